This design comes from an exercise in tuning for small area on the open sky130 flow, not from production work. In this exercise RTL edits were held to simulation tests only and were not proved equivalent to the original. Order is by start time. A run may have started before the one above it ended, and the first run may already hold edits. Not every run is shown, and edits may drop behaviour that the tests do not exercise. Power and IR drop assume default switching activity.

--- flow/run.sh ---
#!/bin/bash
# synth_recipe.tcl (not shown) runs the flow's synth.tcl, then flattens the netlist and writes it again
# the make line also repeats each setting of config.mk as NAME=value (left out here)
make -C /OpenROAD-flow-scripts/flow DESIGN_CONFIG=/design/flow/config.mk WORK_HOME=/design/flow/orfs CLKGATE_MAP_FILE= SYNTH_SCRIPT=/design/flow/synth_recipe.tcl finish
--- flow/config.mk ---
export PLATFORM = sky130hd
export DESIGN_NAME = tv80a
export DESIGN_NICKNAME = tv80a
export VERILOG_FILES = /design/flow/design.v
export SDC_FILE = /design/flow/constraint.sdc
export NUM_CORES = 4
export LEC_CHECK = 0
export CAP_MARGIN = 20
export CORE_MARGIN = 2
export CORE_UTILIZATION = 30
export SLEW_MARGIN = 20
--- flow/constraint.sdc ---
create_clock -name core_clock -period 20.0 [get_ports {clk}]
set_input_delay 4.0000 -clock core_clock [delete_from_list [all_inputs] [get_ports {clk}]]
set_output_delay 4.0000 -clock core_clock [all_outputs]
set_load 0.01 [all_outputs]
--- flow/design.v ---
`default_nettype wire
module tv80_alu ( 
  Q, F_Out, 
  Arith16, Z16, ALU_Op, IR, ISet, BusA, BusB, F_In
  );
  parameter		Mode   = 0;
  parameter		Flag_C = 0;
  parameter		Flag_N = 1;
  parameter		Flag_P = 2;
  parameter		Flag_X = 3;
  parameter		Flag_H = 4;
  parameter		Flag_Y = 5;
  parameter		Flag_Z = 6;
  parameter		Flag_S = 7;
  input 		Arith16;
  input 		Z16;
  input [3:0]           ALU_Op ;
  input [5:0]           IR;
  input [1:0]           ISet;
  input [7:0]           BusA;
  input [7:0]           BusB;
  input [7:0]           F_In;
  output [7:0]          Q;
  output [7:0]          F_Out;
  reg [7:0]             Q;
  reg [7:0]             F_Out;
  function [4:0] AddSub4;
    input [3:0] A;
    input [3:0] B;
    input Sub;
    input Carry_In;
    begin
      AddSub4 = { 1'b0, A } + { 1'b0, (Sub)?~B:B } + {4'h0,Carry_In};
    end
  endfunction  
  function [3:0] AddSub3;
    input [2:0] A;
    input [2:0] B;
    input Sub;
    input Carry_In;
    begin
      AddSub3 = { 1'b0, A } + { 1'b0, (Sub)?~B:B } + {3'h0,Carry_In};
    end
  endfunction  
  function [1:0] AddSub1;
    input A;
    input B;
    input Sub;
    input Carry_In;
    begin
      AddSub1 = { 1'b0, A } + { 1'b0, (Sub)?~B:B } + {1'h0,Carry_In};
    end
  endfunction  
  reg UseCarry;
  reg Carry7_v;
  reg OverFlow_v;
  reg HalfCarry_v;
  reg Carry_v;
  reg [7:0] Q_v;
  reg [7:0] BitMask;
  always @( ALU_Op or BusA or BusB or F_In or IR)
    begin
      case (IR[5:3])
        3'b000 : BitMask = 8'b00000001;
        3'b001 : BitMask = 8'b00000010;
        3'b010 : BitMask = 8'b00000100; 
        3'b011 : BitMask = 8'b00001000; 
        3'b100 : BitMask = 8'b00010000; 
        3'b101 : BitMask = 8'b00100000; 
        3'b110 : BitMask = 8'b01000000; 
        default: BitMask = 8'b10000000; 
      endcase  
      UseCarry = ~ ALU_Op[2] && ALU_Op[0];
      { HalfCarry_v, Q_v[3:0] } = AddSub4(BusA[3:0], BusB[3:0], ALU_Op[1], ALU_Op[1] ^ (UseCarry && F_In[Flag_C]) );
      { Carry7_v, Q_v[6:4]  } = AddSub3(BusA[6:4], BusB[6:4], ALU_Op[1], HalfCarry_v);
      { Carry_v, Q_v[7] } = AddSub1(BusA[7], BusB[7], ALU_Op[1], Carry7_v);
      OverFlow_v = Carry_v ^ Carry7_v;
    end  
  reg [7:0] Q_t;
  reg [8:0] DAA_Q;
  always @ ( ALU_Op or Arith16 or BitMask or BusA or BusB
	    or Carry_v or F_In or HalfCarry_v or IR or ISet
	    or OverFlow_v or Q_v or Z16)
    begin
      Q_t = 8'hxx;
      DAA_Q = {9{1'bx}};
      F_Out = F_In;
      case (ALU_Op)
	4'b0000, 4'b0001,  4'b0010, 4'b0011, 4'b0100, 4'b0101, 4'b0110, 4'b0111 :
          begin
	    F_Out[Flag_N] = 1'b0;
	    F_Out[Flag_C] = 1'b0;
	    case (ALU_Op[2:0])
	      3'b000, 3'b001 :  
                begin
		  Q_t = Q_v;
		  F_Out[Flag_C] = Carry_v;
		  F_Out[Flag_H] = HalfCarry_v;
		  F_Out[Flag_P] = OverFlow_v;
                end
	      3'b010, 3'b011, 3'b111 :  
                begin
		  Q_t = Q_v;
		  F_Out[Flag_N] = 1'b1;
		  F_Out[Flag_C] = ~ Carry_v;
		  F_Out[Flag_H] = ~ HalfCarry_v;
		  F_Out[Flag_P] = OverFlow_v;
                end
	      3'b100 :  
                begin
		  Q_t[7:0] = BusA & BusB;
		  F_Out[Flag_H] = 1'b1;
                end
	      3'b101 :  
                begin
		  Q_t[7:0] = BusA ^ BusB;
		  F_Out[Flag_H] = 1'b0;
                end
	      default :  
                begin
		  Q_t[7:0] = BusA | BusB;
		  F_Out[Flag_H] = 1'b0;
                end
	    endcase  
	    if (ALU_Op[2:0] == 3'b111 ) 
              begin  
		F_Out[Flag_X] = BusB[3];
		F_Out[Flag_Y] = BusB[5];
	      end 
            else 
              begin
		F_Out[Flag_X] = Q_t[3];
		F_Out[Flag_Y] = Q_t[5];
	      end
	    if (Q_t[7:0] == 8'b00000000 ) 
              begin
		F_Out[Flag_Z] = 1'b1;
		if (Z16 == 1'b1 ) 
                  begin
		    F_Out[Flag_Z] = F_In[Flag_Z];	 
		  end
	      end 
            else 
              begin
		F_Out[Flag_Z] = 1'b0;
	      end  
	    F_Out[Flag_S] = Q_t[7];
	    case (ALU_Op[2:0])
	      3'b000, 3'b001, 3'b010, 3'b011, 3'b111 :  
                ;
	      default :
	        F_Out[Flag_P] = ~(^Q_t);                    
	    endcase  
	    if (Arith16 == 1'b1 ) 
              begin
		F_Out[Flag_S] = F_In[Flag_S];
		F_Out[Flag_Z] = F_In[Flag_Z];
		F_Out[Flag_P] = F_In[Flag_P];
	      end
          end  
	4'b1100 :
          begin
	    F_Out[Flag_H] = F_In[Flag_H];
	    F_Out[Flag_C] = F_In[Flag_C];
	    DAA_Q[7:0] = BusA;
	    DAA_Q[8] = 1'b0;
	    if (F_In[Flag_N] == 1'b0 ) 
              begin
		if (DAA_Q[3:0] > 9 || F_In[Flag_H] == 1'b1 ) 
                  begin
		    if ((DAA_Q[3:0] > 9) ) 
                      begin
			F_Out[Flag_H] = 1'b1;
		      end 
                    else 
                      begin
			F_Out[Flag_H] = 1'b0;
		      end
		    DAA_Q = DAA_Q + 6;
		  end  
		if (DAA_Q[8:4] > 9 || F_In[Flag_C] == 1'b1 ) 
                  begin
		    DAA_Q = DAA_Q + 96;  
		  end
	      end 
            else 
              begin
		if (DAA_Q[3:0] > 9 || F_In[Flag_H] == 1'b1 ) 
                  begin
		    if (DAA_Q[3:0] > 5 ) 
                      begin
			F_Out[Flag_H] = 1'b0;
		      end
		    DAA_Q[7:0] = DAA_Q[7:0] - 6;
		  end
		if (BusA > 153 || F_In[Flag_C] == 1'b1 ) 
                  begin
		    DAA_Q = DAA_Q - 352;  
		  end
	      end  
	    F_Out[Flag_X] = DAA_Q[3];
	    F_Out[Flag_Y] = DAA_Q[5];
	    F_Out[Flag_C] = F_In[Flag_C] || DAA_Q[8];
	    Q_t = DAA_Q[7:0];
	    if (DAA_Q[7:0] == 8'b00000000 ) 
              begin
		F_Out[Flag_Z] = 1'b1;
	      end 
            else 
              begin
		F_Out[Flag_Z] = 1'b0;
	      end
	    F_Out[Flag_S] = DAA_Q[7];
	    F_Out[Flag_P] = ~ (^DAA_Q);
          end  
	4'b1101, 4'b1110 :
          begin
	    Q_t[7:4] = BusA[7:4];
	    if (ALU_Op[0] == 1'b1 ) 
              begin
		Q_t[3:0] = BusB[7:4];
	      end 
            else 
              begin
		Q_t[3:0] = BusB[3:0];
	      end
	    F_Out[Flag_H] = 1'b0;
	    F_Out[Flag_N] = 1'b0;
	    F_Out[Flag_X] = Q_t[3];
	    F_Out[Flag_Y] = Q_t[5];
	    if (Q_t[7:0] == 8'b00000000 ) 
              begin
		F_Out[Flag_Z] = 1'b1;
	      end 
            else 
              begin
		F_Out[Flag_Z] = 1'b0;
	      end
	    F_Out[Flag_S] = Q_t[7];
            F_Out[Flag_P] = ~(^Q_t);
          end  
	4'b1001 :
          begin
	    Q_t[7:0] = BusB & BitMask;
	    F_Out[Flag_S] = Q_t[7];
	    if (Q_t[7:0] == 8'b00000000 ) 
              begin
		F_Out[Flag_Z] = 1'b1;
		F_Out[Flag_P] = 1'b1;
	      end 
            else 
              begin
		F_Out[Flag_Z] = 1'b0;
		F_Out[Flag_P] = 1'b0;
	      end
	    F_Out[Flag_H] = 1'b1;
	    F_Out[Flag_N] = 1'b0;
	    F_Out[Flag_X] = 1'b0;
	    F_Out[Flag_Y] = 1'b0;
	    if (IR[2:0] != 3'b110 ) 
              begin
		F_Out[Flag_X] = BusB[3];
		F_Out[Flag_Y] = BusB[5];
	      end
          end  
	4'b1010 :
	  Q_t[7:0] = BusB | BitMask;
	4'b1011 :
	  Q_t[7:0] = BusB & ~ BitMask;
	4'b1000 :
          begin
	    case (IR[5:3])
	      3'b000 :  
                begin
		  Q_t[7:1] = BusA[6:0];
		  Q_t[0] = BusA[7];
		  F_Out[Flag_C] = BusA[7];
                end
	      3'b010 :  
                begin
		  Q_t[7:1] = BusA[6:0];
		  Q_t[0] = F_In[Flag_C];
		  F_Out[Flag_C] = BusA[7];
                end
	      3'b001 :  
                begin
		  Q_t[6:0] = BusA[7:1];
		  Q_t[7] = BusA[0];
		  F_Out[Flag_C] = BusA[0];
                end
	      3'b011 :  
                begin                        
		  Q_t[6:0] = BusA[7:1];
		  Q_t[7] = F_In[Flag_C];
		  F_Out[Flag_C] = BusA[0];
                end
	      3'b100 :  
                begin
		  Q_t[7:1] = BusA[6:0];
		  Q_t[0] = 1'b0;
		  F_Out[Flag_C] = BusA[7];
                end
	      3'b110 :  
                begin
		  if (Mode == 3 ) 
                    begin
		      Q_t[7:4] = BusA[3:0];
		      Q_t[3:0] = BusA[7:4];
		      F_Out[Flag_C] = 1'b0;                            
		    end 
                  else 
                    begin
		      Q_t[7:1] = BusA[6:0];
		      Q_t[0] = 1'b1;
		      F_Out[Flag_C] = BusA[7];
		    end  
                end  
	      3'b101 :  
                begin
		  Q_t[6:0] = BusA[7:1];
		  Q_t[7] = BusA[7];
		  F_Out[Flag_C] = BusA[0];
                end
	      default :  
                begin
		  Q_t[6:0] = BusA[7:1];
		  Q_t[7] = 1'b0;
		  F_Out[Flag_C] = BusA[0];
                end
	    endcase  
	    F_Out[Flag_H] = 1'b0;
	    F_Out[Flag_N] = 1'b0;
	    F_Out[Flag_X] = Q_t[3];
	    F_Out[Flag_Y] = Q_t[5];
	    F_Out[Flag_S] = Q_t[7];
	    if (Q_t[7:0] == 8'b00000000 ) 
              begin
		F_Out[Flag_Z] = 1'b1;
	      end 
            else 
              begin
		F_Out[Flag_Z] = 1'b0;
	      end
            F_Out[Flag_P] = ~(^Q_t);
	    if (ISet == 2'b00 ) 
              begin
		F_Out[Flag_P] = F_In[Flag_P];
		F_Out[Flag_S] = F_In[Flag_S];
		F_Out[Flag_Z] = F_In[Flag_Z];
	      end
          end  
	default :
	  ;
      endcase  
      Q = Q_t;
    end  
endmodule  
`default_nettype wire
module tv80_mcode 
  ( 
  MCycles, TStates, Prefix, Inc_PC, Inc_WZ, IncDec_16, Read_To_Reg, 
  Read_To_Acc, Set_BusA_To, Set_BusB_To, ALU_Op, Save_ALU, PreserveC, 
  Arith16, Set_Addr_To, IORQ, Jump, JumpE, JumpXY, Call, RstP, LDZ, 
  LDW, LDSPHL, Special_LD, ExchangeDH, ExchangeRp, ExchangeAF, 
  ExchangeRS, I_DJNZ, I_CPL, I_CCF, I_SCF, I_RETN, I_BT, I_BC, I_BTR, 
  I_RLD, I_RRD, I_INRC, SetDI, SetEI, IMode, Halt, NoRead, Write, 
  IR, ISet, MCycle, F, NMICycle, IntCycle
  );
  parameter             Mode   = 0;
  parameter             Flag_C = 0;
  parameter             Flag_N = 1;
  parameter             Flag_P = 2;
  parameter             Flag_X = 3;
  parameter             Flag_H = 4;
  parameter             Flag_Y = 5;
  parameter             Flag_Z = 6;
  parameter             Flag_S = 7;
  input [7:0]           IR;
  input [1:0]           ISet                    ;
  input [6:0]           MCycle                  ;
  input [7:0]           F                       ;
  input                 NMICycle                ;
  input                 IntCycle                ;
  output [2:0]          MCycles                 ;
  output [2:0]          TStates                 ;
  output [1:0]          Prefix                  ;  
  output                Inc_PC                  ;
  output                Inc_WZ                  ;
  output [3:0]          IncDec_16               ;  
  output                Read_To_Reg             ;
  output                Read_To_Acc             ;
  output [3:0]          Set_BusA_To     ;  
  output [3:0]          Set_BusB_To     ;  
  output [3:0]          ALU_Op                  ;
  output                Save_ALU                ;
  output                PreserveC               ;
  output                Arith16                 ;
  output [2:0]          Set_Addr_To             ;  
  output                IORQ                    ;
  output                Jump                    ;
  output                JumpE                   ;
  output                JumpXY                  ;
  output                Call                    ;
  output                RstP                    ;
  output                LDZ                     ;
  output                LDW                     ;
  output                LDSPHL                  ;
  output [2:0]          Special_LD              ;  
  output                ExchangeDH              ;
  output                ExchangeRp              ;
  output                ExchangeAF              ;
  output                ExchangeRS              ;
  output                I_DJNZ                  ;
  output                I_CPL                   ;
  output                I_CCF                   ;
  output                I_SCF                   ;
  output                I_RETN                  ;
  output                I_BT                    ;
  output                I_BC                    ;
  output                I_BTR                   ;
  output                I_RLD                   ;
  output                I_RRD                   ;
  output                I_INRC                  ;
  output                SetDI                   ;
  output                SetEI                   ;
  output [1:0]          IMode                   ;
  output                Halt                    ;
  output                NoRead                  ;
  output                Write   ;                
  reg [2:0]             MCycles                 ;
  reg [2:0]             TStates                 ;
  reg [1:0]             Prefix                  ;  
  reg                   Inc_PC                  ;
  reg                   Inc_WZ                  ;
  reg [3:0]             IncDec_16               ;  
  reg                   Read_To_Reg             ;
  reg                   Read_To_Acc             ;
  reg [3:0]             Set_BusA_To     ;  
  reg [3:0]             Set_BusB_To     ;  
  reg [3:0]             ALU_Op                  ;
  reg                   Save_ALU                ;
  reg                   PreserveC               ;
  reg                   Arith16                 ;
  reg [2:0]             Set_Addr_To             ;  
  reg                   IORQ                    ;
  reg                   Jump                    ;
  reg                   JumpE                   ;
  reg                   JumpXY                  ;
  reg                   Call                    ;
  reg                   RstP                    ;
  reg                   LDZ                     ;
  reg                   LDW                     ;
  reg                   LDSPHL                  ;
  reg [2:0]             Special_LD              ;  
  reg                   ExchangeDH              ;
  reg                   ExchangeRp              ;
  reg                   ExchangeAF              ;
  reg                   ExchangeRS              ;
  reg                   I_DJNZ                  ;
  reg                   I_CPL                   ;
  reg                   I_CCF                   ;
  reg                   I_SCF                   ;
  reg                   I_RETN                  ;
  reg                   I_BT                    ;
  reg                   I_BC                    ;
  reg                   I_BTR                   ;
  reg                   I_RLD                   ;
  reg                   I_RRD                   ;
  reg                   I_INRC                  ;
  reg                   SetDI                   ;
  reg                   SetEI                   ;
  reg [1:0]             IMode                   ;
  reg                   Halt                    ;
  reg                   NoRead                  ;
  reg                   Write   ;                
  parameter             aNone   = 3'b111;
  parameter             aBC     = 3'b000;
  parameter             aDE     = 3'b001;
  parameter             aXY     = 3'b010;
  parameter             aIOA    = 3'b100;
  parameter             aSP     = 3'b101;
  parameter             aZI     = 3'b110;
  function is_cc_true;
    input [7:0] FF;
    input [2:0] cc;
    begin
      if (Mode == 3 ) 
        begin
          case (cc)
            3'b000  : is_cc_true = FF[7] == 1'b0;  
            3'b001  : is_cc_true = FF[7] == 1'b1;  
            3'b010  : is_cc_true = FF[4] == 1'b0;  
            3'b011  : is_cc_true = FF[4] == 1'b1;  
            3'b100  : is_cc_true = 0;
            3'b101  : is_cc_true = 0;
            3'b110  : is_cc_true = 0;
            3'b111  : is_cc_true = 0;
          endcase
        end 
      else 
        begin
          case (cc)
            3'b000  : is_cc_true = FF[6] == 1'b0;  
            3'b001  : is_cc_true = FF[6] == 1'b1;  
            3'b010  : is_cc_true = FF[0] == 1'b0;  
            3'b011  : is_cc_true = FF[0] == 1'b1;  
            3'b100  : is_cc_true = FF[2] == 1'b0;  
            3'b101  : is_cc_true = FF[2] == 1'b1;  
            3'b110  : is_cc_true = FF[7] == 1'b0;  
            3'b111  : is_cc_true = FF[7] == 1'b1;  
          endcase
        end
    end
  endfunction  
  reg [2:0] DDD;
  reg [2:0] SSS;
  reg [1:0] DPAIR;
  always @ ( F or IR or ISet or IntCycle or MCycle
            or NMICycle)
    begin
      DDD = IR[5:3];
      SSS = IR[2:0];
      DPAIR = IR[5:4];
      MCycles = 3'b001;
      if (MCycle[0] ) 
        begin
          TStates = 3'b100;
        end 
      else 
        begin
          TStates = 3'b011;
        end
      Prefix = 2'b00;
      Inc_PC = 1'b0;
      Inc_WZ = 1'b0;
      IncDec_16 = 4'b0000;
      Read_To_Acc = 1'b0;
      Read_To_Reg = 1'b0;
      Set_BusB_To = 4'b0000;
      Set_BusA_To = 4'b0000;
      ALU_Op = { 1'b0, IR[5:3] };
      Save_ALU = 1'b0;
      PreserveC = 1'b0;
      Arith16 = 1'b0;
      IORQ = 1'b0;
      Set_Addr_To = aNone;
      Jump = 1'b0;
      JumpE = 1'b0;
      JumpXY = 1'b0;
      Call = 1'b0;
      RstP = 1'b0;
      LDZ = 1'b0;
      LDW = 1'b0;
      LDSPHL = 1'b0;
      Special_LD = 3'b000;
      ExchangeDH = 1'b0;
      ExchangeRp = 1'b0;
      ExchangeAF = 1'b0;
      ExchangeRS = 1'b0;
      I_DJNZ = 1'b0;
      I_CPL = 1'b0;
      I_CCF = 1'b0;
      I_SCF = 1'b0;
      I_RETN = 1'b0;
      I_BT = 1'b0;
      I_BC = 1'b0;
      I_BTR = 1'b0;
      I_RLD = 1'b0;
      I_RRD = 1'b0;
      I_INRC = 1'b0;
      SetDI = 1'b0;
      SetEI = 1'b0;
      IMode = 2'b11;
      Halt = 1'b0;
      NoRead = 1'b0;
      Write = 1'b0;
      case (ISet)
        2'b00  :
          begin
            casez (IR)
              8'b01zzzzzz :
                begin
                  if (IR[5:0] == 6'b110110)
                    Halt = 1'b1;
                  else if (IR[2:0] == 3'b110)
                    begin
                      MCycles = 3'b010;
                      if (MCycle[0])
                        Set_Addr_To = aXY;
                      if (MCycle[1])
                        begin
                          Set_BusA_To[2:0] = DDD;
                          Read_To_Reg = 1'b1;
                        end
                    end  
                  else if (IR[5:3] == 3'b110)
                    begin
                      MCycles = 3'b010;
                      if (MCycle[0])
                        begin
                          Set_Addr_To = aXY;
                          Set_BusB_To[2:0] = SSS;
                          Set_BusB_To[3] = 1'b0;
                        end
                      if (MCycle[1])
                        Write = 1'b1;
                    end  
                  else
                    begin
                      Set_BusB_To[2:0] = SSS;
                      ExchangeRp = 1'b1;
                      Set_BusA_To[2:0] = DDD;
                      Read_To_Reg = 1'b1;
                    end  
                end  
              8'b00zzz110 :
                begin
                  if (IR[5:3] == 3'b110)
                    begin
                      MCycles = 3'b011;
                      if (MCycle[1])
                        begin
                          Inc_PC = 1'b1;
                          Set_Addr_To = aXY;
                          Set_BusB_To[2:0] = SSS;
                          Set_BusB_To[3] = 1'b0;
                        end
                      if (MCycle[2])
                        Write = 1'b1;
                    end  
                  else
                    begin
                      MCycles = 3'b010;
                      if (MCycle[1])
                        begin
                          Inc_PC = 1'b1;
                          Set_BusA_To[2:0] = DDD;
                          Read_To_Reg = 1'b1;
                        end
                    end
                end
              8'b00001010  :
                begin
                  MCycles = 3'b010;
                  if (MCycle[0])
                    Set_Addr_To = aBC;
                  if (MCycle[1])
                    Read_To_Acc = 1'b1;
                end  
              8'b00011010  :
                begin
                  MCycles = 3'b010;
                  if (MCycle[0])
                    Set_Addr_To = aDE;
                  if (MCycle[1])
                    Read_To_Acc = 1'b1;
                end  
              8'b00111010  :
                begin
                  if (Mode == 3 ) 
                    begin
                      MCycles = 3'b010;
                      if (MCycle[0])
                        Set_Addr_To = aXY;
                      if (MCycle[1])
                        begin
                          Read_To_Acc = 1'b1;
                          IncDec_16 = 4'b1110;
                        end
                    end 
                  else 
                    begin
                      MCycles = 3'b100;
                      if (MCycle[1])
                        begin
                          Inc_PC = 1'b1;
                          LDZ = 1'b1;
                        end
                      if (MCycle[2])
                        begin
                          Set_Addr_To = aZI;
                          Inc_PC = 1'b1;
                        end
                      if (MCycle[3])
                        begin
                          Read_To_Acc = 1'b1;
                        end
                    end  
                end  
              8'b00000010  :
                begin
                  MCycles = 3'b010;
                  if (MCycle[0])
                    begin
                      Set_Addr_To = aBC;
                      Set_BusB_To = 4'b0111;
                    end
                  if (MCycle[1])
                    begin
                      Write = 1'b1;
                    end
                end  
              8'b00010010  :
                begin
                  MCycles = 3'b010;
                  case (1'b1)  
                    MCycle[0] :
                      begin
                        Set_Addr_To = aDE;
                        Set_BusB_To = 4'b0111;
                      end
                    MCycle[1] :
                      Write = 1'b1;
                    default :;
                  endcase  
                end  
              8'b00110010  :
                begin
                  if (Mode == 3 ) 
                    begin
                      MCycles = 3'b010;
                      case (1'b1)  
                        MCycle[0] :
                          begin
                            Set_Addr_To = aXY;
                            Set_BusB_To = 4'b0111;
                          end
                        MCycle[1] :
                          begin
                            Write = 1'b1;
                            IncDec_16 = 4'b1110;
                          end
                        default :;
                      endcase  
                    end 
                  else 
                    begin
                      MCycles = 3'b100;
                      case (1'b1)  
                        MCycle[1] :
                          begin
                            Inc_PC = 1'b1;
                            LDZ = 1'b1;
                          end
                        MCycle[2] :
                          begin
                            Set_Addr_To = aZI;
                            Inc_PC = 1'b1;
                            Set_BusB_To = 4'b0111;
                          end
                        MCycle[3] :
                          begin
                            Write = 1'b1;
                          end
                        default :;
                      endcase
                    end  
                end  
              8'b00000001,8'b00010001,8'b00100001,8'b00110001  :
                begin
                  MCycles = 3'b011;
                  case (1'b1)  
                    MCycle[1] :
                      begin
                        Inc_PC = 1'b1;
                        Read_To_Reg = 1'b1;
                        if (DPAIR == 2'b11 ) 
                          begin
                            Set_BusA_To[3:0] = 4'b1000;
                          end 
                        else 
                          begin
                            Set_BusA_To[2:1] = DPAIR;
                            Set_BusA_To[0] = 1'b1;
                          end
                      end  
                    MCycle[2] :
                      begin
                        Inc_PC = 1'b1;
                        Read_To_Reg = 1'b1;
                        if (DPAIR == 2'b11 ) 
                          begin
                            Set_BusA_To[3:0] = 4'b1001;
                          end 
                        else 
                          begin
                            Set_BusA_To[2:1] = DPAIR;
                            Set_BusA_To[0] = 1'b0;
                          end
                      end  
                    default :;
                  endcase  
                end  
              8'b00101010  :
                begin
                  if (Mode == 3 ) 
                    begin
                      MCycles = 3'b010;
                      case (1'b1)  
                        MCycle[0] :
                          Set_Addr_To = aXY;
                        MCycle[1] :
                          begin
                            Read_To_Acc = 1'b1;
                            IncDec_16 = 4'b0110;
                          end
                        default :;
                      endcase
                    end 
                  else 
                    begin
                      MCycles = 3'b101;
                      case (1'b1)  
                        MCycle[1] :
                          begin
                            Inc_PC = 1'b1;
                            LDZ = 1'b1;
                          end
                        MCycle[2] :
                          begin
                            Set_Addr_To = aZI;
                            Inc_PC = 1'b1;
                            LDW = 1'b1;
                          end
                        MCycle[3] :
                          begin
                            Set_BusA_To[2:0] = 3'b101;  
                            Read_To_Reg = 1'b1;
                            Inc_WZ = 1'b1;
                            Set_Addr_To = aZI;
                          end
                        MCycle[4] :
                          begin
                            Set_BusA_To[2:0] = 3'b100;  
                            Read_To_Reg = 1'b1;
                          end
                        default :;
                      endcase
                    end  
                end  
              8'b00100010  :
                begin
                  if (Mode == 3 ) 
                    begin
                      MCycles = 3'b010;
                      case (1'b1)  
                        MCycle[0] :
                          begin
                            Set_Addr_To = aXY;
                            Set_BusB_To = 4'b0111;
                          end
                        MCycle[1] :
                          begin
                            Write = 1'b1;
                            IncDec_16 = 4'b0110;
                          end
                        default :;
                      endcase
                    end 
                  else 
                    begin
                      MCycles = 3'b101;
                      case (1'b1)  
                        MCycle[1] :
                          begin
                            Inc_PC = 1'b1;
                            LDZ = 1'b1;
                          end
                        MCycle[2] :
                          begin
                            Set_Addr_To = aZI;
                            Inc_PC = 1'b1;
                            LDW = 1'b1;
                            Set_BusB_To = 4'b0101;  
                          end
                        MCycle[3] :
                          begin
                            Inc_WZ = 1'b1;
                            Set_Addr_To = aZI;
                            Write = 1'b1;
                            Set_BusB_To = 4'b0100;  
                          end
                        MCycle[4] :                          
                          Write = 1'b1;
                        default :;
                      endcase
                    end  
                end  
              8'b11111001  :
                begin
                  TStates = 3'b110;
                  LDSPHL = 1'b1;
                end
              8'b11zz0101 :
                begin
                  MCycles = 3'b011;
                  case (1'b1)  
                    MCycle[0] :
                      begin
                        TStates = 3'b101;
                        IncDec_16 = 4'b1111;
                        Set_Addr_To = aSP;
                        if (DPAIR == 2'b11 ) 
                          begin
                            Set_BusB_To = 4'b0111;
                          end 
                        else
                          begin
                            Set_BusB_To[2:1] = DPAIR;
                            Set_BusB_To[0] = 1'b0;
                            Set_BusB_To[3] = 1'b0;
                          end
                      end  
                    MCycle[1] :
                      begin
                        IncDec_16 = 4'b1111;
                        Set_Addr_To = aSP;
                        if (DPAIR == 2'b11 ) 
                          begin
                            Set_BusB_To = 4'b1011;
                          end 
                        else 
                          begin
                            Set_BusB_To[2:1] = DPAIR;
                            Set_BusB_To[0] = 1'b1;
                            Set_BusB_To[3] = 1'b0;
                          end
                        Write = 1'b1;
                      end  
                    MCycle[2] :
                      Write = 1'b1;
                    default :;
                  endcase  
                end  
              8'b11zz0001 :
                begin
                  MCycles = 3'b011;
                  case (1'b1)  
                    MCycle[0] :
                      Set_Addr_To = aSP;
                    MCycle[1] :
                      begin
                        IncDec_16 = 4'b0111;
                        Set_Addr_To = aSP;
                        Read_To_Reg = 1'b1;
                        if (DPAIR == 2'b11 ) 
                          begin
                            Set_BusA_To[3:0] = 4'b1011;
                          end 
                        else 
                          begin
                            Set_BusA_To[2:1] = DPAIR;
                            Set_BusA_To[0] = 1'b1;
                          end
                      end  
                    MCycle[2] :
                      begin
                        IncDec_16 = 4'b0111;
                        Read_To_Reg = 1'b1;
                        if (DPAIR == 2'b11 ) 
                          begin
                            Set_BusA_To[3:0] = 4'b0111;
                          end 
                        else 
                          begin
                            Set_BusA_To[2:1] = DPAIR;
                            Set_BusA_To[0] = 1'b0;
                          end
                      end  
                    default :;
                  endcase  
                end  
              8'b11101011  :
                begin
                  if (Mode != 3 ) 
                    begin
                      ExchangeDH = 1'b1;
                    end
                end
              8'b00001000  :
                begin
                  if (Mode == 3 ) 
                    begin
                      MCycles = 3'b101;
                      case (1'b1)  
                        MCycle[1] :
                          begin
                            Inc_PC = 1'b1;
                            LDZ = 1'b1;
                          end
                        MCycle[2] :
                          begin
                            Set_Addr_To = aZI;
                            Inc_PC = 1'b1;
                            LDW = 1'b1;
                            Set_BusB_To = 4'b1000;
                          end
                        MCycle[3] :
                          begin
                            Inc_WZ = 1'b1;
                            Set_Addr_To = aZI;
                            Write = 1'b1;
                            Set_BusB_To = 4'b1001;
                          end
                        MCycle[4] :
                          Write = 1'b1;
                        default :;
                      endcase
                    end 
                  else if (Mode < 2 ) 
                    begin
                      ExchangeAF = 1'b1;
                    end
                end  
              8'b11011001  :
                begin
                  if (Mode == 3 ) 
                    begin
                      MCycles = 3'b011;
                      case (1'b1)  
                        MCycle[0] :
                          Set_Addr_To = aSP;
                        MCycle[1] :
                          begin
                            IncDec_16 = 4'b0111;
                            Set_Addr_To = aSP;
                            LDZ = 1'b1;
                          end
                        MCycle[2] :
                          begin
                            Jump = 1'b1;
                            IncDec_16 = 4'b0111;
                            I_RETN = 1'b1;
                            SetEI = 1'b1;
                          end
                        default :;
                      endcase
                    end 
                  else if (Mode < 2 ) 
                    begin
                      ExchangeRS = 1'b1;
                    end
                end  
              8'b11100011  :
                begin
                  if (Mode != 3 ) 
                    begin
                      MCycles = 3'b101;
                      case (1'b1)  
                        MCycle[0] :
                          Set_Addr_To = aSP;
                        MCycle[1] :
                          begin
                            Read_To_Reg = 1'b1;
                            Set_BusA_To = 4'b0101;
                            Set_BusB_To = 4'b0101;
                            Set_Addr_To = aSP;
                          end
                        MCycle[2] :
                          begin
                            IncDec_16 = 4'b0111;
                            Set_Addr_To = aSP;
                            TStates = 3'b100;
                            Write = 1'b1;
                          end
                        MCycle[3] :
                          begin
                            Read_To_Reg = 1'b1;
                            Set_BusA_To = 4'b0100;
                            Set_BusB_To = 4'b0100;
                            Set_Addr_To = aSP;
                          end
                        MCycle[4] :
                          begin
                            IncDec_16 = 4'b1111;
                            TStates = 3'b101;
                            Write = 1'b1;
                          end
                        default :;
                      endcase
                    end  
                end  
              8'b10zzzzzz :
                begin
                  if (IR[2:0] == 3'b110)
                    begin
                      MCycles = 3'b010;
                      case (1'b1)  
                        MCycle[0] :
                          Set_Addr_To = aXY;
                        MCycle[1] :
                          begin
                            Read_To_Reg = 1'b1;
                            Save_ALU = 1'b1;
                            Set_BusB_To[2:0] = SSS;
                            Set_BusA_To[2:0] = 3'b111;
                          end
                        default :;
                      endcase  
                    end  
                  else
                    begin
                      Set_BusB_To[2:0] = SSS;
                      Set_BusA_To[2:0] = 3'b111;
                      Read_To_Reg = 1'b1;
                      Save_ALU = 1'b1;
                    end  
                end  
              8'b11zzz110 :
                begin
                  MCycles = 3'b010;
                  if (MCycle[1] ) 
                    begin
                      Inc_PC = 1'b1;
                      Read_To_Reg = 1'b1;
                      Save_ALU = 1'b1;
                      Set_BusB_To[2:0] = SSS;
                      Set_BusA_To[2:0] = 3'b111;
                    end
                end
              8'b00zzz100 :
                begin
                  if (IR[5:3] == 3'b110)
                    begin
                      MCycles = 3'b011;
                      case (1'b1)  
                        MCycle[0] :
                          Set_Addr_To = aXY;
                        MCycle[1] :
                          begin
                            TStates = 3'b100;
                            Set_Addr_To = aXY;
                            Read_To_Reg = 1'b1;
                            Save_ALU = 1'b1;
                            PreserveC = 1'b1;
                            ALU_Op = 4'b0000;
                            Set_BusB_To = 4'b1010;
                            Set_BusA_To[2:0] = DDD;
                          end  
                        MCycle[2] :
                          Write = 1'b1;
                        default :;
                      endcase  
                    end  
                  else
                    begin
                      Set_BusB_To = 4'b1010;
                      Set_BusA_To[2:0] = DDD;
                      Read_To_Reg = 1'b1;
                      Save_ALU = 1'b1;
                      PreserveC = 1'b1;
                      ALU_Op = 4'b0000;
                    end
                end
              8'b00zzz101 :
                begin               
                  if (IR[5:3] == 3'b110)
                    begin
                      MCycles = 3'b011;
                      case (1'b1)  
                        MCycle[0] :
                          Set_Addr_To = aXY;
                        MCycle[1] :
                          begin
                            TStates = 3'b100;
                            Set_Addr_To = aXY;
                            ALU_Op = 4'b0010;
                            Read_To_Reg = 1'b1;
                            Save_ALU = 1'b1;
                            PreserveC = 1'b1;
                            Set_BusB_To = 4'b1010;
                            Set_BusA_To[2:0] = DDD;
                          end  
                        MCycle[2] :
                          Write = 1'b1;
                        default :;
                      endcase  
                    end
                  else
                    begin
                      Set_BusB_To = 4'b1010;
                      Set_BusA_To[2:0] = DDD;
                      Read_To_Reg = 1'b1;
                      Save_ALU = 1'b1;
                      PreserveC = 1'b1;
                      ALU_Op = 4'b0010;
                    end
                end
              8'b00100111  :
                begin
                  Set_BusA_To[2:0] = 3'b111;
                  Read_To_Reg = 1'b1;
                  ALU_Op = 4'b1100;
                  Save_ALU = 1'b1;
                end
              8'b00101111  :
                I_CPL = 1'b1;
              8'b00111111  :
                I_CCF = 1'b1;
              8'b00110111  :
                I_SCF = 1'b1;
              8'b00000000  :
                begin
                  if (NMICycle == 1'b1 ) 
                    begin
                      MCycles = 3'b011;
                      case (1'b1)  
                        MCycle[0] :
                          begin
                            TStates = 3'b101;
                            IncDec_16 = 4'b1111;
                            Set_Addr_To = aSP;
                            Set_BusB_To = 4'b1101;
                          end
                        MCycle[1] :
                          begin
                            TStates = 3'b100;
                            Write = 1'b1;
                            IncDec_16 = 4'b1111;
                            Set_Addr_To = aSP;
                            Set_BusB_To = 4'b1100;
                          end
                        MCycle[2] :
                          begin
                            TStates = 3'b100;
                            Write = 1'b1;
                          end
                        default :;
                      endcase  
                    end 
                  else if (IntCycle == 1'b1 ) 
                    begin
                      MCycles = 3'b101;
                      case (1'b1)  
                        MCycle[0] :
                          begin
                            LDZ = 1'b1;
                            TStates = 3'b101;
                            IncDec_16 = 4'b1111;
                            Set_Addr_To = aSP;
                            Set_BusB_To = 4'b1101;
                          end
                        MCycle[1] :
                          begin
                            TStates = 3'b100;
                            Write = 1'b1;
                            IncDec_16 = 4'b1111;
                            Set_Addr_To = aSP;
                            Set_BusB_To = 4'b1100;
                          end
                        MCycle[2] :
                          begin
                            TStates = 3'b100;
                            Write = 1'b1;
                          end
                        MCycle[3] :
                          begin
                            Inc_PC = 1'b1;
                            LDZ = 1'b1;
                          end
                        MCycle[4] :
                          Jump = 1'b1;
                        default :;
                      endcase
                    end
                end  
              8'b11110011  :
                SetDI = 1'b1;
              8'b11111011  :
                SetEI = 1'b1;
              8'b00zz1001  :
                begin
                  MCycles = 3'b011;
                  case (1'b1)  
                    MCycle[1] :
                      begin
                        NoRead = 1'b1;
                        ALU_Op = 4'b0000;
                        Read_To_Reg = 1'b1;
                        Save_ALU = 1'b1;
                        Set_BusA_To[2:0] = 3'b101;
                        case (IR[5:4])
                          0,1,2  :
                            begin
                              Set_BusB_To[2:1] = IR[5:4];
                              Set_BusB_To[0] = 1'b1;
                            end
                          default :
                            Set_BusB_To = 4'b1000;
                        endcase  
                        TStates = 3'b100;
                        Arith16 = 1'b1;
                      end  
                    MCycle[2] :
                      begin
                        NoRead = 1'b1;
                        Read_To_Reg = 1'b1;
                        Save_ALU = 1'b1;
                        ALU_Op = 4'b0001;
                        Set_BusA_To[2:0] = 3'b100;
                        case (IR[5:4])
                          0,1,2  :
                            Set_BusB_To[2:1] = IR[5:4];
                          default :
                            Set_BusB_To = 4'b1001;
                        endcase
                        Arith16 = 1'b1;
                      end  
                    default :;
                  endcase  
                end  
              8'b00zz0011 :
                begin
                  TStates = 3'b110;
                  IncDec_16[3:2] = 2'b01;
                  IncDec_16[1:0] = DPAIR;
                end
              8'b00zz1011 :
                begin
                  TStates = 3'b110;
                  IncDec_16[3:2] = 2'b11;
                  IncDec_16[1:0] = DPAIR;
                end
              8'b00000111,
                  8'b00010111,
                  8'b00001111,
                  8'b00011111 :
                    begin
                      Set_BusA_To[2:0] = 3'b111;
                      ALU_Op = 4'b1000;
                      Read_To_Reg = 1'b1;
                      Save_ALU = 1'b1;
                    end  
              8'b11000011  :
                begin
                  MCycles = 3'b011;
                  if (MCycle[1])
                    begin
                      Inc_PC = 1'b1;
                      LDZ = 1'b1;
                    end
                  if (MCycle[2])
                    begin
                      Inc_PC = 1'b1;
                      Jump = 1'b1;
                    end
                end  
              8'b11zzz010  :
                begin
                  if (IR[5] == 1'b1 && Mode == 3 ) 
                    begin
                      case (IR[4:3])
                        2'b00  :
                          begin
                            MCycles = 3'b010;
                            case (1'b1)  
                              MCycle[0] :
                                begin
                                  Set_Addr_To = aBC;
                                  Set_BusB_To   = 4'b0111;
                                end
                              MCycle[1] :
                                begin
                                  Write = 1'b1;
                                  IORQ = 1'b1;
                                end
                              default :;
                            endcase  
                          end  
                        2'b01  :
                          begin
                            MCycles = 3'b100;
                            case (1'b1)  
                              MCycle[1] :
                                begin
                                  Inc_PC = 1'b1;
                                  LDZ = 1'b1;
                                end
                              MCycle[2] :
                                begin
                                  Set_Addr_To = aZI;
                                  Inc_PC = 1'b1;
                                  Set_BusB_To = 4'b0111;
                                end
                              MCycle[3] :
                                Write = 1'b1;
                              default :;
                            endcase  
                          end  
                        2'b10  :
                          begin
                            MCycles = 3'b010;
                            case (1'b1)  
                              MCycle[0] :
                                Set_Addr_To = aBC;
                              MCycle[1] :
                                begin
                                  Read_To_Acc = 1'b1;
                                  IORQ = 1'b1;
                                end
                              default :;
                            endcase  
                          end  
                        2'b11  :
                          begin
                            MCycles = 3'b100;
                            case (1'b1)  
                              MCycle[1] :
                                begin
                                  Inc_PC = 1'b1;
                                  LDZ = 1'b1;
                                end
                              MCycle[2] :
                                begin
                                  Set_Addr_To = aZI;
                                  Inc_PC = 1'b1;
                                end
                              MCycle[3] :
                                Read_To_Acc = 1'b1;
                              default :;
                            endcase  
                          end
                      endcase
                    end 
                  else 
                    begin
                      MCycles = 3'b011;
                      case (1'b1)  
                        MCycle[1] :
                          begin
                            Inc_PC = 1'b1;
                            LDZ = 1'b1;
                          end
                        MCycle[2] :
                          begin
                            Inc_PC = 1'b1;
                            if (is_cc_true(F, IR[5:3]) ) 
                              begin
                                Jump = 1'b1;
                              end
                          end
                        default :;
                      endcase
                    end  
                end  
              8'b00011000  :
                begin
                  if (Mode != 2 ) 
                    begin
                      MCycles = 3'b011;
                      case (1'b1)  
                        MCycle[1] :
                          Inc_PC = 1'b1;
                        MCycle[2] :
                          begin
                            NoRead = 1'b1;
                            JumpE = 1'b1;
                            TStates = 3'b101;
                          end
                        default :;
                      endcase
                    end  
                end  
              8'b001zz000  :
                begin
                  if (Mode != 2 ) 
                    begin
                      MCycles = 3'd3;
                      case (1'b1)  
                        MCycle[1] :
                          begin
                            Inc_PC = 1'b1;
                            case (IR[4:3])
                              0 : MCycles = (F[Flag_Z]) ? 3'd2 : 3'd3;
                              1 : MCycles = (!F[Flag_Z]) ? 3'd2 : 3'd3;
                              2 : MCycles = (F[Flag_C]) ? 3'd2 : 3'd3;
                              3 : MCycles = (!F[Flag_C]) ? 3'd2 : 3'd3;
                            endcase
                          end
                        MCycle[2] :
                          begin
                            NoRead = 1'b1;
                            JumpE = 1'b1;
                            TStates = 3'd5;
                          end
                        default :;
                      endcase
                    end  
                end  
              8'b11101001  :
                JumpXY = 1'b1;
              8'b00010000  :
                begin
                  if (Mode == 3 ) 
                    begin
                      I_DJNZ = 1'b1;
                    end 
                  else if (Mode < 2 ) 
                    begin
                      MCycles = 3'b011;
                      case (1'b1)  
                        MCycle[0] :
                          begin
                            TStates = 3'b101;
                            I_DJNZ = 1'b1;
                            Set_BusB_To = 4'b1010;
                            Set_BusA_To[2:0] = 3'b000;
                            Read_To_Reg = 1'b1;
                            Save_ALU = 1'b1;
                            ALU_Op = 4'b0010;
                          end
                        MCycle[1] :
                          begin
                            I_DJNZ = 1'b1;
                            Inc_PC = 1'b1;
                          end
                        MCycle[2] :
                          begin
                            NoRead = 1'b1;
                            JumpE = 1'b1;
                            TStates = 3'b101;
                          end
                        default :;
                      endcase
                    end  
                end  
              8'b11001101  :
                begin
                  MCycles = 3'b101;
                  case (1'b1)  
                    MCycle[1] :
                      begin
                        Inc_PC = 1'b1;
                        LDZ = 1'b1;
                      end
                    MCycle[2] :
                      begin
                        IncDec_16 = 4'b1111;
                        Inc_PC = 1'b1;
                        TStates = 3'b100;
                        Set_Addr_To = aSP;
                        LDW = 1'b1;
                        Set_BusB_To = 4'b1101;
                      end
                    MCycle[3] :
                      begin
                        Write = 1'b1;
                        IncDec_16 = 4'b1111;
                        Set_Addr_To = aSP;
                        Set_BusB_To = 4'b1100;
                      end
                    MCycle[4] :
                      begin
                        Write = 1'b1;
                        Call = 1'b1;
                      end
                    default :;
                  endcase  
                end  
              8'b11zzz100  :
                begin
                  if (IR[5] == 1'b0 || Mode != 3 ) 
                    begin
                      MCycles = 3'b101;
                      case (1'b1)  
                        MCycle[1] :
                          begin
                            Inc_PC = 1'b1;
                            LDZ = 1'b1;
                          end
                        MCycle[2] :
                          begin
                            Inc_PC = 1'b1;
                            LDW = 1'b1;
                            if (is_cc_true(F, IR[5:3]) ) 
                              begin
                                IncDec_16 = 4'b1111;
                                Set_Addr_To = aSP;
                                TStates = 3'b100;
                                Set_BusB_To = 4'b1101;
                              end 
                            else 
                              begin
                                MCycles = 3'b011;
                              end  
                          end  
                        MCycle[3] :
                          begin
                            Write = 1'b1;
                            IncDec_16 = 4'b1111;
                            Set_Addr_To = aSP;
                            Set_BusB_To = 4'b1100;
                          end
                        MCycle[4] :
                          begin
                            Write = 1'b1;
                            Call = 1'b1;
                          end
                        default :;
                      endcase
                    end  
                end  
              8'b11001001  :
                begin
                  MCycles = 3'b011;
                  case (1'b1)  
                    MCycle[0] :
                      begin
                        TStates = 3'b101;
                        Set_Addr_To = aSP;
                      end
                    MCycle[1] :
                      begin
                        IncDec_16 = 4'b0111;
                        Set_Addr_To = aSP;
                        LDZ = 1'b1;
                      end
                    MCycle[2] :
                      begin
                        Jump = 1'b1;
                        IncDec_16 = 4'b0111;
                      end
                    default :;
                  endcase  
                end  
              8'b11000000,8'b11001000,8'b11010000,8'b11011000,8'b11100000,8'b11101000,8'b11110000,8'b11111000  :
                begin                  
                  if (IR[5] == 1'b1 && Mode == 3 ) 
                    begin
                      case (IR[4:3])
                        2'b00  :
                          begin
                            MCycles = 3'b011;
                            case (1'b1)  
                              MCycle[1] :
                                begin
                                  Inc_PC = 1'b1;
                                  Set_Addr_To = aIOA;
                                  Set_BusB_To   = 4'b0111;
                                end
                              MCycle[2] :
                                Write = 1'b1;
                              default :;
                            endcase  
                          end  
                        2'b01  :
                          begin
                            MCycles = 3'b011;
                            case (1'b1)  
                              MCycle[1] :
                                begin
                                  ALU_Op = 4'b0000;
                                  Inc_PC = 1'b1;
                                  Read_To_Reg = 1'b1;
                                  Save_ALU = 1'b1;
                                  Set_BusA_To = 4'b1000;
                                  Set_BusB_To = 4'b0110;
                                end
                              MCycle[2] :
                                begin
                                  NoRead = 1'b1;
                                  Read_To_Reg = 1'b1;
                                  Save_ALU = 1'b1;
                                  ALU_Op = 4'b0001;
                                  Set_BusA_To = 4'b1001;
                                  Set_BusB_To = 4'b1110;         
                                end
                              default :;
                            endcase  
                          end  
                        2'b10  :
                          begin
                            MCycles = 3'b011;
                            case (1'b1)  
                              MCycle[1] :
                                begin
                                  Inc_PC = 1'b1;
                                  Set_Addr_To = aIOA;
                                end
                              MCycle[2] :
                                Read_To_Acc = 1'b1;
                              default :;
                            endcase  
                          end  
                        2'b11  :
                          begin
                            MCycles = 3'b101;
                            case (1'b1)  
                              MCycle[1] :
                                begin
                                  Inc_PC = 1'b1;
                                  LDZ = 1'b1;
                                end
                              MCycle[2] :
                                begin
                                  Set_Addr_To = aZI;
                                  Inc_PC = 1'b1;
                                  LDW = 1'b1;
                                end
                              MCycle[3] :
                                begin
                                  Set_BusA_To[2:0] = 3'b101;  
                                  Read_To_Reg = 1'b1;
                                  Inc_WZ = 1'b1;
                                  Set_Addr_To = aZI;
                                end
                              MCycle[4] :
                                begin
                                  Set_BusA_To[2:0] = 3'b100;  
                                  Read_To_Reg = 1'b1;
                                end
                              default :;
                            endcase  
                          end  
                      endcase  
                    end 
                  else 
                    begin
                      MCycles = 3'b011;
                      case (1'b1)  
                        MCycle[0] :
                          begin
                            if (is_cc_true(F, IR[5:3]) )                              
                              begin
                                Set_Addr_To = aSP;
                              end 
                            else 
                              begin
                                MCycles = 3'b001;
                              end
                            TStates = 3'b101;
                          end  
                        MCycle[1] :
                          begin
                            IncDec_16 = 4'b0111;
                            Set_Addr_To = aSP;
                            LDZ = 1'b1;
                          end
                        MCycle[2] :
                          begin
                            Jump = 1'b1;
                            IncDec_16 = 4'b0111;
                          end
                        default :;
                      endcase
                    end  
                end  
              8'b11000111,8'b11001111,8'b11010111,8'b11011111,8'b11100111,8'b11101111,8'b11110111,8'b11111111  :
                begin
                  MCycles = 3'b011;
                  case (1'b1)  
                    MCycle[0] :
                      begin
                        TStates = 3'b101;
                        IncDec_16 = 4'b1111;
                        Set_Addr_To = aSP;
                        Set_BusB_To = 4'b1101;
                      end
                    MCycle[1] :
                      begin
                        Write = 1'b1;
                        IncDec_16 = 4'b1111;
                        Set_Addr_To = aSP;
                        Set_BusB_To = 4'b1100;
                      end
                    MCycle[2] :
                      begin
                        Write = 1'b1;
                        RstP = 1'b1;
                      end
                    default :;
                  endcase  
                end  
              8'b11011011  :
                begin
                  if (Mode != 3 ) 
                    begin
                      MCycles = 3'b011;
                      case (1'b1)  
                        MCycle[1] :
                          begin
                            Inc_PC = 1'b1;
                            Set_Addr_To = aIOA;
                          end
                        MCycle[2] :
                          begin
                            Read_To_Acc = 1'b1;
                            IORQ = 1'b1;
                          end
                        default :;
                      endcase
                    end  
                end  
              8'b11010011  :
                begin
                  if (Mode != 3 ) 
                    begin
                      MCycles = 3'b011;
                      case (1'b1)  
                        MCycle[1] :
                          begin
                            Inc_PC = 1'b1;
                            Set_Addr_To = aIOA;
                            Set_BusB_To = 4'b0111;
                          end
                        MCycle[2] :
                          begin
                            Write = 1'b1;
                            IORQ = 1'b1;
                          end
                        default :;
                      endcase
                    end  
                end  
              8'b11001011  :
                begin
                  if (Mode != 2 ) 
                    begin
                      Prefix = 2'b01;
                    end
                end              
              8'b11101101  :
                begin
                  if (Mode < 2 ) 
                    begin
                      Prefix = 2'b10;
                    end
                end
              8'b11011101,8'b11111101  :
                begin
                  if (Mode < 2 ) 
                    begin
                      Prefix = 2'b11;
                    end
                end
            endcase  
          end  
        2'b01  :
          begin
            Set_BusA_To[2:0] = IR[2:0];
            Set_BusB_To[2:0] = IR[2:0];
            casez (IR)
              8'b00000000,8'b00000001,8'b00000010,8'b00000011,8'b00000100,8'b00000101,8'b00000111,
              8'b00010000,8'b00010001,8'b00010010,8'b00010011,8'b00010100,8'b00010101,8'b00010111,
              8'b00001000,8'b00001001,8'b00001010,8'b00001011,8'b00001100,8'b00001101,8'b00001111,
              8'b00011000,8'b00011001,8'b00011010,8'b00011011,8'b00011100,8'b00011101,8'b00011111,
              8'b00100000,8'b00100001,8'b00100010,8'b00100011,8'b00100100,8'b00100101,8'b00100111,
              8'b00101000,8'b00101001,8'b00101010,8'b00101011,8'b00101100,8'b00101101,8'b00101111,
              8'b00110000,8'b00110001,8'b00110010,8'b00110011,8'b00110100,8'b00110101,8'b00110111,
              8'b00111000,8'b00111001,8'b00111010,8'b00111011,8'b00111100,8'b00111101,8'b00111111 :
                begin
                  if (MCycle[0] ) begin
                    ALU_Op = 4'b1000;
                    Read_To_Reg = 1'b1;
                    Save_ALU = 1'b1;
                  end
                end  
              8'b00zzz110  :
                begin
                  MCycles = 3'b011;
                  case (1'b1)  
                    MCycle[0], MCycle[6] :
                      Set_Addr_To = aXY;
                    MCycle[1] :
                      begin
                        ALU_Op = 4'b1000;
                        Read_To_Reg = 1'b1;
                        Save_ALU = 1'b1;
                        Set_Addr_To = aXY;
                        TStates = 3'b100;
                      end
                    MCycle[2] :
                      Write = 1'b1;
                    default :;
                  endcase  
                end  
              8'b01000000,8'b01000001,8'b01000010,8'b01000011,8'b01000100,8'b01000101,8'b01000111,
                  8'b01001000,8'b01001001,8'b01001010,8'b01001011,8'b01001100,8'b01001101,8'b01001111,
                  8'b01010000,8'b01010001,8'b01010010,8'b01010011,8'b01010100,8'b01010101,8'b01010111,
                  8'b01011000,8'b01011001,8'b01011010,8'b01011011,8'b01011100,8'b01011101,8'b01011111,
                  8'b01100000,8'b01100001,8'b01100010,8'b01100011,8'b01100100,8'b01100101,8'b01100111,
                  8'b01101000,8'b01101001,8'b01101010,8'b01101011,8'b01101100,8'b01101101,8'b01101111,
                  8'b01110000,8'b01110001,8'b01110010,8'b01110011,8'b01110100,8'b01110101,8'b01110111,
                  8'b01111000,8'b01111001,8'b01111010,8'b01111011,8'b01111100,8'b01111101,8'b01111111 :
                    begin
                      if (MCycle[0] )
                        begin
                          Set_BusB_To[2:0] = IR[2:0];
                          ALU_Op = 4'b1001;
                        end
                    end  
              8'b01000110,8'b01001110,8'b01010110,8'b01011110,8'b01100110,8'b01101110,8'b01110110,8'b01111110  :
                begin
                  MCycles = 3'b010;
                  case (1'b1)  
                    MCycle[0], MCycle[6] :
                      Set_Addr_To = aXY;
                    MCycle[1] :
                      begin
                        ALU_Op = 4'b1001;
                        TStates = 3'b100;
                      end
                    default :;
                  endcase  
                end  
              8'b11000000,8'b11000001,8'b11000010,8'b11000011,8'b11000100,8'b11000101,8'b11000111,
                  8'b11001000,8'b11001001,8'b11001010,8'b11001011,8'b11001100,8'b11001101,8'b11001111,
                  8'b11010000,8'b11010001,8'b11010010,8'b11010011,8'b11010100,8'b11010101,8'b11010111,
                  8'b11011000,8'b11011001,8'b11011010,8'b11011011,8'b11011100,8'b11011101,8'b11011111,
                  8'b11100000,8'b11100001,8'b11100010,8'b11100011,8'b11100100,8'b11100101,8'b11100111,
                  8'b11101000,8'b11101001,8'b11101010,8'b11101011,8'b11101100,8'b11101101,8'b11101111,
                  8'b11110000,8'b11110001,8'b11110010,8'b11110011,8'b11110100,8'b11110101,8'b11110111,
                  8'b11111000,8'b11111001,8'b11111010,8'b11111011,8'b11111100,8'b11111101,8'b11111111 :
                    begin
                      if (MCycle[0] ) 
                        begin
                          ALU_Op = 4'b1010;
                          Read_To_Reg = 1'b1;
                          Save_ALU = 1'b1;
                        end
                    end  
              8'b11000110,8'b11001110,8'b11010110,8'b11011110,8'b11100110,8'b11101110,8'b11110110,8'b11111110  :
                begin
                  MCycles = 3'b011;
                  case (1'b1)  
                    MCycle[0], MCycle[6] :
                      Set_Addr_To = aXY;
                    MCycle[1] :
                      begin
                        ALU_Op = 4'b1010;
                        Read_To_Reg = 1'b1;
                        Save_ALU = 1'b1;
                        Set_Addr_To = aXY;
                        TStates = 3'b100;
                      end
                    MCycle[2] :
                      Write = 1'b1;
                    default :;
                  endcase  
                end  
              8'b10000000,8'b10000001,8'b10000010,8'b10000011,8'b10000100,8'b10000101,8'b10000111,
                  8'b10001000,8'b10001001,8'b10001010,8'b10001011,8'b10001100,8'b10001101,8'b10001111,
                  8'b10010000,8'b10010001,8'b10010010,8'b10010011,8'b10010100,8'b10010101,8'b10010111,
                  8'b10011000,8'b10011001,8'b10011010,8'b10011011,8'b10011100,8'b10011101,8'b10011111,
                  8'b10100000,8'b10100001,8'b10100010,8'b10100011,8'b10100100,8'b10100101,8'b10100111,
                  8'b10101000,8'b10101001,8'b10101010,8'b10101011,8'b10101100,8'b10101101,8'b10101111,
                  8'b10110000,8'b10110001,8'b10110010,8'b10110011,8'b10110100,8'b10110101,8'b10110111,
                  8'b10111000,8'b10111001,8'b10111010,8'b10111011,8'b10111100,8'b10111101,8'b10111111 :
                    begin
                      if (MCycle[0] ) 
                        begin
                          ALU_Op = 4'b1011;
                          Read_To_Reg = 1'b1;
                          Save_ALU = 1'b1;
                        end
                    end  
              8'b10000110,8'b10001110,8'b10010110,8'b10011110,8'b10100110,8'b10101110,8'b10110110,8'b10111110  :
                begin
                  MCycles = 3'b011;
                  case (1'b1)  
                    MCycle[0], MCycle[6] :
                      Set_Addr_To = aXY;
                    MCycle[1] :
                      begin
                        ALU_Op = 4'b1011;
                        Read_To_Reg = 1'b1;
                        Save_ALU = 1'b1;
                        Set_Addr_To = aXY;
                        TStates = 3'b100;
                      end
                    MCycle[2] :
                      Write = 1'b1;
                    default :;
                  endcase  
                end  
            endcase  
          end  
        default :
          begin : default_ed_block
            casez (IR)
              8'b01010111  :
                begin
                  Special_LD = 3'b100;
                  TStates = 3'b101;
                end
              8'b01011111  :
                begin
                  Special_LD = 3'b101;
                  TStates = 3'b101;
                end
              8'b01000111  :
                begin
                  Special_LD = 3'b110;
                  TStates = 3'b101;
                end
              8'b01001111  :
                begin
                  Special_LD = 3'b111;
                  TStates = 3'b101;
                end
              8'b01001011,8'b01011011,8'b01101011,8'b01111011  :
                begin
                  MCycles = 3'b101;
                  case (1'b1)  
                    MCycle[1] :
                      begin
                        Inc_PC = 1'b1;
                        LDZ = 1'b1;
                      end
                    MCycle[2] :
                      begin
                        Set_Addr_To = aZI;
                        Inc_PC = 1'b1;
                        LDW = 1'b1;
                      end
                    MCycle[3] :
                      begin
                        Read_To_Reg = 1'b1;
                        if (IR[5:4] == 2'b11 ) 
                          begin
                            Set_BusA_To = 4'b1000;
                          end 
                        else 
                          begin
                            Set_BusA_To[2:1] = IR[5:4];
                            Set_BusA_To[0] = 1'b1;
                          end
                        Inc_WZ = 1'b1;
                        Set_Addr_To = aZI;
                      end  
                    MCycle[4] :
                      begin
                        Read_To_Reg = 1'b1;
                        if (IR[5:4] == 2'b11 ) 
                          begin
                            Set_BusA_To = 4'b1001;
                          end 
                        else 
                          begin
                            Set_BusA_To[2:1] = IR[5:4];
                            Set_BusA_To[0] = 1'b0;
                          end
                      end  
                    default :;
                  endcase  
                end  
              8'b01000011,8'b01010011,8'b01100011,8'b01110011  :
                begin
                  MCycles = 3'b101;
                  case (1'b1)  
                    MCycle[1] :
                      begin
                        Inc_PC = 1'b1;
                        LDZ = 1'b1;
                      end
                    MCycle[2] :
                      begin
                        Set_Addr_To = aZI;
                        Inc_PC = 1'b1;
                        LDW = 1'b1;
                        if (IR[5:4] == 2'b11 ) 
                          begin
                            Set_BusB_To = 4'b1000;
                          end 
                        else 
                          begin
                            Set_BusB_To[2:1] = IR[5:4];
                            Set_BusB_To[0] = 1'b1;
                            Set_BusB_To[3] = 1'b0;
                          end
                      end  
                    MCycle[3] :
                      begin
                        Inc_WZ = 1'b1;
                        Set_Addr_To = aZI;
                        Write = 1'b1;
                        if (IR[5:4] == 2'b11 ) 
                          begin
                            Set_BusB_To = 4'b1001;
                          end 
                        else 
                          begin
                            Set_BusB_To[2:1] = IR[5:4];
                            Set_BusB_To[0] = 1'b0;
                            Set_BusB_To[3] = 1'b0;
                          end
                      end  
                    MCycle[4] :
                      begin
                        Write = 1'b1;
                      end
                    default :;
                  endcase  
                end  
              8'b10100000 , 8'b10101000 , 8'b10110000 , 8'b10111000  :
                begin
                  MCycles = 3'b100;
                  case (1'b1)  
                    MCycle[0] :
                      begin
                        Set_Addr_To = aXY;
                        IncDec_16 = 4'b1100;  
                      end
                    MCycle[1] :
                      begin
                        Set_BusB_To = 4'b0110;
                        Set_BusA_To[2:0] = 3'b111;
                        ALU_Op = 4'b0000;
                        Set_Addr_To = aDE;
                        if (IR[3] == 1'b0 ) 
                          begin
                            IncDec_16 = 4'b0110;  
                          end 
                        else 
                          begin
                            IncDec_16 = 4'b1110;
                          end
                      end  
                    MCycle[2] :
                      begin
                        I_BT = 1'b1;
                        TStates = 3'b101;
                        Write = 1'b1;
                        if (IR[3] == 1'b0 ) 
                          begin
                            IncDec_16 = 4'b0101;  
                          end 
                        else 
                          begin
                            IncDec_16 = 4'b1101;
                          end
                      end  
                    MCycle[3] :
                      begin
                        NoRead = 1'b1;
                        TStates = 3'b101;
                      end
                    default :;
                  endcase  
                end  
              8'b10100001 , 8'b10101001 , 8'b10110001 , 8'b10111001  :
                begin
                  MCycles = 3'b100;
                  case (1'b1)  
                    MCycle[0] :
                      begin
                        Set_Addr_To = aXY;
                        IncDec_16 = 4'b1100;  
                      end
                    MCycle[1] :
                      begin
                        Set_BusB_To = 4'b0110;
                        Set_BusA_To[2:0] = 3'b111;
                        ALU_Op = 4'b0111;
                        Save_ALU = 1'b1;
                        PreserveC = 1'b1;
                        if (IR[3] == 1'b0 ) 
                          begin
                            IncDec_16 = 4'b0110;
                          end 
                        else 
                          begin
                            IncDec_16 = 4'b1110;
                          end
                      end  
                    MCycle[2] :
                      begin
                        NoRead = 1'b1;
                        I_BC = 1'b1;
                        TStates = 3'b101;
                      end
                    MCycle[3] :
                      begin
                        NoRead = 1'b1;
                        TStates = 3'b101;
                      end
                    default :;
                  endcase  
                end  
              8'b01000100,8'b01001100,8'b01010100,8'b01011100,8'b01100100,8'b01101100,8'b01110100,8'b01111100  :
                begin
                  ALU_Op = 4'b0010;
                  Set_BusB_To = 4'b0111;
                  Set_BusA_To = 4'b1010;
                  Read_To_Acc = 1'b1;
                  Save_ALU = 1'b1;
                end
              8'b01000110,8'b01001110,8'b01100110,8'b01101110  :
                begin
                  IMode = 2'b00;
                end
              8'b01010110,8'b01110110  :
                IMode = 2'b01;
              8'b01011110,8'b01110111  :
                IMode = 2'b10;
              8'b01001010,8'b01011010,8'b01101010,8'b01111010  :
                begin
                  MCycles = 3'b011;
                  case (1'b1)  
                    MCycle[1] :
                      begin
                        NoRead = 1'b1;
                        ALU_Op = 4'b0001;
                        Read_To_Reg = 1'b1;
                        Save_ALU = 1'b1;
                        Set_BusA_To[2:0] = 3'b101;
                        case (IR[5:4])
                          0,1,2  :
                            begin
                              Set_BusB_To[2:1] = IR[5:4];
                              Set_BusB_To[0] = 1'b1;
                            end
                          default :
                            Set_BusB_To = 4'b1000;
                        endcase
                        TStates = 3'b100;
                      end  
                    MCycle[2] :
                      begin
                        NoRead = 1'b1;
                        Read_To_Reg = 1'b1;
                        Save_ALU = 1'b1;
                        ALU_Op = 4'b0001;
                        Set_BusA_To[2:0] = 3'b100;
                        case (IR[5:4])
                          0,1,2  :
                            begin
                              Set_BusB_To[2:1] = IR[5:4];
                              Set_BusB_To[0] = 1'b0;
                            end
                          default :
                            Set_BusB_To = 4'b1001;
                        endcase  
                      end  
                    default :;
                  endcase  
                end  
              8'b01000010,8'b01010010,8'b01100010,8'b01110010  :
                begin
                  MCycles = 3'b011;
                  case (1'b1)  
                    MCycle[1] :
                      begin
                        NoRead = 1'b1;
                        ALU_Op = 4'b0011;
                        Read_To_Reg = 1'b1;
                        Save_ALU = 1'b1;
                        Set_BusA_To[2:0] = 3'b101;
                        case (IR[5:4])
                          0,1,2  :
                            begin
                              Set_BusB_To[2:1] = IR[5:4];
                              Set_BusB_To[0] = 1'b1;
                            end
                          default :
                            Set_BusB_To = 4'b1000;
                        endcase
                        TStates = 3'b100;
                      end  
                    MCycle[2] :
                      begin
                        NoRead = 1'b1;
                        ALU_Op = 4'b0011;
                        Read_To_Reg = 1'b1;
                        Save_ALU = 1'b1;
                        Set_BusA_To[2:0] = 3'b100;
                        case (IR[5:4])
                          0,1,2  :
                            Set_BusB_To[2:1] = IR[5:4];
                          default :
                            Set_BusB_To = 4'b1001;
                        endcase
                      end  
                    default :;
                  endcase  
                end  
              8'b01101111  :
                begin
                  MCycles = 3'b100;
                  case (1'b1)  
                    MCycle[1] :
                      begin
                        NoRead = 1'b1;
                        Set_Addr_To = aXY;
                      end
                    MCycle[2] :
                      begin
                        Read_To_Reg = 1'b1;
                        Set_BusB_To[2:0] = 3'b110;
                        Set_BusA_To[2:0] = 3'b111;
                        ALU_Op = 4'b1101;
                        TStates = 3'b100;
                        Set_Addr_To = aXY;
                        Save_ALU = 1'b1;
                      end
                    MCycle[3] :
                      begin
                        I_RLD = 1'b1;
                        Write = 1'b1;
                      end
                    default :;
                  endcase  
                end  
              8'b01100111  :
                begin
                  MCycles = 3'b100;
                  case (1'b1)  
                    MCycle[1] :
                      Set_Addr_To = aXY;
                    MCycle[2] :
                      begin
                        Read_To_Reg = 1'b1;
                        Set_BusB_To[2:0] = 3'b110;
                        Set_BusA_To[2:0] = 3'b111;
                        ALU_Op = 4'b1110;
                        TStates = 3'b100;
                        Set_Addr_To = aXY;
                        Save_ALU = 1'b1;
                      end
                    MCycle[3] :
                      begin
                        I_RRD = 1'b1;
                        Write = 1'b1;
                      end
                    default :;
                  endcase  
                end  
              8'b01000101,8'b01001101,8'b01010101,8'b01011101,8'b01100101,8'b01101101,8'b01110101,8'b01111101  :
                begin
                  MCycles = 3'b011;
                  case (1'b1)  
                    MCycle[0] :
                      Set_Addr_To = aSP;
                    MCycle[1] :
                      begin
                        IncDec_16 = 4'b0111;
                        Set_Addr_To = aSP;
                        LDZ = 1'b1;
                      end
                    MCycle[2] :
                      begin
                        Jump = 1'b1;
                        IncDec_16 = 4'b0111;
                        I_RETN = 1'b1;
                      end
                    default :;
                  endcase  
                end  
              8'b01000000,8'b01001000,8'b01010000,8'b01011000,8'b01100000,8'b01101000,8'b01110000,8'b01111000  :
                begin
                  MCycles = 3'b010;
                  case (1'b1)  
                    MCycle[0] :
                      Set_Addr_To = aBC;
                    MCycle[1] :
                      begin
                        IORQ = 1'b1;
                        if (IR[5:3] != 3'b110 ) 
                          begin
                            Read_To_Reg = 1'b1;
                            Set_BusA_To[2:0] = IR[5:3];
                          end
                        I_INRC = 1'b1;
                      end
                    default :;
                  endcase  
                end  
              8'b01000001,8'b01001001,8'b01010001,8'b01011001,8'b01100001,8'b01101001,8'b01110001,8'b01111001  :
                begin
                  MCycles = 3'b010;
                  case (1'b1)  
                    MCycle[0] :
                      begin
                        Set_Addr_To = aBC;
                        Set_BusB_To[2:0]        = IR[5:3];
                        if (IR[5:3] == 3'b110 ) 
                          begin
                            Set_BusB_To[3] = 1'b1;
                          end
                      end
                    MCycle[1] :
                      begin
                        Write = 1'b1;
                        IORQ = 1'b1;
                      end
                    default :;
                  endcase  
                end  
              8'b10100010 , 8'b10101010 , 8'b10110010 , 8'b10111010  :
                begin
                  MCycles = 3'b100;
                  case (1'b1)  
                    MCycle[0] :
                      begin
                        Set_Addr_To = aBC;
                        Set_BusB_To = 4'b1010;
                        Set_BusA_To = 4'b0000;
                        Read_To_Reg = 1'b1;
                        Save_ALU = 1'b1;
                        ALU_Op = 4'b0010;
                      end
                    MCycle[1] :
                      begin
                        IORQ = 1'b1;
                        Set_BusB_To = 4'b0110;
                        Set_Addr_To = aXY;
                      end
                    MCycle[2] :
                      begin
                        if (IR[3] == 1'b0 ) 
                          begin
			    IncDec_16 = 4'b0110;
                          end 
                        else 
                          begin
			    IncDec_16 = 4'b1110;
                          end
                        TStates = 3'b100;
                        Write = 1'b1;
                        I_BTR = 1'b1;
                      end  
                    MCycle[3] :
                      begin
                        NoRead = 1'b1;
                        TStates = 3'b101;
                      end
                    default :;
                  endcase  
                end  
              8'b10100011 , 8'b10101011 , 8'b10110011 , 8'b10111011  :
                begin
                  MCycles = 3'b100;
                  case (1'b1)  
                    MCycle[0] :
                      begin
                        TStates = 3'b101;
                        Set_Addr_To = aXY;
                        Set_BusB_To = 4'b1010;
                        Set_BusA_To = 4'b0000;
                        Read_To_Reg = 1'b1;
                        Save_ALU = 1'b1;
                        ALU_Op = 4'b0010;
                      end
                    MCycle[1] :
                      begin
                        Set_BusB_To = 4'b0110;
                        Set_Addr_To = aBC;
                        if (IR[3] == 1'b0 ) 
                          begin
                            IncDec_16 = 4'b0110;
                          end 
                        else 
                          begin
                            IncDec_16 = 4'b1110;
                          end
                      end
                    MCycle[2] :
                      begin
                        if (IR[3] == 1'b0 ) 
                          begin
                            IncDec_16 = 4'b0010;
                          end 
                        else 
                          begin
                            IncDec_16 = 4'b1010;
                          end
                        IORQ = 1'b1;
                        Write = 1'b1;
                        I_BTR = 1'b1;
                      end  
                    MCycle[3] :
                      begin
                        NoRead = 1'b1;
                        TStates = 3'b101;
                      end
                    default :;
                  endcase  
                end  
              default : ;
            endcase  
          end  
      endcase  
      if (Mode == 1 ) 
        begin
          if (MCycle[0] ) 
            begin
            end 
          else 
            begin
              TStates = 3'b011;
            end
        end
      if (Mode == 3 ) 
        begin
          if (MCycle[0] ) 
            begin
            end 
          else 
            begin
              TStates = 3'b100;
            end
        end
      if (Mode < 2 ) 
        begin
          if (MCycle[5] ) 
            begin
              Inc_PC = 1'b1;
              if (Mode == 1 ) 
                begin
                  Set_Addr_To = aXY;
                  TStates = 3'b100;
                  Set_BusB_To[2:0] = SSS;
                  Set_BusB_To[3] = 1'b0;
                end
              if (IR == 8'b00110110 || IR == 8'b11001011 ) 
                begin
                  Set_Addr_To = aNone;
                end
            end
          if (MCycle[6] ) 
            begin
              if (Mode == 0 ) 
                begin
                  TStates = 3'b101;
                end
              if (ISet != 2'b01 ) 
                begin
                  Set_Addr_To = aXY;
                end
              Set_BusB_To[2:0] = SSS;
              Set_BusB_To[3] = 1'b0;
              if (IR == 8'b00110110 || ISet == 2'b01 ) 
                begin
                  Inc_PC = 1'b1;
                end 
              else 
                begin
                  NoRead = 1'b1;
                end
            end
        end  
    end  
endmodule  
`default_nettype wire
module tv80_reg ( 
  DOBH, DOAL, DOCL, DOBL, DOCH, DOAH, 
  AddrC, AddrA, AddrB, DIH, DIL, clk, CEN, WEH, WEL
  );
    input  [2:0] AddrC;
    output [7:0] DOBH;
    input  [2:0] AddrA;
    input  [2:0] AddrB;
    input  [7:0] DIH;
    output [7:0] DOAL;
    output [7:0] DOCL;
    input  [7:0] DIL;
    output [7:0] DOBL;
    output [7:0] DOCH;
    output [7:0] DOAH;
    input  clk, CEN, WEH, WEL;
  reg [7:0] RegsH [0:7];
  reg [7:0] RegsL [0:7];
  always @(posedge clk)
    begin
      if (CEN)
        begin
          if (WEH) RegsH[AddrA] <= DIH;
          if (WEL) RegsL[AddrA] <= DIL;
        end
    end
  assign DOAH = RegsH[AddrA];
  assign DOAL = RegsL[AddrA];
  assign DOBH = RegsH[AddrB];
  assign DOBL = RegsL[AddrB];
  assign DOCH = RegsH[AddrC];
  assign DOCL = RegsL[AddrC];
  wire [7:0] B = RegsH[0];
  wire [7:0] C = RegsL[0];
  wire [7:0] D = RegsH[1];
  wire [7:0] E = RegsL[1];
  wire [7:0] H = RegsH[2];
  wire [7:0] L = RegsL[2];
  wire [15:0] IX = { RegsH[3], RegsL[3] };
  wire [15:0] IY = { RegsH[7], RegsL[7] };
endmodule
`default_nettype wire
module tv80_core ( 
  m1_n, iorq, no_read, write, rfsh_n, halt_n, busak_n, A, dout, mc,
  ts, intcycle_n, IntE, stop,
  reset_n, clk, cen, wait_n, int_n, nmi_n, busrq_n, dinst, di
  );
  parameter Mode = 0;    
  parameter IOWait = 1;  
  parameter Flag_C = 0;
  parameter Flag_N = 1;
  parameter Flag_P = 2;
  parameter Flag_X = 3;
  parameter Flag_H = 4;
  parameter Flag_Y = 5;
  parameter Flag_Z = 6;
  parameter Flag_S = 7;
  input     reset_n;            
  input     clk;                
  input     cen;                
  input     wait_n;             
  input     int_n;              
  input     nmi_n;              
  input     busrq_n;            
  output    m1_n;               
  output    iorq;               
  output    no_read;            
  output    write;              
  output    rfsh_n;             
  output    halt_n;             
  output    busak_n;            
  output [15:0] A; 
  input [7:0]   dinst;  
  input [7:0]   di;     
  output [7:0]  dout;     
  output [6:0]  mc;     
  output [6:0]  ts;     
  output        intcycle_n;     
  output        IntE;           
  output        stop;           
  reg    m1_n;          
  reg    iorq; 
  reg    rfsh_n;   
  reg    halt_n;                
  reg    busak_n;               
  reg [15:0] A; 
  reg [7:0]  dout;        
  reg [6:0]  mc;        
  reg [6:0]  ts;        
  reg   intcycle_n;     
  reg   IntE;           
  reg   stop;           
  parameter     aNone    = 3'b111;
  parameter     aBC      = 3'b000;
  parameter     aDE      = 3'b001;
  parameter     aXY      = 3'b010;
  parameter     aIOA     = 3'b100;
  parameter     aSP      = 3'b101;
  parameter     aZI      = 3'b110;
  reg [7:0]     ACC, F;
  reg [7:0]     Ap, Fp;
  reg [7:0]     I;
  reg [7:0]     R;
  reg [15:0]    SP, PC;
  reg [7:0]     RegDIH;
  reg [7:0]     RegDIL;
  wire [15:0]   RegBusA;
  wire [15:0]   RegBusB;
  wire [15:0]   RegBusC;
  reg [2:0]     RegAddrA_r;
  reg [2:0]     RegAddrA;
  reg [2:0]     RegAddrB_r;
  reg [2:0]     RegAddrB;
  reg [2:0]     RegAddrC;
  reg           RegWEH;
  reg           RegWEL;
  reg           Alternate;
  reg [15:0]    TmpAddr;         
  reg [7:0]     IR;              
  reg [1:0]     ISet;            
  reg [15:0]    RegBusA_r;
  reg [15:0]    ID16;
  reg [7:0]     Save_Mux;
  reg [6:0]     tstate;
  reg [6:0]     mcycle;
  reg           last_mcycle, last_tstate;
  reg           IntE_FF1;
  reg           IntE_FF2;
  reg           Halt_FF;
  reg           BusReq_s;
  reg           BusAck;
  reg           ClkEn;
  reg           NMI_s;
  reg           INT_s;
  reg [1:0]     IStatus;
  reg [7:0]     DI_Reg;
  reg           T_Res;
  reg [1:0]     XY_State;
  reg [2:0]     Pre_XY_F_M;
  reg           NextIs_XY_Fetch;
  reg           XY_Ind;
  reg           No_BTR;
  reg           BTR_r;
  reg           Auto_Wait;
  reg           Auto_Wait_t1;
  reg           Auto_Wait_t2;
  reg           IncDecZ;
  reg [7:0]     BusB;
  reg [7:0]     BusA;
  wire [7:0]    ALU_Q;
  wire [7:0]    F_Out;
  reg [4:0]     Read_To_Reg_r;
  reg           Arith16_r;
  reg           Z16_r;
  reg [3:0]     ALU_Op_r;
  reg           Save_ALU_r;
  reg           PreserveC_r;
  reg [2:0]     mcycles;
  wire [2:0]    mcycles_d;
  wire [2:0]    tstates;
  reg           IntCycle;
  reg           NMICycle;
  wire          Inc_PC;
  wire          Inc_WZ;
  wire [3:0]    IncDec_16;
  wire [1:0]    Prefix;
  wire          Read_To_Acc;
  wire          Read_To_Reg;
  wire [3:0]     Set_BusB_To;
  wire [3:0]     Set_BusA_To;
  wire [3:0]     ALU_Op;
  wire           Save_ALU;
  wire           PreserveC;
  wire           Arith16;
  wire [2:0]     Set_Addr_To;
  wire           Jump;
  wire           JumpE;
  wire           JumpXY;
  wire           Call;
  wire           RstP;
  wire           LDZ;
  wire           LDW;
  wire           LDSPHL;
  wire           iorq_i;
  wire [2:0]     Special_LD;
  wire           ExchangeDH;
  wire           ExchangeRp;
  wire           ExchangeAF;
  wire           ExchangeRS;
  wire           I_DJNZ;
  wire           I_CPL;
  wire           I_CCF;
  wire           I_SCF;
  wire           I_RETN;
  wire           I_BT;
  wire           I_BC;
  wire           I_BTR;
  wire           I_RLD;
  wire           I_RRD;
  wire           I_INRC;
  wire           SetDI;
  wire           SetEI;
  wire [1:0]     IMode;
  wire           Halt;
  reg [15:0]     PC16;
  reg [15:0]     PC16_B;
  reg [15:0]     SP16, SP16_A, SP16_B;
  reg [15:0]     ID16_B;
  reg            Oldnmi_n;
  tv80_mcode #(Mode, Flag_C, Flag_N, Flag_P, Flag_X, Flag_H, Flag_Y, Flag_Z, Flag_S) i_mcode
    (
     .IR                   (IR),
     .ISet                 (ISet),
     .MCycle               (mcycle),
     .F                    (F),
     .NMICycle             (NMICycle),
     .IntCycle             (IntCycle),
     .MCycles              (mcycles_d),
     .TStates              (tstates),
     .Prefix               (Prefix),
     .Inc_PC               (Inc_PC),
     .Inc_WZ               (Inc_WZ),
     .IncDec_16            (IncDec_16),
     .Read_To_Acc          (Read_To_Acc),
     .Read_To_Reg          (Read_To_Reg),
     .Set_BusB_To          (Set_BusB_To),
     .Set_BusA_To          (Set_BusA_To),
     .ALU_Op               (ALU_Op),
     .Save_ALU             (Save_ALU),
     .PreserveC            (PreserveC),
     .Arith16              (Arith16),
     .Set_Addr_To          (Set_Addr_To),
     .IORQ                 (iorq_i),
     .Jump                 (Jump),
     .JumpE                (JumpE),
     .JumpXY               (JumpXY),
     .Call                 (Call),
     .RstP                 (RstP),
     .LDZ                  (LDZ),
     .LDW                  (LDW),
     .LDSPHL               (LDSPHL),
     .Special_LD           (Special_LD),
     .ExchangeDH           (ExchangeDH),
     .ExchangeRp           (ExchangeRp),
     .ExchangeAF           (ExchangeAF),
     .ExchangeRS           (ExchangeRS),
     .I_DJNZ               (I_DJNZ),
     .I_CPL                (I_CPL),
     .I_CCF                (I_CCF),
     .I_SCF                (I_SCF),
     .I_RETN               (I_RETN),
     .I_BT                 (I_BT),
     .I_BC                 (I_BC),
     .I_BTR                (I_BTR),
     .I_RLD                (I_RLD),
     .I_RRD                (I_RRD),
     .I_INRC               (I_INRC),
     .SetDI                (SetDI),
     .SetEI                (SetEI),
     .IMode                (IMode),
     .Halt                 (Halt),
     .NoRead               (no_read),
     .Write                (write)
     );
  tv80_alu #(Mode, Flag_C, Flag_N, Flag_P, Flag_X, Flag_H, Flag_Y, Flag_Z, Flag_S) i_alu
    (
     .Arith16              (Arith16_r),
     .Z16                  (Z16_r),
     .ALU_Op               (ALU_Op_r),
     .IR                   (IR[5:0]),
     .ISet                 (ISet),
     .BusA                 (BusA),
     .BusB                 (BusB),
     .F_In                 (F),
     .Q                    (ALU_Q),
     .F_Out                (F_Out)
     );
  function [6:0] number_to_bitvec;
    input [2:0] num;
    begin
      case (num)
        1 : number_to_bitvec = 7'b0000001;
        2 : number_to_bitvec = 7'b0000010;
        3 : number_to_bitvec = 7'b0000100;
        4 : number_to_bitvec = 7'b0001000;
        5 : number_to_bitvec = 7'b0010000;
        6 : number_to_bitvec = 7'b0100000;
        7 : number_to_bitvec = 7'b1000000;
        default : number_to_bitvec = 7'bx;
      endcase  
    end
  endfunction  
  function [2:0] mcyc_to_number;
    input [6:0] mcyc;
    begin
      casez (mcyc)
        7'b1zzzzzz : mcyc_to_number = 3'h7;
        7'b01zzzzz : mcyc_to_number = 3'h6;
        7'b001zzzz : mcyc_to_number = 3'h5;
        7'b0001zzz : mcyc_to_number = 3'h4;
        7'b00001zz : mcyc_to_number = 3'h3;
        7'b000001z : mcyc_to_number = 3'h2;
        7'b0000001 : mcyc_to_number = 3'h1;
        default : mcyc_to_number = 3'h1;
      endcase
    end
  endfunction
  always @( mcycle or mcycles or tstate or tstates)
    begin
      case (mcycles)
        1 : last_mcycle = mcycle[0];
        2 : last_mcycle = mcycle[1];
        3 : last_mcycle = mcycle[2];
        4 : last_mcycle = mcycle[3];
        5 : last_mcycle = mcycle[4];
        6 : last_mcycle = mcycle[5];
        7 : last_mcycle = mcycle[6];
        default : last_mcycle = 1'bx;
      endcase  
      case (tstates)
        0 : last_tstate = tstate[0];
        1 : last_tstate = tstate[1];
        2 : last_tstate = tstate[2];
        3 : last_tstate = tstate[3];
        4 : last_tstate = tstate[4];
        5 : last_tstate = tstate[5];
        6 : last_tstate = tstate[6];
        default : last_tstate = 1'bx;
      endcase
    end  
  always @( ALU_Q or BusAck or BusB or DI_Reg
	   or ExchangeRp or IR or Save_ALU_r or Set_Addr_To or XY_Ind
	   or XY_State or cen or last_tstate or mcycle)
    begin
      ClkEn = cen && ~ BusAck;
      if (last_tstate)
        T_Res = 1'b1;
      else T_Res = 1'b0;
      if (XY_State != 2'b00 && XY_Ind == 1'b0 &&
          ((Set_Addr_To == aXY) ||
           (mcycle[0] && IR == 8'b11001011) ||
           (mcycle[0] && IR == 8'b00110110)))
        NextIs_XY_Fetch = 1'b1;
      else 
        NextIs_XY_Fetch = 1'b0;
      if (ExchangeRp)
        Save_Mux = BusB;
      else if (!Save_ALU_r)
        Save_Mux = DI_Reg;
      else
        Save_Mux = ALU_Q;
    end  
  always @ (posedge clk or negedge reset_n)
    begin
      if (reset_n == 1'b0 ) 
        begin
          PC <= 0;   
          A <= 0;
          TmpAddr <= 0;
          IR <= 8'b00000000;
          ISet <= 2'b00;
          XY_State <= 2'b00;
          IStatus <= 2'b00;
          mcycles <= 3'b000;
          dout <= 8'b00000000;
          ACC <= 8'hFF;
          F <= 8'hFF;
          Ap <= 8'hFF;
          Fp <= 8'hFF;
          I <= 0;
          R <= 0;
          SP <= 16'hFFFF;
          Alternate <= 1'b0;
          Read_To_Reg_r <= 5'b00000;
          Arith16_r <= 1'b0;
          BTR_r <= 1'b0;
          Z16_r <= 1'b0;
          ALU_Op_r <= 4'b0000;
          Save_ALU_r <= 1'b0;
          PreserveC_r <= 1'b0;
          XY_Ind <= 1'b0;
        end 
      else 
        begin
          if (ClkEn == 1'b1 ) 
            begin
              ALU_Op_r <= 4'b0000;
              Save_ALU_r <= 1'b0;
              Read_To_Reg_r <= 5'b00000;
              mcycles <= mcycles_d;
              if (IMode != 2'b11 ) 
                begin
                  IStatus <= IMode;
                end
              Arith16_r <= Arith16;
              PreserveC_r <= PreserveC;
              if (ISet == 2'b10 && ALU_Op[2] == 1'b0 && ALU_Op[0] == 1'b1 && mcycle[2] ) 
                begin
                  Z16_r <= 1'b1;
                end 
              else 
                begin
                  Z16_r <= 1'b0;
                end
              if (mcycle[0] && (tstate[1] | tstate[2] | tstate[3] )) 
                begin
                  if (tstate[2] && wait_n == 1'b1 ) 
                    begin
                      if (Mode < 2 ) 
                        begin
                          A[7:0] <= R;
                          A[15:8] <= I;
                          R[6:0] <= R[6:0] + 1;
                        end
                      if (Jump == 1'b0 && Call == 1'b0 && NMICycle == 1'b0 && IntCycle == 1'b0 && ~ (Halt_FF == 1'b1 || Halt == 1'b1) ) 
                        begin
                          PC <= PC16;
                        end
                      if (IntCycle == 1'b1 && IStatus == 2'b01 ) 
                        begin
                          IR <= 8'b11111111;
                        end 
                      else if (Halt_FF == 1'b1 || (IntCycle == 1'b1 && IStatus == 2'b10) || NMICycle == 1'b1 ) 
                        begin
                          IR <= 8'b00000000;
			  TmpAddr[7:0] <= dinst;  
                        end 
                      else 
                        begin
                          IR <= dinst;
                        end
                      ISet <= 2'b00;
                      if (Prefix != 2'b00 ) 
                        begin
                          if (Prefix == 2'b11 ) 
                            begin
                              if (IR[5] == 1'b1 ) 
                                begin
                                  XY_State <= 2'b10;
                                end 
                              else 
                                begin
                                  XY_State <= 2'b01;
                                end
                            end 
                          else 
                            begin
                              if (Prefix == 2'b10 ) 
                                begin
                                  XY_State <= 2'b00;
                                  XY_Ind <= 1'b0;
                                end
                              ISet <= Prefix;
                            end
                        end 
                      else 
                        begin
                          XY_State <= 2'b00;
                          XY_Ind <= 1'b0;
                        end
                    end  
                end 
              else 
                begin
                  if (mcycle[5] ) 
                    begin
                      XY_Ind <= 1'b1;
                      if (Prefix == 2'b01 ) 
                        begin
                          ISet <= 2'b01;
                        end
                    end
                  if (T_Res == 1'b1 ) 
                    begin
                      BTR_r <= (I_BT || I_BC || I_BTR) && ~ No_BTR;
                      if (Jump == 1'b1 ) 
                        begin
                          A[15:8] <= DI_Reg;
                          A[7:0] <= TmpAddr[7:0];
                          PC[15:8] <= DI_Reg;
                          PC[7:0] <= TmpAddr[7:0];
                        end 
                      else if (JumpXY == 1'b1 ) 
                        begin
                          A <= RegBusC;
                          PC <= RegBusC;
                        end else if (Call == 1'b1 || RstP == 1'b1 ) 
                          begin
                            A <= TmpAddr;
                            PC <= TmpAddr;
                          end 
                        else if (last_mcycle && NMICycle == 1'b1 ) 
                          begin
                            A <= 16'b0000000001100110;
                            PC <= 16'b0000000001100110;
                          end 
                        else if (mcycle[2] && IntCycle == 1'b1 && IStatus == 2'b10 ) 
                          begin
                            A[15:8] <= I;
                            A[7:0] <= TmpAddr[7:0];
                            PC[15:8] <= I;
                            PC[7:0] <= TmpAddr[7:0];
                          end 
                        else 
                          begin
                            case (Set_Addr_To)
                              aXY :
                                begin
                                  if (XY_State == 2'b00 ) 
                                    begin
                                      A <= RegBusC;
                                    end 
                                  else 
                                    begin
                                      if (NextIs_XY_Fetch == 1'b1 )
                                        begin
                                          A <= PC;
                                        end 
                                      else 
                                        begin
                                          A <= TmpAddr;
                                        end
                                    end  
                                end  
                              aIOA :
                                begin
                                  if (Mode == 3 ) 
                                    begin
                                      A[15:8] <= 8'hFF;
                                    end 
                                  else if (Mode == 2 ) 
                                    begin
                                      A[15:8] <= DI_Reg;
                                    end 
                                  else 
                                    begin
                                      A[15:8] <= ACC;
                                    end
                                  A[7:0] <= DI_Reg;
                                end  
                              aSP :
                                begin
                                  A <= SP;
                                end
                              aBC :
                                begin
                                  if (Mode == 3 && iorq_i == 1'b1 ) 
                                    begin
                                      A[15:8] <= 8'hFF;
                                      A[7:0] <= RegBusC[7:0];
                                    end 
                                  else 
                                    begin
                                      A <= RegBusC;
                                    end
                                end  
                              aDE :
                                begin
                                  A <= RegBusC;
                                end
                              aZI :
                                begin                                  
                                  if (Inc_WZ == 1'b1 ) 
                                    begin
                                      A <= TmpAddr + 1;
                                    end 
                                  else 
                                    begin
                                      A[15:8] <= DI_Reg;
                                      A[7:0] <= TmpAddr[7:0];
                                    end
                                end  
                              default   :
                                begin                                    
                                  A <= PC;
                                end
                            endcase  
                          end  
                      Save_ALU_r <= Save_ALU;
                      ALU_Op_r <= ALU_Op;
                      if (I_CPL == 1'b1 ) 
                        begin
                          ACC <= ~ ACC;
                          F[Flag_Y] <= ~ ACC[5];
                          F[Flag_H] <= 1'b1;
                          F[Flag_X] <= ~ ACC[3];
                          F[Flag_N] <= 1'b1;
                        end
                      if (I_CCF == 1'b1 ) 
                        begin
                          F[Flag_C] <= ~ F[Flag_C];
                          F[Flag_Y] <= ACC[5];
                          F[Flag_H] <= F[Flag_C];
                          F[Flag_X] <= ACC[3];
                          F[Flag_N] <= 1'b0;
                        end
                      if (I_SCF == 1'b1 ) 
                        begin
                          F[Flag_C] <= 1'b1;
                          F[Flag_Y] <= ACC[5];
                          F[Flag_H] <= 1'b0;
                          F[Flag_X] <= ACC[3];
                          F[Flag_N] <= 1'b0;
                        end
                    end  
                  if (tstate[2] && wait_n == 1'b1 ) 
                    begin
                      if (ISet == 2'b01 && mcycle[6] ) 
                        begin
                          IR <= dinst;
                        end
                      if (JumpE == 1'b1 ) 
                        begin
                          PC <= PC16;
                        end 
                      else if (Inc_PC == 1'b1 ) 
                        begin
                          PC <= PC16;
                        end
                      if (BTR_r == 1'b1 ) 
                        begin
                          PC <= PC16;
                        end
                      if (RstP == 1'b1 ) 
                        begin
                          TmpAddr <= { 10'h0, IR[5:3], 3'h0 };
                        end
                    end
                  if (tstate[3] && mcycle[5] ) 
                    begin
                      TmpAddr <= SP16;
                    end
                  if ((tstate[2] && wait_n == 1'b1) || (tstate[4] && mcycle[0]) ) 
                    begin
                      if (IncDec_16[2:0] == 3'b111 ) 
                        begin
                          SP <= SP16;
                        end
                    end
                  if (LDSPHL == 1'b1 ) 
                    begin
                      SP <= RegBusC;
                    end
                  if (ExchangeAF == 1'b1 ) 
                    begin
                      Ap <= ACC;
                      ACC <= Ap;
                      Fp <= F;
                      F <= Fp;
                    end
                  if (ExchangeRS == 1'b1 ) 
                    begin
                      Alternate <= ~ Alternate;
                    end
                end  
              if (tstate[3] ) 
                begin
                  if (LDZ == 1'b1 ) 
                    begin
                      TmpAddr[7:0] <= DI_Reg;
                    end
                  if (LDW == 1'b1 ) 
                    begin
                      TmpAddr[15:8] <= DI_Reg;
                    end
                  if (Special_LD[2] == 1'b1 ) 
                    begin
                      case (Special_LD[1:0])
                        2'b00 :
                          begin
                            ACC <= I;
                            F[Flag_P] <= IntE_FF2;
			    F[Flag_Z] <= (I == 0);
			    F[Flag_S] <= I[7];
			    F[Flag_H] <= 0;
			    F[Flag_N] <= 0; 
                          end
                        2'b01 :
                          begin
                            ACC <= R;
                            F[Flag_P] <= IntE_FF2;
			    F[Flag_Z] <= (I == 0);
			    F[Flag_S] <= I[7];
			    F[Flag_H] <= 0;
			    F[Flag_N] <= 0; 
                          end
                        2'b10 :
                          I <= ACC;
                        default :
                          R <= ACC;
                      endcase
                    end
                end  
              if ((I_DJNZ == 1'b0 && Save_ALU_r == 1'b1) || ALU_Op_r == 4'b1001 ) 
                begin
                  if (Mode == 3 ) 
                    begin
                      F[6] <= F_Out[6];
                      F[5] <= F_Out[5];
                      F[7] <= F_Out[7];
                      if (PreserveC_r == 1'b0 ) 
                        begin
                          F[4] <= F_Out[4];
                        end
                    end 
                  else 
                    begin
                      F[7:1] <= F_Out[7:1];
                      if (PreserveC_r == 1'b0 ) 
                        begin
                          F[Flag_C] <= F_Out[0];
                        end
                    end
                end  
              if (T_Res == 1'b1 && I_INRC == 1'b1 ) 
                begin
                  F[Flag_H] <= 1'b0;
                  F[Flag_N] <= 1'b0;
                  if (DI_Reg[7:0] == 8'b00000000 ) 
                    begin
                      F[Flag_Z] <= 1'b1;
                    end 
                  else 
                    begin
                      F[Flag_Z] <= 1'b0;
                    end
                  F[Flag_S] <= DI_Reg[7];
                  F[Flag_P] <= ~ (^DI_Reg[7:0]);
                end  
              if (tstate[1] && Auto_Wait_t1 == 1'b0 ) 
                begin
                  dout <= BusB;
                  if (I_RLD == 1'b1 ) 
                    begin
                      dout[3:0] <= BusA[3:0];
                      dout[7:4] <= BusB[3:0];
                    end
                  if (I_RRD == 1'b1 ) 
                    begin
                      dout[3:0] <= BusB[7:4];
                      dout[7:4] <= BusA[3:0];
                    end
                end
              if (T_Res == 1'b1 ) 
                begin
                  Read_To_Reg_r[3:0] <= Set_BusA_To;
                  Read_To_Reg_r[4] <= Read_To_Reg;
                  if (Read_To_Acc == 1'b1 ) 
                    begin
                      Read_To_Reg_r[3:0] <= 4'b0111;
                      Read_To_Reg_r[4] <= 1'b1;
                    end
                end
              if (tstate[1] && I_BT == 1'b1 ) 
                begin
                  F[Flag_X] <= ALU_Q[3];
                  F[Flag_Y] <= ALU_Q[1];
                  F[Flag_H] <= 1'b0;
                  F[Flag_N] <= 1'b0;
                end
              if (I_BC == 1'b1 || I_BT == 1'b1 ) 
                begin
                  F[Flag_P] <= IncDecZ;
                end
              if ((tstate[1] && Save_ALU_r == 1'b0 && Auto_Wait_t1 == 1'b0) ||
                  (Save_ALU_r == 1'b1 && ALU_Op_r != 4'b0111) ) 
                begin
                  case (Read_To_Reg_r)
                    5'b10111 :
                      ACC <= Save_Mux;
                    5'b10110 :
                      dout <= Save_Mux;
                    5'b11000 :
                      SP[7:0] <= Save_Mux;
                    5'b11001 :
                      SP[15:8] <= Save_Mux;
                    5'b11011 :
                      F <= Save_Mux;
                    default : ;
                  endcase
                end  
            end  
        end  
    end
  always @ (posedge clk)
    begin
      if (ClkEn == 1'b1 ) 
        begin
          RegAddrA_r <= { Alternate, Set_BusA_To[2:1] };
          if (XY_Ind == 1'b0 && XY_State != 2'b00 && Set_BusA_To[2:1] == 2'b10 ) 
            begin
              RegAddrA_r <= { XY_State[1],  2'b11 };
            end
          RegAddrB_r <= { Alternate, Set_BusB_To[2:1] };
          if (XY_Ind == 1'b0 && XY_State != 2'b00 && Set_BusB_To[2:1] == 2'b10 ) 
            begin
              RegAddrB_r <= { XY_State[1],  2'b11 };
            end
          RegAddrC <= { Alternate,  Set_Addr_To[1:0] };
          if ((JumpXY == 1'b1 || LDSPHL == 1'b1) ) 
            begin
              RegAddrC <= { Alternate, 2'b10 };
            end
          if (((JumpXY == 1'b1 || LDSPHL == 1'b1) && XY_State != 2'b00) || (mcycle[5]) ) 
            begin
              RegAddrC <= { XY_State[1],  2'b11 };
            end
          if (I_DJNZ == 1'b1 && Save_ALU_r == 1'b1 && Mode < 2 ) 
            begin
              IncDecZ <= F_Out[Flag_Z];
            end
          if ((tstate[2] || (tstate[3] && mcycle[0])) && IncDec_16[2:0] == 3'b100 ) 
            begin
              if (ID16 == 0 ) 
                begin
                  IncDecZ <= 1'b0;
                end 
              else 
                begin
                  IncDecZ <= 1'b1;
                end
            end
          RegBusA_r <= RegBusA;
        end
    end  
  always @( Alternate or ExchangeDH or IncDec_16
	   or RegAddrA_r or RegAddrB_r or XY_State or mcycle or tstate)
    begin
      if ((tstate[2] || (tstate[3] && mcycle[0] && IncDec_16[2] == 1'b1)) && XY_State == 2'b00)
        RegAddrA = { Alternate, IncDec_16[1:0] };
      else if ((tstate[2] || (tstate[3] && mcycle[0] && IncDec_16[2] == 1'b1)) && IncDec_16[1:0] == 2'b10)
        RegAddrA = { XY_State[1], 2'b11 };
      else if (ExchangeDH == 1'b1 && tstate[3])
        RegAddrA = { Alternate, 2'b10 };
      else if (ExchangeDH == 1'b1 && tstate[4])
        RegAddrA = { Alternate, 2'b01 };
      else
        RegAddrA = RegAddrA_r;
      if (ExchangeDH == 1'b1 && tstate[3])
        RegAddrB = { Alternate, 2'b01 };
      else
        RegAddrB = RegAddrB_r;
    end  
  always @( ALU_Op_r or Auto_Wait_t1 or ExchangeDH
	   or IncDec_16 or Read_To_Reg_r or Save_ALU_r or mcycle
	   or tstate or wait_n)
    begin
      RegWEH = 1'b0;
      RegWEL = 1'b0;
      if ((tstate[1] && ~Save_ALU_r && ~Auto_Wait_t1) ||
          (Save_ALU_r && (ALU_Op_r != 4'b0111)) ) 
        begin
          case (Read_To_Reg_r)
            5'b10000 , 5'b10001 , 5'b10010 , 5'b10011 , 5'b10100 , 5'b10101 :
              begin
                RegWEH = ~ Read_To_Reg_r[0];
                RegWEL = Read_To_Reg_r[0];
              end  
            default : ;
          endcase  
        end  
      if (ExchangeDH && (tstate[3] || tstate[4]) ) 
        begin
          RegWEH = 1'b1;
          RegWEL = 1'b1;
        end
      if (IncDec_16[2] && ((tstate[2] && wait_n && ~mcycle[0]) || (tstate[3] && mcycle[0])) ) 
        begin
          case (IncDec_16[1:0])
            2'b00 , 2'b01 , 2'b10 :
              begin
                RegWEH = 1'b1;
                RegWEL = 1'b1;
              end  
            default : ;
          endcase
        end
    end  
  always @( ExchangeDH or ID16 or IncDec_16 or RegBusA_r
	   or RegBusB or Save_Mux or mcycle or tstate)
    begin
      RegDIH = Save_Mux;
      RegDIL = Save_Mux;
      if (ExchangeDH == 1'b1 && tstate[3] ) 
        begin
          RegDIH = RegBusB[15:8];
          RegDIL = RegBusB[7:0];
        end
      else if (ExchangeDH == 1'b1 && tstate[4] ) 
        begin
          RegDIH = RegBusA_r[15:8];
          RegDIL = RegBusA_r[7:0];
        end
      else if (IncDec_16[2] == 1'b1 && ((tstate[2] && ~mcycle[0]) || (tstate[3] && mcycle[0])) ) 
        begin
          RegDIH = ID16[15:8];
          RegDIL = ID16[7:0];
        end
    end
  tv80_reg i_reg
    (
     .clk                  (clk),
     .CEN                  (ClkEn),
     .WEH                  (RegWEH),
     .WEL                  (RegWEL),
     .AddrA                (RegAddrA),
     .AddrB                (RegAddrB),
     .AddrC                (RegAddrC),
     .DIH                  (RegDIH),
     .DIL                  (RegDIL),
     .DOAH                 (RegBusA[15:8]),
     .DOAL                 (RegBusA[7:0]),
     .DOBH                 (RegBusB[15:8]),
     .DOBL                 (RegBusB[7:0]),
     .DOCH                 (RegBusC[15:8]),
     .DOCL                 (RegBusC[7:0])
     );
  always @ (posedge clk)
    begin
      if (ClkEn == 1'b1 ) 
        begin
          case (Set_BusB_To)
            4'b0111 :
              BusB <= ACC;
            4'b0000 , 4'b0001 , 4'b0010 , 4'b0011 , 4'b0100 , 4'b0101 :
              begin
                if (Set_BusB_To[0] == 1'b1 ) 
                  begin
                    BusB <= RegBusB[7:0];
                  end 
                else 
                  begin
                    BusB <= RegBusB[15:8];
                  end
              end
            4'b0110 :
              BusB <= DI_Reg;
            4'b1000 :
              BusB <= SP[7:0];
            4'b1001 :
              BusB <= SP[15:8];
            4'b1010 :
              BusB <= 8'b00000001;
            4'b1011 :
              BusB <= F;
            4'b1100 :
              BusB <= PC[7:0];
            4'b1101 :
              BusB <= PC[15:8];
            4'b1110 :
              BusB <= 8'b00000000;
            default :
              BusB <= 8'h0;
          endcase
          case (Set_BusA_To)
            4'b0111 :
              BusA <= ACC;
            4'b0000 , 4'b0001 , 4'b0010 , 4'b0011 , 4'b0100 , 4'b0101 :
              begin
                if (Set_BusA_To[0] == 1'b1 )
                  begin
                    BusA <= RegBusA[7:0];
                  end 
                else 
                  begin
                    BusA <= RegBusA[15:8];
                  end
              end
            4'b0110 :
              BusA <= DI_Reg;
            4'b1000 :
              BusA <= SP[7:0];
            4'b1001 :
              BusA <= SP[15:8];
            4'b1010 :
              BusA <= 8'b00000000;
            default :
              BusA <= 8'h0;
          endcase
        end
    end
  always @ (posedge clk or negedge reset_n)
    begin
      if (reset_n == 1'b0 ) 
        begin
          rfsh_n <= 1'b1;
        end 
      else
        begin
          if (cen == 1'b1 ) 
            begin
              if (mcycle[0] && ((tstate[2]  && wait_n == 1'b1) || tstate[3]) ) 
                begin
                  rfsh_n <= 1'b0;
                end 
              else 
                begin
                  rfsh_n <= 1'b1;
                end
            end
        end
    end  
  always @( BusAck or Halt_FF or I_DJNZ or IntCycle
	   or IntE_FF1 or di or iorq_i or mcycle or tstate)
    begin
      mc = mcycle;
      ts = tstate;
      DI_Reg = di;
      halt_n = ~ Halt_FF;
      busak_n = ~ BusAck;
      intcycle_n = ~ IntCycle;
      IntE = IntE_FF1;
      iorq = iorq_i;
      stop = I_DJNZ;
    end
  always @ (posedge clk or negedge reset_n)
    begin : sync_inputs
      if (~reset_n) 
        begin
          BusReq_s <= 1'b0;
          INT_s <= 1'b0;
          NMI_s <= 1'b0;
          Oldnmi_n <= 1'b0;
        end 
      else
        begin
          if (cen == 1'b1 ) 
            begin
              BusReq_s <= ~ busrq_n;
              INT_s <= ~ int_n;
              if (NMICycle == 1'b1 ) 
                begin
                  NMI_s <= 1'b0;
                end 
              else if (nmi_n == 1'b0 && Oldnmi_n == 1'b1 ) 
                begin
                  NMI_s <= 1'b1;
                end
              Oldnmi_n <= nmi_n;
            end
        end
    end
  always @ (posedge clk or negedge reset_n)
    begin
      if (reset_n == 1'b0 ) 
        begin
          mcycle <= 7'b0000001;
          tstate <= 7'b0000001;
          Pre_XY_F_M <= 3'b000;
          Halt_FF <= 1'b0;
          BusAck <= 1'b0;
          NMICycle <= 1'b0;
          IntCycle <= 1'b0;
          IntE_FF1 <= 1'b0;
          IntE_FF2 <= 1'b0;
          No_BTR <= 1'b0;
          Auto_Wait_t1 <= 1'b0;
          Auto_Wait_t2 <= 1'b0;
          m1_n <= 1'b1;
        end 
      else
        begin
          if (cen == 1'b1 ) 
            begin
              if (T_Res == 1'b1 ) 
                begin
                  Auto_Wait_t1 <= 1'b0;
                end 
              else 
                begin
		  Auto_Wait_t1 <= Auto_Wait || (iorq_i & ~Auto_Wait_t2);
                end
              Auto_Wait_t2 <= Auto_Wait_t1 & !T_Res;
              No_BTR <= (I_BT && (~ IR[4] || ~ F[Flag_P])) ||
                        (I_BC && (~ IR[4] || F[Flag_Z] || ~ F[Flag_P])) ||
                        (I_BTR && (~ IR[4] || F[Flag_Z]));
              if (tstate[2] ) 
                begin
                  if (SetEI == 1'b1 ) 
                    begin
                      if (!NMICycle)
                        IntE_FF1 <= 1'b1;
                      IntE_FF2 <= 1'b1;
                    end
                  if (I_RETN == 1'b1 ) 
                    begin
                      IntE_FF1 <= IntE_FF2;
                    end
                end
              if (tstate[3] ) 
                begin
                  if (SetDI == 1'b1 ) 
                    begin
                      IntE_FF1 <= 1'b0;
                      IntE_FF2 <= 1'b0;
                    end
                end
              if (IntCycle == 1'b1 || NMICycle == 1'b1 ) 
                begin
                  Halt_FF <= 1'b0;
                end
              if (mcycle[0] && tstate[2] && wait_n == 1'b1 ) 
                begin
                  m1_n <= 1'b1;
                end
              if (BusReq_s == 1'b1 && BusAck == 1'b1 ) 
                begin
                end 
              else 
                begin
                  BusAck <= 1'b0;
                  if (tstate[2] && wait_n == 1'b0 ) 
                    begin
                    end 
                  else if (T_Res == 1'b1 ) 
                    begin
                      if (Halt == 1'b1 ) 
                        begin
                          Halt_FF <= 1'b1;
                        end
                      if (BusReq_s == 1'b1 ) 
                        begin
                          BusAck <= 1'b1;
                        end 
                      else 
                        begin
                          tstate <= 7'b0000010;
                          if (NextIs_XY_Fetch == 1'b1 ) 
                            begin
                              mcycle <= 7'b0100000;
                              Pre_XY_F_M <= mcyc_to_number(mcycle);
                              if (IR == 8'b00110110 && Mode == 0 ) 
                                begin
                                  Pre_XY_F_M <= 3'b010;
                                end
                            end 
                          else if ((mcycle[6]) || (mcycle[5] && Mode == 1 && ISet != 2'b01) ) 
                            begin
                              mcycle <= number_to_bitvec(Pre_XY_F_M + 1);
                            end 
                          else if ((last_mcycle) ||
                                   No_BTR == 1'b1 ||
                                   (mcycle[1] && I_DJNZ == 1'b1 && IncDecZ == 1'b1) ) 
                            begin
                              m1_n <= 1'b0;
                              mcycle <= 7'b0000001;
                              IntCycle <= 1'b0;
                              NMICycle <= 1'b0;
                              if (NMI_s == 1'b1 && Prefix == 2'b00 ) 
                                begin
                                  NMICycle <= 1'b1;
                                  IntE_FF1 <= 1'b0;
                                end 
                              else if ((IntE_FF1 == 1'b1 && INT_s == 1'b1) && Prefix == 2'b00 && SetEI == 1'b0 ) 
                                begin
                                  IntCycle <= 1'b1;
                                  IntE_FF1 <= 1'b0;
                                  IntE_FF2 <= 1'b0;
                                end
                            end 
                          else 
                            begin
                              mcycle <= { mcycle[5:0], mcycle[6] };
                            end
                        end
                    end 
                  else 
                    begin    
                      if ( ~(Auto_Wait == 1'b1 && Auto_Wait_t2 == 1'b0) &&
                           ~(IOWait == 1 && iorq_i == 1'b1 && Auto_Wait_t1 == 1'b0) ) 
                        begin
                          tstate <= { tstate[5:0], tstate[6] };
                        end
                    end
                end
              if (tstate[0]) 
                begin
                  m1_n <= 1'b0;
                end
            end
        end
    end
  always @( BTR_r or DI_Reg or IncDec_16 or JumpE or PC
	   or RegBusA or RegBusC or SP or tstate)
    begin
      if (JumpE == 1'b1 ) 
        begin
          PC16_B = { {8{DI_Reg[7]}}, DI_Reg };
        end 
      else if (BTR_r == 1'b1 ) 
        begin
          PC16_B = -2;
        end
      else
        begin
          PC16_B = 1;
        end
      if (tstate[3])
        begin
          SP16_A = RegBusC;
          SP16_B = { {8{DI_Reg[7]}}, DI_Reg };
        end
      else
        begin
          SP16_A = SP;
          if (IncDec_16[3] == 1'b1)
            SP16_B = -1;
          else
            SP16_B = 1;
        end
      if (IncDec_16[3])  
        ID16_B = -1;
      else
        ID16_B = 1;
      ID16 = RegBusA + ID16_B;
      PC16 = PC + PC16_B;
      SP16 = SP16_A + SP16_B;
    end  
  always @( IntCycle or NMICycle or mcycle)
    begin
      Auto_Wait = 1'b0;
      if (IntCycle == 1'b1 || NMICycle == 1'b1 ) 
        begin
          if (mcycle[0] ) 
            begin
              Auto_Wait = 1'b1;
            end
        end
    end  
endmodule  
module tv80a ( 
  m1_n, mreq_n, iorq_n, rd_n, wr_n, rfsh_n, halt_n, busak_n, A, dout,
  reset_n, clk, wait_n, int_n, nmi_n, busrq_n, di
  );
  parameter Mode = 0;     
  parameter T2Write = 1;  
  parameter IOWait  = 1;  
  input         reset_n; 
  input         clk; 
  input         wait_n; 
  input         int_n; 
  input         nmi_n; 
  input         busrq_n; 
  output        m1_n; 
  output        mreq_n; 
  output        iorq_n; 
  output        rd_n; 
  output        wr_n; 
  output        rfsh_n; 
  output        halt_n; 
  output        busak_n; 
  output [15:0] A;
  input [7:0]   di;
  output [7:0]  dout;
  reg           mreq_n; 
  reg           iorq_n; 
  reg           rd_n; 
  reg           wr_n; 
  wire          cen;
  wire          intcycle_n;
  wire          no_read;
  wire          write;
  wire          iorq;
  reg [7:0]     di_reg;
  wire [6:0]    mcycle;
  wire [6:0]    tstate;
  assign    cen = 1;
  tv80_core #(Mode, IOWait) i_tv80_core
    (
     .cen (cen),
     .m1_n (m1_n),
     .iorq (iorq),
     .no_read (no_read),
     .write (write),
     .rfsh_n (rfsh_n),
     .halt_n (halt_n),
     .wait_n (wait_n),
     .int_n (int_n),
     .nmi_n (nmi_n),
     .reset_n (reset_n),
     .busrq_n (busrq_n),
     .busak_n (busak_n),
     .clk (clk),
     .IntE (),
     .stop (),
     .A (A),
     .dinst (di),
     .di (di_reg),
     .dout (dout),
     .mc (mcycle),
     .ts (tstate),
     .intcycle_n (intcycle_n)
     );  
    reg [6:0] tstate_r;
    reg [6:0] tstate_rr;
    always @(negedge clk) begin
        tstate_r <= tstate;
    end
    always @(posedge clk) begin
        tstate_rr <= tstate;
    end
    wire mreq_read  = ~iorq & ~no_read & ~write;
    wire mreq_write = ~iorq & ~no_read & write;
    wire iorq_read  = iorq & ~no_read & ~write;
    wire iorq_write = iorq & ~no_read & write;
    always @* begin
        mreq_n = 1;
        rd_n   = 1;
        iorq_n = 1;
        wr_n   = 1;
        if (mcycle[0]) begin
            if (intcycle_n == 1'b1) begin
                if (tstate_r[1] || tstate[2]) begin
                    mreq_n = 1'b0;
                    rd_n = 1'b0;
                end
                else if (rfsh_n == 1'b0 && tstate_r[3]) begin
                    mreq_n = 1'b0;
                end
            end
            else begin
                if (tstate[2]) begin
                    iorq_n = 1'b0;
                end
            end
        end
        else begin
            if (mreq_read == 1'b1) begin
                if (tstate_r[1] || tstate_r[2]) begin
                    mreq_n = 1'b0;
                    rd_n = 1'b0;
                end
            end
            else if (mreq_write == 1'b1) begin
                if (tstate_r[1] || tstate_r[2]) begin
                    mreq_n = 1'b0;
                    if (tstate_r[2]) begin
                        wr_n = 1'b0;
                    end 
                end
            end
            else if (iorq_read == 1'b1) begin
                if (tstate_rr[1] || tstate_r[2]) begin
                    iorq_n = 1'b0;
                    rd_n = 1'b0;
                end
            end
            else if (iorq_write == 1'b1) begin
                if (tstate_rr[1] || tstate_r[2]) begin
                    iorq_n = 1'b0;
                    wr_n = 1'b0;
                end
            end
        end
    end
    always @(posedge clk) begin
        if (!reset_n) begin
            di_reg <= 0;
        end
        else begin
            if (tstate[2] && wait_n == 1'b1)
                di_reg <= di;
        end  
    end  
endmodule  
==> summary.md, run 1 <==
| Metric | Value |
|---|---|
| Status | finished clean |
| Post-synth ARST share | 0.504 |
| DRT antenna net count | 0 |
| DRT iter0 DRCs | 6353 |
| Final hold vios | 0 |
| Xor-xnor portion of the synthesized cell area | 0.0252 |
| Post-synth EDFFs | 170 |
| Area share of fa/ha/maj cells after synthesis | 0.0410 |
| Antenna violations before repair | 9 |
| CP Data Arrival Time | 11860 ps |
| Final WL | 189000 µm |
| Sequential Area | 10100 µm² |
| Multiplexer share of the synthesized area | 0.0904 |
| RSZ-0062 raised after global routing | false |
| DRC viols | 0 |
| Post-synthesis register bit count | 367 |
| Crit Reg-Reg Startpoint | i_tv80_core.tstate[1] |
| Vias in the first global route | 36200 |
| Core area | 118000 µm² |
| Post-Synth Simple-Gate Area | 0.218 |
| CP delay by family, top | buffers and inverters |
| Slew Viols, Final | 0 |
| Layout cell share with drive strength beyond 1 | 0.120 |
| Setup Viol. Count Final | 0 |
| I/O pin count | 46 |
| Post-CTS Setup Inserts | 0 |
| CP most frequent cell | a21oi_1 |
| Clk latency of the worst-skew pair | 650 ps |
| Root Buffer | clkbuf_16 |
| CTS tree | done |
| # resized after CTS | 0 |
| Most common library cell in the layout ignoring fill and taps | nand2_1 |
| Mapped Avg Cell Area | 7.91 µm² |
| Post-CTS Hold Buffers | 0 |
| IO buf count | 45 |
| Largest registers | i_tv80_core.i_reg.RegsH (64), i_tv80_core.i_reg.RegsL (64) |
| Hold crit path type | reg -> reg |
| Multi-input logic area | 23600 µm² |
| Critical path launch point type | register |
| Clock sinks | 367 |
| Vias | 39300 |
| Wire per inst | 31.7 µm |
| Final Wtd Congestion | 1.08 |
| Fin Clk Skew | 50.7 ps |
| Max transition margin | 0.106 |
| Synthesized instance count | 4501 |
| Synth Warn # | 5 |
| Worst Path Max Fanout | 3 |
| Die W | 348 µm |
| CP max stage delay | 550 ps |
| Ys flop type | edfxtp_1 |
| Post-synthesis sequential area ratio | 0.282 |
| Buf/Inv on CP | 1 |
| Nets | 4513 |
| CTS Buf Count | 44 |
| CP required | 16000 ps |
| Largest family of logic cells by synthesized area | compound AO/OA/AOI/OAI gates |
| Vias per cell | 6.60 |
| Starting density of the core | 0.302 |
| Most frequent cells in the layout | 573 x nand2_1, 412 x nor2_1, 387 x a21oi_1 |
| Hold Startpoint | i_tv80_core.No_BTR |
| CTS clk-pin slew, worst paths | 50 ps |
| GRT Total Usage | 0.300 |
| Die height | 348 µm |
| First-pass GRT wire length | 269000 µm |
| Clock Path Buffers | 3 |
| Least-Margin Pin Slew | 1300 ps |
| Pre-antenna DRT Iters | 12 |
| CP Capture Type | primary output |
| DP Wirelength | 138000 µm |
| Sum Neg Setup Slack | 0 ps |
| Pin count of the biggest net entering global routing | 92 |
| Area fraction in compound gates after synthesis | 0.283 |
| CP cell instances | nor2_1 > a21oi_1 > a21oi_1 > clkdlybuf4s50_1 |
| Crit. Startpoint | tstate_r[1] |
| Num rows | 126 |
| Max cap viols | 0 |
| # fillers | 12500 |
| Synth unique cells | 124 |
| Syn-to-layout area delta | 10.3% |
| Slowest cell on crit path | clkdlybuf4s50_1 |
| Crit path kind | reg -> out |
| Htree depth | 2 |
| Netlist Area Pre-Place | 35600 µm² |
| Total grt overflow | 0 |
| Die footprint | 121000 µm² |
-- stage by stage --
stage          setup slack, ps  utilization  hold WS [ps]  cell area, µm²  cells
6_report                  4140        0.333           463           39300   5959
2_1_floorplan             5270            -           421           35600   4501
3_5_place_dp              4790        0.320           457           37700   5874
4_1_cts                   4100        0.333           460           39200   5957
5_1_grt                   3980        0.333           486           39300   5958
3_3_place_gp              4750        0.320           451           37700   5874
-- synthesized netlist by cell type, drive strengths merged (52+ instances only) --
cell type  instances  area share
nand2            574       0.061
nor2             419       0.044
a21oi            391       0.055
o21ai            371       0.052
clkbuf           267       0.028
edfxtp           170        0.14
inv              134       0.014
dfrtp            133       0.093
mux2i            133       0.038
nand3            114       0.016
buf              106       0.018
ha               104       0.037
nor3              87       0.013
a211oi            82       0.017
a22oi             78       0.016
mux2              70       0.022
a31oi             67       0.012
xnor2             67       0.017
o211ai            64       0.013
o22ai             59       0.010
dfstp             52       0.038
-- layout make-up --
cell class,instances,share of cell area
Antenna cell,1,0.0000637
Clock buffer,48,0.0290
Clock inverter,36,0.00943
Inverter,137,0.0131
Multi-Input combinational cell,3623,0.600
Sequential cell,367,0.256
Tap cell,1536,0.0489
Timing Repair Buffer,211,0.0436
-- routing by layer --
layer  track usage  wire length (µm)  vias to the layer above
met1         0.406             75300                    19200
met4         0.147             12000                        6
li1              -                 -                    16700
met5             0                46                        -
met2         0.441             78000                     2821
met3        0.0804             23600                      591
-- kinds of logic (layout without fill, tap and decap cells) --
group                      Yosys count  after routing
AOI/OAI and AO/OA                 1540           1540
xor gates and xnor gates           100            100
adders and majority gates          112            112
buffers and inverters              511            432
DFF                                367            367
muxes                              251            251
other                                0              1
and+or+nand+nor                   1620           1620
-- path summary, 6_finish.rpt --
kind / endpoint / slack (ps) / cells past startpoint
setup / recovery: mreq_n / 4140 / 4
hold / removal: i_tv80_core.BTR_r / 460 / 1
setup reg to reg: tstate_r[1] / 9380 / 0
hold reg to reg: i_tv80_core.BTR_r / 460 / 1
max in group asynchronous: i_tv80_core.Read_To_Reg_r[0] / 14660 / 3
min in group asynchronous: i_tv80_core.dout[7] / 3420 / 1
Power of run 1 is left out: the tool's default activity adds up to more than one toggle a clock period on the data nets, which glitch-free logic cannot reach.
==> run 2: changes to the inputs <==
==> flow/flow/run.sh (new file) <==
#!/bin/bash
# Own flow: the standard layout (standard.sh), but synthesis maps the
# combinational logic with an area-oriented abc script (see my_synth.tcl),
# and CTS runs without dummy loads. Each tool's output goes to a log here.
set -euo pipefail
W=$(pwd)
F=$W/flow
export MY_ABC_SCRIPT=$F/abc_area_deep.script
CTS="-sink_clustering_enable -repair_clock_nets -dont_use_dummy_load"
bash standard.sh SYNTH_SCRIPT=$F/my_synth.tcl "CTS_ARGS=$CTS" finish > $W/flow_make.log 2>&1
cp orfs/logs/sky130hd/tv80a/base/*.log $W/ 2>/dev/null || true
test -f out/final.def
==> flow/flow/abc_area_deep.script (new file) <==
&get -n
&st
&deepsyn -T 120
&dch -f
&nf -a
&put
topo
==> flow/flow/my_synth.tcl (new file) <==
# The standard synthesis script (synth_recipe.tcl), with one change: the
# combinational logic is mapped by abc with an area-oriented script
# (flow/abc_area_deep.script) instead of ORFS's speed script. Registers are
# mapped before abc, so they are the same as the standard synthesis's.
proc synth {args} { yosys synth -nofsm -noshare {*}$args }
proc abc {args} {
  set i [lsearch $args -script]
  lset args [expr {$i+1}] $::env(MY_ABC_SCRIPT)
  set j [lsearch $args -D]
  if {$j >= 0} { set args [lreplace $args $j [expr {$j+1}]] }
  puts "my_synth: abc $args"
  yosys abc {*}$args
}
source $::env(SCRIPTS_DIR)/synth.tcl
# left out here: clear keep_hierarchy, flatten, clean up, hide names made inside functions, write 1_2_yosys.v
==> flow/standard.sh (new file) <==
#!/bin/bash
# synth_recipe.tcl (not shown) runs the flow's synth.tcl, then flattens the netlist and writes it again
# the make line also repeats each setting of config.mk as NAME=value (left out here)
make -C /OpenROAD-flow-scripts/flow DESIGN_CONFIG=/design/flow/config.mk WORK_HOME=/design/flow/orfs CLKGATE_MAP_FILE= SYNTH_SCRIPT=/design/flow/synth_recipe.tcl "${@:-finish}"
removed: flow/run.sh
==> summary.md, run 2 <==
| Metric | Value |
|---|---|
| Final WL | 154000 µm |
| Top-count cell post-synth | nor2_1 |
| Pin count of the biggest net entering global routing | 85 |
| Clock sinks | 367 |
| CTS tree | done |
| Post-synth top area share | 0.186 |
| Fin util | 0.349 |
| GRT Total Usage | 0.318 |
| Synthesized instance count | 3250 |
| Die height | 306 µm |
| Slew Viols, Final | 0 |
| # fillers | 9432 |
| Post-CTS Setup Inserts | 0 |
| IO buf count | 45 |
| Critical path launch point type | register |
| I/O pin count | 46 |
| Antenna violations before repair | 6 |
| Post-synthesis register bit count | 367 |
| Post-synth EDFFs | 170 |
| Die footprint | 93800 µm² |
| Final Wtd Congestion | 1.04 |
| Max cap viols | 0 |
| Wire per inst | 33.1 µm |
| Pre-antenna DRT Iters | 9 |
| Sum Neg Setup Slack | 0 ps |
| Max transition margin | 0.218 |
| Synth unique cells | 74 |
| Layout cell share with drive strength beyond 1 | 0.0706 |
| Multi-input logic area | 17000 µm² |
| RSZ-0062 raised after global routing | false |
| Core area | 90300 µm² |
| Clk latency of the worst-skew pair | 620 ps |
| Vias in the first global route | 29400 |
| Hold crit path type | reg -> reg |
| CTS clk-pin slew, worst paths | 50 ps |
| Finished Layout Cells | 4645 |
| Nets | 3596 |
| Sequential Area | 10000 µm² |
| DP Wirelength | 116000 µm |
| DRC viols | 0 |
| Htree depth | 2 |
| CP Data Arrival Time | 12050 ps |
| Placed instance count | 4595 |
| Ys flop type | edfxtp_1 |
| Worst Path Max Fanout | 3 |
| Final WS setup | 3950 ps |
| Largest registers | i_tv80_core.i_reg.RegsH (64), i_tv80_core.i_reg.RegsL (64) |
| Post-synthesis sequential area ratio | 0.366 |
| First-pass GRT wire length | 219000 µm |
| Die W | 306 µm |
| Mapped Avg Cell Area | 8.43 µm² |
| # resized after CTS | 0 |
| Netlist Area Pre-Place | 27400 µm² |
| Post-place setup slack | 4550 ps |
| Syn-to-layout area delta | 15.0% |
| Synth top cells by count | 470 x nor2_1, 343 x nand2_1, 271 x o21ai_0 |
| Num rows | 110 |
| Crit path kind | reg -> out |
| Final hold vios | 0 |
| Top cells by area, synth | edfxtp_1 19%, dfrtp_1 12%, nor2_1 6.4%, dfstp_2 5.0%, o21ai_0 4.9% |
| Post-synth ARST share | 0.504 |
| Synth Warn # | 5 |
| CP required | 16000 ps |
| Setup Viol. Count Final | 0 |
| Cell taking the most area after synthesis | edfxtp_1 |
| Vias | 31200 |
| Status | finished clean |
| CP Capture Type | primary output |
| DRT iter0 DRCs | 5228 |
| Fin Clk Skew | 70.8 ps |
| Vias per cell | 6.71 |
| Most common library cell in the layout ignoring fill and taps | nor2_1 |
| DRT antenna net count | 0 |
| Total grt overflow | 0 |
| Clock Path Buffers | 3 |
| Least-Margin Pin Slew | 1170 ps |
| Post-CTS Hold Buffers | 0 |
| Root Buffer | clkbuf_16 |
| Starting density of the core | 0.304 |
| CTS Buf Count | 46 |
| Most frequent cells in the layout | 469 x nor2_1, 343 x nand2_1, 267 x o21ai_0 |
run 2: routing by layer:
metal / global-route usage / part of all wire / up-vias
met4: 0.172 / 0.066 / 8
met3: 0.0769 / 0.12 / 531
met2: 0.484 / 0.43 / 2308
met1: 0.414 / 0.39 / 15100
met5: 0 / 0.00031 / -
li1: - / - / 13200
run 2: worst max-delay path: stages (launching register included):
cell and delay, ps:
dfxtp_1 310, nor2_1 100, nor2_1 50, nand2_1 100, o21ai_0 120, o221ai_1 210
clkdlybuf4s50_1 570
run 2: worst paths after layout:
path | depth (start not counted) | slack, ps | from | to
min in group asynchronous | 1 | 3500 | reset_n | i_tv80_core.tstate[2]
hold reg to reg | 2 | 480 | i_tv80_core.Oldnmi_n | i_tv80_core.NMI_s
setup reg to reg | 35 | 8920 | i_tv80_core.IR[5] | i_tv80_core.i_reg.RegsH[7][7]
max in group asynchronous | 3 | 14680 | reset_n | i_tv80_core.PC[10]
setup / recovery | 6 | 3950 | tstate_r[2] | rd_n
hold / removal | 2 | 480 | i_tv80_core.Oldnmi_n | i_tv80_core.NMI_s
run 2: layout make-up:
cell class,instances,area share
well taps,1176,0.0467
clock inverters,3,0.000357
repair buffers,170,0.0443
clock buffers,46,0.0365
flip-flops and latches,367,0.319
inverters,112,0.0133
diodes,1,0.0000794
multi-input cells,2770,0.540
run 2: logic make-up after synthesis:
group / count (synthesis) / share of synthesized area
compound gates: 1201 / 0.293
xor+xnor: 88 / 0.0281
fa+ha+maj: 112 / 0.0533
buf+inv: 113 / 0.0155
flops: 367 / 0.366
mux: 59 / 0.0240
simple gates: 1310 / 0.220
run 2: per-stage QoR:
step                area [µm²]  hold slack [ps]
floorplan                27400              437
global placement         30300              459
detailed placement       30300              476
CTS                      31500              483
global route             31500              524
finish                   31500              481
Power of run 2 is left out for the same reason.
==> run 3: changes to the inputs <==
--- a/flow/config.mk
+++ b/flow/config.mk
@@ -6,6 +6,6 @@
 export NUM_CORES = 4
 export LEC_CHECK = 0
-export CAP_MARGIN = 20
+export CAP_MARGIN = 10
 export CORE_MARGIN = 2
-export CORE_UTILIZATION = 30
-export SLEW_MARGIN = 20
+export CORE_UTILIZATION = 50
+export SLEW_MARGIN = 10
==> summary.md, run 3 <==
| Metric | Value |
|---|---|
| Status | finished clean |
| Post-synth top area share | 0.186 |
| Max cap viols | 0 |
| Post-synth EDFFs | 170 |
| Reg2Reg Depth | 35 |
| Worst Hold Path Cells | 1 |
| Root Buffer | clkbuf_16 |
| Critical path launch point type | register |
| IO buf count | 45 |
| Clk latency of the worst-skew pair | 620 ps |
| Setup Viol. Count Final | 0 |
| DP Wirelength | 110000 µm |
| Wire per inst | 36.4 µm |
| Netlist Area Pre-Place | 27400 µm² |
| Hold Startpoint | i_tv80_core.No_BTR |
| Vias in the first global route | 31200 |
| Final WL | 151000 µm |
| Die W | 238 µm |
| DRT iter0 DRCs | 7034 |
| Highest Signal Layer | met5 |
| Synthesized instance count | 3250 |
| Final hold vios | 0 |
| RSZ-0062 raised after global routing | false |
| CP required | 16000 ps |
| Final Wtd Congestion | 1.10 |
| Post-CTS Setup Inserts | 0 |
| Crit path kind | reg -> out |
| Synth Warn # | 5 |
| Largest registers | i_tv80_core.i_reg.RegsH (64), i_tv80_core.i_reg.RegsL (64) |
| Worst reg2reg setup slack | 8860 ps |
| Layout cell share with drive strength beyond 1 | 0.0647 |
| Met1 wire length | 50300 µm |
| Hold crit path type | reg -> reg |
| Post-place setup slack | 4540 ps |
| Post-synthesis register bit count | 367 |
| Top cells by area, synth | edfxtp_1 19%, dfrtp_1 12%, nor2_1 6.4%, dfstp_2 5.0%, o21ai_0 4.9% |
| Top-count cell post-synth | nor2_1 |
| Num rows | 85 |
| Vias | 33200 |
| Slew Viols, Final | 0 |
| CP delay by family, top | buffers and inverters |
| Post-synthesis sequential area ratio | 0.366 |
| Hold Path End | i_tv80_core.BTR_r |
| CTS Buf Count | 41 |
| Final WS setup | 3900 ps |
| Die footprint | 56700 µm² |
| Placed cell area | 29600 µm² |
| Cell taking the most area after synthesis | edfxtp_1 |
| Sum Neg Setup Slack | 0 ps |
| CTS clk-pin slew, worst paths | 60 ps |
| Least-Margin Pin Slew | 1370 ps |
| Antenna violations before repair | 12 |
| Most frequent cells in the layout | 470 x nor2_1, 343 x nand2_1, 269 x o21ai_0 |
| Nets | 3576 |
| Mapped Avg Cell Area | 8.43 µm² |
| Slowest cell on crit path | clkdlybuf4s50_1 |
| Clock Path Buffers | 3 |
| Syn-to-layout area delta | 12.0% |
| Cell area after layout | 30700 µm² |
| GRT Total Usage | 0.522 |
| Crit Reg-Reg Startpoint | i_tv80_core.IR[6] |
| Post-CTS Hold Buffers | 0 |
| Total grt overflow | 0 |
| CP Capture Type | primary output |
| Die height | 238 µm |
| CP max stage delay | 580 ps |
| Buf/Inv on CP | 1 |
| I/O pin count | 46 |
| Worst Path Max Fanout | 3 |
| CTS tree | done |
| Met3 WL post-DR | 25100 µm |
| Pre-antenna DRT Iters | 17 |
| # resized after CTS | 0 |
| First-pass GRT wire length | 216000 µm |
| Synth top cells by count | 470 x nor2_1, 343 x nand2_1, 271 x o21ai_0 |
| Fin Clk Skew | 64.1 ps |
| Ys flop type | edfxtp_1 |
| Worst reg2reg endpoint | i_tv80_core.i_reg.RegsH[0][7] |
| Vias per cell | 7.99 |
| Clock sinks | 367 |
| Met2 wire length | 60400 µm |
| Synth unique cells | 74 |
| DRT antenna net count | 0 |
| Max transition margin | 0.0753 |
| CP Data Arrival Time | 12100 ps |
| Core area | 54000 µm² |
| Pin count of the biggest net entering global routing | 60 |
| Starting density of the core | 0.507 |
| Htree depth | 2 |
| DRC viols | 0 |
| CP most frequent cell | nor2_1 |
| Most common library cell in the layout ignoring fill and taps | nor2_1 |
| CP cell instances | nor2_1 > nor2_1 > nand2_1 > o21ai_0 > o221ai_1 > clkdlybuf4s50_1 |
| Post-synth ARST share | 0.504 |
| Fin util | 0.568 |
[run 3: cell types whose count changed in the layout (fill, tap and decap cells not counted)]
cell / delta
diode_2: +9
clkbuf_16: -5
o21ai_1: -2
clkbuf_2: +1
nor2_2: -1
o21ai_0: +2
buf_4: -17
nor4_1: +1
buf_2: +1
nor4_2: -1
nor2_1: +1
[run 3: kinds of logic (layout without fill, tap and decap cells)]
group / Yosys count / after routing / synth area share
other: 0 / 10 / 0
and+or+nand+nor: 1310 / 1310 / 0.220
DFF: 367 / 367 / 0.366
AOI/OAI and AO/OA: 1201 / 1201 / 0.293
muxes: 59 / 59 / 0.0240
adders and majority gates: 112 / 112 / 0.0533
buffers and inverters: 113 / 311 / 0.0155
xor gates and xnor gates: 88 / 88 / 0.0281
[run 3: metrics by stage]
step / instances / hold slack, ps
6_report: 4154 / 478
2_1_floorplan: 3250 / 437
3_3_place_gp: 4098 / 461
4_1_cts: 4141 / 474
5_1_grt: 4145 / 505
3_5_place_dp: 4098 / 467
[run 3: area by class of cell]
type / count / area (µm²)
fillers: 4880 / 23300
multi-input cells: 2770 / 17000
flip-flops and latches: 367 / 10000
repair buffers: 155 / 1280
clock buffers: 41 / 1030
well taps: 696 / 871
inverters: 112 / 420
diodes: 10 / 25.0
clock inverters: 3 / 11.3
[run 3: per-layer routing]
layer,vias up,track usage
li1,13200,-
met1,15400,0.630
met2,3520,0.739
met3,1081,0.222
met4,8,0.392
met5,-,0
[run 3: worst max-delay path by stage]
stage | end | depth (start not counted) | from | slack [ps]
after floorplan | mreq_n | 2 | tstate_r[1] | 5100
after global placement | rd_n | 6 | tstate_r[2] | 4490
after detailed placement | rd_n | 6 | tstate_r[2] | 4540
after CTS | rd_n | 6 | tstate_r[2] | 3930
after global routing | rd_n | 6 | tstate_r[2] | 3830
final | rd_n | 6 | tstate_r[2] | 3900
Power of run 3 is left out for the same reason.
==> run 4: changes to the inputs <==
==> flow/flow/run.sh (replaced) <==
#!/bin/bash
# Own flow: the standard layout (standard.sh), with these changes:
#  - synthesis maps the combinational logic with an area-oriented abc script
#    (see my_synth.tcl; registers are mapped before abc, as in the standard one);
#  - ports are buffered with the smallest buffer;
#  - CTS uses no dummy loads and clkbuf_8 buffers.
# Each tool's output goes to a log file in this folder.
set -euo pipefail
W=$(pwd)
F=$W/flow
export MY_ABC_SCRIPT=$F/abc_area_deep.script
CTS="-sink_clustering_enable -repair_clock_nets -dont_use_dummy_load -buf_list sky130_fd_sc_hd__clkbuf_8"
bash standard.sh SYNTH_SCRIPT=$F/my_synth.tcl "CTS_ARGS=$CTS" \
  "BUFFER_PORTS_ARGS=-buffer_cell sky130_fd_sc_hd__buf_1" finish > $W/flow_make.log 2>&1
cp orfs/logs/sky130hd/tv80a/base/*.log $W/ 2>/dev/null || true
test -f out/final.def
--- a/flow/config.mk
+++ b/flow/config.mk
@@ -6,6 +6,7 @@
 export NUM_CORES = 4
 export LEC_CHECK = 0
-export CAP_MARGIN = 10
+export CAP_MARGIN = 20
 export CORE_MARGIN = 2
 export CORE_UTILIZATION = 50
-export SLEW_MARGIN = 10
+export GPL_TIMING_DRIVEN = 0
+export SLEW_MARGIN = 20
==> summary.md, run 4 <==
| Metric | Value |
|---|---|
| Antenna violations before repair | 3 |
| Nets | 3548 |
| Post-synth EDFFs | 170 |
| Pre-antenna DRT Iters | 10 |
| Num rows | 86 |
| DRC viols | 0 |
| Top cells by area, synth | edfxtp_1 19%, dfrtp_1 12%, nor2_1 6.0%, dfstp_2 5.0%, nand2_1 4.8% |
| Clk latency of the worst-skew pair | 720 ps |
| Synthesized instance count | 3263 |
| Status | finished clean |
| Max cap viols | 0 |
| DRT iter0 DRCs | 6020 |
| Htree depth | 2 |
| Post-synthesis register bit count | 367 |
| # fillers | 5037 |
| Max transition margin | 0.169 |
| Worst Path Max Fanout | 3 |
| CP Capture Type | primary output |
| DP Wirelength | 104000 µm |
| Starting density of the core | 0.503 |
| CP required | 16000 ps |
| CTS Buf Count | 61 |
| Least-Margin Pin Slew | 1230 ps |
| Setup Viol. Count Final | 0 |
| Hold crit path type | reg -> reg |
| Sum Neg Setup Slack | 0 ps |
| Wire per inst | 34.1 µm |
| Vias | 32100 |
| Synth Warn # | 5 |
| Syn-to-layout area delta | 10.5% |
| Total grt overflow | 0 |
| Die footprint | 57000 µm² |
| Final WL | 141000 µm |
| Ys flop type | edfxtp_1 |
| Layout cell share with drive strength beyond 1 | 0.0658 |
| Largest registers | i_tv80_core.i_reg.RegsH (64), i_tv80_core.i_reg.RegsL (64) |
| Synth unique cells | 77 |
| I/O pin count | 46 |
| IO buf count | 45 |
| Root Buffer | clkbuf_8 |
| First-pass GRT wire length | 202000 µm |
| Die height | 239 µm |
| Clock sinks | 367 |
| CP cell instances | nor2_1 > nor3_1 > o32a_1 > o21ai_0 > buf_1 |
| Critical path launch point type | register |
| CTS tree | done |
| CTS clk-pin slew, worst paths | 50 ps |
| # resized after CTS | 0 |
| Most common library cell in the layout ignoring fill and taps | nor2_1 |
| CP Data Arrival Time | 11730 ps |
| Post-synthesis sequential area ratio | 0.365 |
| CP max stage delay | 340 ps |
| Hold WS | 452 ps |
| Core area | 54800 µm² |
| Mapped Avg Cell Area | 8.44 µm² |
| Slew Viols, Final | 0 |
| Vias per cell | 7.79 |
| Fin Clk Skew | 80.0 ps |
| Synth top cells by count | 440 x nor2_1, 352 x nand2_1, 262 x a21oi_1, 262 x o21ai_0, 170 x edfxtp_1 |
| GRT Total Usage | 0.481 |
| Final Wtd Congestion | 1.05 |
| Slowest cell on crit path | dfxtp_1 |
| Post-synth top area share | 0.185 |
| Most frequent cells in the layout | 436 x nor2_1, 349 x nand2_1, 261 x a21oi_1 |
| RSZ-0062 raised after global routing | false |
| Crit path kind | reg -> out |
| Pin count of the biggest net entering global routing | 61 |
| Netlist Area Pre-Place | 27500 µm² |
| Cell taking the most area after synthesis | edfxtp_1 |
| Post-synth ARST share | 0.504 |
| Final hold vios | 0 |
| DRT antenna net count | 0 |
| Post-CTS Setup Inserts | 0 |
| Clock Path Buffers | 3 |
| Vias in the first global route | 29800 |
| Die W | 239 µm |
| Top-count cell post-synth | nor2_1 |
| Post-CTS Hold Buffers | 0 |
## run 4: worst paths after layout
kind	start	end	slack [ps]	cells past startpoint
worst max-delay path	tstate_r[2]	rd_n	4270	5
worst min-delay path	i_tv80_core.No_BTR	i_tv80_core.BTR_r	450	1
worst max register to register	i_tv80_core.IR[6]	i_tv80_core.IncDecZ	7850	35
worst min register to register	i_tv80_core.No_BTR	i_tv80_core.BTR_r	450	1
max in group asynchronous	reset_n	i_tv80_core.PC[12]	15310	5
min in group asynchronous	reset_n	i_tv80_core.INT_s	3380	1
## run 4: logic make-up (layout without fill, tap and decap cells)
logic type	Yosys count	after routing	synth area share
xor gates and xnor gates	99	99	0.0315
buffers and inverters	108	265	0.0147
and+or+nand+nor	1300	1300	0.219
other	0	4	0
adders and majority gates	113	113	0.0534
AOI/OAI and AO/OA	1218	1218	0.294
muxes	58	58	0.0230
DFF	367	367	0.365
## run 4: final cells by class
type	instances	area, µm²	area share
diodes	4	10.0	0.000329
inverters	107	407	0.0134
flip-flops and latches	367	10100	0.331
repair buffers	94	870	0.0286
clock buffers	61	840	0.0276
well taps	704	881	0.0290
multi-input cells	2788	17300	0.570
clock inverters	3	11.3	0.000370
## run 4: layer usage
layer / part of all wire / global-route usage / up-vias
met3: 0.14 / 0.144 / 802
met4: 0.090 / 0.337 / 2
met5: 0.000071 / 0 / -
met1: 0.35 / 0.607 / 15200
met2: 0.41 / 0.704 / 3072
li1: - / - / 13100
## run 4: per-stage QoR
step	utilization	std cells	instance area (µm²)	setup WS, ps
6_report	0.556	4128	30400	4270
5_1_grt	0.555	4125	30400	4170
4_1_cts	0.555	4124	30400	4260
3_5_place_dp	0.539	4061	29500	4920
3_3_place_gp	0.522	4012	28600	4950
2_1_floorplan	-	3263	27500	5120
## run 4: worst max-delay path: cells and delay by family, from the launching register on
family / cells / cell delay [ps]
flops: 1 / 340
simple gates: 2 / 330
compound gates: 2 / 270
buf+inv: 1 / 160
Power of run 4 is left out for the same reason.
==> run 5: changes to the inputs <==
--- a/flow/design.v
+++ b/flow/design.v
@@ -2663,5 +2663,4 @@
   reg [7:0]     IR;              
   reg [1:0]     ISet;            
-  reg [15:0]    RegBusA_r;
   reg [15:0]    ID16;
   reg [7:0]     Save_Mux;
@@ -3365,7 +3364,22 @@
                 end
             end
-          RegBusA_r <= RegBusA;
         end
     end  
+  reg           DHswap0, DHswap1;
+  wire [1:0]    DHswap = { DHswap1, DHswap0 };
+  always @ (posedge clk)
+    begin
+      if (ClkEn == 1'b1 && ExchangeDH == 1'b1 && tstate[4] && Alternate == 1'b0)
+        DHswap0 <= ~ DHswap0;
+      if (ClkEn == 1'b1 && ExchangeDH == 1'b1 && tstate[4] && Alternate == 1'b1)
+        DHswap1 <= ~ DHswap1;
+    end
+  function [2:0] dh_map;
+    input [2:0] a;
+    input [1:0] swp;
+    begin
+      dh_map = (swp[a[2]] && (a[1] ^ a[0])) ? { a[2], ~a[1:0] } : a;
+    end
+  endfunction
   always @( Alternate or ExchangeDH or IncDec_16
 	   or RegAddrA_r or RegAddrB_r or XY_State or mcycle or tstate)
@@ -3404,9 +3418,4 @@
           endcase  
         end  
-      if (ExchangeDH && (tstate[3] || tstate[4]) ) 
-        begin
-          RegWEH = 1'b1;
-          RegWEL = 1'b1;
-        end
       if (IncDec_16[2] && ((tstate[2] && wait_n && ~mcycle[0]) || (tstate[3] && mcycle[0])) ) 
         begin
@@ -3421,20 +3430,10 @@
         end
     end  
-  always @( ExchangeDH or ID16 or IncDec_16 or RegBusA_r
+  always @( ExchangeDH or ID16 or IncDec_16
 	   or RegBusB or Save_Mux or mcycle or tstate)
     begin
       RegDIH = Save_Mux;
       RegDIL = Save_Mux;
-      if (ExchangeDH == 1'b1 && tstate[3] ) 
-        begin
-          RegDIH = RegBusB[15:8];
-          RegDIL = RegBusB[7:0];
-        end
-      else if (ExchangeDH == 1'b1 && tstate[4] ) 
-        begin
-          RegDIH = RegBusA_r[15:8];
-          RegDIL = RegBusA_r[7:0];
-        end
-      else if (IncDec_16[2] == 1'b1 && ((tstate[2] && ~mcycle[0]) || (tstate[3] && mcycle[0])) ) 
+      if (IncDec_16[2] == 1'b1 && ((tstate[2] && ~mcycle[0]) || (tstate[3] && mcycle[0])) ) 
         begin
           RegDIH = ID16[15:8];
@@ -3448,7 +3447,7 @@
      .WEH                  (RegWEH),
      .WEL                  (RegWEL),
-     .AddrA                (RegAddrA),
-     .AddrB                (RegAddrB),
-     .AddrC                (RegAddrC),
+     .AddrA                (dh_map(RegAddrA, DHswap)),
+     .AddrB                (dh_map(RegAddrB, DHswap)),
+     .AddrC                (dh_map(RegAddrC, DHswap)),
      .DIH                  (RegDIH),
      .DIL                  (RegDIL),
@@ -3740,5 +3739,5 @@
           PC16_B = 1;
         end
-      if (tstate[3])
+      if (tstate[3] && mcycle[5])
         begin
           SP16_A = RegBusC;
@@ -3747,5 +3746,8 @@
       else
         begin
-          SP16_A = SP;
+          if (IncDec_16[1:0] == 2'b11)
+            SP16_A = SP;
+          else
+            SP16_A = RegBusA;
           if (IncDec_16[3] == 1'b1)
             SP16_B = -1;
@@ -3753,11 +3755,7 @@
             SP16_B = 1;
         end
-      if (IncDec_16[3])  
-        ID16_B = -1;
-      else
-        ID16_B = 1;
-      ID16 = RegBusA + ID16_B;
       PC16 = PC + PC16_B;
       SP16 = SP16_A + SP16_B;
+      ID16 = SP16;
     end  
   always @( IntCycle or NMICycle or mcycle)
==> flow/flow/run.sh (replaced) <==
#!/bin/bash
# Own flow: the standard layout (standard.sh), with these changes:
#  - synthesis maps the combinational logic of each module with an
#    area-oriented abc script (see my_synth.tcl; registers are mapped before
#    abc, exactly as in the standard synthesis);
#  - ports are buffered with the smallest buffer;
#  - CTS uses no dummy loads, clkbuf_16 buffers and larger sink clusters.
# Each tool's output goes to a log file in this folder.
set -euo pipefail
W=$(pwd)
F=$W/flow
export MY_ABC_SCRIPT=$F/abc_area_deep.script
CTS="-sink_clustering_enable -repair_clock_nets -dont_use_dummy_load -buf_list sky130_fd_sc_hd__clkbuf_16 -sink_clustering_size 24 -sink_clustering_max_diameter 60"
bash standard.sh SYNTH_SCRIPT=$F/my_synth.tcl "CTS_ARGS=$CTS" \
  "BUFFER_PORTS_ARGS=-buffer_cell sky130_fd_sc_hd__buf_1" finish > $W/flow_make.log 2>&1
cp orfs/logs/sky130hd/tv80a/base/*.log $W/ 2>/dev/null || true
test -f out/final.def
==> flow/flow/abc_area_deep.script (replaced) <==
&get -n
&st
&deepsyn -T 30
&dch -f
&nf -a -p -F 8 -A 4
&st
&dch -f
&nf -a -p -F 8 -A 4
&put
topo
--- a/flow/config.mk
+++ b/flow/config.mk
@@ -6,7 +6,9 @@
 export NUM_CORES = 4
 export LEC_CHECK = 0
-export CAP_MARGIN = 20
+export CAP_MARGIN = 5
 export CORE_MARGIN = 2
-export CORE_UTILIZATION = 50
+export CORE_UTILIZATION = 35
 export GPL_TIMING_DRIVEN = 0
-export SLEW_MARGIN = 20
+export SLEW_MARGIN = 5
+export SYNTH_HIERARCHICAL = 1
+export SYNTH_MINIMUM_KEEP_SIZE = 0
==> summary.md, run 5 <==
| Metric | Value |
|---|---|
| Status | failed layout checks |
| Layout Check Failures | max-capacitance violations, max-slew violations |
| Post-CTS Setup Inserts | 0 |
| Post-CTS Hold Buffers | 0 |
| CTS clk-pin slew, worst paths | 50 ps |
| CP delay by family, top | compound AO/OA/AOI/OAI gates |
| Die W | 275 µm |
| Synth unique cells | 74 |
| Vias per cell | 6.89 |
| Worst reg2reg setup slack | 6500 ps |
| Vias | 28200 |
| CTS Buf Count | 31 |
| Clock Path Buffers | 3 |
| Ys flop type | edfxtp_1 |
| Core area | 72800 µm² |
| Post-synth EDFFs | 156 |
| Num rows | 99 |
| Syn-to-layout area delta | 10.6% |
| Nets | 3238 |
| Die height | 275 µm |
| Worst Path Max Fanout | 2 |
| CP Capture Type | primary output |
| RSZ-0062 raised after global routing | false |
| Placed instance count | 4061 |
| DRT iter0 DRCs | 4413 |
| CP max stage delay | 340 ps |
| Total grt overflow | 0 |
| Setup Viol. Count Final | 0 |
| Root Buffer | clkbuf_16 |
| Clk latency of the worst-skew pair | 620 ps |
| Slew Viols, Final | 8 |
| Final hold vios | 0 |
| CP Capture Point | rd_n |
| # fillers | 7470 |
| Critical path launch point type | register |
| Clock sinks | 353 |
| CP Data Arrival Time | 11610 ps |
| Pre-antenna DRT Iters | 7 |
| Least-Margin Pin Slew | 1630 ps |
| CP cell instances | a21oi_1 > o32a_1 > o21a_1 > buf_1 |
| Starting density of the core | 0.353 |
| First-pass GRT wire length | 184000 µm |
| Post-synthesis register bit count | 353 |
| Max cap viols | 3 |
| Die footprint | 75600 µm² |
| Fin Clk Skew | 55.9 ps |
| IO buf count | 45 |
| Wire per inst | 31.1 µm |
| Crit path kind | reg -> out |
| GRT Total Usage | 0.326 |
| I/O pin count | 46 |
| Sum Neg Setup Slack | 0 ps |
| Final WL | 127000 µm |
| Mapped Avg Cell Area | 8.54 µm² |
| Synth Warn # | 11 |
| Finished Layout Cells | 4099 |
| # resized after CTS | 0 |
| Antenna violations before repair | 7 |
| Crit Reg-Reg Startpoint | i_tv80_core.IR[1] |
| Buf/Inv on CP | 1 |
| Cell taking the most area after synthesis | edfxtp_1 |
| Top-count cell post-synth | nor2_1 |
| DRT antenna net count | 0 |
| Layout cell share with drive strength beyond 1 | 0.0475 |
| Hold crit path type | reg -> reg |
| Reg2Reg Depth | 38 |
| Post-synth ARST share | 0.524 |
| Post-synth top area share | 0.182 |
| Synthesized instance count | 3012 |
| Crit. Startpoint | tstate_r[2] |
| Worst reg2reg endpoint | i_tv80_core.IncDecZ |
| DP Wirelength | 92700 µm |
| Top cells by area, synth | edfxtp_1 18%, dfrtp_1 13%, nor2_1 5.8%, dfstp_2 5.3%, o21ai_0 5.0% |
| Synth top cells by count | 394 x nor2_1, 298 x nand2_1, 258 x o21ai_0 |
| Vias in the first global route | 26000 |
| Most frequent cells in the layout | 391 x nor2_1, 295 x nand2_1, 255 x o21ai_0 |
| Largest registers | i_tv80_core.i_reg.RegsH (64), i_tv80_core.i_reg.RegsL (64) |
| Final Wtd Congestion | 1.03 |
| Htree depth | 1 |
| Max transition margin | -0.0841 |
| Slowest cell on crit path | o32a_1 |
| Netlist Area Pre-Place | 25700 µm² |
| Most common library cell in the layout ignoring fill and taps | nor2_1 |
| Critical path depth in cells | 4 |
| DRC viols | 0 |
| Post-synthesis sequential area ratio | 0.374 |
| CP required | 16000 ps |
| CTS tree | done |
| Pin count of the biggest net entering global routing | 64 |
-- run 5: cell types whose count changed after synthesis, moves of 16 or more --
| cell | before | now |
|---|---|---|
| o221ai_1 | 48 | 86 |
| a221oi_1 | 60 | 40 |
| or3_1 | 21 | 43 |
| o21bai_1 | 36 | 10 |
| xnor2_1 | 66 | 47 |
| nor2_1 | 440 | 394 |
| nand2_1 | 352 | 298 |
| a31oi_1 | 43 | 27 |
| o22ai_1 | 142 | 196 |
| a221o_1 | 32 | 16 |
| ha_1 | 104 | 77 |
| a21oi_1 | 262 | 171 |
-- run 5: cell families (layout without fill, tap and decap cells) --
logic type      Yosys count  count (layout)  share of synthesized area
compound gates         1137            1137                      0.299
xor+xnor                 73              73                     0.0249
fa+ha+maj                84              84                     0.0429
buf+inv                 121             224                     0.0177
flops                   353             353                      0.374
mux                      60              60                     0.0258
other cells               1              26                   0.000146
simple gates           1183            1183                      0.216
-- run 5: metrics by stage --
stage,hold slack (ps),setup slack (ps),cell area (µm²),util
3_5_place_dp,473,5010,27600,0.379
4_1_cts,482,4360,28400,0.390
3_3_place_gp,462,5020,27200,0.373
2_1_floorplan,444,5160,25800,-
6_report,481,4390,28400,0.390
5_1_grt,513,4310,28400,0.390
-- run 5: worst min-delay path by stage --
stage | start | to | slack, ps | cells after the start
2_1_floorplan | i_tv80_core.Z16_r | i_tv80_core.Z16_r | 440 | 2
3_3_place_gp | i_tv80_core.A[5] | i_tv80_core.A[5] | 460 | 1
3_5_place_dp | i_tv80_core.A[5] | i_tv80_core.A[5] | 470 | 1
4_1_cts | i_tv80_core.Fp[0] | i_tv80_core.Fp[0] | 480 | 2
5_1_grt | i_tv80_core.Z16_r | i_tv80_core.Z16_r | 510 | 2
6_report | i_tv80_core.Fp[0] | i_tv80_core.Fp[0] | 480 | 2
-- run 5: cell type report --
| cell class | instances | area (µm²) | share of cell area |
|---|---|---|---|
| inverters | 118 | 444 | 0.0156 |
| multi-input cells | 2561 | 15900 | 0.557 |
| flip-flops and latches | 353 | 9630 | 0.339 |
| clock buffers | 31 | 776 | 0.0273 |
| plain buffers | 2 | 7.51 | 0.000264 |
| repair buffers | 70 | 514 | 0.0181 |
| clock inverters | 3 | 11.3 | 0.000396 |
| diodes | 2 | 5.00 | 0.000176 |
| well taps | 959 | 1200 | 0.0422 |
-- run 5: worst register-to-register path: cells and delay by family (launching register included) --
| family | cells | cell delay (ps) |
|---|---|---|
| XOR/XNOR | 1 | 400 |
| adder cells (fa/ha/maj) | 1 | 260 |
| AO/OA/AOI/OAI | 14 | 3530 |
| AND/OR/NAND/NOR | 20 | 6720 |
| flip-flops | 1 | 1270 |
| multiplexers | 2 | 920 |
-- run 5: Yosys stat by module, one instance, submodules excluded, a selection --
module | flops+latches | times used | cells | area, µm²
tv80_reg | 128 | 1 | 468 | 5910
tv80a | 12 | 1 | 36 | 412
-- run 5: metal layers --
layer	part of all wire	global-route usage	wire length, µm
met1	0.40	0.442	51000
met2	0.43	0.491	54100
met3	0.11	0.0640	14000
met4	0.064	0.174	8130
met5	0.00060	0	76
Power of run 5 is not shown: the default activity estimate is doubtful for this run.
==> run 6: changes to the inputs <==
==> flow/flow/run.sh (replaced) <==
#!/bin/bash
# Own flow: the standard layout (standard.sh), with these changes:
#  - synthesis maps the combinational logic of each module with an
#    area-oriented abc script (see my_synth.tcl; registers are mapped before
#    abc, exactly as in the standard synthesis);
#  - ports are buffered with the smallest buffer;
#  - CTS uses no dummy loads and clkbuf_8 buffers.
# Each tool's output goes to a log file in this folder.
set -euo pipefail
W=$(pwd)
F=$W/flow
export MY_ABC_SCRIPT=$F/abc_area_deep.script
CTS="-sink_clustering_enable -repair_clock_nets -dont_use_dummy_load -buf_list sky130_fd_sc_hd__clkbuf_8 -sink_clustering_size 12 -sink_clustering_max_diameter 80"
bash standard.sh SYNTH_SCRIPT=$F/my_synth.tcl "CTS_ARGS=$CTS" \
  "BUFFER_PORTS_ARGS=-buffer_cell sky130_fd_sc_hd__buf_1" finish > $W/flow_make.log 2>&1
cp orfs/logs/sky130hd/tv80a/base/*.log $W/ 2>/dev/null || true
test -f out/final.def
==> flow/flow/abc_area_deep.script (replaced) <==
&get -n
&st
&deepsyn -T 30
&dch -f
&nf -a -p -F 8 -A 4
&put
mfs2 -a
&get -n
&st
&dch -f
&nf -a -p -F 8 -A 4
&put
mfs2 -a
&get -n
&st
&dch -f
&nf -a -p -F 8 -A 4
&put
topo
--- a/flow/config.mk
+++ b/flow/config.mk
@@ -6,9 +6,9 @@
 export NUM_CORES = 4
 export LEC_CHECK = 0
-export CAP_MARGIN = 5
+export CAP_MARGIN = 18
 export CORE_MARGIN = 2
 export CORE_UTILIZATION = 35
 export GPL_TIMING_DRIVEN = 0
-export SLEW_MARGIN = 5
+export SLEW_MARGIN = 18
 export SYNTH_HIERARCHICAL = 1
 export SYNTH_MINIMUM_KEEP_SIZE = 0
==> summary.md, run 6 <==
| Metric | Value |
|---|---|
| Core area | 72700 µm² |
| Die height | 274 µm |
| Sw Share | 0.537 |
| Die W | 274 µm |
| Final hold vios | 0 |
| CTS tree | done |
| DRT antenna net count | 0 |
| Antenna violations before repair | 2 |
| Fin Clk Skew | 87.8 ps |
| Cell taking the most area after synthesis | edfxtp_1 |
| Root Buffer | clkbuf_8 |
| Slew Viols, Final | 0 |
| Int Power | 1.95 mW |
| Hold crit path type | reg -> reg |
| CP Data Arrival Time | 11670 ps |
| CTS clk-pin slew, worst paths | 80 ps |
| I/O pin count | 46 |
| Worst Path Max Fanout | 2 |
| Synth top cells by count | 341 x nor2_1, 315 x nand2_1, 277 x o21ai_0 |
| Top cells by area, synth | edfxtp_1 18%, dfrtp_1 13%, o21ai_0 5.4%, dfstp_2 5.3%, o22ai_1 5.1% |
| Ys flop type | edfxtp_1 |
| Crit path kind | reg -> out |
| Nets | 3245 |
| Num rows | 99 |
| Switching power | 2.26 mW |
| Critical path launch point type | register |
| CP Capture Type | primary output |
| Netlist Area Pre-Place | 25600 µm² |
| Clock sinks | 353 |
| Synthesized instance count | 3000 |
| Post-synth EDFFs | 156 |
| Final WL | 122000 µm |
| Starting density of the core | 0.352 |
| DRC viols | 0 |
| CP required | 16000 ps |
| Pwr Density | 148 nW/µm² |
| Synth Warn # | 11 |
| Post-synthesis register bit count | 353 |
| Post-synth ARST share | 0.524 |
| Most common library cell in the layout ignoring fill and taps | nor2_1 |
| IO buf count | 45 |
| Synth unique cells | 74 |
| Clk latency of the worst-skew pair | 680 ps |
| Largest registers | i_tv80_core.i_reg.RegsH (64), i_tv80_core.i_reg.RegsL (64) |
| Post-synthesis sequential area ratio | 0.376 |
| Mapped Avg Cell Area | 8.53 µm² |
| Worst reg2reg endpoint | i_tv80_core.i_reg.RegsH[2][6] |
| Status | finished clean |
| Clk network pwr share | 0.103 |
| Layout cell share with drive strength beyond 1 | 0.0598 |
| Wire per inst | 29.7 µm |
| Post-synth top area share | 0.183 |
| RSZ-0062 raised after global routing | false |
| Sum Neg Setup Slack | 0 ps |
| # fillers | 7434 |
| # resized after CTS | 0 |
| Reg2Reg Depth | 40 |
| Htree depth | 2 |
| DP Wirelength | 88300 µm |
| Max transition margin | 0.0918 |
| Post-CTS Setup Inserts | 0 |
| Die footprint | 75300 µm² |
| Seq pwr share | 0.303 |
| Peak VDD IR | 0.000129 V |
| Worst Hold Path Cells | 2 |
| Least-Margin Pin Slew | 1360 ps |
| Max cap viols | 0 |
| Syn-to-layout area delta | 11.2% |
| Post-CTS Hold Buffers | 0 |
| Setup Viol. Count Final | 0 |
| Vias per cell | 6.84 |
| Hold Path End | i_tv80_core.A[7] |
| Hold WS | 488 ps |
| Crit Reg-Reg Startpoint | i_tv80_core.IR[2] |
| Worst reg2reg setup slack | 8720 ps |
| GRT Total Usage | 0.318 |
| Comb pwr share | 0.594 |
| Vias in the first global route | 26100 |
| Vias | 28100 |
| Clock Path Buffers | 3 |
| CTS Buf Count | 37 |
| DRT iter0 DRCs | 4885 |
| First-pass GRT wire length | 179000 µm |
| Pre-antenna DRT Iters | 8 |
| Hold Startpoint | i_tv80_core.A[7] |
| Most frequent cells in the layout | 335 x nor2_1, 311 x nand2_1, 268 x o21ai_0 |
| Final Wtd Congestion | 1.05 |
| Top-count cell post-synth | nor2_1 |
| Total grt overflow | 0 |
| Pin count of the biggest net entering global routing | 66 |
| Leakage power | 10.2 nW |
run 6: cell types whose count changed after synthesis, moves of 13 or more:
cell / previous run / this run
or4_1: 5 / 28
nor2_1: 394 / 341
clkinv_1: 119 / 105
nand3_1: 75 / 96
nand2_1: 298 / 315
o22ai_1: 196 / 209
o221ai_1: 86 / 60
nor3_1: 101 / 115
a21o_1: 18 / 31
o21ai_0: 258 / 277
run 6: per-module statistics from Yosys, one instance, submodules excluded, a selection:
module	flip-flops and latches	area (µm²)
tv80a	12	405
tv80_reg	128	5900
run 6: worst max-delay path by stage:
stage,startpoint,to
2_1_floorplan,tstate_r[2],rd_n
4_1_cts,tstate_r[2],rd_n
3_3_place_gp,i_tv80_core.IR[3],i_tv80_core.i_reg.RegsH[5][5]
3_5_place_dp,tstate_r[2],rd_n
6_report,tstate_r[2],rd_n
5_1_grt,tstate_r[2],rd_n
run 6: power by group through the flow:
stage / clock network (mW) / logic, mW / registers, mW
2_1_floorplan: 0.00131 / 1.49 / 1.13
6_report: 0.432 / 2.50 / 1.28
3_5_place_dp: 0.00131 / 2.38 / 1.27
3_3_place_gp: 0.00131 / 2.28 / 1.29
5_1_grt: 0.462 / 2.66 / 1.28
4_1_cts: 0.439 / 2.39 / 1.26
run 6: cell type report:
| type | instances | area [µm²] | area share |
|---|---|---|---|
| antenna | 3 | 7.51 | 0.000264 |
| timing repair buffer | 83 | 846 | 0.0297 |
| clock inverter | 3 | 11.3 | 0.000396 |
| tap | 959 | 1200 | 0.0422 |
| multi-input combinational | 2563 | 15900 | 0.557 |
| buffer | 2 | 7.51 | 0.000264 |
| sequential | 353 | 9630 | 0.338 |
| inverter | 104 | 392 | 0.0138 |
| clock buffer | 37 | 509 | 0.0179 |
run 6: logic make-up (layout without fill, tap and decap cells):
kind of cell,count (synthesis),count (layout),share of synthesized area
and+or+nand+nor,1184,1184,0.219
AOI/OAI and AO/OA,1137,1137,0.295
DFF,353,353,0.376
buffers and inverters,107,229,0.0157
adders and majority gates,84,84,0.0431
xor gates and xnor gates,76,76,0.0260
muxes,58,58,0.0251
other,1,27,0.000147
run 6: worst max-delay path, cell delays in order (launching register included):
cell	delay [ps]
dfxtp_1	320
o21bai_1	100
a2111oi_0	420
nor2_1	80
buf_1	140
run 6: stage by stage:
| stage | setup WS [ps] | area [µm²] | power, mW | utilization | std cells |
|---|---|---|---|---|---|
| floorplan | 5120 | 25700 | 2.62 | - | 3023 |
| global placement | 3940 | 27000 | 3.57 | 0.372 | 4027 |
| detailed placement | 4950 | 27900 | 3.65 | 0.383 | 4063 |
| CTS | 4310 | 28400 | 4.09 | 0.391 | 4102 |
| global route | 4190 | 28500 | 4.40 | 0.391 | 4105 |
| finish | 4330 | 28500 | 4.21 | 0.391 | 4107 |
run 6: per-layer routing:
metal / up-vias / routed length (µm) / track usage
li1: 12100 / - / -
met1: 13500 / 47600 / 0.428
met2: 2058 / 52000 / 0.477
met3: 393 / 15000 / 0.0734
met4: 2 / 7390 / 0.160
met5: - / 9 / 0
==> run 7: changes to the inputs <==
--- a/flow/flow/abc_area_deep.script
+++ b/flow/flow/abc_area_deep.script
@@ -2,4 +2,6 @@
 &st
 &deepsyn -T 30
+&st
+&deepsyn -T 30 -S 3
 &dch -f
 &nf -a -p -F 8 -A 4
==> summary.md, run 7 <==
| Metric | Value |
|---|---|
| Status | finished clean |
| Critical path launch point type | register |
| Layout cell share with drive strength beyond 1 | 0.0569 |
| # fillers | 7385 |
| Worst Hold Path Cells | 2 |
| Clock sinks | 353 |
| Root Buffer | clkbuf_8 |
| Hold crit path type | reg -> reg |
| Top-count cell post-synth | nor2_1 |
| Post-synthesis sequential area ratio | 0.380 |
| Post-synth EDFFs | 156 |
| Crit Reg-Reg Startpoint | i_tv80_core.ISet[1] |
| Post-synthesis register bit count | 353 |
| Max transition margin | 0.149 |
| Least-Margin Pin Slew | 1260 ps |
| Top cells by area, synth | edfxtp_1 18%, dfrtp_1 13%, o21ai_0 5.5%, dfstp_2 5.4%, nor2_1 5.0% |
| Clk latency of the worst-skew pair | 650 ps |
| Mapped Avg Cell Area | 8.51 µm² |
| Most frequent cells in the layout | 334 x nor2_1, 313 x nand2_1, 271 x o21ai_0 |
| Cell area after layout | 28200 µm² |
| Die height | 273 µm |
| CP max stage delay | 470 ps |
| Final WL | 121000 µm |
| Synth top cells by count | 340 x nor2_1, 317 x nand2_1, 279 x o21ai_0 |
| Slew Viols, Final | 0 |
| Vias per cell | 6.84 |
| Placed cell area | 27700 µm² |
| Post-synth top area share | 0.185 |
| CP required | 16000 ps |
| Post-CTS Setup Inserts | 0 |
| CTS tree | done |
| Synth Warn # | 11 |
| Crit path kind | reg -> out |
| Multi-input logic area | 15500 µm² |
| Cell taking the most area after synthesis | edfxtp_1 |
| Synth unique cells | 70 |
| Worst reg2reg endpoint | i_tv80_core.i_reg.RegsH[1][7] |
| Starting density of the core | 0.354 |
| Sum Neg Setup Slack | 0 ps |
| # resized after CTS | 0 |
| CP Capture Type | primary output |
| Pin count of the biggest net entering global routing | 65 |
| Total grt overflow | 0 |
| Most common library cell in the layout ignoring fill and taps | nor2_1 |
| Max cap viols | 0 |
| First-pass GRT wire length | 177000 µm |
| Syn-to-layout area delta | 11.5% |
| DP Wirelength | 88800 µm |
| IO buf count | 45 |
| Setup Viol. Count Final | 0 |
| Hold Startpoint | i_tv80_core.Fp[0] |
| Reg2Reg Depth | 36 |
| Post-CTS Hold Buffers | 0 |
| DRT antenna net count | 0 |
| Vias | 27900 |
| Antenna violations before repair | 1 |
| Wire per inst | 29.7 µm |
| Worst Path Max Fanout | 2 |
| Core area | 71600 µm² |
| Final Wtd Congestion | 1.02 |
| Largest registers | i_tv80_core.i_reg.RegsH (64), i_tv80_core.i_reg.RegsL (64) |
| GRT Total Usage | 0.316 |
| DRC viols | 0 |
| DRT iter0 DRCs | 4322 |
| Die footprint | 74500 µm² |
| Final hold vios | 0 |
| Pre-antenna DRT Iters | 10 |
| I/O pin count | 46 |
| Sequential Area | 9630 µm² |
| CP Data Arrival Time | 11710 ps |
| CTS clk-pin slew, worst paths | 80 ps |
| Die W | 273 µm |
| Num rows | 98 |
| CP cell instances | o21bai_1 > a2111oi_0 > nor2_1 > buf_1 |
| Htree depth | 2 |
| CTS Buf Count | 39 |
| Synthesized instance count | 2977 |
| Nets | 3228 |
| Fin Clk Skew | 69.8 ps |
| Clock Path Buffers | 3 |
| Netlist Area Pre-Place | 25300 µm² |
| Worst reg2reg setup slack | 8630 ps |
| Slowest cell on crit path | a2111oi_0 |
| Ys flop type | edfxtp_1 |
| Vias in the first global route | 25800 |
| Hold Path End | i_tv80_core.Fp[0] |
| Post-synth ARST share | 0.524 |
| RSZ-0062 raised after global routing | false |
run 7: worst max path at each step:
stage	end	cells after the start	slack [ps]	from
floorplan	rd_n	3	5120	tstate_r[2]
global placement	i_tv80_core.i_reg.RegsH[0][7]	33	1730	i_tv80_core.IR[3]
detailed placement	rd_n	4	4910	tstate_r[2]
CTS	rd_n	4	4260	tstate_r[2]
global route	rd_n	4	4220	tstate_r[2]
finish	rd_n	4	4290	tstate_r[2]
run 7: kinds of logic (layout without fill, tap and decap cells):
kind of cell,Yosys count,count (layout),share of synthesized area
compound gates,1151,1151,0.297
xor+xnor,79,79,0.0273
fa+ha+maj,84,84,0.0436
buf+inv,111,238,0.0164
flops,353,353,0.380
mux,58,58,0.0253
other cells,1,27,0.000148
simple gates,1140,1140,0.211
run 7: critical path, delay by kind of cell, from the launching register on:
family / cells / cell delay, ps
simple gates: 1 / 80
compound gates: 2 / 560
flops: 1 / 320
buf+inv: 1 / 140
run 7: per-stage QoR:
stage	hold slack, ps	worst slack (ps)	utilization	cells
after floorplan	428	5120	-	3001
after global placement	469	1730	0.374	3996
after detailed placement	477	4910	0.386	4036
after CTS	492	4260	0.394	4077
after global routing	504	4220	0.394	4078
final	488	4290	0.394	4080
run 7: metal layers:
metal  up-vias  share of wire  wire length, µm  global-route usage
li1      12000              -                -                   -
met4         0          0.061             7360               0.155
met1     13500           0.39            47700               0.421
met2      2007           0.44            52700               0.486
met3       435           0.11            13400              0.0658
met5         -              0                0                   0
run 7: per-module statistics from Yosys (local to each module, per instance), excerpt:
| module | copies in the design | cell area [µm²] | flip-flops and latches | cells inside |
|---|---|---|---|---|
| tv80_reg | 1 | 5900 | 128 | 468 |
| tv80a | 1 | 405 | 12 | 38 |
run 7: area by class of cell:
class / count / area share
Sequential cell: 353 / 0.341
Clock buffer: 39 / 0.0190
Tap cell: 950 / 0.0421
Inverter: 108 / 0.0144
Timing Repair Buffer: 86 / 0.0326
Buffer: 2 / 0.000266
Clock inverter: 3 / 0.000399
Multi-Input combinational cell: 2537 / 0.550
Antenna cell: 2 / 0.000177
Power of run 7 is not shown: the default activity estimate is doubtful for this run.
==> run 8: changes to the inputs <==
--- a/flow/design.v
+++ b/flow/design.v
@@ -365,5 +365,5 @@
   ExchangeRS, I_DJNZ, I_CPL, I_CCF, I_SCF, I_RETN, I_BT, I_BC, I_BTR, 
   I_RLD, I_RRD, I_INRC, SetDI, SetEI, IMode, Halt, NoRead, Write, 
-  IR, ISet, MCycle, F, NMICycle, IntCycle
+  IR, ISet, MCycle_b, F, NMICycle, IntCycle
   );
   parameter             Mode   = 0;
@@ -378,5 +378,6 @@
   input [7:0]           IR;
   input [1:0]           ISet                    ;
-  input [6:0]           MCycle                  ;
+  input [2:0]           MCycle_b                ;
+  wire [6:0]            MCycle = 7'b0000001 << MCycle_b;
   input [7:0]           F                       ;
   input                 NMICycle                ;
@@ -2665,6 +2666,8 @@
   reg [15:0]    ID16;
   reg [7:0]     Save_Mux;
-  reg [6:0]     tstate;
-  reg [6:0]     mcycle;
+  reg [2:0]     ts_b;
+  reg [2:0]     mc_b;
+  wire [6:0]    tstate = 7'b0000001 << ts_b;
+  wire [6:0]    mcycle = 7'b0000001 << mc_b;
   reg           last_mcycle, last_tstate;
   reg           IntE_FF1;
@@ -2755,5 +2758,5 @@
      .IR                   (IR),
      .ISet                 (ISet),
-     .MCycle               (mcycle),
+     .MCycle_b             (mc_b),
      .F                    (F),
      .NMICycle             (NMICycle),
@@ -3588,6 +3591,6 @@
       if (reset_n == 1'b0 ) 
         begin
-          mcycle <= 7'b0000001;
-          tstate <= 7'b0000001;
+          mc_b <= 3'd0;
+          ts_b <= 3'd0;
           Pre_XY_F_M <= 3'b000;
           Halt_FF <= 1'b0;
@@ -3668,8 +3671,8 @@
                       else 
                         begin
-                          tstate <= 7'b0000010;
+                          ts_b <= 3'd1;
                           if (NextIs_XY_Fetch == 1'b1 ) 
                             begin
-                              mcycle <= 7'b0100000;
+                              mc_b <= 3'd5;
                               Pre_XY_F_M <= mcyc_to_number(mcycle);
                               if (IR == 8'b00110110 && Mode == 0 ) 
@@ -3680,5 +3683,5 @@
                           else if ((mcycle[6]) || (mcycle[5] && Mode == 1 && ISet != 2'b01) ) 
                             begin
-                              mcycle <= number_to_bitvec(Pre_XY_F_M + 1);
+                              mc_b <= Pre_XY_F_M;
                             end 
                           else if ((last_mcycle) ||
@@ -3687,5 +3690,5 @@
                             begin
                               m1_n <= 1'b0;
-                              mcycle <= 7'b0000001;
+                              mc_b <= 3'd0;
                               IntCycle <= 1'b0;
                               NMICycle <= 1'b0;
@@ -3704,5 +3707,5 @@
                           else 
                             begin
-                              mcycle <= { mcycle[5:0], mcycle[6] };
+                              mc_b <= (mc_b == 3'd6) ? 3'd0 : mc_b + 3'd1;
                             end
                         end
@@ -3713,5 +3716,5 @@
                            ~(IOWait == 1 && iorq_i == 1'b1 && Auto_Wait_t1 == 1'b0) ) 
                         begin
-                          tstate <= { tstate[5:0], tstate[6] };
+                          ts_b <= (ts_b == 3'd6) ? 3'd0 : ts_b + 3'd1;
                         end
                     end
==> flow/flow/run.sh (replaced) <==
#!/bin/bash
# Own flow: the standard layout (standard.sh), with these changes:
#  - synthesis maps the combinational logic of each module with an
#    area-oriented abc script (see my_synth.tcl; registers are mapped before
#    abc, exactly as in the standard synthesis), and leaves adders to abc
#    instead of mapping them to full/half-adder cells first;
#  - ports are buffered with the smallest buffer;
#  - CTS uses no dummy loads and clkbuf_8 buffers.
# Each tool's output goes to a log file in this folder.
set -euo pipefail
W=$(pwd)
F=$W/flow
export MY_ABC_SCRIPT=$F/abc_area_deep.script
CTS="-sink_clustering_enable -repair_clock_nets -dont_use_dummy_load -buf_list sky130_fd_sc_hd__clkbuf_8 -sink_clustering_size 12 -sink_clustering_max_diameter 80"
bash standard.sh SYNTH_SCRIPT=$F/my_synth.tcl ADDER_MAP_FILE= "CTS_ARGS=$CTS" \
  "BUFFER_PORTS_ARGS=-buffer_cell sky130_fd_sc_hd__buf_1" finish > $W/flow_make.log 2>&1
cp orfs/logs/sky130hd/tv80a/base/*.log $W/ 2>/dev/null || true
test -f out/final.def
--- a/flow/config.mk
+++ b/flow/config.mk
@@ -6,5 +6,5 @@
 export NUM_CORES = 4
 export LEC_CHECK = 0
-export CAP_MARGIN = 18
+export CAP_MARGIN = 25
 export CORE_MARGIN = 2
 export CORE_UTILIZATION = 35
==> summary.md, run 8 <==
| Metric | Value |
|---|---|
| Vias in the first global route | 25000 |
| Leakage power | 9.51 nW |
| IO buf count | 45 |
| Fin Clk Skew | 95.6 ps |
| Synthesized instance count | 2879 |
| Starting density of the core | 0.354 |
| Mapped Avg Cell Area | 8.45 µm² |
| Sequential Area | 9430 µm² |
| Core area | 68700 µm² |
| Pre-antenna DRT Iters | 8 |
| Crit Reg-Reg Startpoint | i_tv80_core.IR[1] |
| DRC viols | 0 |
| Die W | 268 µm |
| GRT Total Usage | 0.319 |
| Max transition margin | 0.185 |
| Setup Viol. Count Final | 0 |
| CP max stage delay | 450 ps |
| Final hold vios | 0 |
| Reg2Reg Depth | 28 |
| CP required | 16000 ps |
| Post-CTS Hold Buffers | 0 |
| Nets | 3063 |
| Post-CTS Setup Inserts | 0 |
| Antenna violations before repair | 3 |
| Final WL | 117000 µm |
| I/O pin count | 46 |
| Final Wtd Congestion | 1.02 |
| CTS Buf Count | 39 |
| RSZ-0062 raised after global routing | false |
| Largest registers | i_tv80_core.i_reg.RegsH (64), i_tv80_core.i_reg.RegsL (64) |
| # fillers | 7081 |
| DRT iter0 DRCs | 4201 |
| Status | finished clean |
| CP Capture Point | rd_n |
| CP Data Arrival Time | 11720 ps |
| First-pass GRT wire length | 171000 µm |
| Synth Warn # | 11 |
| Max cap viols | 0 |
| Syn-to-layout area delta | 11.9% |
| Wire per inst | 29.3 µm |
| Finished Layout Cells | 3978 |
| Netlist Area Pre-Place | 24300 µm² |
| Crit path kind | reg -> out |
| CTS clk-pin slew, worst paths | 70 ps |
| Worst Path Max Fanout | 2 |
| Pwr Density | 166 nW/µm² |
| Vias | 27100 |
| Peak VDD IR | 0.000201 V |
| DP Wirelength | 84000 µm |
| Htree depth | 2 |
| Critical path depth in cells | 4 |
| Most common library cell in the layout ignoring fill and taps | nor2_1 |
| Critical path launch point type | register |
| Crit. Startpoint | tstate_r[2] |
| Least-Margin Pin Slew | 1210 ps |
| # resized after CTS | 0 |
| Total grt overflow | 0 |
| Layout cell share with drive strength beyond 1 | 0.0640 |
| Root Buffer | clkbuf_8 |
| Pin count of the biggest net entering global routing | 55 |
| Die footprint | 71700 µm² |
| Placed instance count | 3923 |
| CP Capture Type | primary output |
| Most frequent cells in the layout | 389 x nor2_1, 271 x nand2_1, 242 x o21ai_0 |
| Clock sinks | 345 |
| CP delay by family, top | compound AO/OA/AOI/OAI gates |
| Slew Viols, Final | 0 |
| Die height | 268 µm |
| Num rows | 96 |
| Sum Neg Setup Slack | 0 ps |
| Multi-input logic area | 14900 µm² |
| Slowest cell on crit path | a2111oi_0 |
| CP cell instances | o21bai_1 > a2111oi_0 > nor2_1 > buf_1 |
| CTS tree | done |
| Vias per cell | 6.80 |
| Worst reg2reg endpoint | i_tv80_core.i_reg.RegsH[2][6] |
| Clock Path Buffers | 3 |
| Buf/Inv on CP | 1 |
| Hold crit path type | reg -> reg |
| Worst reg2reg setup slack | 6900 ps |
| Number of diodes | 0 |
| DRT antenna net count | 0 |
| Clk latency of the worst-skew pair | 670 ps |
## run 8: cell type report
cell class | count | area share
Timing Repair Buffer | 103 | 0.0341
Tap cell | 931 | 0.0428
Inverter | 57 | 0.00804
Clock inverter | 3 | 0.000413
Buffer | 2 | 0.000276
Sequential cell | 345 | 0.346
Multi-Input combinational cell | 2498 | 0.549
Clock buffer | 39 | 0.0197
## run 8: worst reg2reg max path, delay by kind of cell, from the launching register on
kind                      cells  cell delay, ps
AOI/OAI and AO/OA            13            6800
and+or+nand+nor               8            2460
xor gates and xnor gates      3            1020
DFF                           1             870
muxes                         3            1280
buffers and inverters         1             260
## run 8: metrics by stage
| stage | area (µm²) | hold WS, ps | setup slack [ps] | utilization | power (mW) |
|---|---|---|---|---|---|
| after global routing | 27200 | 502 | 4130 | 0.396 | 4.73 |
| after CTS | 27100 | 465 | 4250 | 0.395 | 4.39 |
| after detailed placement | 26600 | 454 | 4930 | 0.387 | 3.95 |
| after floorplan | 24400 | 439 | 5120 | - | 2.87 |
| after global placement | 25800 | 448 | 4330 | 0.375 | 3.86 |
| final | 27200 | 463 | 4280 | 0.396 | 4.51 |
## run 8: worst min path at each step
stage,cells past startpoint,slack [ps],to,from
CTS,2,460,i_tv80_core.Ap[6],i_tv80_core.Ap[6]
floorplan,2,440,i_tv80_core.Ap[6],i_tv80_core.Ap[6]
detailed placement,2,450,i_tv80_core.Ap[6],i_tv80_core.Ap[6]
global placement,2,450,i_tv80_core.Ap[6],i_tv80_core.Ap[6]
global route,2,500,i_tv80_core.Ap[6],i_tv80_core.Ap[6]
finish,2,460,i_tv80_core.Ap[6],i_tv80_core.Ap[6]
## run 8: report_power, final
part / switching, mW / internal [mW]
logic: 1.84 / 0.973
registers: 0.341 / 0.935
clock network: 0.256 / 0.174
total: 2.43 / 2.08
## run 8: routing by layer
| metal | vias to the layer above | GRT usage | part of all wire | wire [µm] |
|---|---|---|---|---|
| li1 | 11700 | - | - | - |
| met1 | 13100 | 0.428 | 0.40 | 46400 |
| met2 | 1843 | 0.475 | 0.42 | 49100 |
| met3 | 410 | 0.0761 | 0.11 | 13300 |
| met4 | 8 | 0.171 | 0.066 | 7710 |
| met5 | - | 0 | 0.00049 | 57 |
==> run 9: changes to the inputs <==
--- a/flow/flow/run.sh
+++ b/flow/flow/run.sh
@@ -13,5 +13,5 @@
 export MY_ABC_SCRIPT=$F/abc_area_deep.script
 CTS="-sink_clustering_enable -repair_clock_nets -dont_use_dummy_load -buf_list sky130_fd_sc_hd__clkbuf_8 -sink_clustering_size 12 -sink_clustering_max_diameter 80"
-bash standard.sh SYNTH_SCRIPT=$F/my_synth.tcl ADDER_MAP_FILE= "CTS_ARGS=$CTS" \
+bash standard.sh SYNTH_SCRIPT=$F/my_synth.tcl ADDER_MAP_FILE= RECOVER_POWER=100 "CTS_ARGS=$CTS" \
   "BUFFER_PORTS_ARGS=-buffer_cell sky130_fd_sc_hd__buf_1" finish > $W/flow_make.log 2>&1
 cp orfs/logs/sky130hd/tv80a/base/*.log $W/ 2>/dev/null || true
==> summary.md, run 9 <==
| Metric | Value |
|---|---|
| Least-Margin Pin Slew | 2720 ps |
| Nets | 3016 |
| Clock Path Buffers | 3 |
| Die W | 267 µm |
| Status | failed layout checks |
| DRT antenna net count | 0 |
| Most common library cell in the layout ignoring fill and taps | nor2_1 |
| Most frequent cells in the layout | 332 x nor2_1, 272 x nand2_1, 237 x o21ai_0 |
| Netlist Area Pre-Place | 24300 µm² |
| Post-place setup slack | 4960 ps |
| Synth Warn # | 11 |
| Layout Check Failures | max-capacitance violations, max-slew violations |
| GRT Total Usage | 0.314 |
| Synthesized instance count | 2825 |
| Final WS setup | 4320 ps |
| Post-CTS Setup Inserts | 0 |
| Most used routing layer | met2 |
| Slowest cell on crit path | a2111oi_0 |
| Routing usage on met1 | 0.412 |
| First-pass GRT wire length | 169000 µm |
| Vias | 26900 |
| Worst Path Max Fanout | 2 |
| GRT met3 Usage | 0.0663 |
| Vias per cell | 6.84 |
| M2 GR Usage | 0.477 |
| Critical path launch point type | register |
| Largest registers | i_tv80_core.i_reg.RegsH (64), i_tv80_core.i_reg.RegsL (64) |
| Pre-antenna DRT Iters | 9 |
| Pwr Density | 178 nW/µm² |
| Max transition margin | -0.821 |
| Crit path kind | reg -> out |
| Die height | 267 µm |
| CP max stage delay | 410 ps |
| Design Power | 4.78 mW |
| Leakage power | 9.31 nW |
| Final hold vios | 0 |
| Antenna violations before repair | 1 |
| Root Buffer | clkbuf_8 |
| # resized after CTS | 0 |
| Placed instance count | 3877 |
| CTS tree | done |
| Finished Layout Cells | 3932 |
| Post-CTS Hold Buffers | 0 |
| Core area | 68600 µm² |
| Setup Viol. Count Final | 0 |
| DP Wirelength | 83500 µm |
| Mapped Avg Cell Area | 8.59 µm² |
| Syn-to-layout area delta | 11.0% |
| # fillers | 7075 |
| Total grt overflow | 0 |
| Final Wtd Congestion | 1.03 |
| Starting density of the core | 0.354 |
| Htree depth | 2 |
| DRT iter0 DRCs | 4342 |
| Max cap viols | 11 |
| Fin util | 0.393 |
| IO buf count | 45 |
| DRC viols | 0 |
| Num rows | 96 |
| Hold crit path type | reg -> reg |
| Clock sinks | 345 |
| Layout cell share with drive strength beyond 1 | 0.0517 |
| CTS Buf Count | 37 |
| Peak VDD IR | 0.0000959 V |
| Sum Neg Setup Slack | 0 ps |
| CP Data Arrival Time | 11680 ps |
| Slew Viols, Final | 312 |
| Pin count of the biggest net entering global routing | 62 |
| CP cell instances | o21bai_1 > a2111oi_0 > nor2_1 > buf_1 |
| Clk latency of the worst-skew pair | 670 ps |
| CP required | 16000 ps |
| Die footprint | 71400 µm² |
| Vias in the first global route | 24900 |
| Wire per inst | 29.1 µm |
| CTS clk-pin slew, worst paths | 50 ps |
| CP Capture Type | primary output |
| I/O pin count | 46 |
| RSZ-0062 raised after global routing | false |
| Final WL | 115000 µm |
| Fin Clk Skew | 105 ps |
==> run 9: layout make-up <==
cell class | count | area, µm² | share of cell area
Buffer | 2 | 7.51 | 0.000279
Multi-Input combinational cell | 2436 | 14700 | 0.548
Clock inverter | 3 | 11.3 | 0.000418
Inverter | 66 | 249 | 0.00925
Sequential cell | 345 | 9420 | 0.350
Timing Repair Buffer | 111 | 816 | 0.0303
Antenna cell | 1 | 2.50 | 0.0000929
Tap cell | 931 | 1160 | 0.0433
Clock buffer | 37 | 509 | 0.0189
==> run 9: stage by stage <==
stage               hold WS, ps  area [µm²]
CTS                         488       27100
finish                      488       26900
detailed placement          468       26600
global placement            464       25700
global route                525       26900
floorplan                   437       24300
==> run 9: worst paths after layout <==
path	startpoint	end	slack (ps)	cells past startpoint
min in group asynchronous	reset_n	i_tv80_core.XY_State[1]	3390	1
worst max register to register	i_tv80_core.IR[7]	i_tv80_core.i_reg.RegsH[7][7]	4950	29
worst max-delay path	tstate_r[2]	rd_n	4320	4
max in group asynchronous	reset_n	i_tv80_core.A[6]	12130	4
worst min register to register	i_tv80_core.Ap[3]	i_tv80_core.Ap[3]	490	2
worst min-delay path	i_tv80_core.Ap[3]	i_tv80_core.Ap[3]	490	2
==> run 9: worst max-delay path: cells and delay by family (launching register included) <==
| family | cells | cell delay (ps) |
|---|---|---|
| DFF | 1 | 310 |
| AOI/OAI and AO/OA | 2 | 500 |
| buffers and inverters | 1 | 130 |
| and+or+nand+nor | 1 | 80 |
==> run 9: power breakdown <==
| group | switching, mW | internal, mW |
|---|---|---|
| Clock | 0.253 | 0.166 |
| Sequential | 0.359 | 0.955 |
| Combinational | 2.04 | 1.01 |
==> run 9: per-layer routing <==
layer	wire length, µm	vias to the layer above
met2	48700	1967
met5	10	-
met1	44300	12800
li1	-	11700
met3	13200	445
met4	8410	2
==> run 10: changes to the inputs <==
--- a/flow/flow/run.sh
+++ b/flow/flow/run.sh
@@ -13,5 +13,5 @@
 export MY_ABC_SCRIPT=$F/abc_area_deep.script
 CTS="-sink_clustering_enable -repair_clock_nets -dont_use_dummy_load -buf_list sky130_fd_sc_hd__clkbuf_8 -sink_clustering_size 12 -sink_clustering_max_diameter 80"
-bash standard.sh SYNTH_SCRIPT=$F/my_synth.tcl ADDER_MAP_FILE= RECOVER_POWER=100 "CTS_ARGS=$CTS" \
+bash standard.sh SYNTH_SCRIPT=$F/my_synth.tcl ADDER_MAP_FILE= "CTS_ARGS=$CTS" \
   "BUFFER_PORTS_ARGS=-buffer_cell sky130_fd_sc_hd__buf_1" finish > $W/flow_make.log 2>&1
 cp orfs/logs/sky130hd/tv80a/base/*.log $W/ 2>/dev/null || true
==> flow/flow/abc_area_deep.script (replaced) <==
&get -n
&st
&deepsyn -T 60
&st
&deepsyn -T 60 -S 3
&dch -f
&nf -a -p -F 8 -A 4
&put
mfs2 -a
&get -n
&st
&dch -f
&nf -a -p -F 8 -A 4
&put
mfs2 -a
&get -n
&st
&dch -f
&nf -a -p -F 8 -A 4
&put
topo
==> summary.md, run 10 <==
| Metric | Value |
|---|---|
| GRT Total Usage | 0.313 |
| Crit path kind | reg -> out |
| Clock sinks | 345 |
| Root Buffer | clkbuf_8 |
| IO buf count | 45 |
| I/O pin count | 46 |
| Die height | 268 µm |
| CTS tree | done |
| DP Wirelength | 83200 µm |
| Netlist Area Pre-Place | 24300 µm² |
| Clk latency of the worst-skew pair | 690 ps |
| Die W | 268 µm |
| Num rows | 96 |
| Htree depth | 2 |
| Leakage power | 9.52 nW |
| Peak VDD IR | 0.000123 V |
| Max cap viols | 0 |
| Pre-antenna DRT Iters | 10 |
| Vias per cell | 6.80 |
| Final WL | 115000 µm |
| Worst Path Max Fanout | 2 |
| Post-CTS Setup Inserts | 0 |
| DRT iter0 DRCs | 4282 |
| Clock Path Buffers | 3 |
| Largest registers | i_tv80_core.i_reg.RegsH (64), i_tv80_core.i_reg.RegsL (64) |
| Most frequent cells in the layout | 346 x nor2_1, 295 x nand2_1, 236 x o21ai_0 |
| CP Capture Type | primary output |
| Post-CTS Hold Buffers | 0 |
| # resized after CTS | 0 |
| # fillers | 7075 |
| CP Data Arrival Time | 11710 ps |
| Total grt overflow | 0 |
| Final hold vios | 0 |
| CTS clk-pin slew, worst paths | 90 ps |
| Mapped Avg Cell Area | 8.53 µm² |
| Slew Viols, Final | 0 |
| DRT antenna net count | 0 |
| Most common library cell in the layout ignoring fill and taps | nor2_1 |
| Least-Margin Pin Slew | 1280 ps |
| DRC viols | 0 |
| Setup Viol. Count Final | 0 |
| Layout cell share with drive strength beyond 1 | 0.0638 |
| CP delay by family, top | compound AO/OA/AOI/OAI gates |
| Placed cell area | 26600 µm² |
| CP max stage delay | 460 ps |
| Core area | 68700 µm² |
| Die footprint | 71600 µm² |
| Fin Clk Skew | 92.6 ps |
| Antenna violations before repair | 3 |
| Critical path launch point type | register |
| Worst reg2reg setup slack | 6990 ps |
| CP required | 16000 ps |
| CTS Buf Count | 37 |
| CP cell instances | o21bai_1 > a2111oi_0 > nor2_1 > buf_1 |
| RSZ-0062 raised after global routing | false |
| Syn-to-layout area delta | 12.0% |
| Starting density of the core | 0.354 |
| Nets | 3041 |
| Synthesized instance count | 2852 |
| Placed instance count | 3905 |
| Finished Layout Cells | 3957 |
| Slowest cell on crit path | a2111oi_0 |
| Vias | 26900 |
| Status | finished clean |
| Final Wtd Congestion | 1.03 |
| Sum Neg Setup Slack | 0 ps |
| Synth Warn # | 11 |
| Design Power | 4.36 mW |
| Pin count of the biggest net entering global routing | 65 |
| Vias in the first global route | 24700 |
| Hold crit path type | reg -> reg |
| Max transition margin | 0.147 |
| Wire per inst | 29.0 µm |
| Pwr Density | 160 nW/µm² |
| First-pass GRT wire length | 168000 µm |
| Cell area after layout | 27200 µm² |
| Buf/Inv on CP | 1 |
run 10: final timing paths:
path                                   start                            end  cells past startpoint
setup / recovery                 tstate_r[1]                           rd_n                      4
hold / removal             i_tv80_core.Ap[3]              i_tv80_core.Ap[3]                      2
setup reg to reg           i_tv80_core.IR[1]  i_tv80_core.i_reg.RegsH[7][3]                     33
hold reg to reg            i_tv80_core.Ap[3]              i_tv80_core.Ap[3]                      2
max in group asynchronous            reset_n             i_tv80_core.ACC[3]                      5
min in group asynchronous            reset_n         i_tv80_core.mcycles[1]                      1
run 10: tightest hold or removal path, stage by stage (launching register included):
cell	delay (ps)
dfstp_2	370
clkinv_1	50
a21oi_1	50
run 10: layout make-up:
type,instances,area (µm²),area share
clock buffers,37,509,0.0187
clock inverters,3,11.3,0.000413
diodes,1,2.50,0.0000918
repair buffers,111,1020,0.0376
multi-input cells,2475,14900,0.547
inverters,52,200,0.00735
flip-flops and latches,345,9430,0.346
plain buffers,2,7.51,0.000276
well taps,931,1160,0.0428
run 10: metal layers:
metal	share of wire	global-route usage	wire [µm]
met5	0.00025	0	29
met4	0.063	0.169	7280
met3	0.11	0.0630	12500
met2	0.43	0.474	49300
met1	0.40	0.418	45500
run 10: through the flow:
stage	hold slack (ps)	util	worst slack, ps
final	471	0.397	4290
after global routing	482	0.397	4100
after CTS	469	0.395	4330
after detailed placement	455	0.388	4960
after global placement	448	0.375	2260
after floorplan	438	-	5120
run 10: power by group:
part	internal, mW	total (mW)	switching (mW)
registers	0.885	1.23	0.341
clock network	0.166	0.426	0.260
logic	0.972	2.71	1.73
==> run 11: changes to the inputs <==
==> flow/flow/abc_area_deep.script (replaced) <==
&get -n
&st
&deepsyn -T 30
&st
&deepsyn -T 30 -S 3
&dch -f
&nf -a -p -F 8 -A 4
&put
mfs2 -a
&get -n
&st
&dch -f
&nf -a -p -F 8 -A 4
&put
mfs2 -a
&get -n
&st
&dch -f
&nf -a -p -F 8 -A 4
&put
topo
--- a/flow/config.mk
+++ b/flow/config.mk
@@ -10,4 +10,5 @@
 export CORE_UTILIZATION = 35
 export GPL_TIMING_DRIVEN = 0
+export PLACE_DENSITY = 0.7
 export SLEW_MARGIN = 18
 export SYNTH_HIERARCHICAL = 1
==> summary.md, run 11 <==
| Metric | Value |
|---|---|
| Vias in the first global route | 25200 |
| Most common library cell in the layout ignoring fill and taps | nor2_1 |
| DRC viols | 0 |
| Crit. Startpoint | tstate_r[2] |
| Crit Reg-Reg Startpoint | i_tv80_core.IR[1] |
| CP Capture Type | primary output |
| Hold crit path type | reg -> reg |
| Crit path kind | reg -> out |
| I/O pin count | 46 |
| Worst Hold Path Cells | 2 |
| Routing usage on met1 | 0.390 |
| CTS clk-pin slew, worst paths | 80 ps |
| CTS tree | done |
| Vias per cell | 6.84 |
| Clk latency of the worst-skew pair | 650 ps |
| Root Buffer | clkbuf_8 |
| Most frequent cells in the layout | 386 x nor2_1, 286 x nand2_1, 218 x o21ai_0 |
| CP Capture Point | rd_n |
| Post-CTS Hold Buffers | 0 |
| Worst Path Max Fanout | 2 |
| Layout cell share with drive strength beyond 1 | 0.0634 |
| Wire per inst | 27.9 µm |
| Fin Clk Skew | 59.4 ps |
| Syn-to-layout area delta | 12.2% |
| Mapped Avg Cell Area | 8.44 µm² |
| Setup Viol. Count Final | 0 |
| Num rows | 96 |
| Least-Margin Pin Slew | 1150 ps |
| Pin count of the biggest net entering global routing | 43 |
| Htree depth | 2 |
| Final hold vios | 0 |
| Pwr Density | 162 nW/µm² |
| Post-CTS Setup Inserts | 0 |
| # resized after CTS | 0 |
| Netlist Area Pre-Place | 24300 µm² |
| GRT Total Usage | 0.305 |
| Clock Path Buffers | 3 |
| Antenna violations before repair | 6 |
| Max cap viols | 0 |
| Starting density of the core | 0.354 |
| Clock sinks | 345 |
| Synth Warn # | 11 |
| Slew Viols, Final | 0 |
| # fillers | 7036 |
| Leakage power | 9.59 nW |
| Status | finished clean |
| Vias | 27300 |
| CP Data Arrival Time | 11690 ps |
| First-pass GRT wire length | 165000 µm |
| Die W | 268 µm |
| Max transition margin | 0.229 |
| Worst reg2reg endpoint | i_tv80_core.i_reg.RegsH[2][6] |
| Design Power | 4.42 mW |
| Die height | 268 µm |
| Reg2Reg Depth | 28 |
| IO buf count | 45 |
| Worst reg2reg setup slack | 7730 ps |
| Critical path launch point type | register |
| Most used routing layer | met2 |
| Core area | 68700 µm² |
| RSZ-0062 raised after global routing | false |
| Final Wtd Congestion | 1.04 |
| Pre-antenna DRT Iters | 10 |
| Nets | 3078 |
| Hold Startpoint | i_tv80_core.Ap[5] |
| Peak VDD IR | 0.000146 V |
| Final WL | 112000 µm |
| Sum Neg Setup Slack | 0 ps |
| DRT antenna net count | 0 |
| DP Wirelength | 81200 µm |
| Largest registers | i_tv80_core.i_reg.RegsH (64), i_tv80_core.i_reg.RegsL (64) |
| Synthesized instance count | 2883 |
| Total grt overflow | 0 |
| DRT iter0 DRCs | 4169 |
| M2 GR Usage | 0.460 |
| CP required | 16000 ps |
| GRT met3 Usage | 0.0827 |
| Die footprint | 71700 µm² |
| CTS Buf Count | 38 |
==> run 11: cell type report <==
type	instances	area, µm²	area share
Inverter	51	193	0.00706
Tap cell	931	1160	0.0427
Timing Repair Buffer	114	1050	0.0385
Buffer	2	7.51	0.000275
Antenna cell	2	5.00	0.000183
Multi-Input combinational cell	2509	14900	0.546
Sequential cell	345	9420	0.345
Clock inverter	3	11.3	0.000413
Clock buffer	38	523	0.0192
==> run 11: worst min path at each step <==
stage / endpoint / slack [ps]
floorplan: i_tv80_core.Ap[5] / 430
global placement: i_tv80_core.Ap[5] / 450
detailed placement: i_tv80_core.Ap[5] / 460
CTS: i_tv80_core.Ap[5] / 480
global route: i_tv80_core.Pre_XY_F_M[0] / 500
finish: i_tv80_core.Ap[5] / 480
==> run 11: critical path, cell delays in order, from the launching register on <==
cell       delay (ps)
dfxtp_1           310
o21bai_1           90
a2111oi_0         470
nor2_1             80
buf_1             140
==> run 11: through the flow <==
step	std cells	util	worst slack [ps]	instance area, µm²	hold slack, ps
3_3_place_gp	3884	0.375	4840	25800	450
3_5_place_dp	3939	0.388	4950	26700	461
5_1_grt	3994	0.397	4160	27300	501
6_report	3995	0.397	4310	27300	478
4_1_cts	3979	0.396	4310	27200	475
2_1_floorplan	2908	-	5120	24400	434
==> run 11: routing by layer <==
metal	vias up	wire (µm)
li1	11800	-
met1	13000	41100
met2	2112	47600
met3	479	14800
met4	6	8130
met5	-	37
==> run 11: power by group <==
part	internal, mW	switching (mW)
Sequential	0.953	0.334
Combinational	0.964	1.74
Clock	0.170	0.256
Total	2.09	2.34
==> run 12: changes to the inputs <==
--- a/flow/flow/run.sh
+++ b/flow/flow/run.sh
@@ -12,5 +12,5 @@
 F=$W/flow
 export MY_ABC_SCRIPT=$F/abc_area_deep.script
-CTS="-sink_clustering_enable -repair_clock_nets -dont_use_dummy_load -buf_list sky130_fd_sc_hd__clkbuf_8 -sink_clustering_size 12 -sink_clustering_max_diameter 80"
+CTS="-sink_clustering_enable -repair_clock_nets -dont_use_dummy_load -buf_list sky130_fd_sc_hd__clkbuf_8 -sink_clustering_size 14 -sink_clustering_max_diameter 80"
 bash standard.sh SYNTH_SCRIPT=$F/my_synth.tcl ADDER_MAP_FILE= "CTS_ARGS=$CTS" \
   "BUFFER_PORTS_ARGS=-buffer_cell sky130_fd_sc_hd__buf_1" finish > $W/flow_make.log 2>&1
--- a/flow/config.mk
+++ b/flow/config.mk
@@ -10,6 +10,5 @@
 export CORE_UTILIZATION = 35
 export GPL_TIMING_DRIVEN = 0
-export PLACE_DENSITY = 0.7
-export SLEW_MARGIN = 18
+export SLEW_MARGIN = 16
 export SYNTH_HIERARCHICAL = 1
 export SYNTH_MINIMUM_KEEP_SIZE = 0
==> summary.md, run 12 <==
| Metric | Value |
|---|---|
| Status | finished clean |
| Most frequent cells in the layout | 379 x nor2_1, 285 x nand2_1, 208 x o21ai_0 |
| Layout cell share with drive strength beyond 1 | 0.0648 |
| Vias in the first global route | 24800 |
| Pre-antenna DRT Iters | 10 |
| DRT iter0 DRCs | 4466 |
| Comb pwr share | 0.611 |
| Synthesized instance count | 2877 |
| Max cap viols | 0 |
| GRT Total Usage | 0.310 |
| Wire per inst | 28.6 µm |
| Num rows | 96 |
| Design Power | 4.32 mW |
| CP Data Arrival Time | 11720 ps |
| First-pass GRT wire length | 167000 µm |
| Finished Layout Cells | 3988 |
| DRC viols | 0 |
| Die footprint | 71600 µm² |
| Netlist Area Pre-Place | 24300 µm² |
| Fin Clk Skew | 114 ps |
| Starting density of the core | 0.354 |
| Crit Reg-Reg Startpoint | i_tv80_core.IR[7] |
| Antenna violations before repair | 3 |
| Worst reg2reg setup slack | 7170 ps |
| Final Wtd Congestion | 1.02 |
| CP Capture Type | primary output |
| Final WL | 114000 µm |
| Htree depth | 2 |
| CP max stage delay | 440 ps |
| Post-CTS Setup Inserts | 0 |
| Max transition margin | 0.245 |
| Clock sinks | 345 |
| DP Wirelength | 82400 µm |
| Slowest cell on crit path | a2111oi_0 |
| RSZ-0062 raised after global routing | false |
| Seq pwr share | 0.295 |
| Post-CTS Hold Buffers | 0 |
| Cell area after layout | 27200 µm² |
| DRT antenna net count | 0 |
| CP Capture Point | rd_n |
| Sw Share | 0.528 |
| Final hold vios | 0 |
| Pin count of the biggest net entering global routing | 38 |
| Clk latency of the worst-skew pair | 680 ps |
| Crit path kind | reg -> out |
| Least-Margin Pin Slew | 1130 ps |
| Peak VDD IR | 0.000179 V |
| Sum Neg Setup Slack | 0 ps |
| Crit. Startpoint | tstate_r[2] |
| Placed cell area | 26700 µm² |
| CTS Buf Count | 34 |
| CP required | 16000 ps |
| Pwr Density | 159 nW/µm² |
| Reg2Reg Depth | 30 |
| Die height | 268 µm |
| Die W | 268 µm |
| CTS clk-pin slew, worst paths | 90 ps |
| Vias | 27300 |
| Clk network pwr share | 0.095 |
| Slew Viols, Final | 0 |
| I/O pin count | 46 |
| Multi-input logic area | 14900 µm² |
| Total grt overflow | 0 |
| Critical path launch point type | register |
| Nets | 3072 |
| Setup Viol. Count Final | 0 |
| Mapped Avg Cell Area | 8.45 µm² |
| Synth Warn # | 11 |
| Sequential Area | 9420 µm² |
| Int Power | 2.04 mW |
| Switching power | 2.28 mW |
| IO buf count | 45 |
| CTS tree | done |
| # resized after CTS | 0 |
| Worst reg2reg endpoint | i_tv80_core.i_reg.RegsH[7][6] |
| # fillers | 7172 |
| Clock Path Buffers | 3 |
| Syn-to-layout area delta | 12.1% |
| Hold crit path type | reg -> reg |
| CP cell instances | o21bai_1 > a2111oi_0 > nor2_1 > buf_1 |
| Leakage power | 9.47 nW |
| Most common library cell in the layout ignoring fill and taps | nor2_1 |
| Largest registers | i_tv80_core.i_reg.RegsH (64), i_tv80_core.i_reg.RegsL (64) |
| Vias per cell | 6.85 |
| Placed instance count | 3945 |
| Worst Path Max Fanout | 2 |
| Core area | 68700 µm² |
| Root Buffer | clkbuf_8 |
## run 12: worst min path at each step
stage	startpoint	end	cells past startpoint
after floorplan	i_tv80_core.Ap[5]	i_tv80_core.Ap[5]	2
after global placement	i_tv80_core.Ap[5]	i_tv80_core.Ap[5]	2
after detailed placement	i_tv80_core.Ap[5]	i_tv80_core.Ap[5]	2
after CTS	i_tv80_core.Ap[5]	i_tv80_core.Ap[5]	2
after global routing	i_tv80_core.Ap[5]	i_tv80_core.Ap[5]	2
final	i_tv80_core.Ap[5]	i_tv80_core.Ap[5]	2
## run 12: metrics by stage
stage | hold slack, ps | setup WS (ps) | util
after CTS | 473 | 4240 | 0.396
after global routing | 501 | 4190 | 0.397
final | 470 | 4280 | 0.397
after floorplan | 434 | 5120 | -
after detailed placement | 458 | 4920 | 0.389
after global placement | 451 | 4330 | 0.374
## run 12: final cells by class
cell class	instances	area share
diodes	1	0.0000919
plain buffers	2	0.000276
clock buffers	34	0.0172
clock inverters	3	0.000413
inverters	53	0.00735
multi-input cells	2501	0.546
flip-flops and latches	345	0.346
well taps	931	0.0428
repair buffers	118	0.0395
## run 12: layer usage
metal | GRT usage | up-vias | part of all wire
met5 | 0 | - | 0
met4 | 0.183 | 0 | 0.069
met3 | 0.0643 | 457 | 0.12
met2 | 0.465 | 1983 | 0.42
met1 | 0.414 | 13100 | 0.39
li1 | - | 11800 | -
## run 12: worst max-delay path, delay by kind of cell (launching register included)
kind	cells	cell delay, ps
AO/OA/AOI/OAI	2	530
buffers and inverters	1	140
AND/OR/NAND/NOR	1	80
flip-flops	1	310
## run 12: power groups by stage
stage	sequential, mW	combinational, mW	clock [mW]
global placement	1.30	2.38	0.00131
global route	1.28	2.79	0.438
finish	1.27	2.64	0.409
detailed placement	1.27	2.52	0.00131
floorplan	1.14	1.64	0.00131
CTS	1.25	2.53	0.416
